Background: an optimization exercise with open tools, aiming at small area. Do not read the settings as production practice.
At most, simulation tests tie the RTL to the original design; equivalence was not proved.
Order is by start time. A run may have started before the one above it ended, and the first run may already hold edits.
The series may have gaps, and a smaller design here may also do less where the tests do not look.
Function not checked in runs 10 and 11: the RTL went through the layout flow alone.
The clock port is modelled as an ideal driver; clocking choices that lean on that would not hold on a real chip.
Power figures rest on the tool's default switching activity, not on a simulated workload.

<file path="flow/run.sh">
#!/bin/bash
# synth_recipe.tcl (not shown) runs the flow's synth.tcl, then flattens the netlist and writes it again
# the make line also repeats each setting of config.mk as NAME=value (left out here)
make -C /OpenROAD-flow-scripts/flow DESIGN_CONFIG=/design/flow/config.mk WORK_HOME=/design/flow/orfs CLKGATE_MAP_FILE= SYNTH_SCRIPT=/design/flow/synth_recipe.tcl finish
</file>
<file path="flow/config.mk">
export PLATFORM = sky130hd
export DESIGN_NAME = parking_management_system
export DESIGN_NICKNAME = parking_management_system
export VERILOG_FILES = /design/flow/design.v
export SDC_FILE = /design/flow/constraint.sdc
export NUM_CORES = 4
export LEC_CHECK = 0
export CAP_MARGIN = 20
export CORE_MARGIN = 2
export CORE_UTILIZATION = 40
export SLEW_MARGIN = 20
</file>
<file path="flow/constraint.sdc">
create_clock -name core_clock -period 10.0 [get_ports {clk}]
set_input_delay 2.0000 -clock core_clock [delete_from_list [all_inputs] [get_ports {clk}]]
set_output_delay 2.0000 -clock core_clock [all_outputs]
set_load 0.01 [all_outputs]
</file>
<file path="flow/design.v">
module parking_management_system (
    input wire clk,
    input wire reset,
    input wire car_entered,
    input wire car_exited,
    input wire is_uni_car_entered,
    input wire is_uni_car_exited,
    output reg [9:0] uni_parked_car,  
    output reg [9:0] parked_car,  
    output reg [9:0] uni_vacated_space,  
    output reg [9:0] vacated_space,  
    output reg uni_is_vacated_space,  
    output reg is_vacated_space  
);
    parameter MAX_PARKING_SPACE = 700;  
    parameter MAX_UNI_SPACE = 500;  
    parameter CLK_FREQ = 100;  
    parameter NON_UNI_BASE_SPACE = 200;  
    reg [31:0] elapsed_time_cycles;
    reg [9:0] non_uni_space;
    reg [3:0] time_threshold;
    always @(posedge clk or posedge reset) begin
        if (reset) begin
            elapsed_time_cycles <= 0;
            time_threshold <= 0;
            uni_parked_car <= 0;
            parked_car <= 0;
            uni_vacated_space <= MAX_UNI_SPACE;
            vacated_space <= NON_UNI_BASE_SPACE;
            non_uni_space <= NON_UNI_BASE_SPACE;
            uni_is_vacated_space <= 1;
            is_vacated_space <= 1;
        end else begin
            if (elapsed_time_cycles != 32'hFFFFFFFF)  
                elapsed_time_cycles <= elapsed_time_cycles + 1;
            if (elapsed_time_cycles >= CLK_FREQ * 300 * 60) begin
                time_threshold <= 4;
            end else if (elapsed_time_cycles >= CLK_FREQ * 240 * 60) begin
                time_threshold <= 3;
            end else if (elapsed_time_cycles >= CLK_FREQ * 180 * 60) begin
                time_threshold <= 2;
            end else if (elapsed_time_cycles >= CLK_FREQ * 120 * 60) begin
                time_threshold <= 1;
            end else begin
                time_threshold <= 0;
            end
            if (time_threshold == 0) begin
                non_uni_space <= NON_UNI_BASE_SPACE;
            end else if (time_threshold == 1) begin
                non_uni_space <= 250;
            end else if (time_threshold == 2) begin
                non_uni_space <= 300;
            end else if (time_threshold == 3) begin
                non_uni_space <= 350;
            end else if (time_threshold == 4) begin
                non_uni_space <= MAX_UNI_SPACE;
            end
            if (car_entered && is_uni_car_entered) begin
                if (uni_parked_car < MAX_UNI_SPACE && uni_parked_car + parked_car < MAX_PARKING_SPACE) begin
                    uni_parked_car <= uni_parked_car + 1;
                    uni_vacated_space <= uni_vacated_space - 1;
                end
                if (uni_parked_car < MAX_UNI_SPACE && uni_parked_car + parked_car < MAX_PARKING_SPACE) begin
                    uni_is_vacated_space <= 1;
                end else begin
                    uni_is_vacated_space <= 0;
                end
                if (parked_car < non_uni_space && uni_parked_car + parked_car < MAX_PARKING_SPACE) begin
                    is_vacated_space <= 1;
                end else begin
                    is_vacated_space <= 0;
                end
            end else if (car_exited && is_uni_car_exited) begin
                if (uni_parked_car > 0) begin
                    uni_parked_car <= uni_parked_car - 1;
                    uni_vacated_space <= uni_vacated_space + 1;
                    uni_is_vacated_space <= 1;
                end
            end else if (car_entered && !is_uni_car_entered) begin
                if (parked_car + uni_parked_car < MAX_PARKING_SPACE && parked_car < non_uni_space) begin
                    parked_car <= parked_car + 1;
                    vacated_space <= vacated_space - 1;
                end
                if (uni_parked_car < MAX_UNI_SPACE && uni_parked_car + parked_car < MAX_PARKING_SPACE) begin
                    uni_is_vacated_space <= 1;
                end else begin
                    uni_is_vacated_space <= 0;
                end
                if (parked_car < non_uni_space && uni_parked_car + parked_car < MAX_PARKING_SPACE) begin
                    is_vacated_space <= 1;
                end else begin
                    is_vacated_space <= 0;
                end
            end else if (car_exited && !is_uni_car_exited) begin
                if (parked_car > 0) begin
                    parked_car <= parked_car - 1;
                    vacated_space <= vacated_space + 1;
                    is_vacated_space <= 1;
                end
            end
        end
    end
endmodule
</file>
==> summary.md, run 1 <==
| Metric | Value |
|---|---|
| First-pass GRT wire length | around 24 mm |
| Clk buf depth | 2 |
| TritonCTS clock tree | done |
| Tcrit/Tclk final | between 50 and 60% |
| Worst R2R Start | parked_car[1] |
| Layout cell share with drive strength beyond 1 | under 10% |
| Io pins | between 40 and 50 |
| Cts hold-fix bufs | 0 |
| Vias/cell | 5.59 |
| Path depth of the worst reg2reg path | 9 |
| Fin Setup TNS | 0 ns |
| P&R area growth vs syn | 15.2% |
| CTS sink cnt | 84 |
| Worst relative slew slack | 49.7% |
| Logic pwr share | 58.8% |
| Setup Fix Bufs, Post-CTS | 0 |
| Yosys cell types | approximately 70 |
| Drt first pass iters | 5 |
| # DRC | 0 |
| Max VDD drop | between 0.0001 and 0.00015 V |
| Vias in the first global route | between 4000 and 5000 |
| Register area share after synthesis | between 30% and 40% |
| Critical Path Sink Type | flip-flop |
| Post-DR wirelength/cell | 15.7 um |
| Synth Flop Type | dfrtp_1 |
| Average size of a mapped cell | roughly 9.3 sq um |
| Seq cells post-synth | 84 |
| Cell area after synthesis | ~0.006 sq mm |
| Worst min path class | flip-flop to flip-flop |
| Largest net degree at the start of global routing | about 60 |
| CP arrival | ~5.4 ns |
| Slowest cell on crit path | clkdlybuf4s50_1 |
| Leakage power | 3.00 nW |
| RSZ-0062 raised after global routing | no |
| Seq pwr share | 26.0% |
| Clock transition at path regs | 0.06 ns |
| CP max stage delay | 0.58 ns |
| Post-DP HPWL | 9.96 mm |
| PwrDens | about 330 mW/mm^2 |
| Post-Synthesis Cells | ~650 |
| Clock share of power | between 15 and 20% |
| Count of final hold-check violations | 0 |
| Outcome | no timing/DRC/antenna violations |
| Final #Nets | 750 |
| Required time of the critical path | about 10 ns |
| Die width | 127 um |
| Final setup violation count | 0 |
| Post-synth EDFFs | 0 |
| Clock period minus worst slack | 5.17 ns |
| Antenna diodes | 0 |
| Highest clock rate | between 150 and 200 MHz |
| P_int | roughly 1.3 mW |
| Crit-path max FO | 31 |
| IO Port Bufs | between 40 and 50 |
| Max-cap violations | 0 |
| Final WL | ~14 mm |
| Crit path kind | primary input to flip-flop |
| CP cell instances | clkdlybuf4s50_1 -> nand2b_1 -> inv_1 -> buf_4 -> ha_1 -> nor3_1 -> nor2_1 -> a41oi_1 -> nor4b_1 -> a31oi_1 -> o2111ai_1 |
| Via Count | 4934 |
| Die H | around 130 um |
| Total gr overflow | 0 |
| Post-synth ARST share | 100% |
| Total number of yosys warnings | 1 |
| Initial Util | 40.6% |
| Post-Route Skew | 0.00713 ns |
| Sw Ratio | approximately 44% |
| Num CTS Buffers | 9 |
| Initial DRC count | around 400 |
| WHS | 0.464 ns |
| Max Slew Vio Count | 0 |
| DIE AREA | 0.0162 sq mm |
| Worst-margin pin slew | around 0.75 ns |
| Sw Pwr | 1.03 mW |
| Hold-critical path depth | 1 |
| Core Region | between 0.015 and 0.02 sq mm |
| Post_cts resized | 0 |
| Critical path origin | car_entered |
| Total track usage | 17.8% |
| Initial antenna violation count | 0 |
| Hold_sp | elapsed_time_cycles[5] |
| Antenna viol nets, final | 0 |
| Cell at the root of the clock tree | clkbuf_16 |
| Worst skew pair latency | 0.34 ns |
| H-tree depth | 3 |
| GPL Wtd Cong | 0.849 |
| Site Rows | 45 |
| CP startpoint kind | primary input |
final cells by class:
cell class / count / area [sq um]
Multi-Input combinational cell: 517 / 3760
Clock inverter: 4 / 76.3
Clock buffer: 12 / 236
Inverter: 27 / 103
Tap cell: 188 / 235
Timing Repair Buffer: 51 / 500
Sequential cell: 84 / 2120
Fill cell: 1391 / 8010
power by group through the flow:
stage	registers (mW)	logic, mW	clock network, mW
2_1_floorplan	0.594	0.981	0
3_3_place_gp	0.613	1.33	0
3_5_place_dp	0.615	1.36	0
4_1_cts	0.610	1.37	0.368
5_1_grt	0.627	1.52	0.381
6_report	0.608	1.37	0.356
worst max-delay path: cells and delay by family:
| family | cells | cell delay, ns |
|---|---|---|
| buffers and inverters | 3 | 1.53 |
| AOI/OAI and AO/OA | 3 | 0.58 |
| and+or+nand+nor | 4 | 0.96 |
| adders and majority gates | 1 | 0.34 |
cells in the mapped netlist (13+ instances only):
library cell,n,area (sq um)
dfstp_2,14,368
nand4_1,13,81.3
o211ai_1,15,113
nor3_1,21,105
nor4_1,19,119
xor2_1,22,193
inv_1,27,101
dfrtp_1,70,1750
nand3_1,20,100
clkbuf_1,18,67.6
nand2_1,64,240
xnor2_1,41,359
ha_1,50,626
nor2_1,43,161
a21o_1,15,113
a21oi_1,39,195
o21ai_0,20,100
per-stage QoR:
step	cells	cell area [sq um]	util [%]	total power, mW	setup slack, ns
after floorplan	653	6100	-	1.58	5.09
after global placement	867	6710	44.7	1.94	4.66
after detailed placement	867	6710	44.7	1.98	4.52
after CTS	883	7030	46.7	2.35	4.86
after global routing	883	7030	46.7	2.53	4.59
final	883	7030	46.7	2.34	4.83
state kept, by name, indices dropped and copies added (netlist names):
register              cells
elapsed_time_cycles      32
parked_car               10
uni_parked_car           10
uni_vacated_space        10
vacated_space            10
non_uni_space             7
time_threshold            3
is_vacated_space          1
uni_is_vacated_space      1
kinds of logic (layout without fill, tap and decap cells):
family                   after synthesis  count (layout)  synth area share (%)
flip-flops                            84              84                  34.8
multiplexers                          14              14                  3.10
buffers and inverters                 52              94                  3.63
AO/OA/AOI/OAI                        164             164                  19.8
adder cells (fa/ha/maj)               54              54                  11.6
AND/OR/NAND/NOR                      222             222                  18.0
XOR/XNOR                              63              63                  9.05
cells in the final DEF (no fill, tap or decap), drive strengths merged, types with 22 or more instances in the layout:
| cell type | synthesis | final |
|---|---|---|
| nor2 | 44 | 44 |
| o21ai | 22 | 22 |
| clkdlybuf4s50 | 0 | 47 |
| dfrtp | 70 | 70 |
| xnor2 | 41 | 41 |
| xor2 | 22 | 22 |
| nand2 | 64 | 64 |
| inv | 27 | 26 |
| a21oi | 39 | 39 |
| ha | 50 | 50 |
worst paths after layout:
| path | endpoint | slack, ns |
|---|---|---|
| min reg2reg | elapsed_time_cycles[5] | 0.46 |
| min in group asynchronous | uni_vacated_space[9] | 2.02 |
| max | vacated_space[9] | 4.83 |
| max reg2reg | uni_parked_car[2] | 6.54 |
| max in group asynchronous | elapsed_time_cycles[6] | 6.86 |
| min | elapsed_time_cycles[5] | 0.46 |
routing by layer:
layer	global-route usage [%]	routed length [um]	share of wire (%)
met2	29.1	6470	47
met4	6.59	195	1.4
met5	0	0	0
met3	2.64	477	3.4
met1	23.9	6710	48
==> run 2, diff against run 1 <==
==> flow/design.v (replaced) <==
module parking_management_system (
    input wire clk,
    input wire reset,
    input wire car_entered,
    input wire car_exited,
    input wire is_uni_car_entered,
    input wire is_uni_car_exited,
    output wire [9:0] uni_parked_car,
    output wire [9:0] parked_car,
    output wire [9:0] uni_vacated_space,
    output wire [9:0] vacated_space,
    output reg uni_is_vacated_space,
    output reg is_vacated_space
);
    reg [8:0] uni_cnt;
    reg [8:0] non_cnt;
    assign uni_parked_car    = {1'b0, uni_cnt};
    assign parked_car        = {1'b0, non_cnt};
    assign uni_vacated_space = 10'd500 - {1'b0, uni_cnt};
    assign vacated_space     = 10'd200 - {1'b0, non_cnt};
    reg [18:0] lfsr;
    reg [2:0]  seg;    
    wire hit      = ((lfsr ^ 19'h10821) & 19'h6fdfd) == 19'd0;
    wire seg_last = seg[2] & ~seg[1];
    wire [18:0] lfsr_next = {lfsr[17:0], lfsr[18] ^ lfsr[4] ^ lfsr[1] ^ lfsr[0]} ^ {13'd0, hit, 5'd0};
    reg non_full;
    always @(*) begin
        case (seg)
            3'b011:  non_full = &{non_cnt[7:3], non_cnt[1]};                            
            3'b111:  non_full = &{non_cnt[8], non_cnt[5], non_cnt[3], non_cnt[2]};      
            3'b110:  non_full = &{non_cnt[8], non_cnt[6], non_cnt[4:1]};                
            3'b100:  non_full = &{non_cnt[8:4], non_cnt[2]};                            
            default: non_full = &{non_cnt[7:6], non_cnt[3]};                            
        endcase
    end
    wire uni_room = ~&{uni_cnt[8:4], uni_cnt[2]};
    wire tot_room = ({1'b0, uni_cnt} + {1'b0, non_cnt}) < 10'd700;
    wire uni_ok   = uni_room & tot_room;
    wire non_ok   = ~non_full & tot_room;
    wire uni_in   = car_entered & is_uni_car_entered;
    wire uni_out  = ~uni_in & car_exited & is_uni_car_exited;
    wire non_in   = car_entered & ~is_uni_car_entered & ~(car_exited & is_uni_car_exited);
    wire non_out  = ~car_entered & car_exited & ~is_uni_car_exited;
    wire uni_nz = |uni_cnt;
    wire non_nz = |non_cnt;
    wire uni_en = uni_in ? uni_ok : (uni_out & uni_nz);
    wire non_en = non_in ? non_ok : (non_out & non_nz);
    wire [8:0] uni_x = uni_cnt ^ {9{~uni_in}};
    wire [8:0] non_x = non_cnt ^ {9{~non_in}};
    wire [8:0] uni_tgl, non_tgl;
    assign uni_tgl[0] = uni_en;
    assign non_tgl[0] = non_en;
    genvar gi;
    generate for (gi = 1; gi < 9; gi = gi + 1) begin : g_tgl
        assign uni_tgl[gi] = uni_tgl[gi-1] & uni_x[gi-1];
        assign non_tgl[gi] = non_tgl[gi-1] & non_x[gi-1];
    end endgenerate
    always @(posedge clk or posedge reset) begin
        if (reset) begin
            uni_cnt <= 9'd0;
            non_cnt <= 9'd0;
            uni_is_vacated_space <= 1'b1;
            is_vacated_space <= 1'b1;
            lfsr <= 19'h28418;
            seg <= 3'b000;
        end else begin
            lfsr <= lfsr_next;
            if (hit & ~seg_last)
                seg <= {seg[1:0], ~seg[2]};
            uni_cnt <= uni_cnt ^ uni_tgl;
            non_cnt <= non_cnt ^ non_tgl;
            if (uni_in | non_in) begin
                uni_is_vacated_space <= uni_ok;
                is_vacated_space <= non_ok;
            end else begin
                if (uni_out & uni_nz) uni_is_vacated_space <= 1'b1;
                if (non_out & non_nz) is_vacated_space <= 1'b1;
            end
        end
    end
endmodule
==> run 2 against run 1 <==
- highest routed layer unchanged
- sequential power is about 50% lower
- sequential share of layout area is 2.6 points higher
- clock-buffer cell count is 7 lower
- still clean on timing, DRC and antenna
- non-clock buffer count is 4 lower
- worst setup slack better by 0.63 ns
- final area is 54% lower
- routed wire length is 52% lower
==> summary.md, run 2 <==
| Metric | Value |
|---|---|
| Worst path depth | 6 (was 11) |
| Leakage power | 1.31 nW (was 3.00 nW) |
| Worst min path class | flip-flop to flip-flop (unchanged) |
| First-pass GRT wire length | 11.0 mm (was 23.5 mm) |
| Met1 WL | 3.39 mm (was 6.71 mm) |
| Max Slew Vio Count | 0 (unchanged) |
| Total number of yosys warnings | 1 (unchanged) |
| Commonest cells after routing, fill and taps aside | clkdlybuf4s50_1 (45), dfrtp_1 (35), xnor2_1 (26) (was dfrtp_1 (70), nand2_1 (64), ha_1 (50)) |
| Hold EP | lfsr[17] (was elapsed_time_cycles[5]) |
| Synth area leaders | dfrtp_1 (32%), xnor2_1 (8.4%), dfstp_2 (6.8%) (was dfrtp_1 (29%), ha_1 (10%), dfstp_2 (6.0%)) |
| Initial Util | 42.0% (was 40.6%) |
| Overall power | 1.01 mW (was 2.34 mW) |
| Yosys cell types | 58 (was 69) |
| Register with the most flip-flops | lfsr (was elapsed_time_cycles) |
| Die width | 86.1 um (was 127 um) |
| Logic pwr share | 58.3% (was 58.8%) |
| Max-cap violations | 0 (unchanged) |
| Synth Flop Type | dfrtp_1 (unchanged) |
| Cts hold-fix bufs | 0 (unchanged) |
| Layout cell share with drive strength beyond 1 | 7.72% (was 8.20%) |
| Synth area leader | dfrtp_1 (unchanged) |
| Antenna diodes | 0 (unchanged) |
| Drt first pass iters | 4 (was 5) |
| P&R area growth vs syn | 20.1% (was 15.2%) |
| Total gr overflow | 0 (unchanged) |
| Initial antenna violation count | 0 (unchanged) |
| P_int | 0.560 mW (was 1.30 mW) |
| Critical Path Sink Type | output pin (was flip-flop) |
| Initial DRC count | 160 (was 392) |
| Slowest cell on crit path | clkdlybuf4s50_1 (unchanged) |
| Outcome | no timing/DRC/antenna violations (unchanged) |
| Reg2reg end | uni_cnt[6] (was uni_parked_car[2]) |
| IO Port Bufs | 45 (was 47) |
| Seq cells post-synth | 42 (was 84) |
| Worst skew pair latency | 0.29 ns (was 0.34 ns) |
| Highest Signal Layer | met4 (unchanged) |
| Clock transition at path regs | 0.09 ns (was 0.06 ns) |
| Required time of the critical path | 8.00 ns (was 10.25 ns) |
| Routed wl met2 | 2.85 mm (was 6.47 mm) |
| Synth top cells by count | dfrtp_1 (35), xnor2_1 (26), nand2_1 (24) (was dfrtp_1 (70), nand2_1 (64), ha_1 (50)) |
| Sw Pwr | 0.446 mW (was 1.03 mW) |
| Vias/cell | 5.56 (was 5.59) |
| WHS | 0.363 ns (was 0.464 ns) |
| Worst relative slew slack | 47.9% (was 49.7%) |
| Count of final hold-check violations | 0 (unchanged) |
| Path depth of the worst reg2reg path | 8 (was 9) |
| Post-synth ARST share | 100% (unchanged) |
| Post-Synthesis Cells | 290 (was 653) |
| Largest net degree at the start of global routing | 43 (was 61) |
| Met3 WL | 292 um (was 477 um) |
| CP arrival | 2.54 ns (was 5.42 ns) |
| Top cell type's share of synthesized area | 32.5% (was 28.7%) |
| RSZ-0062 raised after global routing | no (unchanged) |
| Fillers | 600 (was 1391) |
| Vias in the first global route | 2081 (was 4798) |
| Clock period minus worst slack | 4.54 ns (was 5.17 ns) |
| CP startpoint kind | flip-flop (was primary input) |
| Total track usage | 18.8% (was 17.8%) |
| Die H | 86.1 um (was 127 um) |
| Register area share after synthesis | 39.3% (was 34.8%) |
| # DRC | 0 (unchanged) |
| Crit-path max FO | 8 (was 31) |
| Final #Nets | 339 (was 750) |
| Dominant cell by count in the synthesized netlist | dfrtp_1 (unchanged) |
| Commonest non-fill, non-tap cell in the layout | clkdlybuf4s50_1 (was dfrtp_1) |
| Clock share of power | 11.2% (was 15.2%) |
| CP cell instances | or2_0 -> o21a_1 -> nor3_1 -> nand2b_1 -> xor2_1 -> clkdlybuf4s50_1 (was clkdlybuf4s50_1 -> nand2b_1 -> inv_1 -> buf_4 -> ha_1 -> nor3_1 -> nor2_1 -> a41oi_1 -> nor4b_1 -> a31oi_1 -> o2111ai_1) |
| GPL Wtd Cong | 0.802 (was 0.849) |
| Cell area after synthesis | 0.00270 sq mm (was 0.00610 sq mm) |
| Setup WS pre-CTS | 5.64 ns (was 4.52 ns) |
| CP max stage delay | 0.56 ns (was 0.58 ns) |
| Post-Route Skew | 0.00783 ns (was 0.00713 ns) |
| Biggest regs | lfsr x19, non_cnt x9, uni_cnt x9 |
| Core Region | 0.00642 sq mm (was 0.0150 sq mm) |
| Max VDD drop | 0.000203 V (was 0.000112 V) |
| Highest clock rate | 220 MHz (was 193 MHz) |
| Post-DP HPWL | 4.75 mm (was 9.96 mm) |
| Max FFs per register | 19 (was 32) |
| Post-synth EDFFs | 0 (unchanged) |
| DIE AREA | 0.00741 sq mm (was 0.0162 sq mm) |
| Flop-to-flop setup slack | 6.88 ns (was 6.54 ns) |
| Io pins | 48 (unchanged) |
| Final WL | 6.62 mm (was 13.9 mm) |
| Sw Ratio | 44.4% (was 44.2%) |
| Setup WS post-layout | 5.46 ns (was 4.83 ns) |
| Post-DR wirelength/cell | 16.5 um (was 15.7 um) |
| Num CTS Buffers | 5 (was 9) |
| Site Rows | 29 (was 45) |
| Largest delay share family, worst path | simple AND/OR/NAND/NOR gates (was buffers and inverters) |
| Hold-critical path depth | 0 (was 1) |
| Setup Fix Bufs, Post-CTS | 0 (unchanged) |
| Worst R2R Start | non_cnt[4] (was parked_car[1]) |
| Average size of a mapped cell | 9.29 sq um (was 9.34 sq um) |
| Worst-margin pin slew | 0.771 ns (was 0.754 ns) |
| Antenna viol nets, final | 0 (unchanged) |
| Final setup violation count | 0 (unchanged) |
| H-tree depth | 2 (was 3) |
| PwrDens | 311 mW/mm^2 (was 333 mW/mm^2) |
| Crit path kind | flip-flop to output pin (was primary input to flip-flop) |
| Cell at the root of the clock tree | clkbuf_8 (was clkbuf_16) |
| TritonCTS clock tree | done (unchanged) |
| CTS sink cnt | 42 (was 84) |
| Clk buf depth | 2 (unchanged) |
| Buf+Inv Stages, Crit Path | 1 (was 3) |
| Seq pwr share | 30.5% (was 26.0%) |
| Fin Setup TNS | 0 ns (unchanged) |
| Via Count | 2229 (was 4934) |
| Tcrit/Tclk final | 45.4% (was 51.7%) |
| Post_cts resized | 0 (unchanged) |
| Hold_sp | lfsr[16] (was elapsed_time_cycles[5]) |
==> run 2: changes by cell type after synthesis, moves of 13 or more <==
| cell | delta |
|---|---|
| nor2_1 | -30 |
| nor3_1 | -14 |
| ha_1 | -40 |
| xnor2_1 | -15 |
| inv_1 | -19 |
| nor4_1 | -13 |
| xor2_1 | -13 |
| a21oi_1 | -30 |
| dfrtp_1 | -35 |
| nand2_1 | -40 |
==> run 2: routing by layer <==
| metal | global-route usage [%] | vias up |
|---|---|---|
| met1 | 29.3 | 1066 |
| met3 | 2.69 | 6 |
| met4 | 5.92 | 0 |
| li1 | - | 1100 |
| met2 | 26.7 | 57 |
| met5 | 0 | - |
==> run 2: per-stage QoR <==
stage	utilization (%)	area (sq um)	cells
final	50.4	3240	401
after global routing	50.4	3240	401
after CTS	50.4	3240	401
after detailed placement	49.0	3140	393
after global placement	49.0	3140	393
after floorplan	-	2700	291
==> run 2: kinds of logic after synthesis <==
family,after synthesis,share of synthesized area [%]
buffers and inverters,30,5.43
AO/OA/AOI/OAI,66,17.1
other,1,0.139
adder cells (fa/ha/maj),10,4.64
XOR/XNOR,35,11.4
flip-flops,42,39.3
AND/OR/NAND/NOR,105,21.6
multiplexers,1,0.371
==> run 2: cell type report <==
type	instances	area [sq um]	area share, %
multi-input combinational	219	1490	46.1
tap	77	96.3	2.98
timing repair buffer	47	465	14.4
sequential	42	1060	32.7
inverter	8	30.0	0.928
clock buffer	5	68.8	2.13
clock inverter	3	23.8	0.734
==> run 2: how the worst max path moves through the flow <==
stage          slack (ns)               end              start
2_1_floorplan        6.37        non_cnt[8]  is_uni_car_exited
3_3_place_gp         5.65        non_cnt[8]  is_uni_car_exited
3_5_place_dp         5.64        non_cnt[8]  is_uni_car_exited
4_1_cts              5.45  vacated_space[8]         non_cnt[0]
5_1_grt              5.22  vacated_space[8]         non_cnt[0]
6_report             5.46  vacated_space[7]         non_cnt[2]
==> run 2: power groups by stage <==
stage               logic (mW)  registers (mW)  clock network, mW
global route             0.637           0.319              0.124
detailed placement       0.584           0.310                  0
CTS                      0.589           0.306              0.117
finish                   0.586           0.307              0.113
global placement         0.580           0.308                  0
floorplan                0.406           0.253                  0
==> run 2: worst reg2reg max path: stages (launching register included) <==
cell	delay [ns]
dfrtp_1	0.64
ha_1	0.37
a21oi_1	0.27
o21ai_0	0.20
o32a_1	0.41
xor2_1	0.20
o21bai_4	0.41
a21oi_1	0.14
or3_1	0.36
==> run 3, diff against run 2 <==
==> flow/flow/run.sh (new file) <==
#!/bin/bash
# Own layout flow: the standard synthesis, an area-oriented re-mapping of its
# combinational logic (registers untouched), then the standard layout steps
# with the smallest buffer on the ports.
set -euo pipefail
HERE=$(pwd)
RES=$HERE/orfs/results/$FLOW_PLATFORM/parking_management_system/base
LIB=$FLOW_HOME/platforms/sky130hd/lib/sky130_fd_sc_hd__tt_025C_1v80.lib

bash standard.sh synth > $HERE/log_synth.log 2>&1

cp $RES/1_2_yosys.v $HERE/std_1_2_yosys.v
LIB=$LIB NET_IN=$HERE/std_1_2_yosys.v NET_OUT=$HERE/resyn.v ABC_SCRIPT=$HERE/flow/area.abc LOGDIR=$HERE \
  yosys -c $HERE/flow/resyn.tcl > $HERE/log_resyn.log 2>&1
cp $HERE/resyn.v $RES/1_2_yosys.v
touch $RES/1_2_yosys.v

bash standard.sh BUFFER_PORTS_ARGS="-buffer_cell sky130_fd_sc_hd__buf_1" finish > $HERE/log_finish.log 2>&1
==> flow/flow/area.abc (new file) <==
strash; dc2; balance; rewrite; refactor; balance; rewrite; rewrite -z; balance; refactor -z; rewrite -z; balance; dch -f; amap; topo
==> flow/flow/resyn.tcl (new file) <==
# Re-map the combinational logic of the standard synthesis netlist for area.
# The flip-flops (and their instance names) are kept exactly as synthesised.
yosys -import
set lib $::env(LIB)
read_liberty -ignore_miss_func $lib
read_verilog $::env(NET_IN)
hierarchy -top $::env(FLOW_TOP)
blackbox sky130_fd_sc_hd__df* sky130_fd_sc_hd__conb_1
flatten
opt_clean -purge
tee -o $::env(LOGDIR)/resyn_before.stat stat -liberty $lib
abc -liberty $lib -dont_use sky130_fd_sc_hd__probe_p_8 -dont_use sky130_fd_sc_hd__probec_p_8 -dont_use sky130_fd_sc_hd__lpflow_* -script $::env(ABC_SCRIPT)
opt_clean -purge
hilomap -singleton -hicell sky130_fd_sc_hd__conb_1 HI -locell sky130_fd_sc_hd__conb_1 LO
opt_clean -purge
tee -o $::env(LOGDIR)/resyn_after.stat stat -liberty $lib
write_verilog -noattr -nohex -nodec $::env(NET_OUT)
==> flow/standard.sh (new file) <==
#!/bin/bash
# synth_recipe.tcl (not shown) runs the flow's synth.tcl, then flattens the netlist and writes it again
# the make line also repeats each setting of config.mk as NAME=value (left out here)
make -C /OpenROAD-flow-scripts/flow DESIGN_CONFIG=/design/flow/config.mk WORK_HOME=/design/flow/orfs CLKGATE_MAP_FILE= SYNTH_SCRIPT=/design/flow/synth_recipe.tcl "${@:-finish}"
removed: flow/run.sh
==> run 3 against run 2 <==
- largest cell class is now sequential cells
- sequential share of layout area is 8.3 points higher
- largest power group unchanged
- worst setup slack gained 0.093 ns
- hold slack worse by 0.0053 ns
- routed wire length decreased by 16%
- clock-buffer cell count unchanged
- clock power hardly changed
- via count fell by 4.0%
- die area shrank 17%
- sequential cell count stayed put
- still clean
- non-clock buffer count fell by 1
- critical path type unchanged
==> summary.md, run 3 <==
| Metric | Value |
|---|---|
| Outcome | no timing/DRC/antenna violations (unchanged) |
| Total number of yosys warnings | 1 (unchanged) |
| Max Slew Vio Count | 0 (unchanged) |
| P&R area growth vs syn | 16.3% (was 20.1%) |
| Required time of the critical path | 8.00 ns (about the same) |
| CP arrival | 2.44 ns (was 2.54 ns) |
| Io pins | 48 (unchanged) |
| Post-DR wirelength/cell | 13.7 um (was 16.5 um) |
| Sw Pwr | 0.354 mW (was 0.446 mW) |
| Die width | 78.5 um (was 86.1 um) |
| Worst skew pair latency | 0.30 ns (was 0.29 ns) |
| Final setup violation count | 0 (unchanged) |
| Hold-critical path depth | 0 (unchanged) |
| Footprint of the multi-input gates | 0.00102 sq mm (was 0.00149 sq mm) |
| Clk buf depth | 2 (unchanged) |
| WHS | 0.358 ns (was 0.363 ns) |
| Initial Util | 40.8% (was 42.0%) |
| Slowest cell on crit path | dfrtp_1 (was clkdlybuf4s50_1) |
| First-pass GRT wire length | 9.40 mm (was 11.0 mm) |
| IO Port Bufs | 45 (unchanged) |
| Post-Synthesis Cells | 280 (was 290) |
| Final WL | 5.58 mm (was 6.62 mm) |
| CTS sink cnt | 42 (unchanged) |
| Max VDD drop | 0.000109 V (was 0.000203 V) |
| Worst R2R Start | uni_cnt[2] (was non_cnt[4]) |
| Fillers | 545 (was 600) |
| RSZ-0062 raised after global routing | no (unchanged) |
| H-tree depth | 2 (unchanged) |
| Logic pwr share | 47.1% (was 58.3%) |
| CP cell instances | clkinv_1 -> nand2_1 -> clkinv_1 -> nor2_1 -> nor2_1 -> nand2_1 -> clkinv_1 -> nor2_1 -> clkinv_1 -> nor2_1 -> clkinv_1 -> a22oi_1 -> buf_1 (was or2_0 -> o21a_1 -> nor3_1 -> nand2b_1 -> xor2_1 -> clkdlybuf4s50_1) |
| Initial antenna violation count | 0 (unchanged) |
| Flop-to-flop setup slack | 6.41 ns (was 6.88 ns) |
| Antenna diodes | 0 (unchanged) |
| Worst min path class | flip-flop to flip-flop (unchanged) |
| Post-Route Skew | 0.00821 ns (was 0.00783 ns) |
| Crit path kind | flip-flop to output pin (unchanged) |
| Antenna viol nets, final | 0 (unchanged) |
| Clock transition at path regs | 0.09 ns (about the same) |
| Max-cap violations | 0 (unchanged) |
| CP startpoint kind | flip-flop (unchanged) |
| Worst relative slew slack | 55.8% (was 47.9%) |
| Num CTS Buffers | 5 (unchanged) |
| Setup Fix Bufs, Post-CTS | 0 (unchanged) |
| Highest clock rate | 225 MHz (was 220 MHz) |
| Path depth of the worst reg2reg path | 18 (was 8) |
| Reg area | 0.00106 sq mm (unchanged) |
| Drt first pass iters | 4 (unchanged) |
| Max FFs per register | 19 (unchanged) |
| # DRC | 0 (unchanged) |
| Hold EP | lfsr[10] (was lfsr[17]) |
| Vias in the first global route | 1993 (was 2081) |
| Register with the most flip-flops | lfsr (unchanged) |
| Average size of a mapped cell | 7.93 sq um (was 9.29 sq um) |
| Commonest non-fill, non-tap cell in the layout | nor2_1 (was clkdlybuf4s50_1) |
| Cts hold-fix bufs | 0 (unchanged) |
| Fin Setup TNS | 0 ns (unchanged) |
| Commonest cells after routing, fill and taps aside | nor2_1 (56), buf_1 (45), clkinv_1 (39) (was clkdlybuf4s50_1 (45), dfrtp_1 (35), xnor2_1 (26)) |
| Final #Nets | 340 (was 339) |
| PwrDens | 278 mW/mm^2 (was 311 mW/mm^2) |
| Total gr overflow | 0 (unchanged) |
| Total track usage | 19.4% (was 18.8%) |
| DIE AREA | 0.00616 sq mm (was 0.00741 sq mm) |
| P_int | 0.363 mW (was 0.560 mW) |
| Clock period minus worst slack | 4.44 ns (was 4.54 ns) |
| Hold_sp | lfsr[9] (was lfsr[16]) |
| Crit-path max FO | 7 (was 8) |
| Most frequent CP cell | clkinv_1 |
| Cell at the root of the clock tree | clkbuf_8 (unchanged) |
| Initial DRC count | 95 (was 160) |
| Die H | 78.5 um (was 86.1 um) |
| Sw Ratio | 49.3% (was 44.4%) |
| Core Region | 0.00544 sq mm (was 0.00642 sq mm) |
| Tcrit/Tclk final | 44.4% (was 45.4%) |
| GPL Wtd Cong | 0.869 (was 0.802) |
| Leakage power | 1.02 nW (was 1.31 nW) |
| Worst-margin pin slew | 0.656 ns (was 0.771 ns) |
| Reg2reg end | uni_cnt[2] (was uni_cnt[6]) |
| Fin area | 0.00258 sq mm (was 0.00324 sq mm) |
| Count of final hold-check violations | 0 (unchanged) |
| Clock share of power | 16.0% (was 11.2%) |
| Via Count | 2139 (was 2229) |
| Placed Area | 0.00249 sq mm (was 0.00314 sq mm) |
| Cell area after synthesis | 0.00222 sq mm (was 0.00270 sq mm) |
| Largest net degree at the start of global routing | 43 (unchanged) |
| Layout cell share with drive strength beyond 1 | 4.78% (was 7.72%) |
| Post_cts resized | 0 (unchanged) |
| CP max stage delay | 0.44 ns (was 0.56 ns) |
| Biggest regs | lfsr x19, non_cnt x9, uni_cnt x9 (unchanged) |
| Seq pwr share | 36.8% (was 30.5%) |
| Post-DP HPWL | 4.19 mm (was 4.75 mm) |
| Critical Path Sink Type | output pin (unchanged) |
| Vias/cell | 5.26 (was 5.56) |
| TritonCTS clock tree | done (unchanged) |
| Site Rows | 27 (was 29) |
[run 3: how the worst max path moves through the flow]
stage	startpoint	to	depth (start not counted)
2_1_floorplan	non_cnt[2]	vacated_space[8]	12
3_3_place_gp	non_cnt[2]	vacated_space[8]	13
3_5_place_dp	non_cnt[2]	vacated_space[8]	13
4_1_cts	non_cnt[2]	vacated_space[8]	13
5_1_grt	non_cnt[2]	vacated_space[8]	13
6_report	non_cnt[2]	vacated_space[8]	13
[run 3: per-layer routing]
metal / global-route usage, % / vias to the layer above / routed length, um
li1: - / 1102 / -
met1: 24.9 / 970 / 2620
met2: 31.6 / 59 / 2590
met3: 4.94 / 8 / 305
met4: 7.37 / 0 / 68
met5: 0 / - / 0
[run 3: worst max-delay path, delay by kind of cell (launching register included)]
kind,cells,cell delay [ns]
compound gates,1,0.19
flops,1,0.44
buf+inv,6,0.77
simple gates,6,0.74
[run 3: layout make-up]
class / count / area share [%]
inverter: 39 / 5.67
timing repair buffer: 46 / 6.83
clock buffer: 5 / 2.66
clock inverter: 3 / 0.921
multi-input combinational: 200 / 39.4
sequential: 42 / 41.0
tap: 72 / 3.49
[run 3: power groups by stage]
stage / Sequential (mW) / Clock (mW) / Combinational [mW]
4_1_cts: 0.265 / 0.118 / 0.339
2_1_floorplan: 0.267 / 0 / 0.221
3_5_place_dp: 0.269 / 0 / 0.337
3_3_place_gp: 0.267 / 0 / 0.337
5_1_grt: 0.272 / 0.124 / 0.385
6_report: 0.264 / 0.115 / 0.338
[run 3: through the flow]
step | cells | power [mW] | setup WS [ns] | util (%)
floorplan | 281 | 0.488 | 6.12 | -
global placement | 399 | 0.604 | 5.99 | 45.8
detailed placement | 399 | 0.606 | 5.85 | 45.8
CTS | 407 | 0.721 | 5.53 | 47.5
global route | 407 | 0.781 | 5.19 | 47.5
finish | 407 | 0.717 | 5.56 | 47.5
==> run 4, diff against run 3 <==
--- a/flow/flow/run.sh
+++ b/flow/flow/run.sh
@@ -17,2 +17,2 @@
 
-bash standard.sh BUFFER_PORTS_ARGS="-buffer_cell sky130_fd_sc_hd__buf_1" finish > $HERE/log_finish.log 2>&1
+bash standard.sh BUFFER_PORTS_ARGS="-buffer_cell sky130_fd_sc_hd__buf_1" CTS_ARGS="$(cat $HERE/flow/cts_args)" finish > $HERE/log_finish.log 2>&1
==> flow/flow/cts_args (new file) <==
-sink_clustering_enable -repair_clock_nets -dont_use_dummy_load -buf_list sky130_fd_sc_hd__clkbuf_8 -sink_clustering_size 50 -sink_clustering_max_diameter 500
==> run 4 against run 3 <==
- area after synthesis unchanged
- via count decreased by 0.61%
- register-to-register slack about the same
- clock skew increased by 0.012 ns
- global-route usage about the same
- largest power group unchanged
==> summary.md, run 4 <==
| Metric | Value |
|---|---|
| Leakage power | 1.02 nW (about the same) |
| Clk buf depth | 2 (unchanged) |
| Io pins | 48 (unchanged) |
| Reg area | 0.00106 sq mm (unchanged) |
| Drt first pass iters | 4 (unchanged) |
| P&R area growth vs syn | 15.3% (was 16.3%) |
| Average size of a mapped cell | 7.93 sq um (unchanged) |
| Reg2reg end | uni_cnt[2] (unchanged) |
| Vias in the first global route | 1984 (was 1993) |
| CP max stage delay | 0.43 ns (was 0.44 ns) |
| Fin Setup TNS | 0 ns (unchanged) |
| Critical Path Sink Type | output pin (unchanged) |
| Crit path kind | flip-flop to output pin (unchanged) |
| Worst min path class | flip-flop to flip-flop (unchanged) |
| Post_cts resized | 0 (unchanged) |
| Max-cap violations | 0 (unchanged) |
| Most frequent CP cell | clkinv_1 (unchanged) |
| Cts hold-fix bufs | 0 (unchanged) |
| Biggest regs | lfsr x19, non_cnt x9, uni_cnt x9 (unchanged) |
| PwrDens | 275 mW/mm^2 (was 278 mW/mm^2) |
| Final WL | 5.59 mm (was 5.58 mm) |
| Flop-to-flop setup slack | 6.40 ns (was 6.41 ns) |
| CP startpoint kind | flip-flop (unchanged) |
| Footprint of the multi-input gates | 0.00102 sq mm (unchanged) |
| Clock period minus worst slack | 4.43 ns (was 4.44 ns) |
| Max VDD drop | 0.000101 V (was 0.000109 V) |
| Core Region | 0.00544 sq mm (unchanged) |
| Post-Synthesis Cells | 280 (unchanged) |
| Post-Route Skew | 0.0198 ns (was 0.00821 ns) |
| Post-Place Cells | 399 (unchanged) |
| Register with the most flip-flops | lfsr (unchanged) |
| Buf+Inv Stages, Crit Path | 6 (unchanged) |
| Initial antenna violation count | 0 (unchanged) |
| RSZ-0062 raised after global routing | no (unchanged) |
| Outcome | no timing/DRC/antenna violations (unchanged) |
| Required time of the critical path | 8.00 ns (about the same) |
| Clock transition at path regs | 0.09 ns (about the same) |
| Site Rows | 27 (unchanged) |
| Count of final hold-check violations | 0 (unchanged) |
| Die width | 78.5 um (unchanged) |
| Antenna viol nets, final | 0 (unchanged) |
| First-pass GRT wire length | 9.42 mm (was 9.40 mm) |
| Total gr overflow | 0 (unchanged) |
| Final #Nets | 340 (unchanged) |
| H-tree depth | 2 (unchanged) |
| Total track usage | 19.5% (was 19.4%) |
| Final Instance Count excl. Fillers | 404 (was 407) |
| # DRC | 0 (unchanged) |
| Initial Util | 40.8% (unchanged) |
| CP cell instances | clkinv_1 -> nand2_1 -> clkinv_1 -> nor2_1 -> nor2_1 -> nand2_1 -> clkinv_1 -> nor2_1 -> clkinv_1 -> nor2_1 -> clkinv_1 -> a22oi_1 -> buf_1 (unchanged) |
| Die H | 78.5 um (unchanged) |
| Path depth of the worst reg2reg path | 18 (unchanged) |
| Crit-path max FO | 7 (unchanged) |
| Worst skew pair latency | 0.30 ns (about the same) |
| CP arrival | 2.43 ns (was 2.44 ns) |
| CTS sink cnt | 42 (unchanged) |
| Hold-critical path depth | 0 (unchanged) |
| Setup Fix Bufs, Post-CTS | 0 (unchanged) |
| Antenna diodes | 0 (unchanged) |
| Commonest non-fill, non-tap cell in the layout | nor2_1 (unchanged) |
| Highest clock rate | 226 MHz (was 225 MHz) |
| Largest delay share family, worst path | buffers and inverters (unchanged) |
| Via Count | 2126 (was 2139) |
| DIE AREA | 0.00616 sq mm (unchanged) |
| Initial DRC count | 86 (was 95) |
| Max Slew Vio Count | 0 (unchanged) |
| Worst relative slew slack | 56.2% (was 55.8%) |
| Worst-margin pin slew | 0.651 ns (was 0.656 ns) |
| Cell area after synthesis | 0.00222 sq mm (unchanged) |
| Commonest cells after routing, fill and taps aside | nor2_1 (56), buf_1 (45), clkinv_1 (39) (unchanged) |
| TritonCTS clock tree | done (unchanged) |
| Num CTS Buffers | 5 (unchanged) |
| Tcrit/Tclk final | 44.3% (was 44.4%) |
| Hold EP | lfsr[17] (was lfsr[10]) |
| Post-DP HPWL | 4.19 mm (unchanged) |
| Fillers | 545 (unchanged) |
| Cell at the root of the clock tree | clkbuf_8 (unchanged) |
| Final setup violation count | 0 (unchanged) |
| Hold_sp | lfsr[16] (was lfsr[9]) |
| IO Port Bufs | 45 (unchanged) |
| Largest net degree at the start of global routing | 43 (unchanged) |
| Max FFs per register | 19 (unchanged) |
| Total number of yosys warnings | 1 (unchanged) |
| Layout cell share with drive strength beyond 1 | 3.92% (was 4.78%) |
| Post-DR wirelength/cell | 13.8 um (was 13.7 um) |
| Worst R2R Start | uni_cnt[2] (unchanged) |
| Vias/cell | 5.26 (about the same) |
| GPL Wtd Cong | 0.869 (unchanged) |
| Slowest cell on crit path | dfrtp_1 (unchanged) |
-- run 4: cell type report --
class	count	share of cell area [%]
clock buffers	5	2.69
inverters	39	5.72
multi-input cells	200	39.8
flip-flops and latches	42	41.4
well taps	72	3.52
repair buffers	46	6.89
-- run 4: how the worst max path moves through the flow --
stage                          start                to  slack, ns  cells after the start
after floorplan           non_cnt[2]  vacated_space[8]       6.12                     12
after global placement    non_cnt[2]  vacated_space[8]       5.99                     13
after detailed placement  non_cnt[2]  vacated_space[8]       5.85                     13
after CTS                 non_cnt[2]  vacated_space[8]       5.56                     13
after global routing      non_cnt[2]  vacated_space[8]       5.22                     13
final                     non_cnt[2]  vacated_space[8]       5.57                     13
-- run 4: stage by stage --
stage	cell area [sq um]	power, mW	setup slack (ns)	utilization [%]	hold WS (ns)
2_1_floorplan	2220	0.488	6.12	-	0.333
6_report	2560	0.703	5.57	47.0	0.359
4_1_cts	2560	0.705	5.56	47.0	0.364
3_5_place_dp	2490	0.606	5.85	45.8	0.342
5_1_grt	2560	0.766	5.22	47.0	0.366
3_3_place_gp	2490	0.604	5.99	45.8	0.339
-- run 4: layer usage --
| layer | part of all wire [%] | track usage [%] |
|---|---|---|
| met5 | 0 | 0 |
| met4 | 1.3 | 7.54 |
| met3 | 5.7 | 4.94 |
| met2 | 46 | 31.6 |
| met1 | 47 | 25.1 |
-- run 4: where the power goes --
group / leakage, nW / switching [mW] / internal [mW]
registers: 0.522 / 0.0633 / 0.201
clock network: 0.0359 / 0.0547 / 0.0451
logic: 0.459 / 0.226 / 0.112
total: 1.02 / 0.344 / 0.359
==> run 5, diff against run 4 <==
==> flow/flow/run.sh (replaced) <==
#!/bin/bash
# Own layout flow: the standard synthesis, an area-oriented re-mapping of its
# combinational logic (registers untouched; the smallest of a few ABC scripts
# is kept), then the standard layout steps with the smallest buffer on the
# ports and a clock tree without dummy loads.
set -euo pipefail
HERE=$(pwd)
RES=$HERE/orfs/results/$FLOW_PLATFORM/parking_management_system/base
LIB=$FLOW_HOME/platforms/sky130hd/lib/sky130_fd_sc_hd__tt_025C_1v80.lib

bash standard.sh synth > $HERE/log_synth.log 2>&1
cp $RES/1_2_yosys.v $HERE/std_1_2_yosys.v

best=""; best_area=""
for s in $HERE/flow/area*.abc; do
  n=$(basename $s .abc)
  mkdir -p $HERE/resyn_$n
  ( LIB=$LIB NET_IN=$HERE/std_1_2_yosys.v NET_OUT=$HERE/resyn_$n/out.v ABC_SCRIPT=$s LOGDIR=$HERE/resyn_$n \
      yosys -c $HERE/flow/resyn.tcl > $HERE/log_resyn_$n.log 2>&1 ) &
done
wait
for s in $HERE/flow/area*.abc; do
  n=$(basename $s .abc)
  [[ -f $HERE/resyn_$n/out.v ]] || continue
  a=$(awk '/Chip area/ {print $NF}' $HERE/resyn_$n/resyn_after.stat)
  echo "$n $a" >> $HERE/resyn_areas.txt
  if [[ -z "$best" ]] || awk -v a=$a -v b=$best_area 'BEGIN{exit !(a<b)}'; then best=$n; best_area=$a; fi
done
echo "chosen $best $best_area" >> $HERE/resyn_areas.txt
cp $HERE/resyn_$best/out.v $RES/1_2_yosys.v
touch $RES/1_2_yosys.v

bash standard.sh BUFFER_PORTS_ARGS="-buffer_cell sky130_fd_sc_hd__buf_1" CTS_ARGS="$(cat $HERE/flow/cts_args)" finish > $HERE/log_finish.log 2>&1
==> flow/flow/area1.abc (new file) <==
strash; dc2; balance; rewrite; refactor; balance; rewrite; rewrite -z; balance; refactor -z; rewrite -z; balance; dch -f; amap; topo
==> flow/flow/area2.abc (new file) <==
strash; balance -l; resub -K 6 -l; rewrite -l; resub -K 6 -N 2 -l; refactor -l; resub -K 8 -l; balance -l; resub -K 8 -N 2 -l; rewrite -l; resub -K 10 -l; rewrite -z -l; resub -K 10 -N 2 -l; balance -l; resub -K 12 -l; refactor -z -l; resub -K 12 -N 2 -l; rewrite -z -l; balance -l; balance -l; resub -K 6 -l; rewrite -l; resub -K 6 -N 2 -l; refactor -l; resub -K 8 -l; balance -l; resub -K 8 -N 2 -l; rewrite -l; resub -K 10 -l; rewrite -z -l; resub -K 10 -N 2 -l; balance -l; resub -K 12 -l; refactor -z -l; resub -K 12 -N 2 -l; rewrite -z -l; balance -l; dch -f; amap; topo
==> flow/flow/area3.abc (new file) <==
strash; &get -n; &deepsyn -T 20; &put; &get -n; &dch -f; &nf -R 1000; &put; topo
==> flow/flow/area4.abc (new file) <==
strash; &get -n; &deepsyn -T 20 -S 7; &put; dch -f; amap; topo
removed: flow/flow/area.abc
==> run 5 against run 4 <==
- still clean on timing, DRC and antenna
- sequential cell count stayed put
- non-clock buffer count stayed put
- core utilization is 1.9 points higher
- critical path type unchanged
- largest power group unchanged
- highest routed layer unchanged
==> summary.md, run 5 <==
| Metric | Value |
|---|---|
| IO Port Bufs | 45 (unchanged) |
| Biggest regs | lfsr x19, non_cnt x9, uni_cnt x9 (unchanged) |
| Clock share of power | 13.2% (was 14.2%) |
| Setup Fix Bufs, Post-CTS | 0 (unchanged) |
| RSZ-0062 raised after global routing | no (unchanged) |
| # DRC | 0 (unchanged) |
| CTS sink cnt | 42 (unchanged) |
| Site Rows | 25 (was 27) |
| CP cell instances | o31ai_1 -> nor2b_1 -> nand2b_1 -> nand3_1 -> xnor2_1 -> buf_1 (was clkinv_1 -> nand2_1 -> clkinv_1 -> nor2_1 -> nor2_1 -> nand2_1 -> clkinv_1 -> nor2_1 -> clkinv_1 -> nor2_1 -> clkinv_1 -> a22oi_1 -> buf_1) |
| Antenna diodes | 0 (unchanged) |
| Met1 WL | 2.18 mm (was 2.63 mm) |
| Vias in the first global route | 1399 (was 1984) |
| Layout cell share with drive strength beyond 1 | 5.33% (was 3.92%) |
| CP arrival | 2.12 ns (was 2.43 ns) |
| Worst-margin pin slew | 0.530 ns (was 0.651 ns) |
| Met3 WL | 183 um (was 318 um) |
| Total number of yosys warnings | 1 (unchanged) |
| Die width | 75.2 um (was 78.5 um) |
| Commonest cells after routing, fill and taps aside | buf_1 (45), dfrtp_1 (35), xnor2_1 (20) (was nor2_1 (56), buf_1 (45), clkinv_1 (39)) |
| First-pass GRT wire length | 6.82 mm (was 9.42 mm) |
| Worst relative slew slack | 64.7% (was 56.2%) |
| Final WL | 4.14 mm (was 5.59 mm) |
| Cell at the root of the clock tree | clkbuf_8 (unchanged) |
| Required time of the critical path | 8.00 ns (about the same) |
| Clock transition at path regs | 0.09 ns (about the same) |
| Flop-to-flop setup slack | 6.83 ns (was 6.40 ns) |
| Fin Setup TNS | 0 ns (unchanged) |
| Max FFs per register | 19 (unchanged) |
| Seq pwr share | 42.5% (was 37.6%) |
| Sw Pwr | 0.331 mW (was 0.344 mW) |
| Max VDD drop | 0.000152 V (was 0.000101 V) |
| Reg2reg end | non_cnt[8] (was uni_cnt[2]) |
| Core Region | 0.00482 sq mm (was 0.00544 sq mm) |
| Largest net degree at the start of global routing | 43 (unchanged) |
| Die H | 75.2 um (was 78.5 um) |
| Initial DRC count | 74 (was 86) |
| Hold_sp | lfsr[9] (was lfsr[16]) |
| Vias/cell | 4.88 (was 5.26) |
| Post-DP HPWL | 3.00 mm (was 4.19 mm) |
| Path depth of the worst reg2reg path | 12 (was 18) |
| Post-Place Cells | 306 (was 399) |
| Num CTS Buffers | 5 (unchanged) |
| Total track usage | 16.1% (was 19.5%) |
| Clock period minus worst slack | 4.12 ns (was 4.43 ns) |
| Worst skew pair latency | 0.29 ns (was 0.30 ns) |
| Logic pwr share | 44.3% (was 48.2%) |
| Post_cts resized | 0 (unchanged) |
| Sw Ratio | 45.8% (was 49.0%) |
| PwrDens | 307 mW/mm^2 (was 275 mW/mm^2) |
| Max-cap violations | 0 (unchanged) |
| Count of final hold-check violations | 0 (unchanged) |
| Commonest non-fill, non-tap cell in the layout | buf_1 (was nor2_1) |
| Final Instance Count excl. Fillers | 311 (was 404) |
| Max Slew Vio Count | 0 (unchanged) |
| Fillers | 471 (was 545) |
| Setup WS post-layout | 5.88 ns (was 5.57 ns) |
| Worst min path class | flip-flop to flip-flop (unchanged) |
| Via Count | 1519 (was 2126) |
| Slowest cell on crit path | dfrtp_1 (unchanged) |
| Routed wl met2 | 1.74 mm (was 2.57 mm) |
| Initial Util | 42.1% (was 40.8%) |
| Crit path kind | flip-flop to output pin (unchanged) |
| Outcome | no timing/DRC/antenna violations (unchanged) |
| Final #Nets | 252 (was 340) |
| Tcrit/Tclk final | 41.2% (was 44.3%) |
| Post-DR wirelength/cell | 13.3 um (was 13.8 um) |
| P_int | 0.393 mW (was 0.359 mW) |
| Hold-critical path depth | 0 (unchanged) |
| Worst R2R Start | non_cnt[1] (was uni_cnt[2]) |
| P&R area growth vs syn | 16.4% (was 15.3%) |
| Post-Synthesis Cells | 192 (was 280) |
| Setup WS pre-CTS | 6.02 ns (was 5.85 ns) |
| Cell area after synthesis | 0.00203 sq mm (was 0.00222 sq mm) |
| Largest delay share family, worst path | simple AND/OR/NAND/NOR gates (was buffers and inverters) |
| TritonCTS clock tree | done (unchanged) |
| Overall power | 0.724 mW (was 0.703 mW) |
| Buf+Inv Stages, Crit Path | 1 (was 6) |
| Crit-path max FO | 11 (was 7) |
| DIE AREA | 0.00565 sq mm (was 0.00616 sq mm) |
| Total gr overflow | 0 (unchanged) |
| Drt first pass iters | 4 (unchanged) |
| H-tree depth | 2 (unchanged) |
| Leakage power | 1.01 nW (was 1.02 nW) |
| Cts hold-fix bufs | 0 (unchanged) |
| Highest Signal Layer | met4 (unchanged) |
| Critical Path Sink Type | output pin (unchanged) |
| CP startpoint kind | flip-flop (unchanged) |
| Post-Route Skew | 0.0224 ns (was 0.0198 ns) |
| Average size of a mapped cell | 10.6 sq um (was 7.93 sq um) |
| Clk buf depth | 2 (unchanged) |
| Register with the most flip-flops | lfsr (unchanged) |
| Worst path depth | 6 (was 13) |
| Io pins | 48 (unchanged) |
| Final setup violation count | 0 (unchanged) |
| Antenna viol nets, final | 0 (unchanged) |
| Hold EP | lfsr[10] (was lfsr[17]) |
| Highest clock rate | 243 MHz (was 226 MHz) |
| GPL Wtd Cong | 0.800 (was 0.869) |
| Initial antenna violation count | 0 (unchanged) |
| CP max stage delay | 0.51 ns (was 0.43 ns) |
[run 5: metal layers]
metal,vias to the layer above,GRT usage (%)
met5,-,0
met4,0,5.26
met3,5,4.02
met2,36,22.7
met1,696,24.3
li1,782,-
[run 5: worst max path at each step]
| stage | from | to | slack, ns |
|---|---|---|---|
| after floorplan | uni_cnt[0] | uni_vacated_space[8] | 6.30 |
| after global placement | is_uni_car_exited | uni_cnt[7] | 6.02 |
| after detailed placement | is_uni_car_exited | uni_cnt[7] | 6.02 |
| after CTS | non_cnt[1] | vacated_space[8] | 5.85 |
| after global routing | uni_cnt[0] | uni_vacated_space[8] | 5.67 |
| final | non_cnt[1] | vacated_space[8] | 5.88 |
[run 5: worst register-to-register path, stage by stage, from the launching register on]
cell      delay (ns)
dfrtp_1         0.51
o31ai_1         0.44
nor2b_1         0.26
nand2b_1        0.14
or3_1           0.37
nor3b_1         0.25
nor4b_1         0.11
mux2i_1         0.31
nor2b_1         0.12
nor2b_1         0.18
nand2_1         0.12
nor2_1          0.06
o22a_1          0.17
[run 5: metrics by stage]
stage                     hold WS (ns)  utilization [%]  area (sq um)
after floorplan                  0.333                -          2030
after global placement           0.337             47.6          2290
after detailed placement         0.342             47.6          2290
after CTS                        0.360             49.0          2360
after global routing             0.367             49.0          2360
final                            0.359             49.0          2360
[run 5: power groups by stage]
| stage | Combinational (mW) | Clock (mW) | Sequential, mW |
|---|---|---|---|
| final | 0.320 | 0.0955 | 0.308 |
| after detailed placement | 0.322 | 0 | 0.312 |
| after global routing | 0.360 | 0.106 | 0.321 |
| after floorplan | 0.212 | 0 | 0.305 |
| after CTS | 0.325 | 0.101 | 0.308 |
| after global placement | 0.324 | 0 | 0.310 |
[run 5: final cells by class]
cell class	count	area, sq um	share of cell area (%)
inverter	3	11.3	0.477
sequential	42	1060	44.9
timing repair buffer	46	176	7.48
multi-input combinational	148	960	40.7
tap	67	83.8	3.55
clock buffer	5	68.8	2.92
==> run 6, diff against run 5 <==
==> flow/flow/run.sh (replaced) <==
#!/bin/bash
# Own layout flow: the standard synthesis, an area-oriented re-mapping of its
# combinational logic (registers untouched), then the standard layout steps
# with the smallest buffer on the ports.
set -euo pipefail
HERE=$(pwd)
RES=$HERE/orfs/results/$FLOW_PLATFORM/parking_management_system/base
LIB=$FLOW_HOME/platforms/sky130hd/lib/sky130_fd_sc_hd__tt_025C_1v80.lib

bash standard.sh synth > $HERE/log_synth.log 2>&1

cp $RES/1_2_yosys.v $HERE/std_1_2_yosys.v
LIB=$LIB NET_IN=$HERE/std_1_2_yosys.v NET_OUT=$HERE/resyn.v ABC_SCRIPT=$HERE/flow/area.abc LOGDIR=$HERE \
  yosys -c $HERE/flow/resyn.tcl > $HERE/log_resyn.log 2>&1
cp $HERE/resyn.v $RES/1_2_yosys.v
touch $RES/1_2_yosys.v

bash standard.sh BUFFER_PORTS_ARGS="-buffer_cell sky130_fd_sc_hd__buf_1" CTS_ARGS="$(cat $HERE/flow/cts_args)" finish > $HERE/log_finish.log 2>&1
==> flow/flow/area.abc (new file) <==
strash; dc2; balance; rewrite; refactor; balance; rewrite; rewrite -z; balance; refactor -z; rewrite -z; balance; dch -f; amap; topo
==> flow/flow/cts_args (replaced) <==
-sink_clustering_enable -repair_clock_nets -dont_use_dummy_load -root_buf sky130_fd_sc_hd__clkbuf_8 -buf_list sky130_fd_sc_hd__clkbuf_4 -sink_clustering_size 50 -sink_clustering_max_diameter 500
removed: flow/flow/area1.abc
removed: flow/flow/area2.abc
removed: flow/flow/area3.abc
removed: flow/flow/area4.abc
==> run 6 against run 5 <==
- maximum frequency is 7.1% lower
- non-clock buffer count stayed put
- clock power grew 4.4%
- still clean on timing, DRC and antenna
- sequential power is 14% lower
- via count grew 40%
==> summary.md, run 6 <==
| Metric | Value |
|---|---|
| Outcome | no timing/DRC/antenna violations (unchanged) |
| Cell area after synthesis | 0.00222 sq mm (was 0.00203 sq mm) |
| Count of final hold-check violations | 0 (unchanged) |
| Worst-margin pin slew | 0.651 ns (was 0.530 ns) |
| Fin Setup TNS | 0 ns (unchanged) |
| Logic pwr share | 48.2% (was 44.3%) |
| Clock period minus worst slack | 4.43 ns (was 4.12 ns) |
| Clock share of power | 14.2% (was 13.2%) |
| Highest clock rate | 226 MHz (was 243 MHz) |
| # DRC | 0 (unchanged) |
| Initial Util | 40.8% (was 42.1%) |
| Post-Synthesis Cells | 280 (was 192) |
| Max-cap violations | 0 (unchanged) |
| Sw Pwr | 0.344 mW (was 0.331 mW) |
| Vias in the first global route | 1984 (was 1399) |
| Max VDD drop | 0.000101 V (was 0.000152 V) |
| Total number of yosys warnings | 1 (unchanged) |
| Antenna viol nets, final | 0 (unchanged) |
| Vias/cell | 5.26 (was 4.88) |
| Leakage power | 1.02 nW (was 1.01 nW) |
| First-pass GRT wire length | 9.42 mm (was 6.82 mm) |
| Total track usage | 19.5% (was 16.1%) |
| Initial antenna violation count | 0 (unchanged) |
| Buf+Inv Stages, Crit Path | 6 (was 1) |
| Worst R2R Start | uni_cnt[2] (was non_cnt[1]) |
| CP arrival | 2.43 ns (was 2.12 ns) |
| Commonest cells after routing, fill and taps aside | nor2_1 (56), buf_1 (45), clkinv_1 (39) (was buf_1 (45), dfrtp_1 (35), xnor2_1 (20)) |
| Setup Fix Bufs, Post-CTS | 0 (unchanged) |
| Initial DRC count | 86 (was 74) |
| Post_cts resized | 0 (unchanged) |
| Final setup violation count | 0 (unchanged) |
| Hold_sp | lfsr[16] (was lfsr[9]) |
| Cts hold-fix bufs | 0 (unchanged) |
| Critical path origin | non_cnt[2] (was non_cnt[1]) |
| H-tree depth | 2 (unchanged) |
| Clock transition at path regs | 0.09 ns (about the same) |
| CTS sink cnt | 42 (unchanged) |
| Crit path kind | flip-flop to output pin (unchanged) |
| Num CTS Buffers | 5 (unchanged) |
| Average size of a mapped cell | 7.93 sq um (was 10.6 sq um) |
| Post-DR wirelength/cell | 13.8 um (was 13.3 um) |
| Via Count | 2126 (was 1519) |
| RSZ-0062 raised after global routing | no (unchanged) |
| CP cell instances | clkinv_1 -> nand2_1 -> clkinv_1 -> nor2_1 -> nor2_1 -> nand2_1 -> clkinv_1 -> nor2_1 -> clkinv_1 -> nor2_1 -> clkinv_1 -> a22oi_1 -> buf_1 (was o31ai_1 -> nor2b_1 -> nand2b_1 -> nand3_1 -> xnor2_1 -> buf_1) |
| Critical Path Sink Type | output pin (unchanged) |
| Required time of the critical path | 8.00 ns (about the same) |
| Largest delay share family, worst path | buffers and inverters (was simple AND/OR/NAND/NOR gates) |
| Post-route core utilization | 47.0% (was 49.0%) |
| Clk buf depth | 2 (unchanged) |
| TritonCTS clock tree | done (unchanged) |
| Io pins | 48 (unchanged) |
| Max Slew Vio Count | 0 (unchanged) |
| Final WL | 5.59 mm (was 4.14 mm) |
| Worst relative slew slack | 56.2% (was 64.7%) |
| Sw Ratio | 49.0% (was 45.8%) |
| CP max stage delay | 0.43 ns (was 0.51 ns) |
| P_int | 0.359 mW (was 0.393 mW) |
| Max FFs per register | 19 (unchanged) |
| Cell at the root of the clock tree | clkbuf_8 (unchanged) |
| Fillers | 545 (was 471) |
| Worst skew pair latency | 0.30 ns (was 0.29 ns) |
| CP startpoint kind | flip-flop (unchanged) |
| GPL Wtd Cong | 0.869 (was 0.800) |
| Largest net degree at the start of global routing | 43 (unchanged) |
| Die width | 78.5 um (was 75.2 um) |
| Antenna diodes | 0 (unchanged) |
| Total gr overflow | 0 (unchanged) |
| DIE AREA | 0.00616 sq mm (was 0.00565 sq mm) |
| Commonest non-fill, non-tap cell in the layout | nor2_1 (was buf_1) |
| Most frequent CP cell | clkinv_1 |
| Core Region | 0.00544 sq mm (was 0.00482 sq mm) |
| Final #Nets | 340 (was 252) |
| Drt first pass iters | 4 (unchanged) |
| IO Port Bufs | 45 (unchanged) |
| Site Rows | 27 (was 25) |
| Register with the most flip-flops | lfsr (unchanged) |
| Layout cell share with drive strength beyond 1 | 3.92% (was 5.33%) |
| Die H | 78.5 um (was 75.2 um) |
| Post-Route Skew | 0.0198 ns (was 0.0224 ns) |
| Tcrit/Tclk final | 44.3% (was 41.2%) |
| Crit-path max FO | 7 (was 11) |
| Worst min path class | flip-flop to flip-flop (unchanged) |
| Biggest regs | lfsr x19, non_cnt x9, uni_cnt x9 (unchanged) |
| P&R area growth vs syn | 15.3% (was 16.4%) |
| PwrDens | 275 mW/mm^2 (was 307 mW/mm^2) |
| Slowest cell on crit path | dfrtp_1 (unchanged) |
| Post-DP HPWL | 4.19 mm (was 3.00 mm) |
| Seq pwr share | 37.6% (was 42.5%) |
run 6: final timing paths:
| kind | endpoint | cells past startpoint | slack (ns) |
|---|---|---|---|
| max | vacated_space[8] | 13 | 5.57 |
| min reg2reg | lfsr[17] | 0 | 0.36 |
| min in group asynchronous | uni_cnt[4] | 3 | 1.79 |
| max in group asynchronous | lfsr[10] | 3 | 7.82 |
| min | lfsr[17] | 0 | 0.36 |
| max reg2reg | uni_cnt[2] | 18 | 6.40 |
run 6: power by group through the flow:
stage          logic, mW  clock network (mW)  registers, mW
2_1_floorplan      0.221                   0          0.267
5_1_grt            0.385               0.109          0.272
4_1_cts            0.339               0.102          0.265
3_3_place_gp       0.337                   0          0.267
6_report           0.339              0.0997          0.264
3_5_place_dp       0.337                   0          0.269
run 6: area by class of cell:
type                            instances  area, sq um  area share [%]
Sequential cell                        42         1060            41.4
Multi-Input combinational cell        200         1020            39.8
Timing Repair Buffer                   46          176            6.89
Inverter                               39          146            5.72
Tap cell                               72         90.1            3.52
Clock buffer                            5         68.8            2.69
run 6: routing by layer:
| metal | up-vias | wire [um] | track usage (%) |
|---|---|---|---|
| li1 | 1098 | - | - |
| met5 | - | 0 | 0 |
| met2 | 55 | 2570 | 31.6 |
| met4 | 0 | 74 | 7.54 |
| met1 | 965 | 2630 | 25.1 |
| met3 | 8 | 318 | 4.94 |
run 6: per-stage QoR:
stage | total power [mW] | cell area, sq um | cells | worst slack (ns) | hold WS, ns
2_1_floorplan | 0.488 | 2220 | 281 | 6.12 | 0.333
3_3_place_gp | 0.604 | 2490 | 399 | 5.99 | 0.339
3_5_place_dp | 0.606 | 2490 | 399 | 5.85 | 0.342
4_1_cts | 0.705 | 2560 | 404 | 5.56 | 0.364
5_1_grt | 0.766 | 2560 | 404 | 5.22 | 0.366
6_report | 0.703 | 2560 | 404 | 5.57 | 0.359
==> run 7, diff against run 6 <==
==> flow/flow/run.sh (replaced) <==
#!/bin/bash
# Own layout flow: the standard synthesis, an area-oriented re-mapping of its
# combinational logic (registers untouched; the smallest of a few ABC scripts
# is kept), then the standard layout steps with the smallest buffer on the
# ports and a clock tree without dummy loads.
set -euo pipefail
HERE=$(pwd)
RES=$HERE/orfs/results/$FLOW_PLATFORM/parking_management_system/base
LIB=$FLOW_HOME/platforms/sky130hd/lib/sky130_fd_sc_hd__tt_025C_1v80.lib

bash standard.sh synth > $HERE/log_synth.log 2>&1
cp $RES/1_2_yosys.v $HERE/std_1_2_yosys.v

best=""; best_area=""
for s in $HERE/flow/area*.abc; do
  n=$(basename $s .abc)
  mkdir -p $HERE/resyn_$n
  ( LIB=$LIB NET_IN=$HERE/std_1_2_yosys.v NET_OUT=$HERE/resyn_$n/out.v ABC_SCRIPT=$s LOGDIR=$HERE/resyn_$n \
      yosys -c $HERE/flow/resyn.tcl > $HERE/log_resyn_$n.log 2>&1 ) &
done
wait
for s in $HERE/flow/area*.abc; do
  n=$(basename $s .abc)
  [[ -f $HERE/resyn_$n/out.v ]] || continue
  a=$(awk '/Chip area/ {print $NF}' $HERE/resyn_$n/resyn_after.stat)
  echo "$n $a" >> $HERE/resyn_areas.txt
  if [[ -z "$best" ]] || awk -v a=$a -v b=$best_area 'BEGIN{exit !(a<b)}'; then best=$n; best_area=$a; fi
done
echo "chosen $best $best_area" >> $HERE/resyn_areas.txt
cp $HERE/resyn_$best/out.v $RES/1_2_yosys.v
touch $RES/1_2_yosys.v

bash standard.sh BUFFER_PORTS_ARGS="-buffer_cell sky130_fd_sc_hd__buf_1" CTS_ARGS="$(cat $HERE/flow/cts_args)" finish > $HERE/log_finish.log 2>&1
==> flow/flow/area3.abc (new file) <==
strash; &get -n; &deepsyn -T 20; &put; &get -n; &dch -f; &nf -R 1000; &put; topo
==> flow/flow/cts_args (replaced) <==
-sink_clustering_enable -sink_clustering_levels 1 -repair_clock_nets -dont_use_dummy_load -buf_list sky130_fd_sc_hd__clkbuf_8 -sink_clustering_size 50 -sink_clustering_max_diameter 1000
removed: flow/flow/area.abc
==> run 7 against run 6 <==
- still clean on timing, DRC and antenna
- via count is 29% lower
- sequential power is 17% higher
- final area is 7.8% lower
- clock power is 4.2% lower
- critical path type unchanged
- highest routed layer unchanged
==> summary.md, run 7 <==
| Metric | Value |
|---|---|
| Largest net degree at the start of global routing | 43 (unchanged) |
| CTS sink cnt | 42 (unchanged) |
| Total gr overflow | 0 (unchanged) |
| Die H | 75.2 um (was 78.5 um) |
| Max VDD drop | 0.000152 V (was 0.000101 V) |
| RSZ-0062 raised after global routing | no (unchanged) |
| CP arrival | 2.12 ns (was 2.43 ns) |
| Worst-margin pin slew | 0.530 ns (was 0.651 ns) |
| Crit-path max FO | 11 (was 7) |
| Post-Route Skew | 0.0224 ns (was 0.0198 ns) |
| Initial Util | 42.1% (was 40.8%) |
| Clk buf depth | 2 (unchanged) |
| Biggest regs | lfsr x19, non_cnt x9, uni_cnt x9 (unchanged) |
| Initial antenna violation count | 0 (unchanged) |
| Io pins | 48 (unchanged) |
| Post-Place Cells | 306 (was 399) |
| Max Slew Vio Count | 0 (unchanged) |
| Buf+Inv Stages, Crit Path | 1 (was 6) |
| Register with the most flip-flops | lfsr (unchanged) |
| Final #Nets | 252 (was 340) |
| PwrDens | 307 mW/mm^2 (was 275 mW/mm^2) |
| Worst relative slew slack | 64.7% (was 56.2%) |
| Post-Synthesis Cells | 192 (was 280) |
| Cell area after synthesis | 0.00203 sq mm (was 0.00222 sq mm) |
| Clock transition at path regs | 0.09 ns (about the same) |
| Antenna diodes | 0 (unchanged) |
| Count of final hold-check violations | 0 (unchanged) |
| Layout cell share with drive strength beyond 1 | 5.33% (was 3.92%) |
| Die width | 75.2 um (was 78.5 um) |
| Worst min path class | flip-flop to flip-flop (unchanged) |
| GPL Wtd Cong | 0.800 (was 0.869) |
| Initial DRC count | 74 (was 86) |
| Post_cts resized | 0 (unchanged) |
| Max FFs per register | 19 (unchanged) |
| Commonest cells after routing, fill and taps aside | buf_1 (45), dfrtp_1 (35), xnor2_1 (20) (was nor2_1 (56), buf_1 (45), clkinv_1 (39)) |
| Vias in the first global route | 1399 (was 1984) |
| Core Region | 0.00482 sq mm (was 0.00544 sq mm) |
| Crit path kind | flip-flop to output pin (unchanged) |
| Tcrit/Tclk final | 41.2% (was 44.3%) |
| Slowest cell on crit path | dfrtp_1 (unchanged) |
| CP startpoint kind | flip-flop (unchanged) |
| Highest clock rate | 243 MHz (was 226 MHz) |
| Drt first pass iters | 4 (unchanged) |
| Average size of a mapped cell | 10.6 sq um (was 7.93 sq um) |
| First-pass GRT wire length | 6.82 mm (was 9.42 mm) |
| TritonCTS clock tree | done (unchanged) |
| Cts hold-fix bufs | 0 (unchanged) |
| Total number of yosys warnings | 1 (unchanged) |
| Final setup violation count | 0 (unchanged) |
| Largest delay share family, worst path | simple AND/OR/NAND/NOR gates (was buffers and inverters) |
| Site Rows | 25 (was 27) |
| Required time of the critical path | 8.00 ns (about the same) |
| Setup Fix Bufs, Post-CTS | 0 (unchanged) |
| Leakage power | 1.01 nW (was 1.02 nW) |
| Post-DR wirelength/cell | 13.3 um (was 13.8 um) |
| # DRC | 0 (unchanged) |
| CP max stage delay | 0.51 ns (was 0.43 ns) |
| CP cell instances | o31ai_1 -> nor2b_1 -> nand2b_1 -> nand3_1 -> xnor2_1 -> buf_1 (was clkinv_1 -> nand2_1 -> clkinv_1 -> nor2_1 -> nor2_1 -> nand2_1 -> clkinv_1 -> nor2_1 -> clkinv_1 -> nor2_1 -> clkinv_1 -> a22oi_1 -> buf_1) |
| Outcome | no timing/DRC/antenna violations (unchanged) |
| P&R area growth vs syn | 16.4% (was 15.3%) |
| H-tree depth | 2 (unchanged) |
| Critical Path Sink Type | output pin (unchanged) |
| Antenna viol nets, final | 0 (unchanged) |
| Max-cap violations | 0 (unchanged) |
| Clock period minus worst slack | 4.12 ns (was 4.43 ns) |
| Total track usage | 16.1% (was 19.5%) |
| Final Instance Count excl. Fillers | 311 (was 404) |
| IO Port Bufs | 45 (unchanged) |
| Commonest non-fill, non-tap cell in the layout | buf_1 (was nor2_1) |
| Fin Setup TNS | 0 ns (unchanged) |
| Post-DP HPWL | 3.00 mm (was 4.19 mm) |
| DIE AREA | 0.00565 sq mm (was 0.00616 sq mm) |
| Num CTS Buffers | 5 (unchanged) |
| Via Count | 1519 (was 2126) |
| Final WL | 4.14 mm (was 5.59 mm) |
| Worst skew pair latency | 0.29 ns (was 0.30 ns) |
| Post-route core utilization | 49.0% (was 47.0%) |
| Vias/cell | 4.88 (was 5.26) |
| Cell at the root of the clock tree | clkbuf_8 (unchanged) |
[run 7: cell type report]
cell class / instances / area [sq um]
Fill cell: 471 / 2460
Sequential cell: 42 / 1060
Multi-Input combinational cell: 148 / 960
Timing Repair Buffer: 46 / 176
Tap cell: 67 / 83.8
Clock buffer: 5 / 68.8
Inverter: 3 / 11.3
[run 7: worst register-to-register path: cells and delay by family (launching register included)]
kind	cells	cell delay, ns
simple gates	9	1.61
compound gates	2	0.61
flops	1	0.51
mux	1	0.31
[run 7: metrics by stage]
stage / hold slack, ns / setup slack (ns) / power [mW] / instance area, sq um
6_report: 0.359 / 5.88 / 0.724 / 2360
4_1_cts: 0.360 / 5.85 / 0.734 / 2360
3_3_place_gp: 0.337 / 6.02 / 0.634 / 2290
3_5_place_dp: 0.342 / 6.02 / 0.634 / 2290
5_1_grt: 0.367 / 5.67 / 0.788 / 2360
2_1_floorplan: 0.333 / 6.30 / 0.517 / 2030
[run 7: path summary, 6_finish.rpt]
kind,from,to,cells after the start,slack [ns]
setup / recovery,non_cnt[1],vacated_space[8],6,5.88
hold / removal,lfsr[9],lfsr[10],0,0.36
setup reg to reg,non_cnt[1],non_cnt[8],12,6.83
hold reg to reg,lfsr[9],lfsr[10],0,0.36
max in group asynchronous,reset,uni_is_vacated_space,3,7.81
min in group asynchronous,reset,lfsr[18],3,1.79
[run 7: where the power goes]
group	internal, mW	switching, mW
registers	0.206	0.102
logic	0.142	0.179
clock network	0.0450	0.0505
total	0.393	0.331
[run 7: routing by layer]
metal  up-vias  wire length, um  global-route usage, %
li1        782                -                      -
met1       696             2180                   24.3
met2        36             1740                   22.7
met3         5              183                   4.02
met4         0               43                   5.26
met5         -                0                      0
==> run 8, diff against run 7 <==
==> flow/flow/cts_args (replaced) <==
-repair_clock_nets -dont_use_dummy_load -buf_list sky130_fd_sc_hd__clkbuf_16
==> run 8 against run 7 <==
- register-to-register slack worse by 0.02 ns
- non-clock buffer count unchanged
- cell count unchanged
- final area up 2.4%
- combinational power about the same
- still clean on timing, DRC and antenna
- highest routed layer unchanged
- global-route usage up 0.20 points
- clock skew down 0.0057 ns
- largest power group unchanged
==> summary.md, run 8 <==
| Metric | Value |
|---|---|
| Worst relative slew slack | 64.3% (was 64.7%) |
| P&R area growth vs syn | 19.2% (was 16.4%) |
| Cell at the root of the clock tree | clkbuf_16 (was clkbuf_8) |
| Largest net degree at the start of global routing | 43 (unchanged) |
| WHS | 0.354 ns (was 0.359 ns) |
| Total number of yosys warnings | 1 (unchanged) |
| Layout cell share with drive strength beyond 1 | 5.33% (unchanged) |
| Fin Setup TNS | 0 ns (unchanged) |
| Final WL | 4.21 mm (was 4.14 mm) |
| Final #Nets | 252 (unchanged) |
| Max-cap violations | 0 (unchanged) |
| Flop-to-flop setup slack | 6.81 ns (was 6.83 ns) |
| Commonest non-fill, non-tap cell in the layout | buf_1 (unchanged) |
| # DRC | 0 (unchanged) |
| Setup WS pre-CTS | 6.02 ns (unchanged) |
| Slowest cell on crit path | dfrtp_1 (unchanged) |
| CP max stage delay | 0.51 ns (about the same) |
| Antenna diodes | 0 (unchanged) |
| GPL Wtd Cong | 0.800 (unchanged) |
| Cell area after synthesis | 0.00203 sq mm (unchanged) |
| Num CTS Buffers | 5 (unchanged) |
| Highest clock rate | 243 MHz (about the same) |
| TritonCTS clock tree | done (unchanged) |
| Max VDD drop | 0.000173 V (was 0.000152 V) |
| H-tree depth | 2 (unchanged) |
| Cts hold-fix bufs | 0 (unchanged) |
| Total track usage | 16.3% (was 16.1%) |
| Register with the most flip-flops | lfsr (unchanged) |
| Placed Area | 0.00229 sq mm (unchanged) |
| Biggest regs | lfsr x19, non_cnt x9, uni_cnt x9 (unchanged) |
| Critical Path Sink Type | output pin (unchanged) |
| RSZ-0062 raised after global routing | no (unchanged) |
| Post-DP HPWL | 3.00 mm (unchanged) |
| Crit path kind | flip-flop to output pin (unchanged) |
| Via Count | 1515 (was 1519) |
| Required time of the critical path | 8.00 ns (about the same) |
| Hold_sp | lfsr[9] (unchanged) |
| Max Slew Vio Count | 0 (unchanged) |
| Initial DRC count | 84 (was 74) |
| Clock transition at path regs | 0.07 ns (was 0.09 ns) |
| Core Region | 0.00482 sq mm (unchanged) |
| Outcome | no timing/DRC/antenna violations (unchanged) |
| Total gr overflow | 0 (unchanged) |
| CP cell instances | o31ai_1 -> nor2b_1 -> nand2b_1 -> nand3_1 -> xnor2_1 -> buf_1 (unchanged) |
| CTS sink cnt | 42 (unchanged) |
| DIE AREA | 0.00565 sq mm (unchanged) |
| Crit-path max FO | 11 (unchanged) |
| Setup Fix Bufs, Post-CTS | 0 (unchanged) |
| Clk buf depth | 2 (unchanged) |
| Post_cts resized | 0 (unchanged) |
| Clock period minus worst slack | 4.11 ns (was 4.12 ns) |
| Leakage power | 1.03 nW (was 1.01 nW) |
| Antenna viol nets, final | 0 (unchanged) |
| IO Port Bufs | 45 (unchanged) |
| CP arrival | 2.11 ns (was 2.12 ns) |
| Drt first pass iters | 4 (unchanged) |
| PwrDens | 321 mW/mm^2 (was 307 mW/mm^2) |
| Setup WS post-layout | 5.89 ns (was 5.88 ns) |
| Post-Synthesis Cells | 192 (unchanged) |
| Count of final hold-check violations | 0 (unchanged) |
| Buf+Inv Stages, Crit Path | 1 (unchanged) |
| Worst min path class | flip-flop to flip-flop (unchanged) |
| Worst R2R Start | non_cnt[1] (unchanged) |
| CP startpoint kind | flip-flop (unchanged) |
| Initial Util | 42.1% (unchanged) |
| Commonest cells after routing, fill and taps aside | buf_1 (45), dfrtp_1 (35), xnor2_1 (20) (unchanged) |
| Vias/cell | 4.87 (was 4.88) |
| Initial antenna violation count | 0 (unchanged) |
| Largest delay share family, worst path | simple AND/OR/NAND/NOR gates (unchanged) |
| Io pins | 48 (unchanged) |
| Fin area | 0.00242 sq mm (was 0.00236 sq mm) |
| Final setup violation count | 0 (unchanged) |
| Post-Route Skew | 0.0167 ns (was 0.0224 ns) |
| Die width | 75.2 um (unchanged) |
| Average size of a mapped cell | 10.6 sq um (unchanged) |
| Die H | 75.2 um (unchanged) |
| Site Rows | 25 (unchanged) |
| Tcrit/Tclk final | 41.1% (was 41.2%) |
| Worst skew pair latency | 0.28 ns (was 0.29 ns) |
| Critical path origin | non_cnt[1] (unchanged) |
| Post-DR wirelength/cell | 13.5 um (was 13.3 um) |
| Max FFs per register | 19 (unchanged) |
| Vias in the first global route | 1396 (was 1399) |
| Worst-margin pin slew | 0.535 ns (was 0.530 ns) |
| First-pass GRT wire length | 6.88 mm (was 6.82 mm) |
==> run 8: per-stage QoR <==
stage / util (%) / instances / total power, mW
2_1_floorplan: - / 193 / 0.517
3_3_place_gp: 47.6 / 306 / 0.634
3_5_place_dp: 47.6 / 306 / 0.634
4_1_cts: 50.2 / 311 / 0.782
5_1_grt: 50.2 / 311 / 0.838
6_report: 50.2 / 311 / 0.775
==> run 8: layout make-up <==
| type | count | area [sq um] |
|---|---|---|
| clock buffer | 5 | 125 |
| fill | 465 | 2400 |
| inverter | 3 | 11.3 |
| multi-input combinational | 148 | 960 |
| sequential | 42 | 1060 |
| tap | 67 | 83.8 |
| timing repair buffer | 46 | 176 |
==> run 8: worst reg2reg max path: stages, from the launching register on <==
cell and delay [ns]:
dfrtp_1 0.51, o31ai_1 0.45, nor2b_1 0.26, nand2b_1 0.14, or3_1 0.38, nor3b_1 0.25, nor4b_1 0.11, mux2i_1 0.31
nor2b_1 0.12, nor2b_1 0.18, nand2_1 0.12, nor2_1 0.06, o22a_1 0.17
==> run 8: worst paths after layout <==
kind	to	cells after the start
worst max-delay path	vacated_space[8]	6
worst min-delay path	lfsr[10]	0
worst max register to register	non_cnt[8]	12
worst min register to register	lfsr[10]	0
max in group asynchronous	uni_is_vacated_space	3
min in group asynchronous	lfsr[13]	3
==> run 8: routing by layer <==
metal / share of wire (%) / global-route usage [%]
met1: 52 / 24.6
met2: 43 / 22.7
met3: 4.2 / 4.02
met4: 0.69 / 5.85
met5: 0 / 0
==> run 8: report_power, final <==
part | switching [mW] | internal, mW | leakage [nW]
combinational | 0.179 | 0.142 | 0.443
clock | 0.0573 | 0.0881 | 0.0616
sequential | 0.103 | 0.206 | 0.527
total | 0.339 | 0.436 | 1.03
==> run 9, diff against run 8 <==
--- a/flow/design.v
+++ b/flow/design.v
@@ -18,3 +18,3 @@
     assign parked_car        = {1'b0, non_cnt};
-    assign uni_vacated_space = 10'd500 - {1'b0, uni_cnt};
+    assign uni_vacated_space = {1'b0, 9'd500 - uni_cnt};   
     assign vacated_space     = 10'd200 - {1'b0, non_cnt};
==> flow/flow/area1.abc (new file) <==
strash; dc2; balance; rewrite; refactor; balance; rewrite; rewrite -z; balance; refactor -z; rewrite -z; balance; dch -f; amap; topo
==> flow/flow/area2.abc (new file) <==
strash; balance -l; resub -K 6 -l; rewrite -l; resub -K 6 -N 2 -l; refactor -l; resub -K 8 -l; balance -l; resub -K 8 -N 2 -l; rewrite -l; resub -K 10 -l; rewrite -z -l; resub -K 10 -N 2 -l; balance -l; resub -K 12 -l; refactor -z -l; resub -K 12 -N 2 -l; rewrite -z -l; balance -l; balance -l; resub -K 6 -l; rewrite -l; resub -K 6 -N 2 -l; refactor -l; resub -K 8 -l; balance -l; resub -K 8 -N 2 -l; rewrite -l; resub -K 10 -l; rewrite -z -l; resub -K 10 -N 2 -l; balance -l; resub -K 12 -l; refactor -z -l; resub -K 12 -N 2 -l; rewrite -z -l; balance -l; dch -f; amap; topo
==> flow/flow/area4.abc (new file) <==
strash; &get -n; &deepsyn -T 20 -S 7; &put; dch -f; amap; topo
==> flow/flow/cts_args (replaced) <==
-sink_clustering_enable -repair_clock_nets -dont_use_dummy_load -buf_list sky130_fd_sc_hd__clkbuf_8 -sink_clustering_size 50 -sink_clustering_max_diameter 500
==> run 9 against run 8 <==
- still clean
- register-to-register slack improved by 0.11 ns
- clock-buffer cell count is the same
- clock power down 34%
- final area is 1.3% lower
- total power down 5.2%
- critical path depth increased by 7
- largest power group unchanged
- via count grew 21%
- routed wire length rose by 9.4%
==> summary.md, run 9 <==
| Metric | Value |
|---|---|
| Total track usage | 17.1% (was 16.3%) |
| Footprint of the multi-input gates | 850 sq um (was 960 sq um) |
| Crit-path max FO | 7 (was 11) |
| Final WL | 4.61 mm (was 4.21 mm) |
| GPL Wtd Cong | 0.842 (was 0.800) |
| Post-Synthesis Cells | 249 (was 192) |
| Highest clock rate | 229 MHz (was 243 MHz) |
| H-tree depth | 2 (unchanged) |
| Layout cell share with drive strength beyond 1 | 4.32% (was 5.33%) |
| Cts hold-fix bufs | 0 (unchanged) |
| Clock period minus worst slack | 4.37 ns (was 4.11 ns) |
| Setup Fix Bufs, Post-CTS | 0 (unchanged) |
| # DRC | 0 (unchanged) |
| Drt first pass iters | 4 (unchanged) |
| Initial antenna violation count | 0 (unchanged) |
| Post-DR wirelength/cell | 12.4 um (was 13.5 um) |
| Reg area | 0.00106 sq mm (unchanged) |
| Biggest regs | lfsr x19, non_cnt x9, uni_cnt x9 (unchanged) |
| Leakage power | 0.958 nW (was 1.03 nW) |
| Critical Path Sink Type | output pin (unchanged) |
| Initial Util | 40.9% (was 42.1%) |
| Cell area after synthesis | 0.00205 sq mm (was 0.00203 sq mm) |
| Die width | 75.6 um (was 75.2 um) |
| Vias/cell | 4.92 (was 4.87) |
| Commonest non-fill, non-tap cell in the layout | nor2_1 (was buf_1) |
| Initial DRC count | 96 (was 84) |
| RSZ-0062 raised after global routing | no (unchanged) |
| Worst-margin pin slew | 0.526 ns (was 0.535 ns) |
| WHS | 0.357 ns (was 0.354 ns) |
| Post-Place Cells | 366 (was 306) |
| P&R area growth vs syn | 16.4% (was 19.2%) |
| PwrDens | 308 mW/mm^2 (was 321 mW/mm^2) |
| Worst relative slew slack | 64.9% (was 64.3%) |
| TritonCTS clock tree | done (unchanged) |
| Antenna diodes | 0 (unchanged) |
| DIE AREA | 0.00571 sq mm (was 0.00565 sq mm) |
| Setup WS post-layout | 5.63 ns (was 5.89 ns) |
| Fin Setup TNS | 0 ns (unchanged) |
| Post_cts resized | 0 (unchanged) |
| First-pass GRT wire length | 7.29 mm (was 6.88 mm) |
| Core Region | 0.00501 sq mm (was 0.00482 sq mm) |
| Cell at the root of the clock tree | clkbuf_8 (was clkbuf_16) |
| Max Slew Vio Count | 0 (unchanged) |
| Fin area | 0.00238 sq mm (was 0.00242 sq mm) |
| Post-route core utilization | 47.6% (was 50.2%) |
| Placed Area | 0.00232 sq mm (was 0.00229 sq mm) |
| Final #Nets | 309 (was 252) |
| Clk buf depth | 2 (unchanged) |
| Num CTS Buffers | 5 (unchanged) |
| Largest net degree at the start of global routing | 43 (unchanged) |
| Overall power | 0.735 mW (was 0.775 mW) |
| Sw Ratio | 48.6% (was 43.8%) |
| Worst skew pair latency | 0.29 ns (was 0.28 ns) |
| Clock share of power | 13.1% (was 18.8%) |
| P_int | 0.378 mW (was 0.436 mW) |
| Site Rows | 26 (was 25) |
| Total gr overflow | 0 (unchanged) |
| Final setup violation count | 0 (unchanged) |
| Vias in the first global route | 1542 (was 1396) |
| Setup WS pre-CTS | 5.92 ns (was 6.02 ns) |
| Path depth of the worst reg2reg path | 17 (was 12) |
| Count of final hold-check violations | 0 (unchanged) |
| Seq pwr share | 36.4% (was 39.9%) |
| Final Instance Count excl. Fillers | 371 (was 311) |
| Post-DP HPWL | 3.60 mm (was 3.00 mm) |
| Max VDD drop | 0.000141 V (was 0.000173 V) |
| CP arrival | 2.37 ns (was 2.11 ns) |
| Average size of a mapped cell | 8.23 sq um (was 10.6 sq um) |
| Register with the most flip-flops | lfsr (unchanged) |
| Required time of the critical path | 8.00 ns (about the same) |
| Via Count | 1826 (was 1515) |
| Antenna viol nets, final | 0 (unchanged) |
| Io pins | 48 (unchanged) |
| CTS sink cnt | 42 (unchanged) |
| Hold-critical path depth | 0 (unchanged) |
| Tcrit/Tclk final | 43.7% (was 41.1%) |
| Max FFs per register | 19 (unchanged) |
| Logic pwr share | 50.5% (was 41.4%) |
| Sw Pwr | 0.357 mW (was 0.339 mW) |
| Commonest cells after routing, fill and taps aside | nor2_1 (52), buf_1 (44), clkinv_1 (39) (was buf_1 (45), dfrtp_1 (35), xnor2_1 (20)) |
| Worst min path class | flip-flop to flip-flop (unchanged) |
| Max-cap violations | 0 (unchanged) |
| Clock transition at path regs | 0.07 ns (about the same) |
| CP startpoint kind | flip-flop (unchanged) |
| Die H | 75.6 um (was 75.2 um) |
| Crit path kind | flip-flop to output pin (unchanged) |
| Post-Route Skew | 0.0169 ns (was 0.0167 ns) |
| Fillers | 512 (was 465) |
| Total number of yosys warnings | 1 (unchanged) |
| IO Port Bufs | 44 (was 45) |
| Outcome | no timing/DRC/antenna violations (unchanged) |
## run 9: changes by cell type in the layout (fill, tap and decap cells not counted), sizes merged, moves of 6 or more
cell / previous run / this run
nand2: 14 / 26
xor2: 16 / 0
xnor2: 20 / 0
clkinv: 3 / 39
nand2b: 6 / 0
o22ai: 1 / 12
nor2: 16 / 52
a21oi: 7 / 20
## run 9: final cells by class
cell class | instances | area share (%)
timing repair buffer | 45 | 7.24
tap | 70 | 3.67
sequential | 42 | 44.4
clock buffer | 5 | 2.89
multi-input combinational | 170 | 35.6
inverter | 39 | 6.14
## run 9: routing by layer
metal  share of wire, %  GRT usage, %  up-vias
met2                 41          24.5       39
met4                1.2          4.68        0
met5                  0             0        -
met1                 53          25.7      811
met3                4.1          4.50        5
li1                   -             -      971
## run 9: final timing paths
| path | slack [ns] | startpoint | endpoint |
|---|---|---|---|
| setup reg to reg | 6.92 | non_cnt[0] | non_cnt[7] |
| max in group asynchronous | 7.82 | reset | uni_cnt[4] |
| hold / removal | 0.36 | lfsr[9] | lfsr[10] |
| hold reg to reg | 0.36 | lfsr[9] | lfsr[10] |
| setup / recovery | 5.63 | uni_cnt[2] | uni_vacated_space[8] |
| min in group asynchronous | 1.79 | reset | uni_cnt[0] |
## run 9: critical path, cell delays in order (launching register included)
cell      delay, ns
dfrtp_1        0.41
clkinv_1       0.19
nor2_1         0.21
nor2_1         0.09
nor2_1         0.14
clkinv_1       0.10
nor2_1         0.13
clkinv_1       0.09
nor2_1         0.12
clkinv_1       0.09
nor2_1         0.14
clkinv_1       0.10
o22ai_1        0.11
buf_1          0.17
## run 9: power groups by stage
stage	clock [mW]	sequential (mW)	combinational (mW)
2_1_floorplan	0	0.275	0.243
3_3_place_gp	0	0.270	0.372
3_5_place_dp	0	0.271	0.372
4_1_cts	0.100	0.268	0.374
5_1_grt	0.107	0.277	0.426
6_report	0.0960	0.268	0.371
==> run 10, diff against run 9 <==
--- a/flow/design.v
+++ b/flow/design.v
@@ -43,16 +43,22 @@
     wire non_out  = ~car_entered & car_exited & ~is_uni_car_exited;
-    wire uni_nz = |uni_cnt;
-    wire non_nz = |non_cnt;
-    wire uni_en = uni_in ? uni_ok : (uni_out & uni_nz);
-    wire non_en = non_in ? non_ok : (non_out & non_nz);
-    wire [8:0] uni_x = uni_cnt ^ {9{~uni_in}};
-    wire [8:0] non_x = non_cnt ^ {9{~non_in}};
-    wire [8:0] uni_tgl, non_tgl;
-    assign uni_tgl[0] = uni_en;
-    assign non_tgl[0] = non_en;
+    wire [9:0] uni_ones, uni_zero, non_ones, non_zero;
+    assign uni_ones[0] = 1'b1;
+    assign uni_zero[0] = 1'b1;
+    assign non_ones[0] = 1'b1;
+    assign non_zero[0] = 1'b1;
     genvar gi;
-    generate for (gi = 1; gi < 9; gi = gi + 1) begin : g_tgl
-        assign uni_tgl[gi] = uni_tgl[gi-1] & uni_x[gi-1];
-        assign non_tgl[gi] = non_tgl[gi-1] & non_x[gi-1];
+    generate for (gi = 0; gi < 9; gi = gi + 1) begin : g_chain
+        assign uni_ones[gi+1] = uni_ones[gi] & uni_cnt[gi];
+        assign uni_zero[gi+1] = uni_zero[gi] & ~uni_cnt[gi];
+        assign non_ones[gi+1] = non_ones[gi] & non_cnt[gi];
+        assign non_zero[gi+1] = non_zero[gi] & ~non_cnt[gi];
     end endgenerate
+    wire uni_nz = ~uni_zero[9];
+    wire non_nz = ~non_zero[9];
+    wire uni_up = uni_in & uni_ok;
+    wire uni_dn = uni_out & uni_nz;
+    wire non_up = non_in & non_ok;
+    wire non_dn = non_out & non_nz;
+    wire [8:0] uni_tgl = ({9{uni_up}} & uni_ones[8:0]) | ({9{uni_dn}} & uni_zero[8:0]);
+    wire [8:0] non_tgl = ({9{non_up}} & non_ones[8:0]) | ({9{non_dn}} & non_zero[8:0]);
     always @(posedge clk or posedge reset) begin
==> flow/flow/run.sh (replaced) <==
#!/bin/bash
# Own layout flow:
#  1. the standard synthesis (standard.sh synth);
#  2. an area-oriented re-mapping of its combinational logic with ABC
#     (registers, their names and cell types untouched): two passes of four
#     differently seeded runs each, keeping the smallest netlist;
#  3. the standard layout steps, with the smallest buffer on the ports, a
#     clock tree without dummy loads and its buffers resized afterwards.
# Each tool writes its full output to a log_*.log file here.
set -euo pipefail
HERE=$(pwd)
RES=$HERE/orfs/results/$FLOW_PLATFORM/parking_management_system/base
LIB=$FLOW_HOME/platforms/sky130hd/lib/sky130_fd_sc_hd__tt_025C_1v80.lib

bash standard.sh synth > $HERE/log_synth.log 2>&1
cp $RES/1_2_yosys.v $HERE/std_1_2_yosys.v

best=$HERE/std_1_2_yosys.v; best_area=1e99
resyn_pass() {  # $1 = pass name, $2 = input netlist
  local p=$1 in=$2 s n a
  for s in $HERE/flow/${p}_*.abc; do
    n=$(basename $s .abc)
    mkdir -p $HERE/resyn_$n
    ( LIB=$LIB NET_IN=$in NET_OUT=$HERE/resyn_$n/out.v ABC_SCRIPT=$s LOGDIR=$HERE/resyn_$n \
        yosys -c $HERE/flow/resyn.tcl > $HERE/log_resyn_$n.log 2>&1 || true ) &
  done
  wait
  for s in $HERE/flow/${p}_*.abc; do
    n=$(basename $s .abc)
    [[ -f $HERE/resyn_$n/out.v && -f $HERE/resyn_$n/resyn_after.stat ]] || continue
    a=$(awk '/Chip area/ {print $NF}' $HERE/resyn_$n/resyn_after.stat)
    echo "$n $a" >> $HERE/resyn_areas.txt
    if awk -v a=$a -v b=$best_area 'BEGIN{exit !(a<b)}'; then best=$HERE/resyn_$n/out.v; best_area=$a; fi
  done
}
resyn_pass p1 $HERE/std_1_2_yosys.v
resyn_pass p2 $best
echo "chosen $best $best_area" >> $HERE/resyn_areas.txt
cp $best $RES/1_2_yosys.v
touch $RES/1_2_yosys.v

bash standard.sh BUFFER_PORTS_ARGS="-buffer_cell sky130_fd_sc_hd__buf_1" CTS_ARGS="$(cat $HERE/flow/cts_args)" \
  POST_CTS_TCL=$HERE/flow/post_cts.tcl $(cat $HERE/flow/clk_cells) finish > $HERE/log_finish.log 2>&1
==> flow/flow/clk_cells (new file) <==
CLK_LEAF_CELL=sky130_fd_sc_hd__clkbuf_4 CLK_ROOT_CELL=sky130_fd_sc_hd__clkbuf_4
==> flow/flow/p1_1.abc (new file) <==
strash; &get -n; &deepsyn -T 60 -S 1; &put; &get -n; &dch -f; &nf -R 1000; &put; topo
==> flow/flow/p1_2.abc (new file) <==
strash; &get -n; &deepsyn -T 60 -S 2; &put; &get -n; &dch -f; &nf -R 1000; &put; topo
==> flow/flow/p1_3.abc (new file) <==
strash; &get -n; &deepsyn -T 60 -S 3; &put; &get -n; &dch -f; &nf -R 1000; &put; topo
==> flow/flow/p1_4.abc (new file) <==
strash; &get -n; &deepsyn -T 60 -S 4; &put; &get -n; &dch -f; &nf -R 1000; &put; topo
==> flow/flow/p2_1.abc (new file) <==
strash; &get -n; &deepsyn -T 60 -S 11; &put; &get -n; &dch -f; &nf -R 1000; &put; topo
==> flow/flow/p2_2.abc (new file) <==
strash; &get -n; &deepsyn -T 60 -S 12; &put; &get -n; &dch -f; &nf -R 1000; &put; topo
==> flow/flow/p2_3.abc (new file) <==
strash; &get -n; &deepsyn -T 60 -S 13; &put; &get -n; &dch -f; &nf -R 1000; &put; topo
==> flow/flow/p2_4.abc (new file) <==
strash; &get -n; &deepsyn -T 60 -S 14; &put; &get -n; &dch -f; &nf -R 1000; &put; topo
==> flow/flow/post_cts.tcl (new file) <==
# Resize the clock buffers CTS made: the root to CLK_ROOT_CELL and the
# buffers it drives to CLK_LEAF_CELL (when those are set).
set db [ord::get_db]
set block [ord::get_db_block]
set clk_port_net [$block findNet clk]
set roots {}
foreach it [$clk_port_net getITerms] {
  set inst [$it getInst]
  if {[string match "sky130_fd_sc_hd__clkbuf_*" [[$inst getMaster] getName]]} { lappend roots $inst }
}
foreach root $roots {
  set rnet [[$root findITerm X] getNet]
  if {[info exists ::env(CLK_LEAF_CELL)]} {
    set m [$db findMaster $::env(CLK_LEAF_CELL)]
    foreach it [$rnet getITerms] {
      set inst [$it getInst]
      if {$inst eq $root} continue
      if {[string match "sky130_fd_sc_hd__clkbuf_*" [[$inst getMaster] getName]]} {
        $inst swapMaster $m
        puts "post_cts: [$inst getName] -> $::env(CLK_LEAF_CELL)"
      }
    }
  }
  if {[info exists ::env(CLK_ROOT_CELL)]} {
    $root swapMaster [$db findMaster $::env(CLK_ROOT_CELL)]
    puts "post_cts: [$root getName] -> $::env(CLK_ROOT_CELL)"
  }
}
detailed_placement
estimate_parasitics -placement
report_clock_skew
report_check_types -max_slew -max_capacitance -violators
removed: flow/flow/area1.abc
removed: flow/flow/area2.abc
removed: flow/flow/area3.abc
removed: flow/flow/area4.abc
==> run 10 against run 9 <==
- critical path depth fell by 1
- critical path type is now primary input to flip-flop
- still clean on timing, DRC and antenna
- first-iteration DRC count shrank 7.3%
- sequential cell count unchanged
==> summary.md, run 10 <==
| Metric | Value |
|---|---|
| Required time of the critical path | 10.21 ns (was 8.00 ns) |
| Worst-margin pin slew | 0.519 ns (was 0.526 ns) |
| Biggest regs | lfsr x19, non_cnt x9, uni_cnt x9 (unchanged) |
| Average size of a mapped cell | 10.4 sq um (was 8.23 sq um) |
| TritonCTS clock tree | done (unchanged) |
| CP startpoint kind | primary input (was flip-flop) |
| Post-DP HPWL | 3.03 mm (was 3.60 mm) |
| Critical Path Sink Type | flip-flop (was output pin) |
| Clock period minus worst slack | 4.37 ns (about the same) |
| Site Rows | 25 (was 26) |
| Logic pwr share | 45.3% (was 50.5%) |
| WHS | 0.366 ns (was 0.357 ns) |
| Worst min path class | flip-flop to flip-flop (unchanged) |
| Seq pwr share | 44.2% (was 36.4%) |
| Max VDD drop | 0.000115 V (was 0.000141 V) |
| CP arrival | 4.58 ns (was 2.37 ns) |
| P_int | 0.358 mW (was 0.378 mW) |
| Total gr overflow | 0 (unchanged) |
| Outcome | no timing/DRC/antenna violations (unchanged) |
| Clock share of power | 10.5% (was 13.1%) |
| Final setup violation count | 0 (unchanged) |
| DIE AREA | 0.00557 sq mm (was 0.00571 sq mm) |
| Max FFs per register | 19 (unchanged) |
| Crit path kind | primary input to flip-flop (was flip-flop to output pin) |
| Total number of yosys warnings | 1 (unchanged) |
| Via Count | 1571 (was 1826) |
| Drt first pass iters | 4 (unchanged) |
| Worst relative slew slack | 65.1% (was 64.9%) |
| Worst skew pair latency | 0.35 ns (was 0.29 ns) |
| Cell area after synthesis | 0.00200 sq mm (was 0.00205 sq mm) |
| Highest clock rate | 229 MHz (about the same) |
| First-pass GRT wire length | 6.96 mm (was 7.29 mm) |
| Sw Ratio | 47.1% (was 48.6%) |
| Tcrit/Tclk final | 43.7% (about the same) |
| PwrDens | 294 mW/mm^2 (was 308 mW/mm^2) |
| Fillers | 472 (was 512) |
| Count of final hold-check violations | 0 (unchanged) |
| Io pins | 48 (unchanged) |
| Commonest non-fill, non-tap cell in the layout | buf_1 (was nor2_1) |
| Leakage power | 0.954 nW (was 0.958 nW) |
| Initial Util | 42.0% (was 40.9%) |
| IO Port Bufs | 44 (unchanged) |
| Die width | 74.7 um (was 75.6 um) |
| Initial antenna violation count | 0 (unchanged) |
| Clock transition at path regs | 0.11 ns (was 0.07 ns) |
| Fin Setup TNS | 0 ns (unchanged) |
| Antenna diodes | 0 (unchanged) |
| Largest net degree at the start of global routing | 43 (unchanged) |
| Post-Place Cells | 306 (was 366) |
| Crit-path max FO | 4 (was 7) |
| Post-DR wirelength/cell | 13.3 um (was 12.4 um) |
| RSZ-0062 raised after global routing | no (unchanged) |
| P&R area growth vs syn | 15.1% (was 16.4%) |
| Total track usage | 16.9% (was 17.1%) |
| Initial DRC count | 89 (was 96) |
| Vias/cell | 5.05 (was 4.92) |
| Post-Route Skew | 0.0231 ns (was 0.0169 ns) |
| CTS sink cnt | 42 (unchanged) |
| Sw Pwr | 0.319 mW (was 0.357 mW) |
| Max Slew Vio Count | 0 (unchanged) |
| GPL Wtd Cong | 0.780 (was 0.842) |
| Commonest cells after routing, fill and taps aside | buf_1 (44), dfrtp_1 (35), o21ai_0 (20) (was nor2_1 (52), buf_1 (44), clkinv_1 (39)) |
| Vias in the first global route | 1408 (was 1542) |
| Final #Nets | 252 (was 309) |
| Core Region | 0.00475 sq mm (was 0.00501 sq mm) |
| Post-route core utilization | 48.3% (was 47.6%) |
| Antenna viol nets, final | 0 (unchanged) |
| Max-cap violations | 0 (unchanged) |
| Post-Synthesis Cells | 192 (was 249) |
| Final WL | 4.14 mm (was 4.61 mm) |
| Final Instance Count excl. Fillers | 311 (was 371) |
| Layout cell share with drive strength beyond 1 | 5.33% (was 4.32%) |
| # DRC | 0 (unchanged) |
| Die H | 74.7 um (was 75.6 um) |
| Register with the most flip-flops | lfsr (unchanged) |
## run 10: area by class of cell
class	count	area, sq um	share of cell area (%)
inverter	5	18.8	0.817
sequential	42	1060	46.1
tap	67	83.8	3.65
timing repair buffer	45	173	7.51
clock buffer	5	37.5	1.63
multi-input combinational	147	926	40.3
## run 10: routing by layer
metal	part of all wire, %	up-vias	track usage, %
met1	53	744	25.7
met5	0	-	0
met3	4.3	5	4.02
met4	1.5	0	5.95
li1	-	778	-
met2	41	44	23.6
## run 10: worst max-delay path, stage by stage
cell	delay, ns
buf_1	0.13
o21ai_0	0.18
a2111o_1	0.45
or2_0	0.22
nand2_1	0.07
o21ai_0	0.12
nor2_1	0.19
o21ai_0	0.21
or3_1	0.43
or2_0	0.29
nand2b_1	0.18
xnor2_1	0.12
## run 10: final timing paths
| check | start | end | slack, ns | depth (start not counted) |
|---|---|---|---|---|
| setup / recovery | is_uni_car_entered | non_cnt[7] | 5.63 | 12 |
| hold / removal | lfsr[16] | lfsr[17] | 0.37 | 0 |
| setup reg to reg | non_cnt[1] | non_cnt[7] | 6.36 | 11 |
| hold reg to reg | lfsr[16] | lfsr[17] | 0.37 | 0 |
| max in group asynchronous | reset | non_cnt[4] | 7.91 | 3 |
| min in group asynchronous | reset | lfsr[9] | 1.71 | 3 |
## run 10: power groups by stage
stage	Clock [mW]	Sequential [mW]	Combinational, mW
final	0.0713	0.299	0.306
after floorplan	0	0.297	0.198
after detailed placement	0	0.303	0.310
after global routing	0.0826	0.313	0.347
after global placement	0	0.302	0.309
## run 10: metrics by stage
step	cell area, sq um	setup WS [ns]	power, mW
after floorplan	2000	5.65	0.495
after global placement	2260	5.38	0.611
after detailed placement	2260	5.27	0.613
after global routing	2300	5.32	0.743
final	2300	5.63	0.677
==> run 11, diff against run 10 <==
==> flow/flow/clk_cells (replaced) <==
CLK_LEAF_CELL=sky130_fd_sc_hd__clkbuf_4
==> run 11 against run 10 <==
- still clean
- sequential share of layout area fell by 0.13 points
- die area unchanged
- area after synthesis did not move
- hold slack about the same
- clock power up 5.8%
==> summary.md, run 11 <==
| Metric | Value |
|---|---|
| First-pass GRT wire length | 6.96 mm (unchanged) |
| Footprint of the multi-input gates | 926 sq um (unchanged) |
| Required time of the critical path | 10.18 ns (was 10.21 ns) |
| Hold_sp | lfsr[16] (unchanged) |
| Biggest regs | lfsr x19, non_cnt x9, uni_cnt x9 (unchanged) |
| Max Slew Vio Count | 0 (unchanged) |
| Outcome | no timing/DRC/antenna violations (unchanged) |
| DIE AREA | 0.00557 sq mm (unchanged) |
| Post-Route Skew | 0.0245 ns (was 0.0231 ns) |
| PwrDens | 296 mW/mm^2 (was 294 mW/mm^2) |
| Largest delay share family, worst path | simple AND/OR/NAND/NOR gates (unchanged) |
| Vias in the first global route | 1408 (unchanged) |
| CP cell instances | buf_1 -> o21ai_0 -> a2111o_1 -> or2_0 -> nand2_1 -> o21ai_0 -> nor2_1 -> o21ai_0 -> or3_1 -> or2_0 -> nand2b_1 -> xnor2_1 (unchanged) |
| Site Rows | 25 (unchanged) |
| IO Port Bufs | 44 (unchanged) |
| CP startpoint kind | primary input (unchanged) |
| Sw Pwr | 0.319 mW (about the same) |
| Initial Util | 42.0% (unchanged) |
| Leakage power | 0.957 nW (was 0.954 nW) |
| Setup WS post-layout | 5.59 ns (was 5.63 ns) |
| Buf+Inv Stages, Crit Path | 1 (unchanged) |
| Die width | 74.7 um (unchanged) |
| Clock transition at path regs | 0.11 ns (about the same) |
| Logic pwr share | 45.0% (was 45.3%) |
| Max-cap violations | 0 (unchanged) |
| GPL Wtd Cong | 0.780 (unchanged) |
| Sw Ratio | 46.8% (was 47.1%) |
| CP max stage delay | 0.45 ns (about the same) |
| P&R area growth vs syn | 15.4% (was 15.1%) |
| Final WL | 4.13 mm (was 4.14 mm) |
| Commonest non-fill, non-tap cell in the layout | buf_1 (unchanged) |
| Clock share of power | 11.1% (was 10.5%) |
| Die H | 74.7 um (unchanged) |
| Flop-to-flop setup slack | 6.36 ns (about the same) |
| Average size of a mapped cell | 10.4 sq um (unchanged) |
| Post-DP HPWL | 3.03 mm (unchanged) |
| RSZ-0062 raised after global routing | no (unchanged) |
| Crit path kind | primary input to flip-flop (unchanged) |
| Antenna diodes | 0 (unchanged) |
| Final setup violation count | 0 (unchanged) |
| Via Count | 1576 (was 1571) |
| Hold-critical path depth | 0 (unchanged) |
| Initial antenna violation count | 0 (unchanged) |
| Initial DRC count | 90 (was 89) |
| Tcrit/Tclk final | 44.1% (was 43.7%) |
| # DRC | 0 (unchanged) |
| Highest clock rate | 227 MHz (was 229 MHz) |
| Register with the most flip-flops | lfsr (unchanged) |
| Seq pwr share | 44.0% (was 44.2%) |
| Hold EP | lfsr[17] (unchanged) |
| TritonCTS clock tree | done (unchanged) |
| Most frequent CP cell | o21ai_0 (unchanged) |
| Path depth of the worst reg2reg path | 11 (unchanged) |
| Post-DR wirelength/cell | 13.3 um (about the same) |
| Clock period minus worst slack | 4.41 ns (was 4.37 ns) |
| Layout cell share with drive strength beyond 1 | 5.33% (unchanged) |
| Fillers | 473 (was 472) |
| Slowest cell on crit path | a2111o_1 (unchanged) |
| Cell area after synthesis | 0.00200 sq mm (unchanged) |
| Total number of yosys warnings | 1 (unchanged) |
| Antenna viol nets, final | 0 (unchanged) |
| Worst relative slew slack | 65.1% (about the same) |
| Drt first pass iters | 4 (unchanged) |
| WHS | 0.366 ns (about the same) |
| Setup WS pre-CTS | 5.27 ns (unchanged) |
| Io pins | 48 (unchanged) |
| CTS sink cnt | 42 (unchanged) |
| Vias/cell | 5.07 (was 5.05) |
| Worst R2R Start | non_cnt[1] (unchanged) |
| Max FFs per register | 19 (unchanged) |
| Final Instance Count excl. Fillers | 311 (unchanged) |
| Crit-path max FO | 4 (unchanged) |
| Reg2reg end | non_cnt[7] (unchanged) |
| Reg area | 0.00106 sq mm (unchanged) |
| Worst skew pair latency | 0.32 ns (was 0.35 ns) |
| Count of final hold-check violations | 0 (unchanged) |
| Worst-margin pin slew | 0.519 ns (about the same) |
| Critical Path Sink Type | flip-flop (unchanged) |
| Core Region | 0.00475 sq mm (unchanged) |
| Worst path depth | 12 (unchanged) |
| Fin Setup TNS | 0 ns (unchanged) |
| Total track usage | 16.9% (unchanged) |
| Worst min path class | flip-flop to flip-flop (unchanged) |
| Largest net degree at the start of global routing | 43 (unchanged) |
| Final #Nets | 252 (unchanged) |
| Post-Synthesis Cells | 192 (unchanged) |
| P_int | 0.362 mW (was 0.358 mW) |
| Post-Place Cells | 306 (unchanged) |
| CP arrival | 4.59 ns (was 4.58 ns) |
| Total gr overflow | 0 (unchanged) |
| Commonest cells after routing, fill and taps aside | buf_1 (44), dfrtp_1 (35), o21ai_0 (20) (unchanged) |
| Max VDD drop | 0.000115 V (about the same) |
run 11: changes by cell type in the layout (fill, tap and decap cells not counted):
cell	change
clkbuf_8	+1
clkbuf_4	-1
run 11: routing by layer:
layer | vias to the layer above | part of all wire, % | global-route usage, %
met4 | 0 | 1.5 | 5.95
met2 | 44 | 41 | 23.6
li1 | 779 | - | -
met3 | 6 | 4.4 | 4.02
met5 | - | 0 | 0
met1 | 747 | 53 | 25.7
run 11: worst reg2reg max path, cell delays in order (launching register included):
cell,delay (ns)
dfrtp_1,0.50
nor3_1,0.49
xnor2_1,0.27
nor3_1,0.15
nor4b_1,0.46
o21ai_0,0.21
nor2_1,0.19
o21ai_0,0.21
or3_1,0.43
or2_0,0.29
nand2b_1,0.18
xnor2_1,0.12
run 11: worst max path at each step:
stage                       to               start  slack [ns]
finish              non_cnt[7]  is_uni_car_entered        5.59
global placement    non_cnt[7]  is_uni_car_entered        5.38
global route        non_cnt[7]  is_uni_car_entered        5.28
detailed placement  non_cnt[7]  is_uni_car_entered        5.27
floorplan           non_cnt[7]   is_uni_car_exited        5.65
run 11: power groups by stage:
stage               Clock (mW)  Sequential (mW)  Combinational (mW)
floorplan                    0            0.297               0.198
global placement             0            0.302               0.309
detailed placement           0            0.303               0.310
global route            0.0870            0.313               0.347
finish                  0.0754            0.299               0.306
run 11: layout make-up:
class                      instances  share of cell area [%]
sequential                        42                    46.0
multi-input combinational        147                    40.2
timing repair buffer              45                    7.49
tap                               67                    3.64
clock buffer                       5                    1.90
inverter                           5                   0.814
run 11: through the flow:
step	instance area, sq um	utilization, %	power (mW)
6_report	2300	48.5	0.681
5_1_grt	2300	48.5	0.747
3_5_place_dp	2260	47.6	0.613
3_3_place_gp	2260	47.6	0.611
2_1_floorplan	2000	-	0.495
==> run 12, diff against run 11 <==
--- a/flow/design.v
+++ b/flow/design.v
@@ -14,2 +14,3 @@
 );
+    genvar gi;
     reg [8:0] uni_cnt;
@@ -36,3 +37,12 @@
     wire uni_room = ~&{uni_cnt[8:4], uni_cnt[2]};
-    wire tot_room = ({1'b0, uni_cnt} + {1'b0, non_cnt}) < 10'd700;
+    localparam [9:0] TOT_K = 10'd324;
+    wire [9:0] tot_s = {1'b0, uni_cnt} ^ {1'b0, non_cnt} ^ TOT_K;
+    wire [9:0] tot_g = ({1'b0, uni_cnt} & {1'b0, non_cnt}) | (({1'b0, uni_cnt} | {1'b0, non_cnt}) & TOT_K);
+    wire [10:0] tot_c;
+    assign tot_c[0] = 1'b0;
+    generate for (gi = 0; gi < 10; gi = gi + 1) begin : g_tot
+        wire b = (gi == 0) ? 1'b0 : tot_g[gi-1];
+        assign tot_c[gi+1] = (tot_s[gi] & b) | (tot_c[gi] & (tot_s[gi] | b));
+    end endgenerate
+    wire tot_room = ~(tot_c[10] | tot_g[9]);
     wire uni_ok   = uni_room & tot_room;
@@ -48,3 +58,2 @@
     assign non_zero[0] = 1'b1;
-    genvar gi;
     generate for (gi = 0; gi < 9; gi = gi + 1) begin : g_chain
==> flow/flow/clk_cells (replaced) <==
CLK_ROOT_CELL=sky130_fd_sc_hd__clkbuf_4
==> run 12 against run 11 <==
- highest routed layer unchanged
- total power decreased by 1.0%
- core utilization increased by 0.11 points
- hold slack got worse by 0.0087 ns
- maximum frequency is 3.4% higher
- largest cell class unchanged
- sequential share of layout area grew 0.20 points
- via count decreased by 4.6%
- final area is 0.43% lower
- still clean on timing, DRC and antenna
- clock power increased by about 20%
==> summary.md, run 12 <==
| Metric | Value |
|---|---|
| Critical path origin | non_cnt[0] (was is_uni_car_entered) |
| Buf+Inv Stages, Crit Path | 1 (unchanged) |
| TritonCTS clock tree | done (unchanged) |
| Drt first pass iters | 4 (unchanged) |
| Post-Synthesis Cells | 184 (was 192) |
| Worst R2R Start | non_cnt[0] (was non_cnt[1]) |
| Site Rows | 25 (unchanged) |
| Total track usage | 16.7% (was 16.9%) |
| Io pins | 48 (unchanged) |
| Post-DR wirelength/cell | 13.5 um (was 13.3 um) |
| Initial antenna violation count | 0 (unchanged) |
| DIE AREA | 0.00550 sq mm (was 0.00557 sq mm) |
| Max FFs per register | 19 (unchanged) |
| GPL Wtd Cong | 0.788 (was 0.780) |
| Largest delay share family, worst path | simple AND/OR/NAND/NOR gates (unchanged) |
| IO Port Bufs | 44 (unchanged) |
| Final setup violation count | 0 (unchanged) |
| CTS sink cnt | 42 (unchanged) |
| Worst min path class | flip-flop to flip-flop (unchanged) |
| Commonest non-fill, non-tap cell in the layout | buf_1 (unchanged) |
| Total gr overflow | 0 (unchanged) |
| Crit path kind | flip-flop to output pin (was primary input to flip-flop) |
| Commonest cells after routing, fill and taps aside | buf_1 (44), dfrtp_1 (35), nand2_1 (18), xnor2_1 (18), xor2_1 (16) (was buf_1 (44), dfrtp_1 (35), o21ai_0 (20)) |
| Sw Pwr | 0.309 mW (was 0.319 mW) |
| Worst skew pair latency | 0.33 ns (was 0.32 ns) |
| Max Slew Vio Count | 0 (unchanged) |
| P&R area growth vs syn | 16.6% (was 15.4%) |
| Overall power | 0.674 mW (was 0.681 mW) |
| First-pass GRT wire length | 6.89 mm (was 6.96 mm) |
| Total number of yosys warnings | 1 (unchanged) |
| Count of final hold-check violations | 0 (unchanged) |
| Initial DRC count | 61 (was 90) |
| Fillers | 470 (was 473) |
| PwrDens | 294 mW/mm^2 (was 296 mW/mm^2) |
| Worst relative slew slack | 65.7% (was 65.1%) |
| Final #Nets | 244 (was 252) |
| Largest net degree at the start of global routing | 43 (unchanged) |
| Slowest cell on crit path | dfrtp_1 (was a2111o_1) |
| Fin Setup TNS | 0 ns (unchanged) |
| Antenna viol nets, final | 0 (unchanged) |
| Setup WS post-layout | 5.73 ns (was 5.59 ns) |
| Logic pwr share | 43.2% (was 45.0%) |
| Required time of the critical path | 8.00 ns (was 10.18 ns) |
| Clock share of power | 13.5% (was 11.1%) |
| Setup WS pre-CTS | 5.70 ns (was 5.27 ns) |
| CP cell instances | nor3_1 -> nand2b_1 -> nor2b_1 -> nand2b_1 -> nand3_1 -> xnor2_1 -> buf_1 (was buf_1 -> o21ai_0 -> a2111o_1 -> or2_0 -> nand2_1 -> o21ai_0 -> nor2_1 -> o21ai_0 -> or3_1 -> or2_0 -> nand2b_1 -> xnor2_1) |
| Die width | 74.1 um (was 74.7 um) |
| Leakage power | 0.987 nW (was 0.957 nW) |
| CP max stage delay | 0.52 ns (was 0.45 ns) |
| Critical Path Sink Type | output pin (was flip-flop) |
| Average size of a mapped cell | 10.7 sq um (was 10.4 sq um) |
| Sw Ratio | 45.9% (was 46.8%) |
| Vias/cell | 4.96 (was 5.07) |
| RSZ-0062 raised after global routing | no (unchanged) |
| Highest clock rate | 234 MHz (was 227 MHz) |
| Final WL | 4.09 mm (was 4.13 mm) |
| Initial Util | 41.7% (was 42.0%) |
| Hold_sp | lfsr[16] (unchanged) |
| Tcrit/Tclk final | 42.7% (was 44.1%) |
| Via Count | 1504 (was 1576) |
| Max-cap violations | 0 (unchanged) |
| Vias in the first global route | 1348 (was 1408) |
| P_int | 0.365 mW (was 0.362 mW) |
| Max VDD drop | 0.000185 V (was 0.000115 V) |
| Core Region | 0.00472 sq mm (was 0.00475 sq mm) |
| Post-DP HPWL | 3.04 mm (was 3.03 mm) |
| Most frequent CP cell | nand2b_1 (was o21ai_0) |
| Layout cell share with drive strength beyond 1 | 5.51% (was 5.33%) |
| Outcome | no timing/DRC/antenna violations (unchanged) |
| # DRC | 0 (unchanged) |
| Clock transition at path regs | 0.08 ns (was 0.11 ns) |
| Biggest regs | lfsr x19, non_cnt x9, uni_cnt x9 (unchanged) |
| Register with the most flip-flops | lfsr (unchanged) |
| CP arrival | 2.27 ns (was 4.59 ns) |
| CP startpoint kind | flip-flop (was primary input) |
| Clock period minus worst slack | 4.27 ns (was 4.41 ns) |
| Die H | 74.1 um (was 74.7 um) |
| Seq pwr share | 43.3% (was 44.0%) |
| Post-Route Skew | 0.0243 ns (was 0.0245 ns) |
| Antenna diodes | 0 (unchanged) |
| Worst-margin pin slew | 0.515 ns (was 0.519 ns) |
| Cell area after synthesis | 0.00197 sq mm (was 0.00200 sq mm) |
| Crit-path max FO | 9 (was 4) |
[run 12: changes by cell type in the layout (fill, tap and decap cells not counted), sizes merged, moves of 3 or more]
cell / previous run / this run
nand2: 15 / 18
o21ai: 20 / 10
nor3: 5 / 2
nor2: 11 / 14
[run 12: area by class of cell]
type / count / area [sq um] / share of cell area, %
sequential: 42 / 1060 / 46.2
multi-input combinational: 140 / 901 / 39.3
timing repair buffer: 45 / 173 / 7.52
tap: 67 / 83.8 / 3.65
clock buffer: 5 / 62.6 / 2.73
inverter: 4 / 15.0 / 0.654
[run 12: per-layer routing]
layer | up-vias | share of wire, % | global-route usage [%]
li1 | 758 | - | -
met4 | 0 | 1.0 | 4.85
met1 | 711 | 53 | 26.5
met3 | 4 | 4.2 | 4.34
met2 | 31 | 41 | 22.1
met5 | - | 0 | 0
[run 12: power by group through the flow]
| stage | sequential (mW) | combinational (mW) | clock, mW |
|---|---|---|---|
| after floorplan | 0.291 | 0.187 | 0 |
| after global placement | 0.294 | 0.295 | 0 |
| after detailed placement | 0.294 | 0.295 | 0 |
| after global routing | 0.304 | 0.330 | 0.101 |
| final | 0.292 | 0.291 | 0.0908 |
[run 12: path summary, 6_finish.rpt]
check / endpoint / slack (ns) / cells past startpoint
min in group asynchronous: lfsr[12] / 1.75 / 3
worst max-delay path: vacated_space[8] / 5.73 / 7
worst max register to register: non_cnt[7] / 6.60 / 13
max in group asynchronous: uni_is_vacated_space / 7.86 / 3
worst min register to register: lfsr[17] / 0.36 / 0
worst min-delay path: lfsr[17] / 0.36 / 0
[run 12: through the flow]
step	utilization, %	cells	cell area (sq um)	hold slack (ns)
after floorplan	-	186	1980	0.333
after global placement	47.3	298	2230	0.336
after detailed placement	47.3	298	2230	0.337
after global routing	48.6	303	2290	0.366
final	48.6	303	2290	0.357
==> run 13, diff against run 12 <==
--- a/flow/flow/run.sh
+++ b/flow/flow/run.sh
@@ -4,6 +4,8 @@
 #  2. an area-oriented re-mapping of its combinational logic with ABC
-#     (registers, their names and cell types untouched): two passes of four
-#     differently seeded runs each, keeping the smallest netlist;
+#     (registers, their names and cell types untouched): three passes of four
+#     differently seeded runs each, every pass starting from the smallest
+#     netlist so far, keeping the smallest;
 #  3. the standard layout steps, with the smallest buffer on the ports, a
-#     clock tree without dummy loads and its buffers resized afterwards.
+#     clock tree without dummy loads, its root and its lightly loaded leaf
+#     buffers resized afterwards.
 # Each tool writes its full output to a log_*.log file here.
@@ -37,2 +39,3 @@
 resyn_pass p2 $best
+resyn_pass p3 $best
 echo "chosen $best $best_area" >> $HERE/resyn_areas.txt
==> flow/flow/clk_cells (replaced) <==
CLK_ROOT_CELL=sky130_fd_sc_hd__clkbuf_4 CLK_SMALL_LEAF_CELL=sky130_fd_sc_hd__clkbuf_4 CLK_SMALL_LEAF_SINKS=10
==> flow/flow/p1_1.abc (replaced) <==
strash; &get -n; &deepsyn -T 90 -S 11; &put; &get -n; &dch -f; &nf -R 1000; &put; topo
==> flow/flow/p1_2.abc (replaced) <==
strash; &get -n; &deepsyn -T 90 -S 12; &put; &get -n; &dch -f; &nf -R 1000; &put; topo
==> flow/flow/p1_3.abc (replaced) <==
strash; &get -n; &deepsyn -T 90 -S 13; &put; dch -f; amap; topo
==> flow/flow/p1_4.abc (replaced) <==
strash; &get -n; &deepsyn -T 90 -S 14; &put; dch -f; amap; topo
==> flow/flow/p2_1.abc (replaced) <==
strash; &get -n; &deepsyn -T 90 -S 21; &put; &get -n; &dch -f; &nf -R 1000; &put; topo
==> flow/flow/p2_2.abc (replaced) <==
strash; &get -n; &deepsyn -T 90 -S 22; &put; &get -n; &dch -f; &nf -R 1000; &put; topo
==> flow/flow/p2_3.abc (replaced) <==
strash; &get -n; &deepsyn -T 90 -S 23; &put; dch -f; amap; topo
==> flow/flow/p2_4.abc (replaced) <==
strash; &get -n; &deepsyn -T 90 -S 24; &put; dch -f; amap; topo
==> flow/flow/p3_1.abc (new file) <==
strash; &get -n; &deepsyn -T 90 -S 31; &put; &get -n; &dch -f; &nf -R 1000; &put; topo
==> flow/flow/p3_2.abc (new file) <==
strash; &get -n; &deepsyn -T 90 -S 32; &put; &get -n; &dch -f; &nf -R 1000; &put; topo
==> flow/flow/p3_3.abc (new file) <==
strash; &get -n; &deepsyn -T 90 -S 33; &put; dch -f; amap; topo
==> flow/flow/p3_4.abc (new file) <==
strash; &get -n; &deepsyn -T 90 -S 34; &put; dch -f; amap; topo
--- a/flow/flow/post_cts.tcl
+++ b/flow/flow/post_cts.tcl
@@ -1,3 +1,4 @@
-# Resize the clock buffers CTS made: the root to CLK_ROOT_CELL and the
-# buffers it drives to CLK_LEAF_CELL (when those are set).
+# Resize the clock buffers CTS made: the root to CLK_ROOT_CELL, and each
+# buffer it drives to CLK_SMALL_LEAF_CELL when that buffer drives at most
+# CLK_SMALL_LEAF_SINKS clock pins.
 set db [ord::get_db]
@@ -12,4 +13,4 @@
   set rnet [[$root findITerm X] getNet]
-  if {[info exists ::env(CLK_LEAF_CELL)]} {
-    set m [$db findMaster $::env(CLK_LEAF_CELL)]
+  if {[info exists ::env(CLK_SMALL_LEAF_CELL)]} {
+    set m [$db findMaster $::env(CLK_SMALL_LEAF_CELL)]
     foreach it [$rnet getITerms] {
@@ -17,5 +18,9 @@
       if {$inst eq $root} continue
-      if {[string match "sky130_fd_sc_hd__clkbuf_*" [[$inst getMaster] getName]]} {
+      if {![string match "sky130_fd_sc_hd__clkbuf_*" [[$inst getMaster] getName]]} continue
+      set sinks [expr {[llength [[[$inst findITerm X] getNet] getITerms]] - 1}]
+      if {$sinks <= $::env(CLK_SMALL_LEAF_SINKS)} {
         $inst swapMaster $m
-        puts "post_cts: [$inst getName] -> $::env(CLK_LEAF_CELL)"
+        puts "post_cts: [$inst getName] ($sinks sinks) -> $::env(CLK_SMALL_LEAF_CELL)"
+      } else {
+        puts "post_cts: [$inst getName] ($sinks sinks) kept"
       }
==> run 13 against run 12 <==
- sequential share of layout area increased by 0.38 points
- maximum frequency decreased by 1.7%
- register-to-register slack got worse by 0.28 ns
- global-route usage increased by 0.55 points
- via count increased by 5.7%
- largest power group is now combinational logic
- highest routed layer unchanged
==> summary.md, run 13 <==
| Metric | Value |
|---|---|
| Worst R2R Start | non_cnt[1] (was non_cnt[0]) |
| Outcome | no timing/DRC/antenna violations (unchanged) |
| Leakage power | 0.965 nW (was 0.987 nW) |
| CP arrival | 2.34 ns (was 2.27 ns) |
| CP startpoint kind | flip-flop (unchanged) |
| Final setup violation count | 0 (unchanged) |
| Fillers | 461 (was 470) |
| Post-Route Skew | 0.0184 ns (was 0.0243 ns) |
| Count of final hold-check violations | 0 (unchanged) |
| Average size of a mapped cell | 10.3 sq um (was 10.7 sq um) |
| Drt first pass iters | 4 (unchanged) |
| Via Count | 1590 (was 1504) |
| Initial DRC count | 100 (was 61) |
| Initial antenna violation count | 0 (unchanged) |
| Total number of yosys warnings | 1 (unchanged) |
| Layout cell share with drive strength beyond 1 | 5.35% (was 5.51%) |
| Max VDD drop | 0.000157 V (was 0.000185 V) |
| Post-Synthesis Cells | 191 (was 184) |
| Crit path kind | flip-flop to output pin (unchanged) |
| Fin Setup TNS | 0 ns (unchanged) |
| IO Port Bufs | 44 (unchanged) |
| Initial Util | 41.7% (unchanged) |
| Die width | 74.1 um (unchanged) |
| DIE AREA | 0.00550 sq mm (unchanged) |
| Tcrit/Tclk final | 43.4% (was 42.7%) |
| Clock period minus worst slack | 4.34 ns (was 4.27 ns) |
| Total gr overflow | 0 (unchanged) |
| Largest net degree at the start of global routing | 43 (unchanged) |
| Max FFs per register | 19 (unchanged) |
| P&R area growth vs syn | 15.6% (was 16.6%) |
| Critical Path Sink Type | output pin (unchanged) |
| Commonest non-fill, non-tap cell in the layout | buf_1 (unchanged) |
| Hold_sp | lfsr[3] (was lfsr[16]) |
| Site Rows | 25 (unchanged) |
| Max-cap violations | 0 (unchanged) |
| Worst min path class | flip-flop to flip-flop (unchanged) |
| Post-DR wirelength/cell | 13.7 um (was 13.5 um) |
| Commonest cells after routing, fill and taps aside | buf_1 (44), dfrtp_1 (35), nand2_1 (22) (was buf_1 (44), dfrtp_1 (35), nand2_1 (18), xnor2_1 (18), xor2_1 (16)) |
| Cell area after synthesis | 0.00197 sq mm (unchanged) |
| Antenna diodes | 0 (unchanged) |
| Post-DP HPWL | 3.09 mm (was 3.04 mm) |
| Final #Nets | 251 (was 244) |
| Crit-path max FO | 9 (unchanged) |
| CTS sink cnt | 42 (unchanged) |
| Slowest cell on crit path | dfrtp_1 (unchanged) |
| # DRC | 0 (unchanged) |
| Io pins | 48 (unchanged) |
| CP cell instances | nor3_1 -> nand2b_1 -> nor2b_1 -> nand2_1 -> nand3_1 -> xnor2_1 -> buf_1 (was nor3_1 -> nand2b_1 -> nor2b_1 -> nand2b_1 -> nand3_1 -> xnor2_1 -> buf_1) |
| Critical path origin | non_cnt[1] (was non_cnt[0]) |
| CP max stage delay | 0.52 ns (about the same) |
| Max Slew Vio Count | 0 (unchanged) |
| Antenna viol nets, final | 0 (unchanged) |
| Highest clock rate | 230 MHz (was 234 MHz) |
| Core Region | 0.00472 sq mm (unchanged) |
| PwrDens | 311 mW/mm^2 (was 294 mW/mm^2) |
| Buf+Inv Stages, Crit Path | 1 (unchanged) |
| Clock transition at path regs | 0.10 ns (was 0.08 ns) |
| Total track usage | 17.2% (was 16.7%) |
| Post-route core utilization | 48.2% (was 48.6%) |
| Worst skew pair latency | 0.34 ns (was 0.33 ns) |
| First-pass GRT wire length | 7.17 mm (was 6.89 mm) |
| RSZ-0062 raised after global routing | no (unchanged) |
| Register with the most flip-flops | lfsr (unchanged) |
| Vias in the first global route | 1454 (was 1348) |
| Required time of the critical path | 8.00 ns (about the same) |
| Vias/cell | 5.13 (was 4.96) |
| Final WL | 4.25 mm (was 4.09 mm) |
| Worst-margin pin slew | 0.519 ns (was 0.515 ns) |
| GPL Wtd Cong | 0.810 (was 0.788) |
| Biggest regs | lfsr x19, non_cnt x9, uni_cnt x9 (unchanged) |
| Die H | 74.1 um (unchanged) |
| Worst relative slew slack | 65.4% (was 65.7%) |
| Flop-to-flop setup slack | 6.32 ns (was 6.60 ns) |
| Largest delay share family, worst path | simple AND/OR/NAND/NOR gates (unchanged) |
| TritonCTS clock tree | done (unchanged) |
==> run 13: cell type report <==
type / count / area, sq um / area share, %
clock buffers: 5 / 43.8 / 1.92
well taps: 67 / 83.8 / 3.68
multi-input cells: 145 / 893 / 39.3
repair buffers: 45 / 173 / 7.59
flip-flops and latches: 42 / 1060 / 46.6
inverters: 6 / 22.5 / 0.990
==> run 13: through the flow <==
| stage | setup slack, ns | instance area (sq um) | hold slack, ns | power (mW) | std cells |
|---|---|---|---|---|---|
| final | 5.66 | 2280 | 0.370 | 0.709 | 310 |
| after global routing | 5.49 | 2280 | 0.376 | 0.769 | 310 |
| after detailed placement | 5.67 | 2230 | 0.348 | 0.634 | 305 |
| after global placement | 5.84 | 2230 | 0.333 | 0.633 | 305 |
| after floorplan | 6.05 | 1980 | 0.333 | 0.513 | 193 |
==> run 13: final timing paths <==
check | endpoint | cells after the start
min in group asynchronous | non_cnt[6] | 3
min | lfsr[4] | 0
max | vacated_space[8] | 7
max in group asynchronous | lfsr[15] | 3
min reg2reg | lfsr[4] | 0
max reg2reg | non_cnt[7] | 17
==> run 13: routing by layer <==
layer  up-vias  global-route usage [%]  share of wire [%]
met5         -                       0                  0
met4         0                    7.27                2.0
met3         9                    3.12                4.9
met2        50                    24.2                 43
met1       762                    26.2                 50
li1        769                       -                  -
==> run 13: power by group <==
part	switching [mW]	leakage [nW]	internal [mW]
Combinational	0.193	0.413	0.137
Clock	0.0503	0.0256	0.0279
Sequential	0.0941	0.526	0.206
Total	0.338	0.965	0.371
==> run 14, diff against run 13 <==
--- a/flow/design.v
+++ b/flow/design.v
@@ -21,16 +21,18 @@
     assign vacated_space     = 10'd200 - {1'b0, non_cnt};
-    reg [18:0] lfsr;
-    reg [2:0]  seg;    
-    wire hit      = ((lfsr ^ 19'h10821) & 19'h6fdfd) == 19'd0;
-    wire seg_last = seg[2] & ~seg[1];
-    wire [18:0] lfsr_next = {lfsr[17:0], lfsr[18] ^ lfsr[4] ^ lfsr[1] ^ lfsr[0]} ^ {13'd0, hit, 5'd0};
+    reg [16:0] lfsr;
+    reg [3:0]  seg;
+    wire hit      = ((lfsr ^ 17'h10637) & 17'h1dbff) == 17'd0;
+    wire seg_last = &seg;
+    wire [16:0] lfsr_next = {lfsr[15:0], ~(lfsr[16] ^ lfsr[5])} ^ {10'd0, hit, 6'd0};
+    wire lim250 = seg[3] | (seg[2] & seg[1]);               
+    wire lim300 = seg[3] & (seg[2] | seg[1] | seg[0]);      
+    wire lim350 = seg[3] & seg[2];                          
+    wire lim500 = &seg;                                     
     reg non_full;
     always @(*) begin
-        case (seg)
-            3'b011:  non_full = &{non_cnt[7:3], non_cnt[1]};                            
-            3'b111:  non_full = &{non_cnt[8], non_cnt[5], non_cnt[3], non_cnt[2]};      
-            3'b110:  non_full = &{non_cnt[8], non_cnt[6], non_cnt[4:1]};                
-            3'b100:  non_full = &{non_cnt[8:4], non_cnt[2]};                            
-            default: non_full = &{non_cnt[7:6], non_cnt[3]};                            
-        endcase
+        if (lim500)      non_full = &{non_cnt[8:4], non_cnt[2]};                            
+        else if (lim350) non_full = &{non_cnt[8], non_cnt[6], non_cnt[4:1]};                
+        else if (lim300) non_full = &{non_cnt[8], non_cnt[5], non_cnt[3], non_cnt[2]};      
+        else if (lim250) non_full = &{non_cnt[7:3], non_cnt[1]};                            
+        else             non_full = &{non_cnt[7:6], non_cnt[3]};                            
     end
@@ -78,4 +80,4 @@
             is_vacated_space <= 1'b1;
-            lfsr <= 19'h28418;
-            seg <= 3'b000;
+            lfsr <= 17'h0030b;
+            seg <= 4'd0;
         end else begin
@@ -83,3 +85,3 @@
             if (hit & ~seg_last)
-                seg <= {seg[1:0], ~seg[2]};
+                seg <= seg + 4'd1;
             uni_cnt <= uni_cnt ^ uni_tgl;
==> run 14 against run 13 <==
- clock power increased by 4.3%
- maximum frequency fell by 4.3%
- global-route usage shrank 0.56 points
- sequential share of layout area down 1.4 points
- worst setup slack lost 0.20 ns
- hold slack lost 0.019 ns
- final area rose by 0.66%
- total power down 4.5%
- sequential cell count decreased by 1
- register-to-register slack improved by 0.46 ns
- combinational power is 8.2% lower
- critical path depth unchanged
==> summary.md, run 14 <==
| Metric | Value |
|---|---|
| Outcome | no timing/DRC/antenna violations (unchanged) |
| GPL Wtd Cong | 0.788 (was 0.810) |
| Final WL | 4.28 mm (was 4.25 mm) |
| Sw Ratio | 47.0% (was 47.7%) |
| Leakage power | 0.921 nW (was 0.965 nW) |
| Layout cell share with drive strength beyond 1 | 5.12% (was 5.35%) |
| WHS | 0.352 ns (was 0.370 ns) |
| Via Count | 1593 (was 1590) |
| Initial Util | 41.6% (was 41.7%) |
| Total gr overflow | 0 (unchanged) |
| Clock period minus worst slack | 4.54 ns (was 4.34 ns) |
| Max Slew Vio Count | 0 (unchanged) |
| Vias/cell | 4.96 (was 5.13) |
| Setup WS pre-CTS | 5.89 ns (was 5.67 ns) |
| Final #Nets | 262 (was 251) |
| Average size of a mapped cell | 9.79 sq um (was 10.3 sq um) |
| Post-Place Cells | 316 (was 305) |
| Final setup violation count | 0 (unchanged) |
| Die width | 74.3 um (was 74.1 um) |
| Initial antenna violation count | 0 (unchanged) |
| Register with the most flip-flops | lfsr (unchanged) |
| Commonest non-fill, non-tap cell in the layout | buf_1 (unchanged) |
| Antenna diodes | 0 (unchanged) |
| RSZ-0062 raised after global routing | no (unchanged) |
| Cell area after synthesis | 0.00198 sq mm (was 0.00197 sq mm) |
| Max VDD drop | 0.000164 V (was 0.000157 V) |
| Fillers | 500 (was 461) |
| CTS sink cnt | 41 (was 42) |
| Count of final hold-check violations | 0 (unchanged) |
| Worst relative slew slack | 63.2% (was 65.4%) |
| Setup WS post-layout | 5.46 ns (was 5.66 ns) |
| Antenna viol nets, final | 0 (unchanged) |
| Crit path kind | flip-flop to output pin (unchanged) |
| Fin Setup TNS | 0 ns (unchanged) |
| Clock share of power | 12.1% (was 11.0%) |
| Highest clock rate | 220 MHz (was 230 MHz) |
| Post-Synthesis Cells | 202 (was 191) |
| CP arrival | 2.54 ns (was 2.34 ns) |
| Vias in the first global route | 1399 (was 1454) |
| Drt first pass iters | 5 (was 4) |
| Worst min path class | flip-flop to flip-flop (unchanged) |
| Critical Path Sink Type | output pin (unchanged) |
| Die H | 74.3 um (was 74.1 um) |
| Final Instance Count excl. Fillers | 321 (was 310) |
| Site Rows | 25 (unchanged) |
| Seq pwr share | 43.2% (was 42.4%) |
| IO Port Bufs | 44 (unchanged) |
| Max-cap violations | 0 (unchanged) |
| Worst skew pair latency | 0.35 ns (was 0.34 ns) |
| Largest net degree at the start of global routing | 42 (was 43) |
| P_int | 0.359 mW (was 0.371 mW) |
| Sw Pwr | 0.318 mW (was 0.338 mW) |
| PwrDens | 295 mW/mm^2 (was 311 mW/mm^2) |
| # DRC | 0 (unchanged) |
| Fin area | 0.00229 sq mm (was 0.00228 sq mm) |
| Required time of the critical path | 8.00 ns (about the same) |
| Initial DRC count | 78 (was 100) |
| Placed Area | 0.00224 sq mm (was 0.00223 sq mm) |
| Biggest regs | lfsr x17, non_cnt x9, uni_cnt x9 (was lfsr x19, non_cnt x9, uni_cnt x9) |
| DIE AREA | 0.00552 sq mm (was 0.00550 sq mm) |
| Overall power | 0.677 mW (was 0.709 mW) |
| Tcrit/Tclk final | 45.4% (was 43.4%) |
| Worst-margin pin slew | 0.547 ns (was 0.519 ns) |
| Total track usage | 16.7% (was 17.2%) |
| P&R area growth vs syn | 15.9% (was 15.6%) |
| Post-Route Skew | 0.0288 ns (was 0.0184 ns) |
| Post-DP HPWL | 3.10 mm (was 3.09 mm) |
| Post-DR wirelength/cell | 13.3 um (was 13.7 um) |
| Clock transition at path regs | 0.09 ns (was 0.10 ns) |
| CP startpoint kind | flip-flop (unchanged) |
| TritonCTS clock tree | done (unchanged) |
| Io pins | 48 (unchanged) |
| Logic pwr share | 44.7% (was 46.6%) |
| Total number of yosys warnings | 1 (unchanged) |
| Core Region | 0.00475 sq mm (was 0.00472 sq mm) |
| Max FFs per register | 17 (was 19) |
| Crit-path max FO | 11 (was 9) |
| Post-route core utilization | 48.2% (about the same) |
| First-pass GRT wire length | 6.85 mm (was 7.17 mm) |
| Commonest cells after routing, fill and taps aside | buf_1 (44), dfrtp_1 (34), nand2_1 (30) (was buf_1 (44), dfrtp_1 (35), nand2_1 (22)) |
-- run 14: final cells by class --
cell class	count	area, sq um	share of cell area, %
Sequential cell	41	1030	45.2
Multi-Input combinational cell	156	923	40.3
Timing Repair Buffer	45	173	7.54
Tap cell	67	83.8	3.66
Clock buffer	5	50.0	2.18
Inverter	7	26.3	1.15
-- run 14: critical path, stage by stage, from the launching register on --
cell      delay (ns)
dfrtp_1         0.52
nor3_1          0.52
nand2b_1        0.22
nand2b_1        0.10
o21ai_0         0.27
or2_0           0.25
xnor2_1         0.15
buf_1           0.17
-- run 14: worst paths after layout --
path	start	endpoint	slack, ns	cells past startpoint
hold reg to reg	lfsr[13]	lfsr[14]	0.35	0
max in group asynchronous	reset	lfsr[9]	7.87	3
setup reg to reg	non_cnt[0]	uni_cnt[7]	6.78	14
setup / recovery	non_cnt[0]	vacated_space[8]	5.46	7
hold / removal	lfsr[13]	lfsr[14]	0.35	0
min in group asynchronous	reset	uni_cnt[8]	1.73	3
-- run 14: routing by layer --
layer	share of wire [%]	global-route usage (%)
met5	0	0
met3	4.7	4.47
met2	41	22.1
met4	1.1	5.95
met1	53	25.9
-- run 14: power groups by stage --
stage                     registers [mW]  logic (mW)  clock network [mW]
after floorplan                    0.292       0.194                   0
after global placement             0.293       0.303                   0
after detailed placement           0.296       0.303                   0
after global routing               0.306       0.340              0.0926
final                              0.293       0.303              0.0816
==> run 15, diff against run 14 <==
--- a/flow/design.v
+++ b/flow/design.v
@@ -21,18 +21,17 @@
     assign vacated_space     = 10'd200 - {1'b0, non_cnt};
-    reg [16:0] lfsr;
-    reg [3:0]  seg;
-    wire hit      = ((lfsr ^ 17'h10637) & 17'h1dbff) == 17'd0;
-    wire seg_last = &seg;
-    wire [16:0] lfsr_next = {lfsr[15:0], ~(lfsr[16] ^ lfsr[5])} ^ {10'd0, hit, 6'd0};
-    wire lim250 = seg[3] | (seg[2] & seg[1]);               
-    wire lim300 = seg[3] & (seg[2] | seg[1] | seg[0]);      
-    wire lim350 = seg[3] & seg[2];                          
-    wire lim500 = &seg;                                     
+    reg [17:0] lfsr;
+    reg        half;
+    reg [2:0]  seg;    
+    wire hit      = ((lfsr ^ 18'h0a33c) & 18'h3dbf7) == 18'd0;
+    wire seg_last = seg[2] & ~seg[1];
+    wire [17:0] lfsr_next = {lfsr[16:0], lfsr[17] ^ lfsr[6]} ^ {7'd0, hit, 10'd0};
     reg non_full;
     always @(*) begin
-        if (lim500)      non_full = &{non_cnt[8:4], non_cnt[2]};                            
-        else if (lim350) non_full = &{non_cnt[8], non_cnt[6], non_cnt[4:1]};                
-        else if (lim300) non_full = &{non_cnt[8], non_cnt[5], non_cnt[3], non_cnt[2]};      
-        else if (lim250) non_full = &{non_cnt[7:3], non_cnt[1]};                            
-        else             non_full = &{non_cnt[7:6], non_cnt[3]};                            
+        case (seg)
+            3'b011:  non_full = &{non_cnt[7:3], non_cnt[1]};                            
+            3'b111:  non_full = &{non_cnt[8], non_cnt[5], non_cnt[3], non_cnt[2]};      
+            3'b110:  non_full = &{non_cnt[8], non_cnt[6], non_cnt[4:1]};                
+            3'b100:  non_full = &{non_cnt[8:4], non_cnt[2]};                            
+            default: non_full = &{non_cnt[7:6], non_cnt[3]};                            
+        endcase
     end
@@ -80,8 +79,12 @@
             is_vacated_space <= 1'b1;
-            lfsr <= 17'h0030b;
-            seg <= 4'd0;
+            lfsr <= 18'h0509e;
+            half <= 1'b0;
+            seg <= 3'b000;
         end else begin
             lfsr <= lfsr_next;
-            if (hit & ~seg_last)
-                seg <= seg + 4'd1;
+            if (hit & ~seg_last) begin
+                half <= ~half;
+                if (half)
+                    seg <= {seg[1:0], ~seg[2]};
+            end
             uni_cnt <= uni_cnt ^ uni_tgl;
==> run 15 against run 14 <==
- clock skew fell by 0.013 ns
- still clean
- sequential share of layout area rose by 1.7 points
- critical path type unchanged
- clock power barely moved
==> summary.md, run 15 <==
| Metric | Value |
|---|---|
| Vias in the first global route | 1539 (was 1399) |
| Core Region | 0.00472 sq mm (was 0.00475 sq mm) |
| CTS sink cnt | 42 (was 41) |
| Site Rows | 25 (unchanged) |
| CP cell instances | nor2_1 -> clkinv_1 -> nor2_1 -> nor2_1 -> nor2_1 -> clkinv_1 -> nor2_1 -> nor2_1 -> clkinv_1 -> nor2_1 -> a22oi_1 -> buf_1 (was nor3_1 -> nand2b_1 -> nand2b_1 -> o21ai_0 -> or2_0 -> xnor2_1 -> buf_1) |
| Total number of yosys warnings | 1 (unchanged) |
| Layout cell share with drive strength beyond 1 | 5.38% (was 5.12%) |
| IO Port Bufs | 44 (unchanged) |
| CP arrival | 2.35 ns (was 2.54 ns) |
| Drt first pass iters | 4 (was 5) |
| Total gr overflow | 0 (unchanged) |
| Buf+Inv Stages, Crit Path | 4 (was 1) |
| Flop-to-flop setup slack | 6.08 ns (was 6.78 ns) |
| Antenna viol nets, final | 0 (unchanged) |
| P_int | 0.359 mW (about the same) |
| Worst skew pair latency | 0.33 ns (was 0.35 ns) |
| Antenna diodes | 0 (unchanged) |
| Seq pwr share | 39.3% (was 43.2%) |
| Hold_sp | lfsr[3] (was lfsr[13]) |
| Largest net degree at the start of global routing | 43 (was 42) |
| Max-cap violations | 0 (unchanged) |
| Register with the most flip-flops | lfsr (unchanged) |
| Most frequent CP cell | nor2_1 (was nand2b_1) |
| Crit path kind | flip-flop to output pin (unchanged) |
| Biggest regs | lfsr x18, non_cnt x9, uni_cnt x9 (was lfsr x17, non_cnt x9, uni_cnt x9) |
| Initial antenna violation count | 0 (unchanged) |
| Commonest non-fill, non-tap cell in the layout | nor2_1 (was buf_1) |
| Max Slew Vio Count | 0 (unchanged) |
| CP startpoint kind | flip-flop (unchanged) |
| Fin Setup TNS | 0 ns (unchanged) |
| Sw Ratio | 48.1% (was 47.0%) |
| Total track usage | 17.8% (was 16.7%) |
| PwrDens | 306 mW/mm^2 (was 295 mW/mm^2) |
| Worst relative slew slack | 58.1% (was 63.2%) |
| Leakage power | 0.887 nW (was 0.921 nW) |
| Critical Path Sink Type | output pin (unchanged) |
| Post-DR wirelength/cell | 12.6 um (was 13.3 um) |
| Slowest cell on crit path | dfrtp_1 (unchanged) |
| Max VDD drop | 0.000140 V (was 0.000164 V) |
| RSZ-0062 raised after global routing | no (unchanged) |
| Highest clock rate | 230 MHz (was 220 MHz) |
| Tcrit/Tclk final | 43.5% (was 45.4%) |
| Io pins | 48 (unchanged) |
| Sw Pwr | 0.333 mW (was 0.318 mW) |
| Outcome | no timing/DRC/antenna violations (unchanged) |
| Required time of the critical path | 8.00 ns (about the same) |
| Final #Nets | 287 (was 262) |
| CP max stage delay | 0.47 ns (was 0.52 ns) |
| Count of final hold-check violations | 0 (unchanged) |
| Worst min path class | flip-flop to flip-flop (unchanged) |
| GPL Wtd Cong | 0.790 (was 0.788) |
| Worst R2R Start | non_cnt[1] (was non_cnt[0]) |
| Die H | 73.9 um (was 74.3 um) |
| Worst-margin pin slew | 0.620 ns (was 0.547 ns) |
| Vias/cell | 4.96 (about the same) |
| Average size of a mapped cell | 8.60 sq um (was 9.79 sq um) |
| Crit-path max FO | 7 (was 11) |
| Post-DP HPWL | 3.33 mm (was 3.10 mm) |
| TritonCTS clock tree | done (unchanged) |
| Post-Route Skew | 0.0157 ns (was 0.0288 ns) |
| Clock share of power | 11.8% (was 12.1%) |
| Logic pwr share | 48.8% (was 44.7%) |
| Die width | 73.9 um (was 74.3 um) |
| Cell area after synthesis | 0.00195 sq mm (was 0.00198 sq mm) |
| Path depth of the worst reg2reg path | 22 (was 14) |
| Largest delay share family, worst path | simple AND/OR/NAND/NOR gates (unchanged) |
| Post-Synthesis Cells | 227 (was 202) |
| First-pass GRT wire length | 7.37 mm (was 6.85 mm) |
| Reg2reg end | uni_cnt[8] (was uni_cnt[7]) |
| Commonest cells after routing, fill and taps aside | nor2_1 (49), buf_1 (44), clkinv_1 (35) (was buf_1 (44), dfrtp_1 (34), nand2_1 (30)) |
| Clock period minus worst slack | 4.35 ns (was 4.54 ns) |
| Final setup violation count | 0 (unchanged) |
| Max FFs per register | 18 (was 17) |
| Hold-critical path depth | 0 (unchanged) |
| Final WL | 4.35 mm (was 4.28 mm) |
| Hold EP | lfsr[4] (was lfsr[14]) |
| Post-route core utilization | 48.0% (was 48.2%) |
| Via Count | 1715 (was 1593) |
| P&R area growth vs syn | 16.1% (was 15.9%) |
| Initial Util | 41.3% (was 41.6%) |
| DIE AREA | 0.00545 sq mm (was 0.00552 sq mm) |
| Initial DRC count | 91 (was 78) |
| Clock transition at path regs | 0.09 ns (about the same) |
| # DRC | 0 (unchanged) |
==> run 15: power groups by stage <==
stage	combinational (mW)	clock, mW	sequential, mW
after floorplan	0.220	0	0.278
after global placement	0.341	0	0.276
after detailed placement	0.341	0	0.276
after global routing	0.389	0.0917	0.284
final	0.338	0.0818	0.272
==> run 15: worst max-delay path by stage <==
stage | cells after the start | slack [ns] | startpoint | endpoint
after floorplan | 15 | 5.99 | is_uni_car_entered | uni_cnt[8]
after global placement | 16 | 5.70 | car_entered | uni_cnt[8]
after detailed placement | 16 | 5.56 | car_entered | uni_cnt[8]
after global routing | 12 | 5.30 | non_cnt[1] | vacated_space[8]
final | 12 | 5.65 | non_cnt[1] | vacated_space[8]
==> run 15: area by class of cell <==
cell class,instances,area (sq um)
inverter,35,131
clock buffer,5,50.0
timing repair buffer,45,173
sequential,42,1060
fill,480,2460
multi-input combinational,152,766
tap,67,83.8
==> run 15: per-layer routing <==
layer / GRT usage [%] / share of wire (%) / up-vias
met2: 24.7 / 44 / 36
met1: 27.1 / 50 / 781
li1: - / - / 890
met4: 6.26 / 1.4 / 0
met5: 0 / 0 / -
met3: 4.12 / 4.4 / 8
==> run 15: metrics by stage <==
step / power [mW] / area (sq um) / setup slack [ns] / std cells / hold slack, ns
floorplan: 0.498 / 1960 / 5.99 / 229 / 0.331
global placement: 0.617 / 2220 / 5.70 / 341 / 0.335
detailed placement: 0.617 / 2220 / 5.56 / 341 / 0.347
global route: 0.764 / 2270 / 5.30 / 346 / 0.368
finish: 0.693 / 2270 / 5.65 / 346 / 0.358
==> run 16, diff against run 15 <==
--- a/flow/design.v
+++ b/flow/design.v
@@ -21,18 +21,13 @@
     assign vacated_space     = 10'd200 - {1'b0, non_cnt};
-    reg [17:0] lfsr;
-    reg        half;
+    reg [18:0] lfsr;
     reg [2:0]  seg;    
-    wire hit      = ((lfsr ^ 18'h0a33c) & 18'h3dbf7) == 18'd0;
+    wire hit      = ((lfsr ^ 19'h10821) & 19'h6fdfd) == 19'd0;
     wire seg_last = seg[2] & ~seg[1];
-    wire [17:0] lfsr_next = {lfsr[16:0], lfsr[17] ^ lfsr[6]} ^ {7'd0, hit, 10'd0};
-    reg non_full;
-    always @(*) begin
-        case (seg)
-            3'b011:  non_full = &{non_cnt[7:3], non_cnt[1]};                            
-            3'b111:  non_full = &{non_cnt[8], non_cnt[5], non_cnt[3], non_cnt[2]};      
-            3'b110:  non_full = &{non_cnt[8], non_cnt[6], non_cnt[4:1]};                
-            3'b100:  non_full = &{non_cnt[8:4], non_cnt[2]};                            
-            default: non_full = &{non_cnt[7:6], non_cnt[3]};                            
-        endcase
-    end
+    wire [18:0] lfsr_next = {lfsr[17:0], lfsr[18] ^ lfsr[4] ^ lfsr[1] ^ lfsr[0]} ^ {13'd0, hit, 5'd0};
+    wire non_full =
+        (~seg[2] & ~seg[1] & (&{non_cnt[7:6], non_cnt[3]}))                         
+      | (~seg[2] &  seg[1] & (&{non_cnt[7:3], non_cnt[1]}))                         
+      | ( seg[2] &  seg[0] & (&{non_cnt[8], non_cnt[5], non_cnt[3], non_cnt[2]}))   
+      | ( seg[1] & ~seg[0] & (&{non_cnt[8], non_cnt[6], non_cnt[4:1]}))             
+      | ( seg[2] & ~seg[1] & (&{non_cnt[8:4], non_cnt[2]}));                        
     wire uni_room = ~&{uni_cnt[8:4], uni_cnt[2]};
@@ -79,4 +74,3 @@
             is_vacated_space <= 1'b1;
-            lfsr <= 18'h0509e;
-            half <= 1'b0;
+            lfsr <= 19'h28418;
             seg <= 3'b000;
@@ -84,7 +78,4 @@
             lfsr <= lfsr_next;
-            if (hit & ~seg_last) begin
-                half <= ~half;
-                if (half)
-                    seg <= {seg[1:0], ~seg[2]};
-            end
+            if (hit & ~seg_last)
+                seg <= {seg[1:0], ~seg[2]};
             uni_cnt <= uni_cnt ^ uni_tgl;
==> run 16 against run 15 <==
- via count rose by 2.6%
- still clean on timing, DRC and antenna
- combinational power rose by 7.4%
- register-to-register slack improved by 0.10 ns
- sequential cell count did not move
- die area rose by 0.18%
- total power rose by 4.2%
- critical endpoint is now uni_vacated_space[8]
- sequential power barely moved
- maximum frequency fell by 1.1%
- critical path depth rose by 1
- clock skew rose by 0.018 ns
==> summary.md, run 16 <==
| Metric | Value |
|---|---|
| P_int | 0.365 mW (was 0.359 mW) |
| Initial Util | 41.4% (was 41.3%) |
| CP startpoint kind | flip-flop (unchanged) |
| CP arrival | 2.40 ns (was 2.35 ns) |
| Commonest cells after routing, fill and taps aside | nor2_1 (47), buf_1 (44), clkinv_1 (37) (was nor2_1 (49), buf_1 (44), clkinv_1 (35)) |
| Fillers | 492 (was 480) |
| Post-Route Skew | 0.0342 ns (was 0.0157 ns) |
| Critical Path Sink Type | output pin (unchanged) |
| Total number of yosys warnings | 1 (unchanged) |
| Post-route core utilization | 48.1% (was 48.0%) |
| Clock period minus worst slack | 4.40 ns (was 4.35 ns) |
| Max-cap violations | 0 (unchanged) |
| Max FFs per register | 19 (was 18) |
| Post-DR wirelength/cell | 12.3 um (was 12.6 um) |
| Layout cell share with drive strength beyond 1 | 4.64% (was 5.38%) |
| Final WL | 4.26 mm (was 4.35 mm) |
| Crit-path max FO | 5 (was 7) |
| Crit path kind | flip-flop to output pin (unchanged) |
| First-pass GRT wire length | 7.20 mm (was 7.37 mm) |
| Via Count | 1760 (was 1715) |
| Setup WS post-layout | 5.60 ns (was 5.65 ns) |
| Setup WS pre-CTS | 5.45 ns (was 5.56 ns) |
| GPL Wtd Cong | 0.825 (was 0.790) |
| Vias in the first global route | 1530 (was 1539) |
| Max VDD drop | 0.000177 V (was 0.000140 V) |
| Worst skew pair latency | 0.36 ns (was 0.33 ns) |
| Slowest cell on crit path | dfrtp_1 (unchanged) |
| Cell area after synthesis | 0.00196 sq mm (was 0.00195 sq mm) |
| Core Region | 0.00472 sq mm (unchanged) |
| Initial DRC count | 106 (was 91) |
| Largest net degree at the start of global routing | 43 (unchanged) |
| Fin Setup TNS | 0 ns (unchanged) |
| Worst-margin pin slew | 0.615 ns (was 0.620 ns) |
| Biggest regs | lfsr x19, non_cnt x9, uni_cnt x9 (was lfsr x18, non_cnt x9, uni_cnt x9) |
| Commonest non-fill, non-tap cell in the layout | nor2_1 (unchanged) |
| Io pins | 48 (unchanged) |
| DIE AREA | 0.00546 sq mm (was 0.00545 sq mm) |
| Post-Synthesis Cells | 228 (was 227) |
| Leakage power | 0.914 nW (was 0.887 nW) |
| CP cell instances | nor2_1 -> clkinv_1 -> a21oi_1 -> nor2_1 -> clkinv_1 -> nor2_1 -> clkinv_1 -> nor2_1 -> clkinv_1 -> nor2_1 -> clkinv_1 -> a22oi_1 -> buf_1 (was nor2_1 -> clkinv_1 -> nor2_1 -> nor2_1 -> nor2_1 -> clkinv_1 -> nor2_1 -> nor2_1 -> clkinv_1 -> nor2_1 -> a22oi_1 -> buf_1) |
| Final #Nets | 288 (was 287) |
| CTS sink cnt | 42 (unchanged) |
| # DRC | 0 (unchanged) |
| Tcrit/Tclk final | 44.0% (was 43.5%) |
| Required time of the critical path | 8.00 ns (about the same) |
| Seq pwr share | 38.1% (was 39.3%) |
| CP max stage delay | 0.44 ns (was 0.47 ns) |
| PwrDens | 318 mW/mm^2 (was 306 mW/mm^2) |
| Post-DP HPWL | 3.22 mm (was 3.33 mm) |
| Total gr overflow | 0 (unchanged) |
| TritonCTS clock tree | done (unchanged) |
| P&R area growth vs syn | 16.1% (about the same) |
| RSZ-0062 raised after global routing | no (unchanged) |
| Highest clock rate | 227 MHz (was 230 MHz) |
| Logic pwr share | 50.4% (was 48.8%) |
| Final setup violation count | 0 (unchanged) |
| Clock share of power | 11.6% (was 11.8%) |
| Outcome | no timing/DRC/antenna violations (unchanged) |
| Antenna viol nets, final | 0 (unchanged) |
| Sw Pwr | 0.357 mW (was 0.333 mW) |
| Die H | 73.9 um (about the same) |
| Die width | 73.9 um (about the same) |
| Total track usage | 17.4% (was 17.8%) |
| Worst min path class | flip-flop to flip-flop (unchanged) |
| Average size of a mapped cell | 8.58 sq um (was 8.60 sq um) |
| Count of final hold-check violations | 0 (unchanged) |
| Drt first pass iters | 4 (unchanged) |
| Antenna diodes | 0 (unchanged) |
| Initial antenna violation count | 0 (unchanged) |
| Sw Ratio | 49.5% (was 48.1%) |
| IO Port Bufs | 44 (unchanged) |
| Vias/cell | 5.07 (was 4.96) |
| Worst relative slew slack | 58.7% (was 58.1%) |
| Max Slew Vio Count | 0 (unchanged) |
| Clock transition at path regs | 0.11 ns (was 0.09 ns) |
| Site Rows | 25 (unchanged) |
| Register with the most flip-flops | lfsr (unchanged) |
run 16: cell types whose count changed in the layout (fill, tap and decap cells not counted), sizes merged, moves of 2 or more:
| cell | change |
|---|---|
| a21oi | -4 |
| a32oi | -2 |
| clkinv | +2 |
| dfrtp | +2 |
| dfstp | -2 |
| nand3 | +3 |
| nor2 | -2 |
| nor3 | -9 |
| o21ai | +6 |
| o221ai | +2 |
| o22ai | +2 |
| o31ai | +2 |
| or4 | +2 |
run 16: path summary, 6_finish.rpt:
path                            start              endpoint  slack [ns]  cells past startpoint
max                        uni_cnt[1]  uni_vacated_space[8]        5.60                     13
max reg2reg                non_cnt[1]            non_cnt[8]        6.18                     19
min reg2reg                   lfsr[9]              lfsr[10]        0.36                      0
min                           lfsr[9]              lfsr[10]        0.36                      0
min in group asynchronous       reset            uni_cnt[0]        1.73                      3
max in group asynchronous       reset               lfsr[3]        7.87                      3
run 16: through the flow:
stage	power, mW	cell area (sq um)	std cells	hold WS, ns
final	0.722	2270	347	0.355
after floorplan	0.517	1960	230	0.333
after detailed placement	0.643	2220	342	0.339
after global routing	0.791	2270	347	0.364
after global placement	0.643	2220	342	0.335
run 16: power groups by stage:
stage / logic (mW) / registers (mW) / clock network, mW
final: 0.363 / 0.275 / 0.0835
after global routing: 0.414 / 0.286 / 0.0915
after detailed placement: 0.364 / 0.279 / 0
after global placement: 0.365 / 0.279 / 0
after floorplan: 0.232 / 0.285 / 0
run 16: routing by layer:
metal | vias to the layer above | GRT usage (%) | routed length, um | part of all wire, %
li1 | 905 | - | - | -
met3 | 7 | 4.12 | 191 | 4.5
met4 | 0 | 6.06 | 59 | 1.4
met5 | - | 0 | 0 | 0
met1 | 807 | 26.9 | 2270 | 53
met2 | 41 | 23.8 | 1740 | 41
run 16: worst max-delay path, delay by kind of cell, from the launching register on:
| family | cells | cell delay [ns] |
|---|---|---|
| buffers and inverters | 6 | 0.65 |
| DFF | 1 | 0.44 |
| AOI/OAI and AO/OA | 2 | 0.29 |
| and+or+nand+nor | 5 | 0.65 |
run 16: final cells by class:
class	count	area (sq um)	share of cell area, %
clock buffers	5	50.0	2.21
inverters	37	139	6.12
multi-input cells	151	764	33.7
flip-flops and latches	42	1060	46.7
well taps	67	83.8	3.69
repair buffers	45	173	7.61
==> run 17, diff against run 16 <==
--- a/flow/design.v
+++ b/flow/design.v
@@ -21,7 +21,8 @@
     assign vacated_space     = 10'd200 - {1'b0, non_cnt};
-    reg [18:0] lfsr;
+    reg [17:0] lfsr;
+    reg        half;
     reg [2:0]  seg;    
-    wire hit      = ((lfsr ^ 19'h10821) & 19'h6fdfd) == 19'd0;
+    wire hit      = ((lfsr ^ 18'h0a33c) & 18'h3dbf7) == 18'd0;
     wire seg_last = seg[2] & ~seg[1];
-    wire [18:0] lfsr_next = {lfsr[17:0], lfsr[18] ^ lfsr[4] ^ lfsr[1] ^ lfsr[0]} ^ {13'd0, hit, 5'd0};
+    wire [17:0] lfsr_next = {lfsr[16:0], lfsr[17] ^ lfsr[6]} ^ {7'd0, hit, 10'd0};
     wire non_full =
@@ -74,3 +75,4 @@
             is_vacated_space <= 1'b1;
-            lfsr <= 19'h28418;
+            lfsr <= 18'h0509e;
+            half <= 1'b0;
             seg <= 3'b000;
@@ -78,4 +80,7 @@
             lfsr <= lfsr_next;
-            if (hit & ~seg_last)
-                seg <= {seg[1:0], ~seg[2]};
+            if (hit & ~seg_last) begin
+                half <= ~half;
+                if (half)
+                    seg <= {seg[1:0], ~seg[2]};
+            end
             uni_cnt <= uni_cnt ^ uni_tgl;
==> run 17 against run 16 <==
- critical endpoint is now non_cnt[8]
- clock skew up 0.0060 ns
- non-clock buffer count unchanged
- maximum frequency fell by 0.62%
- largest cell class unchanged
- register-to-register slack better by 0.13 ns
- first-iteration DRC count down 9.4%
==> summary.md, run 17 <==
| Metric | Value |
|---|---|
| Layout cell share with drive strength beyond 1 | 5.36% (was 4.64%) |
| Io pins | 48 (unchanged) |
| Worst-margin pin slew | 0.550 ns (was 0.615 ns) |
| Vias/cell | 4.96 (was 5.07) |
| Site Rows | 25 (unchanged) |
| Most frequent CP cell | clkinv_1 |
| Final WL | 4.42 mm (was 4.26 mm) |
| RSZ-0062 raised after global routing | no (unchanged) |
| Commonest non-fill, non-tap cell in the layout | nor2_1 (unchanged) |
| Fin Setup TNS | 0 ns (unchanged) |
| Antenna viol nets, final | 0 (unchanged) |
| Die H | 73.9 um (about the same) |
| Clock transition at path regs | 0.09 ns (was 0.11 ns) |
| Hold_sp | lfsr[3] (was lfsr[9]) |
| Overall power | 0.645 mW (was 0.722 mW) |
| Initial DRC count | 96 (was 106) |
| Hold EP | lfsr[4] (was lfsr[10]) |
| Worst path depth | 13 (unchanged) |
| Register with the most flip-flops | lfsr (unchanged) |
| Required time of the critical path | 10.26 ns (was 8.00 ns) |
| TritonCTS clock tree | done (unchanged) |
| Final setup violation count | 0 (unchanged) |
| Post-DR wirelength/cell | 12.7 um (was 12.3 um) |
| Crit path kind | primary input to flip-flop (was flip-flop to output pin) |
| Worst relative slew slack | 62.9% (was 58.7%) |
| Total number of yosys warnings | 1 (unchanged) |
| CTS sink cnt | 42 (unchanged) |
| Max-cap violations | 0 (unchanged) |
| IO Port Bufs | 44 (unchanged) |
| Worst R2R Start | non_cnt[1] (unchanged) |
| Highest clock rate | 226 MHz (was 227 MHz) |
| Flop-to-flop setup slack | 6.31 ns (was 6.18 ns) |
| Post-Route Skew | 0.0401 ns (was 0.0342 ns) |
| # DRC | 0 (unchanged) |
| GPL Wtd Cong | 0.889 (was 0.825) |
| P_int | 0.338 mW (was 0.365 mW) |
| Total track usage | 18.3% (was 17.4%) |
| Reg area | 0.00106 sq mm (about the same) |
| Vias in the first global route | 1579 (was 1530) |
| Crit-path max FO | 5 (unchanged) |
| Clock period minus worst slack | 4.42 ns (was 4.40 ns) |
| Post-DP HPWL | 3.36 mm (was 3.22 mm) |
| Average size of a mapped cell | 8.57 sq um (was 8.58 sq um) |
| Logic pwr share | 46.8% (was 50.4%) |
| Footprint of the multi-input gates | 767 sq um (was 764 sq um) |
| Fillers | 485 (was 492) |
| Total gr overflow | 0 (unchanged) |
| Largest delay share family, worst path | simple AND/OR/NAND/NOR gates (unchanged) |
| Max FFs per register | 18 (was 19) |
| Tcrit/Tclk final | 44.2% (was 44.0%) |
| P&R area growth vs syn | 16.1% (about the same) |
| Worst skew pair latency | 0.36 ns (about the same) |
| Final #Nets | 288 (unchanged) |
| Drt first pass iters | 4 (unchanged) |
| Max Slew Vio Count | 0 (unchanged) |
| Critical Path Sink Type | flip-flop (was output pin) |
| Slowest cell on crit path | nor4_1 (was dfrtp_1) |
| CP max stage delay | 0.44 ns (about the same) |
| Core Region | 0.00472 sq mm (unchanged) |
| Post-Synthesis Cells | 228 (unchanged) |
| CP cell instances | buf_1 -> nand2_1 -> o21ai_0 -> nor4_1 -> nor2b_1 -> o22ai_1 -> nor3_1 -> clkinv_1 -> nor3_1 -> clkinv_1 -> nor2_1 -> clkinv_1 -> o21ai_0 (was nor2_1 -> clkinv_1 -> a21oi_1 -> nor2_1 -> clkinv_1 -> nor2_1 -> clkinv_1 -> nor2_1 -> clkinv_1 -> nor2_1 -> clkinv_1 -> a22oi_1 -> buf_1) |
| Sw Ratio | 47.7% (was 49.5%) |
| Outcome | no timing/DRC/antenna violations (unchanged) |
| Leakage power | 0.882 nW (was 0.914 nW) |
| Count of final hold-check violations | 0 (unchanged) |
| Buf+Inv Stages, Crit Path | 4 (was 6) |
| Biggest regs | lfsr x18, non_cnt x9, uni_cnt x9 (was lfsr x19, non_cnt x9, uni_cnt x9) |
| Seq pwr share | 40.2% (was 38.1%) |
| CP startpoint kind | primary input (was flip-flop) |
| Worst min path class | flip-flop to flip-flop (unchanged) |
| DIE AREA | 0.00546 sq mm (about the same) |
| Antenna diodes | 0 (unchanged) |
| Reg2reg end | non_cnt[8] (unchanged) |
| PwrDens | 285 mW/mm^2 (was 318 mW/mm^2) |
| Hold-critical path depth | 0 (unchanged) |
| Sw Pwr | 0.308 mW (was 0.357 mW) |
| Cell area after synthesis | 0.00195 sq mm (was 0.00196 sq mm) |
| Largest net degree at the start of global routing | 43 (unchanged) |
| CP arrival | 4.69 ns (was 2.40 ns) |
| Initial antenna violation count | 0 (unchanged) |
| Via Count | 1721 (was 1760) |
| Clock share of power | 13.0% (was 11.6%) |
| Max VDD drop | 0.000136 V (was 0.000177 V) |
| Die width | 73.9 um (about the same) |
| Initial Util | 41.4% (about the same) |
| Path depth of the worst reg2reg path | 16 (was 19) |
| Commonest cells after routing, fill and taps aside | nor2_1 (46), buf_1 (44), clkinv_1 (35) (was nor2_1 (47), buf_1 (44), clkinv_1 (37)) |
| First-pass GRT wire length | 7.51 mm (was 7.20 mm) |
## run 17: cell types whose count changed in the layout (fill, tap and decap cells not counted), moves of 3 or more
| cell | before | now |
|---|---|---|
| a21oi_1 | 17 | 20 |
| a22oi_1 | 3 | 0 |
| nand2_1 | 17 | 20 |
| nor3_1 | 2 | 5 |
## run 17: how the worst max path moves through the flow
stage	from	to	slack, ns
floorplan	is_uni_car_exited	non_cnt[8]	5.94
global placement	car_exited	non_cnt[8]	5.56
detailed placement	car_exited	non_cnt[8]	5.31
global route	car_exited	non_cnt[8]	5.20
finish	car_exited	non_cnt[8]	5.58
## run 17: layer usage
layer	GRT usage [%]	wire, um	up-vias
li1	-	-	892
met1	27.2	2230	771
met2	25.6	1850	52
met3	4.39	264	6
met4	7.27	71	0
met5	0	0	-
## run 17: area by class of cell
| cell class | count | area share [%] |
|---|---|---|
| inverter | 35 | 5.79 |
| sequential | 42 | 46.9 |
| timing repair buffer | 45 | 7.62 |
| clock buffer | 5 | 2.21 |
| tap | 67 | 3.70 |
| multi-input combinational | 153 | 33.8 |
## run 17: worst reg2reg max path, cell delays in order, from the launching register on
cell and delay, ns:
dfrtp_1 0.46, nor2_1 0.17, clkinv_1 0.09, nor2_1 0.18
nor2_1 0.09, a21oi_1 0.21, clkinv_1 0.15, nand3_1 0.13
nor4bb_1 0.40, o22ai_1 0.20, nor3_1 0.30, clkinv_1 0.17
nor3_1 0.33, clkinv_1 0.15, nor2_1 0.28, clkinv_1 0.13
o21ai_0 0.17
## run 17: power by group through the flow
stage               Sequential, mW  Combinational (mW)  Clock [mW]
global route                 0.269               0.348      0.0950
global placement             0.263               0.299           0
floorplan                    0.267               0.193           0
detailed placement           0.263               0.302           0
finish                       0.259               0.302      0.0842
## run 17: stage by stage
| step | std cells | cell area [sq um] | setup WS (ns) | util (%) | hold slack, ns |
|---|---|---|---|---|---|
| after floorplan | 230 | 1960 | 5.94 | - | 0.331 |
| after global placement | 342 | 2220 | 5.56 | 46.9 | 0.335 |
| final | 347 | 2270 | 5.58 | 48.0 | 0.359 |
| after detailed placement | 342 | 2220 | 5.31 | 46.9 | 0.343 |
| after global routing | 347 | 2270 | 5.20 | 48.0 | 0.363 |
==> run 18, diff against run 17 <==
--- a/flow/design.v
+++ b/flow/design.v
@@ -27,8 +27,12 @@
     wire [17:0] lfsr_next = {lfsr[16:0], lfsr[17] ^ lfsr[6]} ^ {7'd0, hit, 10'd0};
-    wire non_full =
-        (~seg[2] & ~seg[1] & (&{non_cnt[7:6], non_cnt[3]}))                         
-      | (~seg[2] &  seg[1] & (&{non_cnt[7:3], non_cnt[1]}))                         
-      | ( seg[2] &  seg[0] & (&{non_cnt[8], non_cnt[5], non_cnt[3], non_cnt[2]}))   
-      | ( seg[1] & ~seg[0] & (&{non_cnt[8], non_cnt[6], non_cnt[4:1]}))             
-      | ( seg[2] & ~seg[1] & (&{non_cnt[8:4], non_cnt[2]}));                        
+    reg non_full;
+    always @(*) begin
+        case (seg)
+            3'b011:  non_full = &{non_cnt[7:3], non_cnt[1]};                            
+            3'b111:  non_full = &{non_cnt[8], non_cnt[5], non_cnt[3], non_cnt[2]};      
+            3'b110:  non_full = &{non_cnt[8], non_cnt[6], non_cnt[4:1]};                
+            3'b100:  non_full = &{non_cnt[8:4], non_cnt[2]};                            
+            default: non_full = &{non_cnt[7:6], non_cnt[3]};                            
+        endcase
+    end
     wire uni_room = ~&{uni_cnt[8:4], uni_cnt[2]};
--- a/flow/flow/run.sh
+++ b/flow/flow/run.sh
@@ -4,4 +4,4 @@
 #  2. an area-oriented re-mapping of its combinational logic with ABC
-#     (registers, their names and cell types untouched): three passes of four
-#     differently seeded runs each, every pass starting from the smallest
+#     (registers, their names and cell types untouched): three passes of eight
+#     differently seeded runs each (four at a time), every pass starting from the smallest
 #     netlist so far, keeping the smallest;
@@ -22,2 +22,3 @@
   local p=$1 in=$2 s n a
+  local k=0
   for s in $HERE/flow/${p}_*.abc; do
@@ -27,2 +28,3 @@
         yosys -c $HERE/flow/resyn.tcl > $HERE/log_resyn_$n.log 2>&1 || true ) &
+    k=$((k+1)); if (( k % 4 == 0 )); then wait; fi
   done
==> flow/flow/p1_5.abc (new file) <==
strash; &get -n; &deepsyn -T 90 -S 15; &put; &get -n; &dch -f; &nf -R 1000; &put; topo
==> flow/flow/p1_6.abc (new file) <==
strash; &get -n; &deepsyn -T 90 -S 16; &put; &get -n; &dch -f; &nf -R 1000; &put; topo
==> flow/flow/p1_7.abc (new file) <==
strash; &get -n; &deepsyn -T 90 -S 17; &put; dch -f; amap; topo
==> flow/flow/p1_8.abc (new file) <==
strash; &get -n; &deepsyn -T 90 -S 18; &put; dch -f; amap; topo
==> flow/flow/p2_5.abc (new file) <==
strash; &get -n; &deepsyn -T 90 -S 25; &put; &get -n; &dch -f; &nf -R 1000; &put; topo
==> flow/flow/p2_6.abc (new file) <==
strash; &get -n; &deepsyn -T 90 -S 26; &put; &get -n; &dch -f; &nf -R 1000; &put; topo
==> flow/flow/p2_7.abc (new file) <==
strash; &get -n; &deepsyn -T 90 -S 27; &put; dch -f; amap; topo
==> flow/flow/p2_8.abc (new file) <==
strash; &get -n; &deepsyn -T 90 -S 28; &put; dch -f; amap; topo
==> flow/flow/p3_5.abc (new file) <==
strash; &get -n; &deepsyn -T 90 -S 35; &put; &get -n; &dch -f; &nf -R 1000; &put; topo
==> flow/flow/p3_6.abc (new file) <==
strash; &get -n; &deepsyn -T 90 -S 36; &put; &get -n; &dch -f; &nf -R 1000; &put; topo
==> flow/flow/p3_7.abc (new file) <==
strash; &get -n; &deepsyn -T 90 -S 37; &put; dch -f; amap; topo
==> flow/flow/p3_8.abc (new file) <==
strash; &get -n; &deepsyn -T 90 -S 38; &put; dch -f; amap; topo
==> run 18 against run 17 <==
- core utilization about the same
- cell count decreased by 0.29%
- sequential power increased by 5%
- worst setup slack improved by 0.076 ns
- global-route usage decreased by 0.49 points
- sequential share of layout area about the same
- still clean
- critical path depth decreased by 1
- sequential cell count unchanged
- clock skew decreased by 0.024 ns
- routed wire length decreased by 1.7%
- hold slack about the same
==> summary.md, run 18 <==
| Metric | Value |
|---|---|
| Layout cell share with drive strength beyond 1 | 5.38% (was 5.36%) |
| Leakage power | 0.887 nW (was 0.882 nW) |
| Routed wl met2 | 1.91 mm (was 1.85 mm) |
| CP arrival | 2.35 ns (was 4.69 ns) |
| Max-cap violations | 0 (unchanged) |
| Highest Signal Layer | met4 (unchanged) |
| Drt first pass iters | 4 (unchanged) |
| Commonest non-fill, non-tap cell in the layout | nor2_1 (unchanged) |
| Site Rows | 25 (unchanged) |
| Fillers | 480 (was 485) |
| DIE AREA | 0.00545 sq mm (was 0.00546 sq mm) |
| Max FFs per register | 18 (unchanged) |
| Fin Setup TNS | 0 ns (unchanged) |
| Overall power | 0.693 mW (was 0.645 mW) |
| Worst-margin pin slew | 0.620 ns (was 0.550 ns) |
| Commonest cells after routing, fill and taps aside | nor2_1 (49), buf_1 (44), clkinv_1 (35) (was nor2_1 (46), buf_1 (44), clkinv_1 (35)) |
| Crit-path max FO | 7 (was 5) |
| Post-Route Skew | 0.0157 ns (was 0.0401 ns) |
| PwrDens | 306 mW/mm^2 (was 285 mW/mm^2) |
| Core Region | 0.00472 sq mm (unchanged) |
| First-pass GRT wire length | 7.37 mm (was 7.51 mm) |
| Tcrit/Tclk final | 43.5% (was 44.2%) |
| Worst skew pair latency | 0.33 ns (was 0.36 ns) |
| Clock transition at path regs | 0.09 ns (about the same) |
| Antenna diodes | 0 (unchanged) |
| Vias in the first global route | 1539 (was 1579) |
| Die width | 73.9 um (about the same) |
| Initial Util | 41.3% (was 41.4%) |
| Setup WS post-layout | 5.65 ns (was 5.58 ns) |
| Io pins | 48 (unchanged) |
| Final setup violation count | 0 (unchanged) |
| Crit path kind | flip-flop to output pin (was primary input to flip-flop) |
| Met3 WL | 191 um (was 264 um) |
| Initial DRC count | 91 (was 96) |
| Via Count | 1715 (was 1721) |
| RSZ-0062 raised after global routing | no (unchanged) |
| Largest net degree at the start of global routing | 43 (unchanged) |
| Count of final hold-check violations | 0 (unchanged) |
| TritonCTS clock tree | done (unchanged) |
| GPL Wtd Cong | 0.790 (was 0.889) |
| Die H | 73.9 um (about the same) |
| Post-Synthesis Cells | 227 (was 228) |
| Post-DP HPWL | 3.33 mm (was 3.36 mm) |
| Setup WS pre-CTS | 5.56 ns (was 5.31 ns) |
| Critical Path Sink Type | output pin (was flip-flop) |
| Met1 WL | 2.18 mm (was 2.23 mm) |
| Required time of the critical path | 8.00 ns (was 10.26 ns) |
| Total number of yosys warnings | 1 (unchanged) |
| Total track usage | 17.8% (was 18.3%) |
| WHS | 0.358 ns (was 0.359 ns) |
| Max Slew Vio Count | 0 (unchanged) |
| Reg area | 0.00106 sq mm (unchanged) |
| Post-DR wirelength/cell | 12.6 um (was 12.7 um) |
| Footprint of the multi-input gates | 766 sq um (was 767 sq um) |
| Antenna viol nets, final | 0 (unchanged) |
| Final WL | 4.35 mm (was 4.42 mm) |
| IO Port Bufs | 44 (unchanged) |
| P&R area growth vs syn | 16.1% (about the same) |
| Initial antenna violation count | 0 (unchanged) |
| Clock period minus worst slack | 4.35 ns (was 4.42 ns) |
| Worst relative slew slack | 58.1% (was 62.9%) |
| Worst min path class | flip-flop to flip-flop (unchanged) |
| # DRC | 0 (unchanged) |
| Final #Nets | 287 (was 288) |
| Total gr overflow | 0 (unchanged) |
| Average size of a mapped cell | 8.60 sq um (was 8.57 sq um) |
| Flop-to-flop setup slack | 6.08 ns (was 6.31 ns) |
| Register with the most flip-flops | lfsr (unchanged) |
| Outcome | no timing/DRC/antenna violations (unchanged) |
| CP startpoint kind | flip-flop (was primary input) |
| Max VDD drop | 0.000140 V (was 0.000136 V) |
| CTS sink cnt | 42 (unchanged) |
| Highest clock rate | 230 MHz (was 226 MHz) |
| Cell area after synthesis | 0.00195 sq mm (about the same) |
| Biggest regs | lfsr x18, non_cnt x9, uni_cnt x9 (unchanged) |
| Vias/cell | 4.96 (about the same) |
==> run 18: cell type report <==
class / count / share of cell area, %
Clock buffer: 5 / 2.21
Tap cell: 67 / 3.70
Inverter: 35 / 5.80
Sequential cell: 42 / 46.9
Timing Repair Buffer: 45 / 7.62
Multi-Input combinational cell: 152 / 33.8
==> run 18: worst paths after layout <==
check | start | end | depth (start not counted)
max | non_cnt[1] | vacated_space[8] | 12
min | lfsr[3] | lfsr[4] | 0
max reg2reg | non_cnt[1] | uni_cnt[8] | 22
min reg2reg | lfsr[3] | lfsr[4] | 0
max in group asynchronous | reset | is_vacated_space | 3
min in group asynchronous | reset | non_cnt[1] | 3
==> run 18: critical path, cell delays in order (launching register included) <==
cell and delay [ns]:
dfrtp_1 0.47, nor2_1 0.17, clkinv_1 0.10, nor2_1 0.21, nor2_1 0.10, nor2_1 0.14, clkinv_1 0.10, nor2_1 0.20
nor2_1 0.08, clkinv_1 0.06, nor2_1 0.05, a22oi_1 0.15, buf_1 0.17
==> run 18: power by group <==
part	internal, mW	switching [mW]	total, mW
clock	0.0321	0.0497	0.0818
combinational	0.120	0.219	0.338
sequential	0.208	0.0649	0.272
total	0.359	0.333	0.693
==> run 18: metal layers <==
layer	global-route usage, %	up-vias
li1	-	890
met1	27.1	781
met2	24.7	36
met3	4.12	8
met4	6.26	0
met5	0	-
==> run 18: metrics by stage <==
step	std cells	utilization [%]	instance area (sq um)
floorplan	229	-	1960
global placement	341	46.9	2220
detailed placement	341	46.9	2220
global route	346	48.0	2270
finish	346	48.0	2270
==> run 19, diff against run 18 <==
--- a/flow/design.v
+++ b/flow/design.v
@@ -27,12 +27,8 @@
     wire [17:0] lfsr_next = {lfsr[16:0], lfsr[17] ^ lfsr[6]} ^ {7'd0, hit, 10'd0};
-    reg non_full;
-    always @(*) begin
-        case (seg)
-            3'b011:  non_full = &{non_cnt[7:3], non_cnt[1]};                            
-            3'b111:  non_full = &{non_cnt[8], non_cnt[5], non_cnt[3], non_cnt[2]};      
-            3'b110:  non_full = &{non_cnt[8], non_cnt[6], non_cnt[4:1]};                
-            3'b100:  non_full = &{non_cnt[8:4], non_cnt[2]};                            
-            default: non_full = &{non_cnt[7:6], non_cnt[3]};                            
-        endcase
-    end
+    wire non_full =
+        (~seg[2] & ~seg[1] & (&{non_cnt[7:6], non_cnt[3]}))                         
+      | (~seg[2] &  seg[1] & (&{non_cnt[7:3], non_cnt[1]}))                         
+      | ( seg[2] &  seg[0] & (&{non_cnt[8], non_cnt[5], non_cnt[3], non_cnt[2]}))   
+      | ( seg[1] & ~seg[0] & (&{non_cnt[8], non_cnt[6], non_cnt[4:1]}))             
+      | ( seg[2] & ~seg[1] & (&{non_cnt[8:4], non_cnt[2]}));                        
     wire uni_room = ~&{uni_cnt[8:4], uni_cnt[2]};
==> run 19 against run 18 <==
- non-clock buffer count stayed put
- sequential power decreased by 5%
- cell count grew 0.29%
- sequential cell count stayed put
- still clean on timing, DRC and antenna
- synthesized cell count rose by 0.44%
- die area about the same
- largest power group unchanged
==> summary.md, run 19 <==
| Metric | Value |
|---|---|
| Antenna diodes | 0 (unchanged) |
| Average size of a mapped cell | 8.57 sq um (was 8.60 sq um) |
| Final setup violation count | 0 (unchanged) |
| Commonest cells after routing, fill and taps aside | nor2_1 (46), buf_1 (44), clkinv_1 (35) (was nor2_1 (49), buf_1 (44), clkinv_1 (35)) |
| Required time of the critical path | 10.26 ns (was 8.00 ns) |
| Crit-path max FO | 5 (was 7) |
| Die width | 73.9 um (about the same) |
| Final #Nets | 288 (was 287) |
| Post-DR wirelength/cell | 12.7 um (was 12.6 um) |
| Max Slew Vio Count | 0 (unchanged) |
| Vias/cell | 4.96 (about the same) |
| Total track usage | 18.3% (was 17.8%) |
| Post-DP HPWL | 3.36 mm (was 3.33 mm) |
| CP max stage delay | 0.44 ns (was 0.47 ns) |
| Register with the most flip-flops | lfsr (unchanged) |
| Slowest cell on crit path | nor4_1 (was dfrtp_1) |
| Vias in the first global route | 1579 (was 1539) |
| Sw Pwr | 0.308 mW (was 0.333 mW) |
| CP startpoint kind | primary input (was flip-flop) |
| # DRC | 0 (unchanged) |
| Clock period minus worst slack | 4.42 ns (was 4.35 ns) |
| Post-Synthesis Cells | 228 (was 227) |
| Post-Route Skew | 0.0401 ns (was 0.0157 ns) |
| TritonCTS clock tree | done (unchanged) |
| Worst skew pair latency | 0.36 ns (was 0.33 ns) |
| Most frequent CP cell | clkinv_1 (was nor2_1) |
| CP cell instances | buf_1 -> nand2_1 -> o21ai_0 -> nor4_1 -> nor2b_1 -> o22ai_1 -> nor3_1 -> clkinv_1 -> nor3_1 -> clkinv_1 -> nor2_1 -> clkinv_1 -> o21ai_0 (was nor2_1 -> clkinv_1 -> nor2_1 -> nor2_1 -> nor2_1 -> clkinv_1 -> nor2_1 -> nor2_1 -> clkinv_1 -> nor2_1 -> a22oi_1 -> buf_1) |
| Biggest regs | lfsr x18, non_cnt x9, uni_cnt x9 (unchanged) |
| Count of final hold-check violations | 0 (unchanged) |
| Outcome | no timing/DRC/antenna violations (unchanged) |
| Total gr overflow | 0 (unchanged) |
| Max-cap violations | 0 (unchanged) |
| Setup WS post-layout | 5.58 ns (was 5.65 ns) |
| First-pass GRT wire length | 7.51 mm (was 7.37 mm) |
| CP arrival | 4.69 ns (was 2.35 ns) |
| Layout cell share with drive strength beyond 1 | 5.36% (was 5.38%) |
| Commonest non-fill, non-tap cell in the layout | nor2_1 (unchanged) |
| RSZ-0062 raised after global routing | no (unchanged) |
| Core Region | 0.00472 sq mm (unchanged) |
| Setup WS pre-CTS | 5.31 ns (was 5.56 ns) |
| Leakage power | 0.882 nW (was 0.887 nW) |
| Tcrit/Tclk final | 44.2% (was 43.5%) |
| Seq pwr share | 40.2% (was 39.3%) |
| Via Count | 1721 (was 1715) |
| Drt first pass iters | 4 (unchanged) |
| Overall power | 0.645 mW (was 0.693 mW) |
| Cell area after synthesis | 0.00195 sq mm (about the same) |
| Highest clock rate | 226 MHz (was 230 MHz) |
| Buf+Inv Stages, Crit Path | 4 (unchanged) |
| Worst-margin pin slew | 0.550 ns (was 0.620 ns) |
| DIE AREA | 0.00546 sq mm (was 0.00545 sq mm) |
| P_int | 0.338 mW (was 0.359 mW) |
| Final WL | 4.42 mm (was 4.35 mm) |
| Clock transition at path regs | 0.09 ns (about the same) |
| Sw Ratio | 47.7% (was 48.1%) |
| Max FFs per register | 18 (unchanged) |
| Initial DRC count | 96 (was 91) |
| CTS sink cnt | 42 (unchanged) |
| Crit path kind | primary input to flip-flop (was flip-flop to output pin) |
| Largest net degree at the start of global routing | 43 (unchanged) |
| Site Rows | 25 (unchanged) |
| Fillers | 485 (was 480) |
| Max VDD drop | 0.000136 V (was 0.000140 V) |
| P&R area growth vs syn | 16.1% (about the same) |
| Fin Setup TNS | 0 ns (unchanged) |
| Worst min path class | flip-flop to flip-flop (unchanged) |
| Initial Util | 41.4% (was 41.3%) |
| Initial antenna violation count | 0 (unchanged) |
| Antenna viol nets, final | 0 (unchanged) |
| Total number of yosys warnings | 1 (unchanged) |
| Largest delay share family, worst path | simple AND/OR/NAND/NOR gates (unchanged) |
| Die H | 73.9 um (about the same) |
| Logic pwr share | 46.8% (was 48.8%) |
| Clock share of power | 13.0% (was 11.8%) |
| Worst relative slew slack | 62.9% (was 58.1%) |
| IO Port Bufs | 44 (unchanged) |
| Io pins | 48 (unchanged) |
| GPL Wtd Cong | 0.889 (was 0.790) |
| Critical Path Sink Type | flip-flop (was output pin) |
| PwrDens | 285 mW/mm^2 (was 306 mW/mm^2) |
## run 19: worst paths after layout
check / startpoint / cells past startpoint / slack (ns) / endpoint
worst max-delay path: car_exited / 13 / 5.58 / non_cnt[8]
min in group asynchronous: reset / 3 / 1.72 / seg[0]
worst max register to register: non_cnt[1] / 16 / 6.31 / non_cnt[8]
worst min-delay path: lfsr[3] / 0 / 0.36 / lfsr[4]
worst min register to register: lfsr[3] / 0 / 0.36 / lfsr[4]
max in group asynchronous: reset / 3 / 7.87 / lfsr[12]
## run 19: per-stage QoR
step	utilization [%]	hold WS (ns)	cell area [sq um]	instances
after floorplan	-	0.331	1960	230
after global placement	46.9	0.335	2220	342
final	48.0	0.359	2270	347
after global routing	48.0	0.363	2270	347
after detailed placement	46.9	0.343	2220	342
## run 19: cell type report
cell class	instances	area, sq um	area share, %
multi-input cells	153	767	33.8
well taps	67	83.8	3.70
clock buffers	5	50.0	2.21
inverters	35	131	5.79
flip-flops and latches	42	1060	46.9
repair buffers	45	173	7.62
## run 19: power groups by stage
stage	clock, mW	sequential (mW)	combinational [mW]
finish	0.0842	0.259	0.302
global route	0.0950	0.269	0.348
detailed placement	0	0.263	0.302
global placement	0	0.263	0.299
floorplan	0	0.267	0.193
## run 19: metal layers
metal / global-route usage [%] / share of wire, % / wire length [um]
met2: 25.6 / 42 / 1850
met1: 27.2 / 51 / 2230
met4: 7.27 / 1.6 / 71
met5: 0 / 0 / 0
met3: 4.39 / 6.0 / 264
==> run 20, diff against run 19 <==
--- a/flow/design.v
+++ b/flow/design.v
@@ -27,8 +27,12 @@
     wire [17:0] lfsr_next = {lfsr[16:0], lfsr[17] ^ lfsr[6]} ^ {7'd0, hit, 10'd0};
-    wire non_full =
-        (~seg[2] & ~seg[1] & (&{non_cnt[7:6], non_cnt[3]}))                         
-      | (~seg[2] &  seg[1] & (&{non_cnt[7:3], non_cnt[1]}))                         
-      | ( seg[2] &  seg[0] & (&{non_cnt[8], non_cnt[5], non_cnt[3], non_cnt[2]}))   
-      | ( seg[1] & ~seg[0] & (&{non_cnt[8], non_cnt[6], non_cnt[4:1]}))             
-      | ( seg[2] & ~seg[1] & (&{non_cnt[8:4], non_cnt[2]}));                        
+    reg non_full;
+    always @(*) begin
+        case (seg)
+            3'b011:  non_full = &{non_cnt[7:3], non_cnt[1]};                            
+            3'b111:  non_full = &{non_cnt[8], non_cnt[5], non_cnt[3], non_cnt[2]};      
+            3'b110:  non_full = &{non_cnt[8], non_cnt[6], non_cnt[4:1]};                
+            3'b100:  non_full = &{non_cnt[8:4], non_cnt[2]};                            
+            default: non_full = &{non_cnt[7:6], non_cnt[3]};                            
+        endcase
+    end
     wire uni_room = ~&{uni_cnt[8:4], uni_cnt[2]};
--- a/flow/flow/run.sh
+++ b/flow/flow/run.sh
@@ -4,4 +4,4 @@
 #  2. an area-oriented re-mapping of its combinational logic with ABC
-#     (registers, their names and cell types untouched): three passes of eight
-#     differently seeded runs each (four at a time), every pass starting from the smallest
+#     (registers, their names and cell types untouched): three passes of four
+#     differently seeded runs each, every pass starting from the smallest
 #     netlist so far, keeping the smallest;
@@ -22,3 +22,2 @@
   local p=$1 in=$2 s n a
-  local k=0
   for s in $HERE/flow/${p}_*.abc; do
@@ -28,3 +27,2 @@
         yosys -c $HERE/flow/resyn.tcl > $HERE/log_resyn_$n.log 2>&1 || true ) &
-    k=$((k+1)); if (( k % 4 == 0 )); then wait; fi
   done
==> flow/flow/cts_args (replaced) <==
-sink_clustering_enable -repair_clock_nets -dont_use_dummy_load -buf_list sky130_fd_sc_hd__clkbuf_8 -sink_clustering_size 10 -sink_clustering_max_diameter 60
removed: flow/flow/p1_5.abc
removed: flow/flow/p1_6.abc
removed: flow/flow/p1_7.abc
removed: flow/flow/p1_8.abc
removed: flow/flow/p2_5.abc
removed: flow/flow/p2_6.abc
removed: flow/flow/p2_7.abc
removed: flow/flow/p2_8.abc
removed: flow/flow/p3_5.abc
removed: flow/flow/p3_6.abc
removed: flow/flow/p3_7.abc
removed: flow/flow/p3_8.abc
==> run 20 against run 19 <==
- sequential cell count unchanged
- sequential share of layout area about the same
- die area about the same
- maximum frequency up 1.7%
- via count down 0.35%
- total power up 7.3%
- clock-buffer cell count unchanged
- final area about the same
- area after synthesis about the same
- critical endpoint is now vacated_space[8]
==> summary.md, run 20 <==
| Metric | Value |
|---|---|
| Outcome | no timing/DRC/antenna violations (unchanged) |
| CTS sink cnt | 42 (unchanged) |
| Post-DP HPWL | 3.33 mm (was 3.36 mm) |
| # DRC | 0 (unchanged) |
| Clock period minus worst slack | 4.35 ns (was 4.42 ns) |
| Commonest cells after routing, fill and taps aside | nor2_1 (49), buf_1 (44), clkinv_1 (35) (was nor2_1 (46), buf_1 (44), clkinv_1 (35)) |
| P&R area growth vs syn | 16.1% (about the same) |
| Final Instance Count excl. Fillers | 346 (was 347) |
| Antenna diodes | 0 (unchanged) |
| Initial DRC count | 91 (was 96) |
| Hold_sp | lfsr[3] (unchanged) |
| Via Count | 1715 (was 1721) |
| Total number of yosys warnings | 1 (unchanged) |
| Commonest non-fill, non-tap cell in the layout | nor2_1 (unchanged) |
| Hold-critical path depth | 0 (unchanged) |
| Fillers | 480 (was 485) |
| Average size of a mapped cell | 8.60 sq um (was 8.57 sq um) |
| Reg2reg end | uni_cnt[8] (was non_cnt[8]) |
| Hold EP | lfsr[4] (unchanged) |
| Max FFs per register | 18 (unchanged) |
| PwrDens | 306 mW/mm^2 (was 285 mW/mm^2) |
| Worst R2R Start | non_cnt[1] (unchanged) |
| Initial Util | 41.3% (was 41.4%) |
| Crit-path max FO | 7 (was 5) |
| CP arrival | 2.35 ns (was 4.69 ns) |
| Largest net degree at the start of global routing | 43 (unchanged) |
| Die width | 73.9 um (about the same) |
| Vias in the first global route | 1539 (was 1579) |
| Antenna viol nets, final | 0 (unchanged) |
| Clock transition at path regs | 0.09 ns (about the same) |
| TritonCTS clock tree | done (unchanged) |
| Register with the most flip-flops | lfsr (unchanged) |
| Leakage power | 0.887 nW (was 0.882 nW) |
| Count of final hold-check violations | 0 (unchanged) |
| Biggest regs | lfsr x18, non_cnt x9, uni_cnt x9 (unchanged) |
| IO Port Bufs | 44 (unchanged) |
| Worst-margin pin slew | 0.620 ns (was 0.550 ns) |
| Die H | 73.9 um (about the same) |
| Final WL | 4.35 mm (was 4.42 mm) |
| Setup WS post-layout | 5.65 ns (was 5.58 ns) |
| Fin Setup TNS | 0 ns (unchanged) |
| Initial antenna violation count | 0 (unchanged) |
| GPL Wtd Cong | 0.790 (was 0.889) |
| Io pins | 48 (unchanged) |
| Required time of the critical path | 8.00 ns (was 10.26 ns) |
| Placed Area | 0.00222 sq mm (about the same) |
| Setup WS pre-CTS | 5.56 ns (was 5.31 ns) |
| Max VDD drop | 0.000140 V (was 0.000136 V) |
| Final #Nets | 287 (was 288) |
| Flop-to-flop setup slack | 6.08 ns (was 6.31 ns) |
| Post-Route Skew | 0.0157 ns (was 0.0401 ns) |
| Worst min path class | flip-flop to flip-flop (unchanged) |
| Highest clock rate | 230 MHz (was 226 MHz) |
| Path depth of the worst reg2reg path | 22 (was 16) |
| Fin area | 0.00227 sq mm (about the same) |
| DIE AREA | 0.00545 sq mm (was 0.00546 sq mm) |
| Tcrit/Tclk final | 43.5% (was 44.2%) |
| Total gr overflow | 0 (unchanged) |
| Post-Synthesis Cells | 227 (was 228) |
| Final setup violation count | 0 (unchanged) |
| First-pass GRT wire length | 7.37 mm (was 7.51 mm) |
| Vias/cell | 4.96 (about the same) |
| RSZ-0062 raised after global routing | no (unchanged) |
| Post-DR wirelength/cell | 12.6 um (was 12.7 um) |
| CP startpoint kind | flip-flop (was primary input) |
| Layout cell share with drive strength beyond 1 | 5.38% (was 5.36%) |
| Worst skew pair latency | 0.33 ns (was 0.36 ns) |
| Site Rows | 25 (unchanged) |
| Critical Path Sink Type | output pin (was flip-flop) |
| Cell area after synthesis | 0.00195 sq mm (about the same) |
| Post-route core utilization | 48.0% (about the same) |
| Drt first pass iters | 4 (unchanged) |
| Max Slew Vio Count | 0 (unchanged) |
| Post-Place Cells | 341 (was 342) |
| Crit path kind | flip-flop to output pin (was primary input to flip-flop) |
| Core Region | 0.00472 sq mm (unchanged) |
| Total track usage | 17.8% (was 18.3%) |
| Worst relative slew slack | 58.1% (was 62.9%) |
| Max-cap violations | 0 (unchanged) |
-- run 20: worst max path at each step --
stage | start | end | slack, ns | cells after the start
after floorplan | is_uni_car_entered | uni_cnt[8] | 5.99 | 15
final | non_cnt[1] | vacated_space[8] | 5.65 | 12
after global routing | non_cnt[1] | vacated_space[8] | 5.30 | 12
after detailed placement | car_entered | uni_cnt[8] | 5.56 | 16
after global placement | car_entered | uni_cnt[8] | 5.70 | 16
-- run 20: critical path, stage by stage (launching register included) --
cell      delay [ns]
dfrtp_1         0.47
nor2_1          0.17
clkinv_1        0.10
nor2_1          0.21
nor2_1          0.10
nor2_1          0.14
clkinv_1        0.10
nor2_1          0.20
nor2_1          0.08
clkinv_1        0.06
nor2_1          0.05
a22oi_1         0.15
buf_1           0.17
-- run 20: area by class of cell --
| cell class | count | area (sq um) | area share, % |
|---|---|---|---|
| Clock buffer | 5 | 50.0 | 2.21 |
| Inverter | 35 | 131 | 5.80 |
| Multi-Input combinational cell | 152 | 766 | 33.8 |
| Sequential cell | 42 | 1060 | 46.9 |
| Tap cell | 67 | 83.8 | 3.70 |
| Timing Repair Buffer | 45 | 173 | 7.62 |
-- run 20: routing by layer --
layer	up-vias	global-route usage (%)	wire length, um
li1	890	-	-
met3	8	4.12	191
met4	0	6.26	62
met5	-	0	0
met1	781	27.1	2180
met2	36	24.7	1910
-- run 20: stage by stage --
step                      power, mW  hold slack (ns)
after floorplan               0.498            0.331
after global placement        0.617            0.335
after detailed placement      0.617            0.347
after global routing          0.764            0.368
final                         0.693            0.358
-- run 20: where the power goes --
group / total (mW) / internal [mW] / switching, mW
combinational: 0.338 / 0.120 / 0.219
sequential: 0.272 / 0.208 / 0.0649
clock: 0.0818 / 0.0321 / 0.0497

[static timing again, ports no longer ideal]
How much do the figures lean on ideal ports? The routed layouts below were timed once more, with nothing changed but the port constraints. Step 1 sets driving cells, clkbuf_16 on the clock port and buf_2 on the other inputs (assumed; they add their load-dependent delay and slew). Step 2 times the ports against the registers' clock, not the clock port: input delays grow and output delays shrink by t, the midpoint of the rising clock arrivals with the driver on. Three values: ideal, step 1, step 2; two values: the first two.
run | t (ns) | slack for setup (ns) | worst hold slack (ns) | worst setup path at the end | worst register clock-pin slew, ns
run 1 | 0.372 | 4.830 / 4.834 / 4.462 | 0.464 / 0.464 / 0.464 | input to register | 0.07 / 0.07
run 2 | 0.320 | 5.462 / 5.430 / 5.634 | 0.363 / 0.363 / 0.363 | input to register | 0.09 / 0.09
run 3 | 0.326 | 5.556 / 5.527 / 5.853 | 0.358 / 0.358 / 0.358 | register to output | 0.09 / 0.09
run 4 | 0.317 | 5.569 / 5.541 / 5.857 | 0.359 / 0.359 / 0.359 | register to output | 0.09 / 0.09
run 5 | 0.310 | 5.884 / 5.857 / 6.017 | 0.359 / 0.359 / 0.359 | input to register | 0.09 / 0.09
run 6 | 0.317 | 5.569 / 5.541 / 5.857 | 0.359 / 0.359 / 0.359 | register to output | 0.09 / 0.09
run 7 | 0.310 | 5.884 / 5.857 / 6.017 | 0.359 / 0.359 / 0.359 | input to register | 0.09 / 0.09
run 8 | 0.310 | 5.885 / 5.852 / 6.010 | 0.354 / 0.354 / 0.354 | input to register | 0.07 / 0.07
run 9 | 0.312 | 5.627 / 5.598 / 5.910 | 0.357 / 0.357 / 0.357 | register to output | 0.08 / 0.08
run 10 | 0.363 | 5.628 / 5.632 / 5.268 | 0.366 / 0.366 / 0.366 | input to register | 0.12 / 0.12
run 11 | 0.330 | 5.591 / 5.597 / 5.267 | 0.366 / 0.366 / 0.366 | input to register | 0.12 / 0.12
run 12 | 0.344 | 5.735 / 5.711 / 5.678 | 0.357 / 0.357 / 0.357 | input to register | 0.08 / 0.08
run 13 | 0.359 | 5.659 / 5.634 / 5.700 | 0.370 / 0.370 / 0.370 | input to register | 0.10 / 0.10
run 14 | 0.355 | 5.463 / 5.440 / 5.795 | 0.352 / 0.352 / 0.352 | register to output | 0.10 / 0.10
run 15 | 0.352 | 5.653 / 5.627 / 5.539 | 0.358 / 0.358 / 0.358 | input to register | 0.09 / 0.09
run 16 | 0.367 | 5.604 / 5.579 / 5.396 | 0.355 / 0.355 / 0.355 | input to register | 0.11 / 0.11
run 17 | 0.366 | 5.577 / 5.581 / 5.215 | 0.359 / 0.359 / 0.359 | input to register | 0.12 / 0.12
run 18 | 0.352 | 5.653 / 5.627 / 5.539 | 0.358 / 0.358 / 0.358 | input to register | 0.09 / 0.09
run 19 | 0.366 | 5.577 / 5.581 / 5.215 | 0.359 / 0.359 / 0.359 | input to register | 0.12 / 0.12
run 20 | 0.352 | 5.653 / 5.627 / 5.539 | 0.358 / 0.358 / 0.358 | input to register | 0.09 / 0.09
After both steps every run listed still meets setup and hold. For run 1, which loses most, drivers alone change the setup slack by +0.004 ns; drivers and shift together by -0.368 ns.
